Background: an optimization exercise with open tools, aiming at small area. Do not read the settings as production practice.
RTL that was checked went through simulation tests only; none was proved equivalent to the original.
Runs are listed by start time; runs that overlapped did not see each other's results, and the first one shown may already differ from the original design.
Some runs may be left out. An edit can pass the tests and still lose a function that they never use.
No functional check of the RTL was part of runs 3, 4, 12, 14 and 19.

## flow/run.sh

```bash
#!/bin/bash
# synth_recipe.tcl (not shown) runs the flow's synth.tcl, then flattens the netlist and writes it again
# the make line also repeats each setting of config.mk as NAME=value (left out here)
make -C /OpenROAD-flow-scripts/flow DESIGN_CONFIG=/design/flow/config.mk WORK_HOME=/design/flow/orfs CLKGATE_MAP_FILE= SYNTH_SCRIPT=/design/flow/synth_recipe.tcl finish
```

## flow/config.mk

```make
export PLATFORM = sky130hd
export DESIGN_NAME = AES_Composite_enc
export DESIGN_NICKNAME = AES_Composite_enc
export VERILOG_FILES = /design/flow/design.v
export SDC_FILE = /design/flow/constraint.sdc
export NUM_CORES = 4
export LEC_CHECK = 0
export CAP_MARGIN = 20
export CORE_MARGIN = 2
export CORE_UTILIZATION = 40
export SLEW_MARGIN = 20
```

## flow/constraint.sdc

```tcl
create_clock -name core_clock -period 14.0 [get_ports {CLK}]
set_input_delay 2.8000 -clock core_clock [delete_from_list [all_inputs] [get_ports {CLK}]]
set_output_delay 2.8000 -clock core_clock [all_outputs]
set_load 0.01 [all_outputs]
```

## flow/design.v

```verilog
`timescale 1ns / 1ps
module AES_Composite_enc(Kin, Din, Dout, Krdy, Drdy, Kvld, Dvld, EN, BSY, CLK, RSTn, cc_out);  
   input  [127:0] Kin;   
   input [127:0]  Din;   
   output [127:0] Dout;  
   input          Krdy;  
   input          Drdy;  
   output         Kvld;  
   output         Dvld;  
   input          EN;    
   output         BSY;   
   input          CLK;   
   input          RSTn;  
   reg [127:0]    dat,key, rkey;
   reg [15:0]      dat0,dat1,dat2,dat3,dat4,dat5,dat6,dat7;   
   wire [127:0]   dat_next,rkey_next;
   wire [15:0] dat_next0;
   reg [79:0]      rnd;  
   reg [7:0]      rcon; 
   reg            sel;   
   reg            Dvld, Kvld, BSY;
   wire           rst;
	reg [79:0]      store;
   reg            m;
   reg [1:0]      n;
   reg [2:0]      k;
   reg [3:0]      l;
   reg [3:0] d;
   reg [7:0] i;  
   (* keep = "true" *) (* s = "true" *) output reg [31:0] cc_out;
   reg [31:0] R;
   wire [31:0] r;
   wire [31:0] b;
	reg [3:0] j;
	reg on;
assign rst = ~RSTn;
aes_core dut1(sel,i,dat,dat0,dat1,dat2,dat3,dat4,dat5,dat6,rkey_next,dat_next,dat_next0); 
KeyExpantion keyexpantion (.kin(rkey), .kout(rkey_next), .rcon(rcon));
always @(posedge CLK or posedge rst) begin
      if (rst)     Dvld <= 0;
      else if (EN) Dvld <= sel;
   end
   always @(posedge CLK or posedge rst) begin
      if (rst) Kvld <= 0;
      else if (EN) Kvld <= Krdy;
   end
   always @(posedge CLK or posedge rst) begin
      if (rst) BSY <= 0;
      else if (EN) BSY <= Drdy || (rnd[79:1] | sel);
   end  
 always@(posedge CLK or posedge rst)
 begin
  if(rst) i<=8'd0; 
  else if (EN) begin
       if(i[7])         i<=8'd1;
       else if(Drdy)    i<=8'd1;
       else if(~rnd[0]) i<={i[6:0],i[7]};
 end
 end
 always @(posedge CLK or posedge rst) begin
      if (rst)     sel <= 0;
      else if (EN) sel <= rnd[79];
   end
 always @(posedge CLK or posedge rst) begin
      if (rst)
      begin
              dat <= 128'h0;
              dat7<=16'h0;
      end
      else if (EN) begin
         if (Drdy)   
         begin             
         dat <= Din ^ Kin;
         end
         else if ((i[7]) && (~rnd[0]|sel)) 
            begin
            dat <= dat_next;   
            dat7<=dat_next0;   
            end
      end
   end
 always @(posedge CLK or posedge rst) begin
      if (rst)                 dat0 <= 16'h0;
      else if (EN) begin
          if ((i[0]) && (~rnd[0]|sel))  dat0 <= dat_next0;   
      end
   end
 always @(posedge CLK or posedge rst) begin
      if (rst)                 dat1 <= 16'h0;
      else if (EN) begin
          if ((i[1]) && (~rnd[0]|sel))  dat1 <= dat_next0; 
      end
   end
 always @(posedge CLK or posedge rst) begin
      if (rst)                 dat2 <= 16'h0;
      else if (EN) begin
          if ((i[2]) && (~rnd[0]|sel))  dat2 <= dat_next0; 
      end
   end
  always @(posedge CLK or posedge rst) begin
      if (rst)                 dat3 <= 16'h0;
      else if (EN) begin
          if ((i[3]) && (~rnd[0]|sel))  dat3<= dat_next0; 
      end
   end
always @(posedge CLK or posedge rst) begin
      if (rst)                 dat4 <= 16'h0;
      else if (EN) begin
          if ((i[4]) && (~rnd[0]|sel))  dat4<= dat_next0; 
      end
   end
always @(posedge CLK or posedge rst) begin
      if (rst)                 dat5 <= 16'h0;
      else if (EN) begin
          if ((i[5]) && (~rnd[0]|sel))  dat5<= dat_next0; 
      end
   end
always @(posedge CLK or posedge rst) begin
      if (rst)                 dat6 <= 16'h0;
      else if (EN) begin
          if ((i[6]) && (~rnd[0]|sel))  dat6<= dat_next0; 
      end
   end
 assign Dout = dat; 
 always @(posedge CLK or posedge rst) begin
      if (rst)     key <= 128'h0;
      else if (EN)
        if (Krdy)  key <= Kin;
   end
   always @(posedge CLK or posedge rst) begin
      if (rst)         rkey <= 128'h0;
      else if (EN) begin
         if (Krdy)        rkey <= Kin;
         else if (rnd[0] && ~on) rkey <= key;
         else if (i[7] && (~rnd[0]|sel)) rkey <= rkey_next;
      end
   end 
 always @(posedge CLK or posedge rst) begin
     if (rst)          rcon <= 8'h01;
     else if (EN) begin
        if (Drdy)    rcon <= 8'h01;
        else if ((i[7])&& ~rnd[0]) rcon <= xtime(rcon);
     end
   end
   function [7:0] xtime;
      input [7:0] x;
      xtime = (x[7]==1'b0)? {x[6:0],1'b0} : {x[6:0],1'b0} ^ 8'h1B;
   endfunction
	always @(posedge CLK or posedge rst) begin
      if (rst)                 m <= 1'b0;
		else if (m!=1'b0)           m <= 1'b0;
      else if (EN && (~store[0]) && (rnd[8] | rnd[72]) && d[0])   m <= 1'b1;
      else m <= 1'b0;
   end
   always @(posedge CLK or posedge rst) begin
      if (rst)                 n <= 2'b00;
		else if (n!=2'd0)           n <= {1'b0,n[1]};
      else if (EN && (~store[0]) && (rnd[8] | rnd[72]) && d[1])   n <= 2'b10;
		else n <= 2'd0;
   end
   always @(posedge CLK or posedge rst) begin
      if (rst)                 k <= 3'b000;
		else if (k!=3'd0)           k <= {1'b0,k[2:1]};    
      else if (EN && (~store[0]) && (rnd[8] | rnd[72]) && d[2])   k <= 3'b100;
		else k <= 3'd0;
   end
   always @(posedge CLK or posedge rst) begin
      if (rst)                 l <= 4'b0000;
		else if (l!=4'd0)           l <= {1'b0,l[3:1]};
      else if (EN && (~store[0]) && (rnd[8] | rnd[72]) && d[2])   l <= 4'b1000;
		else l <= 4'd0;
   end
	always @ (posedge CLK or posedge rst) begin
	   if (rst) on <= 1'b0;
		else if (rnd[8] | rnd[72] && ~store[0]) on <= 1'b1;
		else if ((!m) && (!n) && (!k) && (!l)) on <= 1'b0;
	end
	wire h = (on && (!m) && (!n) && (!k) && (!l));
	always @(posedge CLK or posedge rst) begin
      if (rst)    begin    rnd <= 80'd1;  store <= 80'd1; end
      else if (EN) begin
         if (Drdy)  begin       rnd <= {rnd[78:0], rnd[79]};  store <= 80'd0; end
         else if ((rnd[8] | rnd[72] && ~store[0]) || h)  begin 
                 if(store==80'd0) begin store <= {rnd[78:0], rnd[79]}; rnd <= 80'd1;  end
                 else if ((!m) && (!n) && (!k) && (!l)) begin rnd <= store; store <= 80'd0; end    
         end
			else if(~rnd[0])  rnd <= {rnd[78:0],rnd[79]};
      end
   end
   assign r = R;
   assign b = cc_out;
   always @ (posedge CLK or posedge rst) begin
   if (rst) R <= 32'hffffffff;
	else R <= cc_out;
   end
    always @ (posedge CLK or posedge rst) begin
      if (rst) j <= 4'd0;
		else if (sel) j <= 4'd0;
      else if (i[7]) j <= j + 4'd1;
      else j <= j;
    end
	wire g = ((|rnd[8:0]) || (j == 4'd9)) && BSY;
	always @ (*) begin
     if (rst) cc_out <= R;
     else if (g) begin  
		 case (dat_next0[1:0]%4)
         2'd0: cc_out[31:0] <= (r[0]==0)?(r[31:0]>>1):(r[31:0]<<1)+r[31:0]+32'd1;
         2'd1: cc_out[31:0] <= (r[0]==0)?(r[31:0]>>1):(r[31:0]<<2)+32'd1;
         2'd2: cc_out[31:0] <= (r[0]==0)?(r[31:0]>>1):(r[31:0]<<2)+r[31:0]+32'd1;
         2'd3: cc_out[31:0] <= (r[0]==0)?(r[31:0]>>1):(r[31:0]<<2)+(r[31:0]<<1)+32'd1;
         default: cc_out <= R;
       endcase
     end
     else cc_out <= R;
    end
	 wire [1:0]  p;
    assign p=cc_out%4;
    always@(*) begin
     case(p)
     0: begin d=4'b0001; end
     1: begin d=4'b0010; end
     2: begin d=4'b0100; end
     3: begin d=4'b1000; end
     endcase
	 end
endmodule
module aes_core(sel,i,dat,din0,din1,din2,din3,din4,din5,din6,k,datout,dout);
input sel;
input [7:0]i;
input [15:0] din0,din1,din2,din3,din4,din5,din6;
output reg[15:0] dout;
input [127:0] dat,k;
output [127:0] datout;
reg [15:0] a;
wire [15:0]b;  
wire [127:0]data,data1,data2;
wire [127:0] rx;  
wire [127:0] rs;  
wire [31:0] mx0,mx1,mx2,mx3;  
wire [31:0] my0,my1,my2,my3;  
masoleh f(a,b);
always@(*)begin 
    case(i)
    8'd1: begin
        a<=dat[127:112];
        dout<=b;
    end
    8'd2: begin
        a<=dat[111:96];
        dout<=b;
    end
    8'd4: begin
        a<=dat[95:80];
        dout<=b;
    end
    8'd8: begin
        a<=dat[79:64];
        dout<=b;
    end
    8'd16: begin
        a<=dat[63:48];
        dout<=b;
    end
    8'd32: begin
        a<=dat[47:32];
        dout<=b;
    end
    8'd64: begin
        a<=dat[31:16];
        dout<=b;
    end
    8'd128: begin
        a<=dat[15:0];
        dout<=b;
    end
	 default: begin
	     a<=dat[15:0];
        dout<=b;
	 end
    endcase
end
row_shift f17(rx,rs);
MixColumns f18(mx0,my0);
MixColumns f19(mx1,my1);
MixColumns f20(mx2,my2);
MixColumns f21(mx3,my3);
 assign data={din0,din1,din2,din3,din4,din5,din6,b};
 assign rx=data;
 assign data1=rs;
 assign {mx0,mx1,mx2,mx3}=data1;
 assign data2={my0,my1,my2,my3};
 assign datout=(sel)?data1^k:data2^k;
endmodule
module MixColumns(x, y);
   input  [31:0]  x;
   output [31:0]  y;
   wire [7:0]    a0, a1, a2, a3;
   wire [7:0]    b0, b1, b2, b3;
   assign a0 = x[31:24];
   assign a1 = x[23:16];
   assign a2 = x[15: 8];
   assign a3 = x[ 7: 0];
   assign b0 = xtime(a0);
   assign b1 = xtime(a1);
   assign b2 = xtime(a2);
   assign b3 = xtime(a3);
   assign y[31:24] =    b0 ^ a1^b1 ^ a2    ^ a3;
   assign y[23:16] = a0        ^b1 ^ a2^b2 ^ a3;
   assign y[15: 8] = a0    ^ a1        ^b2 ^ a3^b3;
   assign y[ 7: 0] = a0^b0 ^ a1    ^ a2        ^b3;
   function [7:0] xtime;
      input [7:0] x;
      xtime = (x[7]==1'b0)? {x[6:0],1'b0} : {x[6:0],1'b0} ^ 8'h1B;
   endfunction
endmodule  
module KeyExpantion (kin, kout, rcon);
   input [127:0]  kin;
   output [127:0] kout;
   input [7:0] 	  rcon;
   wire [31:0]   ws,wr, w0, w1, w2, w3;
   wire [15:0] ws1,ws2;
   masoleh max1({kin[23:16],kin[15:8]},ws1);
   masoleh max2({kin[7:0],kin[31:24]},ws2);
   assign ws={ws1,ws2};
   assign wr = {(ws[31:24] ^ rcon), ws[23:0]};
   assign w0 = wr ^ kin[127:96];
   assign w1 = w0 ^ kin[95:64];
   assign w2 = w1 ^ kin[63:32];
   assign w3 = w2 ^ kin[31:0];
   assign kout = {w0, w1, w2, w3};
endmodule  
module masoleh(x,y);  
input [15:0] x;
output [15:0] y;
wire [7:0] byte_in1, byte_in2;
wire [7:0] byte_out1, byte_out2;
assign byte_in1 = x[15:8];
assign byte_in2 = x[7:0];
Newlight_sbox cm1(byte_in1, byte_out1);
Newlight_sbox cm2(byte_in2, byte_out2);
assign y = {byte_out1, byte_out2};
endmodule
module Newlight_sbox( input [7:0] g,
                      output [7:0] s
    );
wire y1,y2,y3,y4,y5,y6,y7,y8,y9,y10,y11,y12,y13,y14,y15,y16,y17,y18;
wire l1,l2,l3,l4;
wire x1,x2,x3,x4;
wire r1,r2,r3,r4,r5,r6,r7,r8,r9,r10,r11,r12;
In_tf m1 (.g(g),.a0(y1),.a1(y2),.a2(y3),.a3(y4),.b0(y5),.b1(y6),.b2(y7),.b3(y8),
          .a01(y9),.a02(y10),.a13(y11),.a23(y12),.ap(y13),.b01(y14),.b02(y15),.b13(y16),.b23(y17),.bp(y18)   );
expo_comp m2 (.a0(y1) ,.a1(y2),.a2(y3),.a3(y4),.b0(y5),.b1(y6),.b2(y7),.b3(y8),
           .a01(y9),.a02(y10),.a13(y11),.a23(y12),.ap(y13),.b01(y14),.b02(y15),.b13(y16),.b23(y17),.bp(y18),.d0(l1),.d1(l2),.d2(l3),.d3(l4));
Inv_4 m3 (   .d0(l1),.d1(l2),.d2(l3),.d3(l4),.e0(x1),.e1(x2),.e2(x3),.e3(x4)  );
mul_out m4 ( .e0(x1),.e1(x2),.e2(x3),.e3(x4),.a0(y1),.a1(y2),.a2(y3),.a3(y4),.b0(y5),.b1(y6),.b2(y7),.b3(y8),
             .a01(y9),.a02(y10),.a13(y11),.a23(y12),.ap(y13),.b01(y14),.b02(y15),.b13(y16),.b23(y17),.bp(y18),
             .w0(r1),.w1(r2),.w2(r3),.w3(r4),.w4(r5),.w5(r6),.z0(r7),.z1(r8),.z2(r9),.z3(r10),.z4(r11),.z5(r12) );
out_tf m5 (  .w0(r1),.w1(r2),.w2(r3),.w3(r4),.w4(r5),.w5(r6),.z0(r7),.z1(r8),.z2(r9),.z3(r10),.z4(r11),.z5(r12),.s(s));            
endmodule
module In_tf(input [7:0] g,
             output a0,a1,a2,a3,b0,b1,b2,b3,
             output a01,a02,a13,a23,ap,b01,b02,b13,b23,bp
             );
             wire t0,t1;
assign a0 = b3^g[4];
assign a1 = a13^a3;
assign a2 = b3^g[7];
assign a3 = b3^g[1];
assign b0 = g[0];
assign b1 = b01^g[0];
assign b2 = b0^b02;
assign b3 = b23^b2;
assign a01 = a23^ap;
assign a02 = g[7]^g[4];
assign a13 = g[7]^g[2];
assign a23 = g[7]^g[1];
assign ap = g[4]^g[2];
assign b01 = t0^a01;
assign b02 = t1^g[6];
assign b13 = b02^bp;
assign b23 = t1^g[5];
assign bp = b23^b01;
assign t0 = g[3]^g[2];
assign t1 = t0^g[1]; 
endmodule
module expo_comp( input a0,a1,a2,a3,b0,b1,b2,b3,a01,a02,a13,a23,ap,b01,b02,b13,b23,bp,
                  output d0,d1,d2,d3  );
assign d0 = ~(a01&b01)^(~(a02&b02))^(~(a0&b0))^(~(a13|b13));
assign d1 = ~(a01&b01)^(~(a02|b02))^(~(a1&b1))^(~(ap&bp));
assign d2 = ~(a2|b2)^(~(a13&b13))^(~(a23&b23))^(~(a02&b02));
assign d3 = ~(a3&b3)^(~(ap&bp))^(~(a23|b23))^(~(a02&b02));                 
endmodule
module Inv_4( input d0,d1,d2,d3,
              output e0,e1,e2,e3 );
   assign e0 = d3&(d0^d1) | d2&((~d0)|d3);
   assign e1 = (~d2)&d3&(d0^~d1) | d2&(d1|(~d3));           
   assign e2 = d1&(d2^d3) | d0&((~d2)|d1);   
   assign e3 = (~d0)&d1&(d2^~d3) | d0&(d3 | (~d1));       
endmodule
module mul_out( input a0,a1,a2,a3,b0,b1,b2,b3,a01,a02,a13,a23,ap,b01,b02,b13,b23,bp,
                      e0,e1,e2,e3,
                output w0,w1,w2,w3,w4,w5,
                output z0,z1,z2,z3,z4,z5      
    );
  wire e02,e13;
assign  e02 = e0^e2;
assign  e13 = e1^e3;
assign w0 = ~(b1&e0)^(~(b01&e1)); 
assign w1 = ~(b0&e1)^(~(b01&e0));
assign w2 = ~(b3&e2)^(~(b23&e3));
assign w3 = ~(b2&e3)^(~(b23&e2));
assign w4 = ~(b13&e13)^(~(b02&e02));
assign w5 = ~(bp&e13)^(~(b13&e02));
assign z0 = ~(a1&e0)^(~(a01&e1));
assign z1 = ~(a0&e1)^(~(a01&e0));
assign z2 = ~(a3&e2)^(~(a23&e3));
assign z3 = ~(a2&e3)^(~(a23&e2));
assign z4 = ~(a13&e13)^(~(a02&e02));
assign z5 = ~(ap&e13)^(~(a13&e02));   
endmodule
module out_tf( input w0,w1,w2,w3,w4,w5,
               input z0,z1,z2,z3,z4,z5,
               output [7:0] s
                                         );
 wire t2,t3,t4,t5,t6;                                        
 assign t2 = w3^z1^z5;                                        
 assign t3 = w0^w2;
 assign t4 = w3^w5;
 assign t5 = w0^w4;  
 assign t6 = t5^z2;
 assign s[7] = t2^w5;
 assign s[6] = t4^~s[4];
 assign s[5] = t6^~z4;
 assign s[4] = t2^w1;
 assign s[3] = t3^s[4];
 assign s[2] = t6^z0^s[7];
 assign s[1] = t5^t4^s[0];
 assign s[0] = ~(t3^z3^z5);
endmodule
module row_shift(sb,rs);
input [127:0] sb;
output reg [127:0] rs;
always@(sb)
begin
       rs[127:120] = sb[127:120];  
       rs[119:112] = sb[87:80];  
       rs[111:104] = sb[47:40];  
       rs[103:96]  = sb[7:0];    
       rs[95:88]   = sb[95:88];  
       rs[87:80]   = sb[55:48];  
       rs[79:72]   = sb[15:8];   
       rs[71:64]   = sb[103:96]; 
       rs[63:56]   = sb[63:56];  
       rs[55:48]   = sb[23:16];  
       rs[47:40]   = sb[111:104]; 
       rs[39:32]   = sb[71:64];  
       rs[31:24]   = sb[31:24];  
       rs[23:16]   = sb[119:112];  
       rs[15:8]    = sb[79:72];  
       rs[7:0]     = sb[39:32];  
end                 
endmodule
```

==> run_results.csv, run 1 <==
group,metric,value,unit
timing,skew,0.0781,ns
worst_setup_path,worstPathArrival,10.54,ns
synth,yosysUniqueCellTypes,112,
timing,timing.fmax,74.9,MHz
routing,final_antenna_net_count,0,
worst_setup_path,critPathKind,"flop to primary output",
timing,min_period_over_period,95.3,%
timing,worst_pin_slew,1.30,ns
timing,rsz0062_at_grt,"no",
global_route,grt_use_total,32.9,%
clock_tree,cts.sinks,723,
routing,avgViaCountPerCell,5.86,
synth,synth_seq_area_share,33.6,%
place,dp_hpwl,178000,um
synth,ys_ff_latch,723,
worst_setup_path,crit_top_cell,"xnor2_1",
routing,first_pass_iters,6,
worst_setup_path,critPathRequiredTime,11.20,ns
place,gp_congestion,0.992,
global_route,grt_pass1_wl,330000,um
routing,drc,0,
worst_setup_path,start_kind,"flop",
synth,synth_cells,6466,
timing,drv_slew,0,
clock_tree,postCtsHoldBufs,0,
timing,finalSetupTns,0,ns
synth,synth_enable_flop_cells,0,
synth,synth_top_flop_cell,"dfrtp_1",
worst_setup_path,slowest_stage,"or4_4",
routing,initialDrtViolationCount,6159,
synth,ys_warn_count,4,
synth,netlist.area_leader.share,31.9,%
timing,hold_violations,0,
global_route,grt_max_degree,196,
clock_tree,cts_max_level,3,
synth,synth_area_per_cell,8.35,um2
clock_tree,cts.path.max_buffers,3,
clock_tree,clkTransAtPathRegs,0.06,ns
timing,period_needed,13.34,ns
finish,final_nets,6963,
floorplanning,die_w,371,um
synth,synth_area_leaders,"dfrtp_1 (32%), xnor2_1 (14%), o21ai_0 (6.6%)",
global_route,grt-ovfl-total,0,
synth,synth_area_leader_cell,"dfrtp_1",
finish,area_growth,16.7,%
clock_tree,clk_latency,0.74,ns
timing,timing.slew.headroom,12.7,%
routing,routed_wl,232000,um
synth,synth_nets,6822,
finish,drive_gt1_share,8.86,%
timing,final-setup-viol-count,0,
floorplanning,fp.dieArea,138000,um2
synth,syn_area,54000,um2
routing,vias,49600,
synth,synthArstFlopShare,100,%
floorplanning,io-pin-count,424,
timing,hold_ws,0.384,ns
clock_tree,cts_tree,"done",
floorplanning,coreArea,134000,um2
clock_tree,clockRootBuffer,"clkbuf_16",
worst_setup_path,setup.worst_path.end_class,"primary output",
worst_hold_path,holdCritPathClass,"flop to flop",
worst_setup_path,cp_max_fo,15,
global_route,grt_pass1_vias,45400,
finish,fillers,13100,
place,port_buffers,423,
routing,wl_per_cell,27.4,um
floorplanning,die_h,371,um
run,max_cap_violations,0,
clock_tree,cts_buffers,89,
worst_setup_path,max_stage_delay,0.69,ns
run_status,outcome,"finished clean",
floorplanning,std_cell_rows,134,
synth,yosysMostFrequentCell,"nand2_1",
floorplanning,initial_core_util,40.4,%
synth,synth.top_cells.by_count,"nand2_1 (932), xnor2_1 (860), o21ai_0 (708)",
global_route,grt_antenna_before_repair,34,
worst_setup_path,cp.buffers_inverters,7,
worst_setup_path,cp_top_family,"simple AND/OR/NAND/NOR gates",
-- per-stage QoR --
| step | setup WS (ns) | std cells | util (%) | instance area (um2) |
|---|---|---|---|---|
| floorplan | 2.38 | 6466 | - | 54000 |
| global placement | 0.639 | 8281 | 44.6 | 59700 |
| detailed placement | 0.634 | 8282 | 44.6 | 59700 |
| CTS | 0.00382 | 8447 | 47.0 | 62900 |
| global route | 0.0147 | 8450 | 47.1 | 63000 |
| finish | 0.656 | 8459 | 47.1 | 63000 |
-- routing by layer --
metal	vias up	global-route usage [%]	routed length [um]
li1	22500	-	-
met1	24300	47.9	102000
met2	2414	46.0	94500
met3	311	9.79	27000
met4	14	10.6	7990
met5	-	0	93
-- placed cells by master, fill, tap and decap left out, types with 44 or more instances in the layout --
cell and count:
ha_1 92, mux2i_1 53, a22oi_1 105, and3_1 47
clkdlybuf4s50_1 419, nor4_1 54, nand2_1 930, nand3_1 47
xnor2_1 850, nor3_1 61, inv_1 72, o21ai_1 44
dfrtp_1 684, clkbuf_16 89, mux2_2 145, nor2_1 445
o21ai_0 707, a21oi_1 503, buf_4 133, xor2_1 327
a211oi_1 101
-- final timing paths --
check / start / endpoint / slack (ns) / cells after the start
max: i[4] / cc_out[16] / 0.66 / 39
min: l[1] / l[0] / 0.38 / 0
max reg2reg: rkey[15] / dat[23] / 3.28 / 22
min reg2reg: l[1] / l[0] / 0.38 / 0
max in group asynchronous: RSTn / store[71] / 7.42 / 6
min in group asynchronous: RSTn / key[40] / 1.98 / 1
-- cells by family (layout without fill, tap and decap cells) --
logic type                 count (synthesis)  count (layout)  share of synthesized area, %
DFF                                      723             723                          33.6
buffers and inverters                    587             802                          4.20
muxes                                    199             199                          4.05
other                                      0              10                             0
AOI/OAI and AO/OA                       1780            1780                          19.5
adders and majority gates                 95              95                          2.23
xor gates and xnor gates                1245            1245                          21.5
and+or+nand+nor                         1837            1837                          15.0
-- area by class of cell --
type                       instances  area, um2  area share (%)
multi-input combinational       5156      33800            53.7
sequential                       723      18100            28.8
timing repair buffer             561       5340            8.47
clock buffer                     131       2680            4.24
tap                             1768       2210            3.51
clock inverter                    34        528           0.838
inverter                          76        285           0.453
antenna                           10       25.0          0.0397
-- registers in the layout, summed over array words and instances, names as in the netlist, 16 cells and up --
signal,cells
dat3,16
dat0,16
dat5,16
store,80
dat,128
dat2,16
key,128
rnd,80
dat6,16
R,32
dat1,16
rkey,128
dat4,16
-- repair_timing --
item / CTS / global route
resized for setup: 2 / 12
buffers inserted: 0 / 2
pin swaps: 0 / 1
setup endpoints to repair: 8 / 21
Power of run 1 is left out: the tool's default activity adds up to more than one toggle a clock period on the data nets, which glitch-free logic cannot reach.
==> run 2, diff against run 1 <==
==> flow/design.v (replaced) <==
`timescale 1ns / 1ps
module AES_Composite_enc(Kin, Din, Dout, Krdy, Drdy, Kvld, Dvld, EN, BSY, CLK, RSTn, cc_out);
   input  [127:0] Kin;   
   input  [127:0] Din;   
   output [127:0] Dout;  
   input          Krdy;  
   input          Drdy;  
   output         Kvld;  
   output         Dvld;  
   input          EN;    
   output         BSY;   
   input          CLK;   
   input          RSTn;  
   output reg [31:0] cc_out;
   wire rst = ~RSTn;
   reg [127:0] dat, key, rkey;
   reg [111:0] sh;           
   reg         Dvld, Kvld, BSY, sel;
   reg [7:0]   i;            
   reg [6:0]   p;            
   reg         sv;           
   reg [6:0]   sq;           
   reg [7:0]   rcon;
   reg         m;
   reg [1:0]   n;
   reg [2:0]   k;
   reg [3:0]   l;
   reg         on;
   reg [3:0]   j;
   reg [31:0]  R;
   wire p0  = (p == 7'd0);
   wire p8  = (p == 7'd8);
   wire p72 = (p == 7'd72);
   wire p79 = (p == 7'd79);
   wire [6:0] pinc = p79 ? 7'd0 : p + 7'd1;
   wire st0 = sv & (sq == 7'd0);            
   wire idle = (m == 1'b0) && (n == 2'd0) && (k == 3'd0) && (l == 4'd0);
   wire h = on & idle;
   wire ev = p8 | (p72 & ~st0);
   wire act = ~p0 | sel;                    
   wire i7 = i[7];
   reg  [15:0] a;
   always @(*) begin
      case (1'b1)
        i[0]: a = dat[127:112];
        i[1]: a = dat[111:96];
        i[2]: a = dat[95:80];
        i[3]: a = dat[79:64];
        i[4]: a = dat[63:48];
        i[5]: a = dat[47:32];
        i[6]: a = dat[31:16];
        default: a = dat[15:0];
      endcase
   end
   wire [15:0] sb;
   masoleh sbd (a, sb);
   wire [127:0] rkey_next;
   KeyExpantion keyexpantion (.kin(rkey), .kout(rkey_next), .rcon(rcon));
   wire [127:0] sub = {sh, sb};
   wire [127:0] rs = {sub[127:120], sub[87:80],  sub[47:40],  sub[7:0],
                      sub[95:88],   sub[55:48],  sub[15:8],   sub[103:96],
                      sub[63:56],   sub[23:16],  sub[111:104],sub[71:64],
                      sub[31:24],   sub[119:112],sub[79:72],  sub[39:32]};
   wire [127:0] mc;
   MixColumns mc0 (rs[127:96], mc[127:96]);
   MixColumns mc1 (rs[95:64],  mc[95:64]);
   MixColumns mc2 (rs[63:32],  mc[63:32]);
   MixColumns mc3 (rs[31:0],   mc[31:0]);
   wire [127:0] dat_next = (sel ? rs : mc) ^ rkey_next;
   assign Dout = dat;
   always @(posedge CLK) begin
      if (EN) begin
         if (Drdy) dat <= Din ^ Kin;
         else if (i7 && act) dat <= dat_next;
      end
   end
   always @(posedge CLK) begin
      if (EN && !Drdy && !i7 && !p0 && (|i[6:0])) sh <= {sh[95:0], sb};
   end
   wire [127:0] kd = Krdy ? Kin : key;
   always @(posedge CLK or posedge rst) begin
      if (rst) key <= 128'h0;
      else if (EN) key <= kd;
   end
   always @(posedge CLK) begin
      if (EN) begin
         if (Krdy || (p0 && !on)) rkey <= kd;
         else if (i7 && act) rkey <= rkey_next;
      end
   end
   always @(posedge CLK or posedge rst) begin
      if (rst) begin
         Dvld <= 1'b0; Kvld <= 1'b0; BSY <= 1'b0; sel <= 1'b0;
      end else if (EN) begin
         Dvld <= sel;
         Kvld <= Krdy;
         BSY  <= Drdy | ~p0 | sel;
         sel  <= p79;
      end
   end
   always @(posedge CLK or posedge rst) begin
      if (rst) i <= 8'd0;
      else if (EN) begin
         if (i7 || Drdy) i <= 8'd1;
         else if (!p0) i <= {i[6:0], i[7]};
      end
   end
   always @(posedge CLK or posedge rst) begin
      if (rst) rcon <= 8'h01;
      else if (EN) begin
         if (Drdy) rcon <= 8'h01;
         else if (i7 && !p0) rcon <= {rcon[6:0], 1'b0} ^ (rcon[7] ? 8'h1b : 8'h00);
      end
   end
   wire trig = EN & ~st0 & (p8 | p72);
   wire [3:0] d = 4'b0001 << cc_out[1:0];
   always @(posedge CLK or posedge rst) begin
      if (rst) begin
         m <= 1'b0; n <= 2'd0; k <= 3'd0; l <= 4'd0;
      end else begin
         m <= ~m & trig & d[0];
         if (n != 2'd0) n <= {1'b0, n[1]};
         else n <= {trig & d[1], 1'b0};
         if (k != 3'd0) k <= {1'b0, k[2:1]};
         else k <= {trig & d[2], 2'b0};
         if (l != 4'd0) l <= {1'b0, l[3:1]};
         else l <= {trig & d[2], 3'b0};
      end
   end
   always @(posedge CLK or posedge rst) begin
      if (rst) on <= 1'b0;
      else if (ev) on <= 1'b1;
      else if (idle) on <= 1'b0;
   end
   always @(posedge CLK or posedge rst) begin
      if (rst) begin
         p <= 7'd0; sv <= 1'b1; sq <= 7'd0;
      end else if (EN) begin
         if (Drdy) begin
            p <= pinc; sv <= 1'b0;
         end else if (ev || h) begin
            if (!sv) begin
               sv <= 1'b1; sq <= pinc; p <= 7'd0;
            end else if (idle) begin
               p <= sq; sv <= 1'b0;
            end
         end else if (!p0) p <= pinc;
      end
   end
   always @(posedge CLK or posedge rst) begin
      if (rst) j <= 4'd0;
      else if (sel) j <= 4'd0;
      else if (i7) j <= j + 4'd1;
   end
   always @(posedge CLK or posedge rst) begin
      if (rst) R <= 32'hffffffff;
      else R <= cc_out;
   end
   wire g = ((p <= 7'd8) || (j == 4'd9)) && BSY;
   wire [1:0] s = sb[1:0];
   wire [31:0] ca = (s == 2'd0) ? {R[30:0], 1'b0} : {R[29:0], 2'b0};
   wire [31:0] cb = (s == 2'd1) ? 32'd0 : (s == 2'd3) ? {R[30:0], 1'b0} : R;
   wire [31:0] csum = ca + cb + 32'd1;
   always @(*) begin
      if (g && !rst) cc_out = R[0] ? csum : {1'b0, R[31:1]};
      else cc_out = R;
   end
endmodule
module MixColumns(x, y);
   input  [31:0] x;
   output [31:0] y;
   wire [7:0] a0 = x[31:24], a1 = x[23:16], a2 = x[15:8], a3 = x[7:0];
   wire [7:0] s01 = a0 ^ a1, s12 = a1 ^ a2, s23 = a2 ^ a3, s30 = a3 ^ a0;
   assign y[31:24] = xtime(s01) ^ a1 ^ s23;
   assign y[23:16] = xtime(s12) ^ a2 ^ s30;
   assign y[15: 8] = xtime(s23) ^ a3 ^ s01;
   assign y[ 7: 0] = xtime(s30) ^ a0 ^ s12;
   function [7:0] xtime;
      input [7:0] v;
      xtime = {v[6:0], 1'b0} ^ (v[7] ? 8'h1b : 8'h00);
   endfunction
endmodule
module KeyExpantion (kin, kout, rcon);
   input  [127:0] kin;
   output [127:0] kout;
   input  [7:0]   rcon;
   wire [31:0] ws, wr, w0, w1, w2, w3;
   wire [15:0] ws1, ws2;
   masoleh max1({kin[23:16], kin[15:8]}, ws1);
   masoleh max2({kin[7:0], kin[31:24]}, ws2);
   assign ws = {ws1, ws2};
   assign wr = {(ws[31:24] ^ rcon), ws[23:0]};
   assign w0 = wr ^ kin[127:96];
   assign w1 = w0 ^ kin[95:64];
   assign w2 = w1 ^ kin[63:32];
   assign w3 = w2 ^ kin[31:0];
   assign kout = {w0, w1, w2, w3};
endmodule
module masoleh(x,y);  
input [15:0] x;
output [15:0] y;
wire [7:0] byte_in1, byte_in2;
wire [7:0] byte_out1, byte_out2;
assign byte_in1 = x[15:8];
assign byte_in2 = x[7:0];
Newlight_sbox cm1(byte_in1, byte_out1);
Newlight_sbox cm2(byte_in2, byte_out2);
assign y = {byte_out1, byte_out2};
endmodule
module Newlight_sbox( input [7:0] g,
                      output [7:0] s
    );
wire y1,y2,y3,y4,y5,y6,y7,y8,y9,y10,y11,y12,y13,y14,y15,y16,y17,y18;
wire l1,l2,l3,l4;
wire x1,x2,x3,x4;
wire r1,r2,r3,r4,r5,r6,r7,r8,r9,r10,r11,r12;
In_tf m1 (.g(g),.a0(y1),.a1(y2),.a2(y3),.a3(y4),.b0(y5),.b1(y6),.b2(y7),.b3(y8),
          .a01(y9),.a02(y10),.a13(y11),.a23(y12),.ap(y13),.b01(y14),.b02(y15),.b13(y16),.b23(y17),.bp(y18)   );
expo_comp m2 (.a0(y1) ,.a1(y2),.a2(y3),.a3(y4),.b0(y5),.b1(y6),.b2(y7),.b3(y8),
           .a01(y9),.a02(y10),.a13(y11),.a23(y12),.ap(y13),.b01(y14),.b02(y15),.b13(y16),.b23(y17),.bp(y18),.d0(l1),.d1(l2),.d2(l3),.d3(l4));
Inv_4 m3 (   .d0(l1),.d1(l2),.d2(l3),.d3(l4),.e0(x1),.e1(x2),.e2(x3),.e3(x4)  );
mul_out m4 ( .e0(x1),.e1(x2),.e2(x3),.e3(x4),.a0(y1),.a1(y2),.a2(y3),.a3(y4),.b0(y5),.b1(y6),.b2(y7),.b3(y8),
             .a01(y9),.a02(y10),.a13(y11),.a23(y12),.ap(y13),.b01(y14),.b02(y15),.b13(y16),.b23(y17),.bp(y18),
             .w0(r1),.w1(r2),.w2(r3),.w3(r4),.w4(r5),.w5(r6),.z0(r7),.z1(r8),.z2(r9),.z3(r10),.z4(r11),.z5(r12) );
out_tf m5 (  .w0(r1),.w1(r2),.w2(r3),.w3(r4),.w4(r5),.w5(r6),.z0(r7),.z1(r8),.z2(r9),.z3(r10),.z4(r11),.z5(r12),.s(s));            
endmodule
module In_tf(input [7:0] g,
             output a0,a1,a2,a3,b0,b1,b2,b3,
             output a01,a02,a13,a23,ap,b01,b02,b13,b23,bp
             );
             wire t0,t1;
assign a0 = b3^g[4];
assign a1 = a13^a3;
assign a2 = b3^g[7];
assign a3 = b3^g[1];
assign b0 = g[0];
assign b1 = b01^g[0];
assign b2 = b0^b02;
assign b3 = b23^b2;
assign a01 = a23^ap;
assign a02 = g[7]^g[4];
assign a13 = g[7]^g[2];
assign a23 = g[7]^g[1];
assign ap = g[4]^g[2];
assign b01 = t0^a01;
assign b02 = t1^g[6];
assign b13 = b02^bp;
assign b23 = t1^g[5];
assign bp = b23^b01;
assign t0 = g[3]^g[2];
assign t1 = t0^g[1]; 
endmodule
module expo_comp( input a0,a1,a2,a3,b0,b1,b2,b3,a01,a02,a13,a23,ap,b01,b02,b13,b23,bp,
                  output d0,d1,d2,d3  );
assign d0 = ~(a01&b01)^(~(a02&b02))^(~(a0&b0))^(~(a13|b13));
assign d1 = ~(a01&b01)^(~(a02|b02))^(~(a1&b1))^(~(ap&bp));
assign d2 = ~(a2|b2)^(~(a13&b13))^(~(a23&b23))^(~(a02&b02));
assign d3 = ~(a3&b3)^(~(ap&bp))^(~(a23|b23))^(~(a02&b02));                 
endmodule
module Inv_4( input d0,d1,d2,d3,
              output e0,e1,e2,e3 );
   assign e0 = d3&(d0^d1) | d2&((~d0)|d3);
   assign e1 = (~d2)&d3&(d0^~d1) | d2&(d1|(~d3));           
   assign e2 = d1&(d2^d3) | d0&((~d2)|d1);   
   assign e3 = (~d0)&d1&(d2^~d3) | d0&(d3 | (~d1));       
endmodule
module mul_out( input a0,a1,a2,a3,b0,b1,b2,b3,a01,a02,a13,a23,ap,b01,b02,b13,b23,bp,
                      e0,e1,e2,e3,
                output w0,w1,w2,w3,w4,w5,
                output z0,z1,z2,z3,z4,z5      
    );
  wire e02,e13;
assign  e02 = e0^e2;
assign  e13 = e1^e3;
assign w0 = ~(b1&e0)^(~(b01&e1)); 
assign w1 = ~(b0&e1)^(~(b01&e0));
assign w2 = ~(b3&e2)^(~(b23&e3));
assign w3 = ~(b2&e3)^(~(b23&e2));
assign w4 = ~(b13&e13)^(~(b02&e02));
assign w5 = ~(bp&e13)^(~(b13&e02));
assign z0 = ~(a1&e0)^(~(a01&e1));
assign z1 = ~(a0&e1)^(~(a01&e0));
assign z2 = ~(a3&e2)^(~(a23&e3));
assign z3 = ~(a2&e3)^(~(a23&e2));
assign z4 = ~(a13&e13)^(~(a02&e02));
assign z5 = ~(ap&e13)^(~(a13&e02));   
endmodule
module out_tf( input w0,w1,w2,w3,w4,w5,
               input z0,z1,z2,z3,z4,z5,
               output [7:0] s
                                         );
 wire t2,t3,t4,t5,t6;                                        
 assign t2 = w3^z1^z5;                                        
 assign t3 = w0^w2;
 assign t4 = w3^w5;
 assign t5 = w0^w4;  
 assign t6 = t5^z2;
 assign s[7] = t2^w5;
 assign s[6] = t4^~s[4];
 assign s[5] = t6^~z4;
 assign s[4] = t2^w1;
 assign s[3] = t3^s[4];
 assign s[2] = t6^z0^s[7];
 assign s[1] = t5^t4^s[0];
 assign s[0] = ~(t3^z3^z5);
endmodule
==> run 2 against run 1 <==
  * Still clean on timing, DRC and antenna
  * Final cell count decreased by 26%
  * Flip-flop and latch count decreased by 145
  * Sequential share of layout area increased by 2.2 points
  * Hold slack got worse by 0.0076 ns
  * First-iteration DRC count decreased by 32%
  * Critical path depth increased by 9
  * Register-to-register slack improved by 0.58 ns
  * Routed wire length decreased by 23%
  * Area after synthesis decreased by 20%
  * Highest routed layer unchanged
==> run_results.csv, run 2 <==
group,metric,value,unit
floorplanning,io-pin-count,424,
finish,drive_gt1_share,13.7,%
run,max_cap_violations,0,
timing,hold_violations,0,
global_route,grt_antenna_before_repair,7,
synth,synthArstFlopShare,36.3,%
worst_setup_path,crit_top_cell,"a21oi_2",
clock_tree,cts_buffers,72,
finish,area_growth,22.0,%
worst_setup_path,setup.worst_path.end_class,"primary output",
timing,drv_slew,0,
routing,vias,35400,
clock_tree,cts_tree,"done",
floorplanning,std_cell_rows,120,
clock_tree,clk_latency,0.70,ns
floorplanning,die_w,333,um
worst_setup_path,start_kind,"flop",
timing,hold_ws,0.376,ns
synth,synthAdderAreaFrac,1.81,%
place,port_buffers,423,
timing,timing.slew.headroom,18.9,%
synth,synth_nets,4640,
synth,synth_cells,4317,
floorplanning,initial_core_util,40.4,%
worst_hold_path,holdCritPathClass,"flop to flop",
worst_setup_path,slowest_stage,"dfrtp_2",
timing,worst_pin_slew,1.20,ns
global_route,grt_use_total,31.3,%
worst_setup_path,critPathKind,"flop to primary output",
timing,final-setup-viol-count,0,
floorplanning,die_h,333,um
synth,synthMuxAreaShare,8.53,%
synth,synth-xor-area-share,26.1,%
routing,final_antenna_net_count,0,
global_route,grt_max_degree,124,
finish,largestRegisters,"dat x128, key x128, rkey x128",
synth,synth.top_cells.by_count,"xnor2_1 (774), nand2_1 (403), edfxtp_1 (368)",
global_route,grt_pass1_wl,249000,um
synth,synth_seq_area_share,37.7,%
synth,synth_simple_gate_area_share,9.79,%
timing,skew,0.0490,ns
timing,period_needed,13.61,ns
synth,ys_ff_latch,578,
routing,avgViaCountPerCell,5.69,
synth,netlist.area_leader.share,25.5,%
routing,initialDrtViolationCount,4201,
worst_setup_path,max_stage_delay,0.47,ns
synth,synth_compound_area_share,13.3,%
routing,wl_per_cell,28.6,um
floorplanning,coreArea,107000,um2
clock_tree,cts.path.max_buffers,3,
place,gp_congestion,1.01,
synth,yosysMostFrequentCell,"xnor2_1",
timing,min_period_over_period,97.2,%
place,dp_cells,6059,
clock_tree,clockRootBuffer,"clkbuf_16",
run_status,outcome,"finished clean",
finish,final_cells,6229,
synth,synth_area_leaders,"edfxtp_1 (26%), xnor2_1 (16%), dfrtp_1 (10%)",
finish,mostFrequentLayoutCells,"xnor2_1 (763), clkdlybuf4s50_1 (417), nand2_1 (402), edfxtp_1 (368), xor2_1 (348)",
worst_setup_path,cp_max_fo,31,
clock_tree,postCtsHoldBufs,0,
floorplanning,fp.dieArea,111000,um2
finish,final_common_cell,"xnor2_1",
synth,synth_top_flop_cell,"edfxtp_1",
synth,synth_top_family_by_area,"XOR/XNOR gates",
clock_tree,cts.sinks,578,
worst_setup_path,worstPathArrival,10.81,ns
global_route,grt_pass1_vias,33400,
clock_tree,cts_max_level,3,
routing,drc,0,
clock_tree,clkTransAtPathRegs,0.06,ns
routing,first_pass_iters,7,
timing,timing.fmax,73.5,MHz
synth,synth_area_per_cell,10.0,um2
synth,syn_area,43300,um2
place,dp_hpwl,142000,um
synth,ys_warn_count,2,
finish,final_nets,5087,
synth,synth_area_leader_cell,"edfxtp_1",
global_route,grt-ovfl-total,0,
synth,synth_enable_flop_cells,368,
worst_setup_path,critPathRequiredTime,11.20,ns
routing,routed_wl,178000,um
synth,yosysUniqueCellTypes,109,
run 2: final cells by class:
type	count	area (um2)
clock buffers	95	2010
well taps	1403	1760
flip-flops and latches	578	16400
inverters	62	236
fillers	10000	54400
repair buffers	609	5730
diodes	2	5.00
clock inverters	39	493
multi-input cells	3441	26300
run 2: path summary, 6_finish.rpt:
path | from | end | slack, ns | cells after the start
min | l[2] | l[1] | 0.38 | 0
min in group asynchronous | RSTn | key[33] | 2.08 | 1
min reg2reg | l[2] | l[1] | 0.38 | 0
max in group asynchronous | RSTn | rcon[1] | 10.12 | 3
max | i[1] | cc_out[28] | 0.39 | 48
max reg2reg | i[5] | dat[80] | 3.86 | 29
run 2: routing by layer:
metal	routed length (um)	global-route usage (%)
met2	76200	46.3
met3	17300	8.11
met5	7	0
met1	75600	43.0
met4	8680	13.2
run 2: timing repair:
item / 4_1_cts / 5_1_grt
endpoints found under the setup margin: 7 / 7
pin swaps: 18 / 38
setup buffers: 14 / 20
resized for setup: 35 / 66
endpoints found under the hold margin: 0 / 0
run 2: per-stage QoR:
step | area, um2 | setup TNS (ns) | setup WS, ns | util [%]
CTS | 52400 | 0 | 0.0712 | 48.8
finish | 52800 | 0 | 0.386 | 49.3
floorplan | 43300 | 0 | 0.0756 | -
global placement | 49600 | -0.167 | -0.167 | 46.3
global route | 52800 | -0.0620 | -0.0445 | 49.3
detailed placement | 49600 | -0.282 | -0.232 | 46.3
run 2: cells by family after synthesis:
kind of cell               Yosys count
and+or+nand+nor                    939
muxes                              347
adders and majority gates           62
AOI/OAI and AO/OA                  902
xor gates and xnor gates          1191
buffers and inverters              298
DFF                                578
run 2: worst max-delay path, delay by kind of cell, from the launching register on:
family	cells	cell delay (ns)
xor+xnor	6	1.55
simple gates	7	1.66
fa+ha+maj	4	1.02
buf+inv	9	1.52
compound gates	20	3.72
mux	2	0.21
flops	1	0.47
Power of run 2 is left out for the same reason.
==> run 3, diff against run 2 <==
--- a/flow/design.v
+++ b/flow/design.v
@@ -54,19 +54,30 @@
    end
    wire [15:0] sb;
    masoleh sbd (a, sb);
-   wire [127:0] rkey_next;
-   KeyExpantion keyexpantion (.kin(rkey), .kout(rkey_next), .rcon(rcon));
+   wire [127:0] kd = Krdy ? Kin : key;
+   wire         rsel = EN & (Krdy | (p0 & ~on));
+   wire [127:0] rkd = rsel ? kd : rkey;
+   wire [15:0]  ks;
+   reg  [15:0]  kc;
+   masoleh sbk (i7 ? {rkey[7:0], rkey[31:24]} : rkd[23:8], ks);
+   always @(posedge CLK) if (!i7) kc <= ks;
+   wire [31:0] wr = {kc[15:8] ^ rcon, kc[7:0], ks};
+   wire [31:0] w0 = wr ^ rkey[127:96];
+   wire [31:0] w1 = w0 ^ rkey[95:64];
+   wire [31:0] w2 = w1 ^ rkey[63:32];
+   wire [31:0] w3 = w2 ^ rkey[31:0];
+   wire [127:0] rkey_next = {w0, w1, w2, w3};
    wire [127:0] sub = {sh, sb};
    wire [127:0] rs = {sub[127:120], sub[87:80],  sub[47:40],  sub[7:0],
                       sub[95:88],   sub[55:48],  sub[15:8],   sub[103:96],
                       sub[63:56],   sub[23:16],  sub[111:104],sub[71:64],
                       sub[31:24],   sub[119:112],sub[79:72],  sub[39:32]};
-   wire [127:0] mc;
-   MixColumns mc0 (rs[127:96], mc[127:96]);
-   MixColumns mc1 (rs[95:64],  mc[95:64]);
-   MixColumns mc2 (rs[63:32],  mc[63:32]);
-   MixColumns mc3 (rs[31:0],   mc[31:0]);
-   wire [127:0] dat_next = (sel ? rs : mc) ^ rkey_next;
+   wire [127:0] dl;
+   MixDelta mc0 (rs[127:96], dl[127:96]);
+   MixDelta mc1 (rs[95:64],  dl[95:64]);
+   MixDelta mc2 (rs[63:32],  dl[63:32]);
+   MixDelta mc3 (rs[31:0],   dl[31:0]);
+   wire [127:0] dat_next = rs ^ (dl & {128{~sel}}) ^ rkey_next;
    assign Dout = dat;
    always @(posedge CLK) begin
       if (EN) begin
@@ -77,16 +88,13 @@
    always @(posedge CLK) begin
       if (EN && !Drdy && !i7 && !p0 && (|i[6:0])) sh <= {sh[95:0], sb};
    end
-   wire [127:0] kd = Krdy ? Kin : key;
    always @(posedge CLK or posedge rst) begin
       if (rst) key <= 128'h0;
       else if (EN) key <= kd;
    end
    always @(posedge CLK) begin
-      if (EN) begin
-         if (Krdy || (p0 && !on)) rkey <= kd;
-         else if (i7 && act) rkey <= rkey_next;
-      end
+      if (EN && i7 && act && !rsel) rkey <= rkey_next;
+      else rkey <= rkd;
    end
    always @(posedge CLK or posedge rst) begin
       if (rst) begin
@@ -166,36 +174,21 @@
       else cc_out = R;
    end
 endmodule
-module MixColumns(x, y);
+module MixDelta(x, y);
    input  [31:0] x;
    output [31:0] y;
    wire [7:0] a0 = x[31:24], a1 = x[23:16], a2 = x[15:8], a3 = x[7:0];
    wire [7:0] s01 = a0 ^ a1, s12 = a1 ^ a2, s23 = a2 ^ a3, s30 = a3 ^ a0;
-   assign y[31:24] = xtime(s01) ^ a1 ^ s23;
-   assign y[23:16] = xtime(s12) ^ a2 ^ s30;
-   assign y[15: 8] = xtime(s23) ^ a3 ^ s01;
-   assign y[ 7: 0] = xtime(s30) ^ a0 ^ s12;
+   wire [7:0] t = s01 ^ s23;
+   assign y[31:24] = xtime(s01) ^ t;
+   assign y[23:16] = xtime(s12) ^ t;
+   assign y[15: 8] = xtime(s23) ^ t;
+   assign y[ 7: 0] = xtime(s30) ^ t;
    function [7:0] xtime;
       input [7:0] v;
       xtime = {v[6:0], 1'b0} ^ (v[7] ? 8'h1b : 8'h00);
    endfunction
 endmodule
-module KeyExpantion (kin, kout, rcon);
-   input  [127:0] kin;
-   output [127:0] kout;
-   input  [7:0]   rcon;
-   wire [31:0] ws, wr, w0, w1, w2, w3;
-   wire [15:0] ws1, ws2;
-   masoleh max1({kin[23:16], kin[15:8]}, ws1);
-   masoleh max2({kin[7:0], kin[31:24]}, ws2);
-   assign ws = {ws1, ws2};
-   assign wr = {(ws[31:24] ^ rcon), ws[23:0]};
-   assign w0 = wr ^ kin[127:96];
-   assign w1 = w0 ^ kin[95:64];
-   assign w2 = w1 ^ kin[63:32];
-   assign w3 = w2 ^ kin[31:0];
-   assign kout = {w0, w1, w2, w3};
-endmodule
 module masoleh(x,y);  
 input [15:0] x;
 output [15:0] y;
==> flow/flow/run.sh (new file) <==
#!/bin/bash
# Layout flow: the standard ORFS flow (standard.sh) with
#  - synthesis: the standard script, but abc maps for area (flow/abc_area.script)
#  - port buffers: buf_1 instead of the resizer's default pick
#  - CTS: clkbuf_4 buffers, no dummy loads
set -euo pipefail
W=$PWD
export MY_ABC_SCRIPT=$W/flow/abc_area.script
export FLOW_SYNTH_TCL=$W/synth_recipe.tcl
export BUFFER_PORTS_ARGS="-buffer_cell sky130_fd_sc_hd__buf_1"
export CTS_ARGS="-sink_clustering_enable -repair_clock_nets -dont_use_dummy_load -buf_list sky130_fd_sc_hd__clkbuf_4"
bash standard.sh SYNTH_SCRIPT=$W/flow/my_synth.tcl finish > $W/flow_make.log 2>&1
==> flow/flow/abc_area.script (new file) <==
strash
dch
amap
topo
==> flow/flow/my_synth.tcl (new file) <==
proc abc {args} {
  set i [lsearch -exact $args -script]
  if {$i >= 0} { lset args [expr {$i+1}] $::env(MY_ABC_SCRIPT) }
  puts "abc (area script): $args"
  yosys abc {*}$args
}
source $::env(FLOW_SYNTH_TCL)
==> flow/standard.sh (new file) <==
#!/bin/bash
# synth_recipe.tcl (not shown) runs the flow's synth.tcl, then flattens the netlist and writes it again
# the make line also repeats each setting of config.mk as NAME=value (left out here)
make -C /OpenROAD-flow-scripts/flow DESIGN_CONFIG=/design/flow/config.mk WORK_HOME=/design/flow/orfs CLKGATE_MAP_FILE= SYNTH_SCRIPT=/design/flow/synth_recipe.tcl "${@:-finish}"
removed: flow/run.sh
==> run 3 against run 2 <==
  * Now fails the layout checks on setup timing
  * Critical path depth is 29 higher
  * Hold slack lost 0.018 ns
  * Synthesized cell count grew 1.9%
  * Final area fell by 15%
  * Sequential share of layout area grew 6.1 points
  * Flip-flop and latch count up 16
  * Utilization is 0.50 points higher
  * Clock-buffer cell count rose by 80
  * First-iteration DRC count increased by 2.9%
  * Final cell count increased by 5.2%
  * Critical path type unchanged
  * Critical endpoint is now cc_out[6]
  * Largest cell class unchanged
==> run_results.csv, run 3 <==
group,metric,value,unit
run_status,outcome,"finished with violations",
run_status,failed_checks,"setup timing",
floorplanning,io-pin-count,424,
finish,area_growth,22.8,%
worst_setup_path,critPathKind,"flop to primary output",
synth,yosysUniqueCellTypes,49,
finish,largestRegisters,"dat x128, key x128, rkey x128",
timing,finalSetupTns,-1.65,ns
worst_setup_path,setup.worst_path.end_class,"primary output",
synth,synth_enable_flop_cells,368,
place,dp_hpwl,122000,um
finish,finalInstanceArea,45000,um2
clock_tree,clockRootBuffer,"clkbuf_4",
timing,skew,0.178,ns
timing,period_needed,14.71,ns
worst_setup_path,slowest_stage,"dfrtp_2",
worst_hold_path,holdCritPathClass,"flop to flop",
finish,final_common_cell,"nor2_1",
floorplanning,die_h,306,um
synth,ys_warn_count,2,
floorplanning,fp.dieArea,93900,um2
floorplanning,die_w,306,um
floorplanning,initial_core_util,40.5,%
timing,hold_violations,0,
floorplanning,coreArea,90300,um2
timing,final-setup-viol-count,4,
synth,ys_ff_latch,594,
global_route,grt_pass1_wl,231000,um
global_route,grt_antenna_before_repair,7,
place,port_buffers,423,
synth,synth_top_flop_cell,"edfxtp_1",
synth,synth_area_leader_cell,"edfxtp_1",
clock_tree,clk_latency,1.16,ns
synth,syn_area,36600,um2
synth,synth_area_leaders,"edfxtp_1 (30%), dfrtp_1 (12%), o22ai_1 (11%)",
worst_setup_path,start_kind,"flop",
finish,fillers,8858,
clock_tree,cts_max_level,4,
routing,drc,0,
routing,vias,39100,
synth,synth_seq_area_share,45.5,%
finish,drive_gt1_share,14.3,%
place,pre_cts_ws,-0.657,ns
routing,routed_wl,160000,um
timing,fin_ws,-0.706,ns
clock_tree,clkTransAtPathRegs,0.06,ns
routing,wl_per_cell,24.4,um
worst_setup_path,cp_max_fo,8,
clock_tree,postCtsHoldBufs,0,
clock_tree,cts_tree,"done",
synth,synthArstFlopShare,35.4,%
place,gp_congestion,0.990,
clock_tree,cts_buffers,175,
synth,synth_nets,4712,
global_route,grt_pass1_vias,35900,
synth,synth.top_cells.by_count,"nor2_1 (696), o22ai_1 (623), clkinv_1 (513)",
synth,yosysMostFrequentCell,"nor2_1",
worst_setup_path,worstPathArrival,11.91,ns
worst_setup_path,critPathRequiredTime,11.20,ns
worst_setup_path,max_stage_delay,0.42,ns
routing,final_antenna_net_count,0,
synth,synth_cells,4397,
timing,timing.slew.headroom,24.7,%
synth,netlist.area_leader.share,30.2,%
finish,final_nets,5686,
floorplanning,std_cell_rows,110,
global_route,grt-ovfl-total,0,
worst_setup_path,crit_top_cell,"buf_4",
routing,avgViaCountPerCell,5.96,
clock_tree,cts.path.max_buffers,3,
routing,initialDrtViolationCount,4323,
global_route,grt_use_total,33.2,%
synth,synth_area_per_cell,8.32,um2
place,placed_cell_area,42100,um2
timing,min_period_over_period,105,%
global_route,grt_max_degree,79,
finish,mostFrequentLayoutCells,"nor2_1 (663), o22ai_1 (607), clkinv_1 (482), a21oi_1 (464), nand2_1 (420)",
timing,drv_slew,0,
timing,worst_pin_slew,1.12,ns
timing,rsz0062_at_grt,"yes",
timing,timing.fmax,68.0,MHz
clock_tree,cts.sinks,594,
run,max_cap_violations,0,
routing,first_pass_iters,8,
run 3: cell count changes after synthesis, sizes merged, moves of 61 or more:
cell    before  now
xnor2      785   14
clkbuf     187    0
inv         61    0
nor2b       86    1
o22ai       14  623
clkinv       1  513
nor2       244  696
xor2       356    5
mux2i      170    0
a22oi       17   78
o22a         3   64
a21oi      225  493
mux2       177    0
run 3: cell type report:
class                           instances  area, um2  area share, %
Sequential cell                       594      16700           37.1
Antenna cell                            8       20.0         0.0445
Tap cell                             1176       1470           3.27
Inverter                              513       2000           4.45
Clock buffer                          175       1310           2.92
Multi-Input combinational cell       3284      18900           42.0
Timing Repair Buffer                  803       4570           10.2
run 3: cells by family after synthesis:
group | synth area share, %
xor+xnor | 0.455
compound gates | 33.3
flops | 45.5
buf+inv | 5.32
fa+ha+maj | 1.87
simple gates | 13.5
run 3: worst paths after layout:
path                       slack, ns  cells past startpoint  start         to
setup / recovery               -0.71                     77   i[4]  cc_out[6]
hold / removal                  0.36                      0   k[1]       k[0]
setup reg to reg                1.82                     45   i[6]    dat[82]
hold reg to reg                 0.36                      0   k[1]       k[0]
max in group asynchronous      10.30                      4   RSTn        sel
min in group asynchronous       1.93                      2   RSTn    key[12]
run 3: repair_timing:
item,4_1_cts,5_1_grt
endpoints found under the setup margin,18,19
gates cloned,0,0
resized for setup,135,92
pin swaps,66,55
setup buffers,68,23
run 3: per-stage QoR:
step | hold slack [ns] | utilization, % | instances
after detailed placement | 0.359 | 46.6 | 6288
after floorplan | 0.410 | - | 4397
final | 0.359 | 49.8 | 6553
after CTS | 0.363 | 49.2 | 6526
after global routing | 0.373 | 49.8 | 6548
after global placement | 0.349 | 46.6 | 6287
run 3: critical path: cells and delay by family (launching register included):
| kind | cells | cell delay (ns) |
|---|---|---|
| adders and majority gates | 3 | 0.76 |
| buffers and inverters | 42 | 5.31 |
| and+or+nand+nor | 10 | 0.71 |
| DFF | 1 | 0.42 |
| AOI/OAI and AO/OA | 22 | 3.53 |
run 3: per-layer routing:
layer  wire (um)  track usage [%]
met1       65300             44.3
met5          13                0
met4        7580             15.1
met3       14700             6.19
met2       72400             52.6
Power of run 3 is left out for the same reason.
==> run 4, diff against run 3 <==
--- a/flow/design.v
+++ b/flow/design.v
@@ -39,24 +39,37 @@
    wire ev = p8 | (p72 & ~st0);
    wire act = ~p0 | sel;                    
    wire i7 = i[7];
-   reg  [15:0] a;
+   reg  [7:0] ahi, anx;
+   reg  [7:0] alo;
    always @(*) begin
       case (1'b1)
-        i[0]: a = dat[127:112];
-        i[1]: a = dat[111:96];
-        i[2]: a = dat[95:80];
-        i[3]: a = dat[79:64];
-        i[4]: a = dat[63:48];
-        i[5]: a = dat[47:32];
-        i[6]: a = dat[31:16];
-        default: a = dat[15:0];
+        i[0]: ahi = dat[127:120];
+        i[1]: ahi = dat[111:104];
+        i[2]: ahi = dat[95:88];
+        i[3]: ahi = dat[79:72];
+        i[4]: ahi = dat[63:56];
+        i[5]: ahi = dat[47:40];
+        i[6]: ahi = dat[31:24];
+        default: ahi = dat[15:8];
       endcase
    end
+   always @(*) begin
+      case (1'b1)
+        i[0]: anx = dat[103:96];
+        i[1]: anx = dat[87:80];
+        i[2]: anx = dat[71:64];
+        i[3]: anx = dat[55:48];
+        i[4]: anx = dat[39:32];
+        i[5]: anx = dat[23:16];
+        default: anx = dat[7:0];
+      endcase
+   end
+   wire [15:0] a = {ahi, alo};
    wire [15:0] sb;
    masoleh sbd (a, sb);
-   wire [127:0] kd = Krdy ? Kin : key;
+   wire [127:0] key_d = (EN & Krdy) ? Kin : key;    
    wire         rsel = EN & (Krdy | (p0 & ~on));
-   wire [127:0] rkd = rsel ? kd : rkey;
+   wire [127:0] rkd = rsel ? key_d : rkey;
    wire [15:0]  ks;
    reg  [15:0]  kc;
    masoleh sbk (i7 ? {rkey[7:0], rkey[31:24]} : rkd[23:8], ks);
@@ -86,11 +99,18 @@
       end
    end
    always @(posedge CLK) begin
+      if (EN) begin
+         if (Drdy) alo <= Din[119:112] ^ Kin[119:112];
+         else if (i7) alo <= act ? dat_next[119:112] : dat[119:112];
+         else if (!p0) alo <= anx;
+      end
+   end
+   always @(posedge CLK) begin
       if (EN && !Drdy && !i7 && !p0 && (|i[6:0])) sh <= {sh[95:0], sb};
    end
    always @(posedge CLK or posedge rst) begin
       if (rst) key <= 128'h0;
-      else if (EN) key <= kd;
+      else key <= key_d;
    end
    always @(posedge CLK) begin
       if (EN && i7 && act && !rsel) rkey <= rkey_next;
==> flow/flow/abc_area.script (replaced) <==
strash
dch
amap -F 10 -A 10
topo
--- a/flow/config.mk
+++ b/flow/config.mk
@@ -7,5 +7,5 @@
 export LEC_CHECK = 0
 export CAP_MARGIN = 20
 export CORE_MARGIN = 2
-export CORE_UTILIZATION = 40
+export CORE_UTILIZATION = 55
 export SLEW_MARGIN = 20
==> run 4 against run 3 <==
  * Setup slack better by 0.18 ns
  * Synthesized cell count decreased by 2.9%
  * Via count is 5.2% lower
  * Non-clock buffer count fell by 146
  * Fmax up 1.3%
  * The layout still fails its checks (setup timing)
  * Utilization up 16 points
  * Flip-flop and latch count rose by 8
==> run_results.csv, run 4 <==
group,metric,value,unit
run_status,outcome,"finished with violations",
run_status,failed_checks,"setup timing",
global_route,grt_antenna_before_repair,3,
run,max_cap_violations,0,
floorplanning,coreArea,64300,um2
synth,ys_ff_latch,602,
floorplanning,fp.dieArea,67100,um2
timing,hold_violations,0,
routing,vias,37000,
synth,ys_warn_count,2,
synth,synth.top_cells.by_count,"o22ai_1 (651), o21ai_0 (569), clkinv_1 (541)",
global_route,grt_pass1_wl,198000,um
global_route,grt_use_total,39.1,%
routing,routed_wl,134000,um
synth,synth_cells,4271,
routing,wl_per_cell,22.6,um
synth,synth_nets,4586,
floorplanning,io-pin-count,424,
synth,synth_compound_area_share,33.1,%
synth,synth_simple_gate_area_share,11.2,%
worst_setup_path,crit_top_cell,"buf_4",
clock_tree,clkTransAtPathRegs,0.06,ns
finish,largestRegisters,"dat x128, key x128, rkey x128",
floorplanning,initial_core_util,55.6,%
synth,synth_area_leader_cell,"edfxtp_1",
routing,final_antenna_net_count,0,
clock_tree,cts_max_level,4,
timing,drv_slew,0,
finish,area_growth,17.6,%
synth,synthAdderAreaFrac,1.91,%
floorplanning,std_cell_rows,93,
timing,fin_ws,-0.521,ns
global_route,grt-ovfl-total,0,
synth,netlist.area_leader.share,31.6,%
place,gp_congestion,0.995,
global_route,grt_pass1_vias,33600,
timing,hold_ws,0.372,ns
worst_hold_path,hold_end,"l[2]",
synth,yosysUniqueCellTypes,47,
finish,fin_util,65.4,%
clock_tree,clockRootBuffer,"clkbuf_4",
floorplanning,die_w,259,um
clock_tree,cts.path.max_buffers,3,
synth,synth_area_leaders,"edfxtp_1 (32%), dfrtp_1 (12%), o22ai_1 (11%)",
synth,synth_top_family_by_area,"compound AO/OA/AOI/OAI gates",
place,port_buffers,423,
worst_setup_path,setup.worst_path.end_class,"flop",
global_route,grt_max_degree,129,
timing,final-setup-viol-count,6,
worst_setup_path,reg2reg_to,"R[28]",
clock_tree,postCtsHoldBufs,0,
timing,min_period_over_period,104,%
worst_hold_path,whs_path_depth,0,
routing,drc,0,
finish,mostFrequentLayoutCells,"o22ai_1 (643), o21ai_0 (546), clkinv_1 (524), a21oi_1 (505), nor2_1 (499)",
worst_setup_path,max_stage_delay,0.42,ns
timing,timing.fmax,68.9,MHz
synth,syn_area,35800,um2
synth,synth_top_flop_cell,"edfxtp_1",
timing,finalSetupTns,-1.85,ns
finish,drive_gt1_share,10.7,%
synth,yosysMostFrequentCell,"o22ai_1",
synth,synth_area_per_cell,8.37,um2
timing,rsz0062_at_grt,"yes",
worst_setup_path,critPathKind,"flop to flop",
clock_tree,cts_tree,"done",
routing,avgViaCountPerCell,6.23,
routing,first_pass_iters,10,
worst_setup_path,reg2reg_slack,-0.52,ns
synth,synthArstFlopShare,34.9,%
synth,synth-xor-area-share,0.833,%
routing,initialDrtViolationCount,4179,
finish,final_nets,5401,
worst_setup_path,slowest_stage,"edfxtp_1",
place,dp_hpwl,97200,um
worst_hold_path,holdCritPathClass,"flop to flop",
worst_setup_path,cp_max_fo,4,
worst_setup_path,start_kind,"flop",
clock_tree,cts.sinks,602,
finish,final_cells,5941,
worst_setup_path,worstPathArrival,15.41,ns
clock_tree,cts_buffers,162,
worst_hold_path,hp-start,"l[3]",
timing,worst_pin_slew,1.39,ns
timing,skew,0.0995,ns
timing,timing.slew.headroom,6.03,%
floorplanning,die_h,259,um
synth,synth_seq_area_share,47.3,%
synth,synthMuxAreaShare,0,%
worst_setup_path,r2r-start,"alo[2]",
finish,final_common_cell,"o22ai_1",
place,dp_cells,5690,
clock_tree,clk_latency,1.01,ns
timing,period_needed,14.52,ns
worst_setup_path,reg2regPathDepth,109,
worst_setup_path,critPathRequiredTime,14.89,ns
synth,synth_enable_flop_cells,376,
## run 4: cell type report
cell class,count,area [um2]
multi-input combinational,3122,17400
clock buffer,162,1220
tap,855,1070
sequential,602,16900
fill,5624,22300
inverter,541,2080
antenna,2,5.00
timing repair buffer,657,3420
## run 4: how the worst max path moves through the flow
stage	from	to	slack, ns	depth (start not counted)
after floorplan	alo[2]	cc_out[30]	0.04	71
after global placement	alo[2]	cc_out[30]	0.11	73
after detailed placement	alo[2]	cc_out[30]	-0.19	74
after CTS	alo[2]	cc_out[30]	0.0001	75
after global routing	alo[2]	R[28]	-1.36	109
final	alo[2]	R[28]	-0.52	109
## run 4: logic make-up (layout without fill, tap and decap cells)
logic type | after synthesis | count (layout)
other | 0 | 2
AO/OA/AOI/OAI | 2013 | 2013
AND/OR/NAND/NOR | 1021 | 1021
adder cells (fa/ha/maj) | 54 | 54
XOR/XNOR | 34 | 34
flip-flops | 602 | 602
buffers and inverters | 547 | 1360
## run 4: per-layer routing
metal / vias to the layer above / track usage, % / part of all wire [%]
met5: - / 0 / 0.023
met4: 4 / 16.5 / 4.2
met3: 336 / 9.12 / 11
met2: 2136 / 60.7 / 45
met1: 16800 / 52.8 / 40
li1: 17700 / - / -
## run 4: per-stage QoR
step / instance area [um2] / setup WS, ns
after global routing: 42100 / -1.36
after CTS: 41700 / 0.000142
after floorplan: 35800 / 0.0407
after detailed placement: 39700 / -0.186
after global placement: 39600 / 0.106
final: 42100 / -0.521
## run 4: what timing repair did
action                     in CTS  in global routing
buffers inserted               70                 17
resized for setup              90                 67
cloned                          0                  0
pin swaps                      26                 41
setup endpoints to repair       7                 11
## run 4: worst max-delay path: cells and delay by family (launching register included)
kind                       cells  cell delay, ns
AOI/OAI and AO/OA             32            4.70
adders and majority gates      4            0.94
DFF                            1            0.42
buffers and inverters         42            5.19
and+or+nand+nor               31            3.17
Power of run 4 is left out for the same reason.
==> run 5, diff against run 4 <==
--- a/flow/design.v
+++ b/flow/design.v
@@ -188,12 +188,57 @@
    wire [1:0] s = sb[1:0];
    wire [31:0] ca = (s == 2'd0) ? {R[30:0], 1'b0} : {R[29:0], 2'b0};
    wire [31:0] cb = (s == 2'd1) ? 32'd0 : (s == 2'd3) ? {R[30:0], 1'b0} : R;
-   wire [31:0] csum = ca + cb + 32'd1;
+   wire [31:0] csum;
+   bk_add32 cadd (ca, cb, 1'b1, csum);
    always @(*) begin
       if (g && !rst) cc_out = R[0] ? csum : {1'b0, R[31:1]};
       else cc_out = R;
    end
 endmodule
+module bk_add32(input [31:0] a, input [31:0] b, input cin, output [31:0] sum);
+   wire [31:0] p0 = a ^ b;
+   wire [31:0] g0 = a & b;
+   wire [31:0] gi = {g0[31:1], g0[0] | (p0[0] & cin)};
+   wire [31:0] pi = p0;
+   wire [31:0] G1, P1, G2, P2, G3, P3, G4, P4, G5, P5;
+   genvar x;
+   generate for (x = 0; x < 32; x = x + 1) begin : l1
+      if (x % 2 == 1) begin
+         assign G1[x] = gi[x] | (pi[x] & gi[x-1]); assign P1[x] = pi[x] & pi[x-1];
+      end else begin assign G1[x] = gi[x]; assign P1[x] = pi[x]; end
+   end endgenerate
+   generate for (x = 0; x < 32; x = x + 1) begin : l2
+      if (x % 4 == 3) begin
+         assign G2[x] = G1[x] | (P1[x] & G1[x-2]); assign P2[x] = P1[x] & P1[x-2];
+      end else begin assign G2[x] = G1[x]; assign P2[x] = P1[x]; end
+   end endgenerate
+   generate for (x = 0; x < 32; x = x + 1) begin : l3
+      if (x % 8 == 7) begin
+         assign G3[x] = G2[x] | (P2[x] & G2[x-4]); assign P3[x] = P2[x] & P2[x-4];
+      end else begin assign G3[x] = G2[x]; assign P3[x] = P2[x]; end
+   end endgenerate
+   generate for (x = 0; x < 32; x = x + 1) begin : l4
+      if (x % 16 == 15) begin
+         assign G4[x] = G3[x] | (P3[x] & G3[x-8]); assign P4[x] = P3[x] & P3[x-8];
+      end else begin assign G4[x] = G3[x]; assign P4[x] = P3[x]; end
+   end endgenerate
+   generate for (x = 0; x < 32; x = x + 1) begin : l5
+      if (x == 31) begin
+         assign G5[x] = G4[x] | (P4[x] & G4[x-16]); assign P5[x] = P4[x] & P4[x-16];
+      end else begin assign G5[x] = G4[x]; assign P5[x] = P4[x]; end
+   end endgenerate
+   wire [31:0] C;
+   generate for (x = 0; x < 32; x = x + 1) begin : dn
+      if (x == 0) assign C[x] = G5[0];
+      else if (x == 1 || x == 3 || x == 7 || x == 15 || x == 31) assign C[x] = G5[x];
+      else if (x % 16 == 15 && x > 15) assign C[x] = G5[x];
+      else if (x % 8 == 7) assign C[x] = G3[x] | (P3[x] & C[x-8]);
+      else if (x % 4 == 3) assign C[x] = G2[x] | (P2[x] & C[x-4]);
+      else if (x % 2 == 1) assign C[x] = G1[x] | (P1[x] & C[x-2]);
+      else assign C[x] = gi[x] | (pi[x] & C[x-1]);
+   end endgenerate
+   assign sum = p0 ^ {C[30:0], cin};
+endmodule
 module MixDelta(x, y);
    input  [31:0] x;
    output [31:0] y;
==> run 5 against run 4 <==
  * Now clean on timing, DRC and antenna
  * Flip-flop and latch count stayed put
  * Clock-buffer cell count is 2 higher
  * Sequential share of layout area is 1.0 points higher
  * Via count is 3.1% lower
  * Fmax is 9.2% higher
  * Register-to-register slack better by 1.9 ns
  * Hold slack worse by 0.0056 ns
  * First-iteration DRC count is 1.6% lower
  * Synthesized cell count is 2.2% lower
==> run_results.csv, run 5 <==
group,metric,value,unit
timing,final-setup-viol-count,0,
finish,mostFrequentLayoutCells,"o22ai_1 (625), o21ai_0 (520), clkinv_1 (503), a21oi_1 (489), nor2_1 (489)",
synth,synth_cells,4179,
synth,synth_area_leaders,"edfxtp_1 (32%), dfrtp_1 (12%), o22ai_1 (11%)",
clock_tree,clkTransAtPathRegs,0.05,ns
place,placed_cell_area,39100,um2
timing,min_period_over_period,95.0,%
clock_tree,cts.path.max_buffers,3,
synth,synth_nets,4507,
finish,area_growth,15.4,%
place,dp_cells,5555,
synth,synth_simple_gate_area_share,10.8,%
worst_setup_path,start_kind,"flop",
routing,routed_wl,133000,um
synth,ys_warn_count,2,
synth,syn_area,35600,um2
finish,final_common_cell,"o22ai_1",
worst_setup_path,setup.worst_path.end_class,"primary output",
synth,synthAdderAreaFrac,2.70,%
finish,multi_input_area,17200,um2
worst_setup_path,r2r-start,"i[4]",
global_route,grt-ovfl-total,0,
synth,yosysUniqueCellTypes,43,
routing,top_layer,"met5",
global_route,grt_use_total,39.2,%
place,dp_hpwl,98900,um
synth,synth_area_leader_cell,"edfxtp_1",
routing,wl_met2,58700,um
worst_setup_path,critPathRequiredTime,11.20,ns
clock_tree,cts.sinks,602,
synth,synth_top_flop_cell,"edfxtp_1",
timing,timing.slew.headroom,21.6,%
finish,fillers,5738,
finish,final_cells,5755,
worst_hold_path,hp-start,"k[2]",
floorplanning,fp.dieArea,66700,um2
routing,initialDrtViolationCount,4112,
synth,synthMuxAreaShare,0,%
finish,drive_gt1_share,8.72,%
place,port_buffers,423,
finish,final_nets,5224,
synth,yosysMostFrequentCell,"o22ai_1",
timing,skew,0.101,ns
clock_tree,cts_max_level,4,
routing,avgViaCountPerCell,6.23,
finish,finalInstanceArea,41000,um2
floorplanning,die_w,258,um
global_route,grt_pass1_vias,32400,
clock_tree,clk_latency,0.98,ns
synth,synth_enable_flop_cells,376,
synth,synth_compound_area_share,32.9,%
synth,synth_seq_area_share,47.6,%
synth,synth_area_per_cell,8.51,um2
worst_setup_path,startpoint,"alo[2]",
run,max_cap_violations,0,
routing,final_antenna_net_count,0,
routing,first_pass_iters,6,
timing,timing.fmax,75.2,MHz
timing,hold_violations,0,
routing,wl_met3,15100,um
worst_hold_path,holdCritPathClass,"flop to flop",
timing,drv_slew,0,
synth,synth-xor-area-share,0.468,%
routing,wl_met1,53200,um
worst_setup_path,critPathKind,"flop to primary output",
finish,largestRegisters,"dat x128, key x128, rkey x128",
worst_setup_path,worstPathArrival,10.50,ns
synth,synth.top_cells.by_count,"o22ai_1 (633), o21ai_0 (538), clkinv_1 (525)",
clock_tree,clockRootBuffer,"clkbuf_4",
synth,netlist.area_leader.share,31.8,%
worst_setup_path,slowest_stage,"edfxtp_1",
global_route,grt_antenna_before_repair,5,
floorplanning,die_h,258,um
run_status,outcome,"finished clean",
place,gp_congestion,1.03,
clock_tree,cts_tree,"done",
worst_setup_path,cp_max_fo,28,
worst_setup_path,cp.buffers_inverters,14,
finish,fin_util,63.9,%
synth,synth_top_family_by_area,"compound AO/OA/AOI/OAI gates",
routing,vias,35900,
floorplanning,std_cell_rows,93,
clock_tree,cts_buffers,164,
floorplanning,coreArea,64200,um2
finish,regArea,16900,um2
floorplanning,io-pin-count,424,
timing,worst_pin_slew,1.18,ns
global_route,grt_max_degree,111,
global_route,grt_pass1_wl,195000,um
timing,hold_ws,0.367,ns
synth,synthArstFlopShare,34.9,%
synth,ys_ff_latch,602,
routing,drc,0,
timing,period_needed,13.30,ns
routing,wl_per_cell,23.1,um
worst_setup_path,max_stage_delay,0.41,ns
worst_setup_path,cp_top_family,"compound AO/OA/AOI/OAI gates",
floorplanning,initial_core_util,55.3,%
==> run 5: metrics by stage <==
step / setup TNS (ns) / worst slack [ns]
floorplan: -0.0465 / -0.0465
global placement: 0 / 0.127
detailed placement: -0.423 / -0.215
CTS: 0 / 0.0145
global route: -0.317 / -0.122
finish: 0 / 0.701
==> run 5: logic make-up after synthesis <==
kind of cell	count (synthesis)
DFF	602
adders and majority gates	67
AOI/OAI and AO/OA	1975
buffers and inverters	531
xor gates and xnor gates	19
and+or+nand+nor	985
==> run 5: cell type report <==
type | count | share of cell area (%)
Antenna cell | 6 | 0.0366
Clock buffer | 164 | 3.00
Inverter | 525 | 4.92
Multi-Input combinational cell | 3046 | 41.8
Sequential cell | 602 | 41.2
Tap cell | 855 | 2.61
Timing Repair Buffer | 557 | 6.40
==> run 5: worst paths after layout <==
kind / endpoint / slack, ns / cells past startpoint
max in group asynchronous: rcon[3] / 10.20 / 3
min: k[1] / 0.37 / 0
min in group asynchronous: sq[1] / 1.96 / 1
max: cc_out[30] / 0.70 / 63
min reg2reg: k[1] / 0.37 / 0
max reg2reg: dat[95] / 1.41 / 46
==> run 5: repair_timing <==
action | CTS | global route
endpoints found under the hold margin | 0 | 0
hold buffers | 0 | 0
setup endpoints to repair | 8 | 11
pin swaps | 9 | 18
resized for setup | 61 | 58
setup buffers | 11 | 18
==> run 5: metal layers <==
layer | global-route usage (%) | vias up
met5 | 0 | -
met4 | 19.1 | 2
met3 | 10.2 | 333
met2 | 58.8 | 1972
met1 | 53.0 | 16400
li1 | - | 17200
Power of run 5 is left out for the same reason.
==> run 6, diff against run 5 <==
--- a/flow/flow/run.sh
+++ b/flow/flow/run.sh
@@ -8,5 +8,5 @@
 export MY_ABC_SCRIPT=$W/flow/abc_area.script
 export FLOW_SYNTH_TCL=$W/synth_recipe.tcl
 export BUFFER_PORTS_ARGS="-buffer_cell sky130_fd_sc_hd__buf_1"
-export CTS_ARGS="-sink_clustering_enable -repair_clock_nets -dont_use_dummy_load -buf_list sky130_fd_sc_hd__clkbuf_4"
+export CTS_ARGS="-sink_clustering_enable -repair_clock_nets -dont_use_dummy_load -buf_list sky130_fd_sc_hd__clkbuf_8 -sink_clustering_size 15 -sink_clustering_max_diameter 70"
 bash standard.sh SYNTH_SCRIPT=$W/flow/my_synth.tcl finish > $W/flow_make.log 2>&1
==> run 6 against run 5 <==
  * Fmax is 0.14% lower
  * Largest cell class unchanged
  * Synthesized cell count did not move
  * Non-clock buffer count decreased by 11
  * Clock skew is 0.022 ns lower
  * Utilization decreased by 1.2 points
  * Via count is 1.9% lower
  * Register-to-register slack worse by 0.08 ns
  * Still clean on timing, DRC and antenna
  * Area after synthesis unchanged
==> run_results.csv, run 6 <==
group,metric,value,unit
routing,first_pass_iters,6,
timing,final-setup-viol-count,0,
place,port_buffers,423,
synth,synth_nets,4507,
floorplanning,io-pin-count,424,
worst_setup_path,critPathCapture,"cc_out[30]",
floorplanning,fp.dieArea,66700,um2
finish,final_nets,5098,
timing,skew,0.0793,ns
routing,avgViaCountPerCell,6.26,
clock_tree,cts.sinks,602,
synth,synth_area_leaders,"edfxtp_1 (32%), dfrtp_1 (12%), o22ai_1 (11%)",
worst_setup_path,reg2reg_to,"dat[86]",
timing,period_needed,13.32,ns
timing,hold_ws,0.379,ns
place,dp_hpwl,98900,um
global_route,grt_use_total,38.5,%
finish,largestRegisters,"dat x128, key x128, rkey x128",
global_route,grt_pass1_vias,31400,
clock_tree,cts_tree,"done",
worst_setup_path,cp.buffers_inverters,14,
finish,regArea,16900,um2
clock_tree,cts_max_level,2,
finish,final_cells,5626,
worst_setup_path,cp_top_family,"compound AO/OA/AOI/OAI gates",
worst_setup_path,r2r-start,"i[4]",
clock_tree,clkTransAtPathRegs,0.10,ns
synth,yosysMostFrequentCell,"o22ai_1",
run,max_cap_violations,0,
timing,drv_slew,0,
routing,drc,0,
synth,synth.top_cells.by_count,"o22ai_1 (633), o21ai_0 (538), clkinv_1 (525)",
worst_setup_path,start_kind,"flop",
timing,timing.fmax,75.1,MHz
global_route,grt-ovfl-total,0,
finish,fillers,5766,
routing,final_antenna_net_count,0,
synth,ys_warn_count,2,
clock_tree,postCtsHoldBufs,0,
worst_setup_path,reg2reg_slack,1.33,ns
worst_setup_path,slowest_stage,"edfxtp_1",
worst_hold_path,holdCritPathClass,"flop to flop",
clock_tree,cts.path.max_buffers,3,
routing,wl_per_cell,23.5,um
finish,multi_input_area,17100,um2
worst_setup_path,worstPathArrival,10.52,ns
synth,yosysUniqueCellTypes,43,
synth,synth_top_flop_cell,"edfxtp_1",
floorplanning,initial_core_util,55.3,%
global_route,grt_pass1_wl,193000,um
worst_setup_path,critPathRequiredTime,11.20,ns
clock_tree,cts_buffers,49,
synth,synth_seq_area_share,47.6,%
worst_setup_path,crit_cells,65,
finish,area_growth,13.3,%
place,dp_cells,5555,
routing,initialDrtViolationCount,4362,
place,gp_congestion,1.03,
synth,synthArstFlopShare,34.9,%
floorplanning,die_h,258,um
synth,synth_cells,4179,
clock_tree,clockRootBuffer,"clkbuf_8",
worst_setup_path,crit_top_cell,"nand2_1",
global_route,grt_max_degree,111,
synth,synth_area_leader_cell,"edfxtp_1",
floorplanning,coreArea,64200,um2
synth,synth_area_per_cell,8.51,um2
worst_setup_path,reg2regPathDepth,49,
timing,worst_pin_slew,1.17,ns
timing,hold_violations,0,
run_status,outcome,"finished clean",
timing,min_period_over_period,95.1,%
floorplanning,std_cell_rows,93,
synth,synth_enable_flop_cells,376,
finish,mostFrequentLayoutCells,"o22ai_1 (627), o21ai_0 (518), clkinv_1 (506), a21oi_1 (489), nor2_1 (489)",
worst_setup_path,critPathKind,"flop to primary output",
timing,timing.slew.headroom,21.9,%
worst_setup_path,cp_max_fo,6,
worst_setup_path,max_stage_delay,0.45,ns
clock_tree,clk_latency,0.72,ns
finish,drive_gt1_share,6.15,%
worst_setup_path,startpoint,"alo[2]",
synth,netlist.area_leader.share,31.8,%
worst_setup_path,setup.worst_path.end_class,"primary output",
routing,routed_wl,132000,um
finish,final_common_cell,"o22ai_1",
synth,ys_ff_latch,602,
synth,syn_area,35600,um2
floorplanning,die_w,258,um
global_route,grt_antenna_before_repair,6,
routing,vias,35200,
[run 6: worst min-delay path by stage]
stage	cells past startpoint	to	startpoint
after floorplan	1	m	m
after global placement	0	k[1]	k[2]
after detailed placement	0	k[0]	k[1]
after CTS	0	k[1]	k[2]
after global routing	0	l[0]	l[1]
final	0	k[1]	k[2]
[run 6: metrics by stage]
| step | setup slack [ns] | utilization, % | TNS [ns] | cell area, um2 |
|---|---|---|---|---|
| 2_1_floorplan | -0.0465 | - | -0.0465 | 35600 |
| 3_3_place_gp | 0.127 | 60.9 | 0 | 39100 |
| 3_5_place_dp | -0.215 | 60.9 | -0.423 | 39100 |
| 4_1_cts | 0.0268 | 62.2 | 0 | 39900 |
| 5_1_grt | -0.0815 | 62.7 | -0.162 | 40300 |
| 6_report | 0.682 | 62.7 | 0 | 40300 |
[run 6: worst register-to-register path, delay by kind of cell (launching register included)]
kind,cells,cell delay [ns]
simple gates,15,1.55
compound gates,27,8.64
flops,1,0.66
fa+ha+maj,2,0.64
buf+inv,5,0.94
[run 6: cell families after synthesis]
kind of cell | after synthesis | share of synthesized area (%)
DFF | 602 | 47.6
adders and majority gates | 67 | 2.70
xor gates and xnor gates | 19 | 0.468
AOI/OAI and AO/OA | 1975 | 32.9
buffers and inverters | 531 | 5.61
and+or+nand+nor | 985 | 10.8
[run 6: area by class of cell]
type                            instances  area share, %
Tap cell                              855           2.66
Multi-Input combinational cell       3046           42.4
Timing Repair Buffer                  546           6.31
Sequential cell                       602           42.0
Clock buffer                           49           1.67
Antenna cell                            3         0.0186
Inverter                              525           4.99
[run 6: routing by layer]
| metal | up-vias | share of wire [%] | track usage, % |
|---|---|---|---|
| met3 | 293 | 11 | 7.82 |
| met2 | 1872 | 44 | 58.9 |
| met5 | - | 0.020 | 0 |
| li1 | 16900 | - | - |
| met4 | 4 | 4.6 | 15.7 |
| met1 | 16100 | 40 | 53.8 |
[run 6: repair_timing]
action,CTS,global route
pin swaps,3,18
resized for setup,33,71
setup buffers,4,14
setup endpoints to repair,6,26
Power of run 6 is left out for the same reason.
==> run 7, diff against run 6 <==
--- a/flow/flow/run.sh
+++ b/flow/flow/run.sh
@@ -8,5 +8,5 @@
 export MY_ABC_SCRIPT=$W/flow/abc_area.script
 export FLOW_SYNTH_TCL=$W/synth_recipe.tcl
 export BUFFER_PORTS_ARGS="-buffer_cell sky130_fd_sc_hd__buf_1"
-export CTS_ARGS="-sink_clustering_enable -repair_clock_nets -dont_use_dummy_load -buf_list sky130_fd_sc_hd__clkbuf_8 -sink_clustering_size 15 -sink_clustering_max_diameter 70"
+export CTS_ARGS="-sink_clustering_enable -repair_clock_nets -dont_use_dummy_load -buf_list {sky130_fd_sc_hd__clkbuf_16 sky130_fd_sc_hd__clkbuf_8} -sink_clustering_size 28 -sink_clustering_max_diameter 90"
 bash standard.sh SYNTH_SCRIPT=$W/flow/my_synth.tcl finish > $W/flow_make.log 2>&1
==> run 7 against run 6 <==
  * Clock skew down 0.025 ns
  * Fmax up 0.93%
  * Critical path type unchanged
  * Synthesized cell count unchanged
  * Hold slack worse by 0.0027 ns
  * Largest cell class unchanged
  * Via count down 0.22%
  * Final area up 0.39%
==> run_results.csv, run 7 <==
group,metric,value,unit
finish,final_cells,5608,
synth,synth_cells,4179,
synth,synth_enable_flop_cells,376,
clock_tree,cts_tree,"done",
worst_setup_path,critPathKind,"flop to primary output",
routing,drc,0,
finish,finalInstanceArea,40400,um2
synth,synth_nets,4507,
routing,initialDrtViolationCount,4366,
place,gp_congestion,1.03,
timing,period_needed,13.20,ns
run,max_cap_violations,0,
timing,skew,0.0542,ns
clock_tree,clockRootBuffer,"clkbuf_16",
clock_tree,cts_max_level,2,
synth,synth_area_per_cell,8.51,um2
synth,yosysMostFrequentCell,"o22ai_1",
synth,synth_top_family_by_area,"compound AO/OA/AOI/OAI gates",
global_route,grt_use_total,38.5,%
synth,ys_ff_latch,602,
clock_tree,clkTransAtPathRegs,0.09,ns
synth,synth.top_cells.by_count,"o22ai_1 (633), o21ai_0 (538), clkinv_1 (525)",
synth,synthArstFlopShare,34.9,%
run_status,outcome,"finished clean",
worst_setup_path,reg2reg_slack,1.35,ns
clock_tree,clk_latency,0.61,ns
synth,synth-xor-area-share,0.468,%
floorplanning,die_h,258,um
synth,synthAdderAreaFrac,2.70,%
synth,synth_seq_area_share,47.6,%
global_route,grt_pass1_vias,31400,
finish,final_nets,5081,
worst_hold_path,holdCritPathClass,"flop to flop",
routing,wl_per_cell,23.5,um
timing,min_period_over_period,94.3,%
finish,area_growth,13.8,%
place,pre_cts_ws,-0.215,ns
synth,netlist.area_leader.share,31.8,%
timing,timing.fmax,75.8,MHz
timing,timing.slew.headroom,21.1,%
synth,synthMuxAreaShare,0,%
floorplanning,die_w,258,um
worst_setup_path,worstPathArrival,10.40,ns
timing,hold_ws,0.376,ns
synth,synth_area_leaders,"edfxtp_1 (32%), dfrtp_1 (12%), o22ai_1 (11%)",
global_route,grt-ovfl-total,0,
finish,largestRegisters,"dat x128, key x128, rkey x128",
synth,synth_top_flop_cell,"edfxtp_1",
routing,vias,35100,
clock_tree,cts.sinks,602,
worst_setup_path,slowest_stage,"edfxtp_1",
finish,drive_gt1_share,5.77,%
routing,first_pass_iters,6,
floorplanning,coreArea,64200,um2
global_route,grt_pass1_wl,193000,um
synth,synth_compound_area_share,32.9,%
global_route,grt_max_degree,111,
synth,yosysUniqueCellTypes,43,
clock_tree,cts_buffers,35,
routing,routed_wl,132000,um
timing,drv_slew,0,
place,dp_cells,5555,
timing,fin_ws,0.805,ns
clock_tree,cts.path.max_buffers,3,
finish,fillers,5737,
floorplanning,initial_core_util,55.3,%
worst_setup_path,setup.worst_path.end_class,"primary output",
routing,avgViaCountPerCell,6.27,
floorplanning,io-pin-count,424,
finish,final_common_cell,"o22ai_1",
floorplanning,fp.dieArea,66700,um2
synth,synth_simple_gate_area_share,10.8,%
finish,mostFrequentLayoutCells,"o22ai_1 (626), o21ai_0 (516), clkinv_1 (505), nor2_1 (490), a21oi_1 (488)",
floorplanning,std_cell_rows,93,
place,dp_hpwl,98900,um
routing,final_antenna_net_count,0,
timing,worst_pin_slew,1.18,ns
place,port_buffers,423,
synth,ys_warn_count,2,
place,placed_cell_area,39100,um2
worst_setup_path,crit_top_cell,"nand2_1",
timing,hold_violations,0,
synth,synth_area_leader_cell,"edfxtp_1",
global_route,grt_antenna_before_repair,4,
worst_setup_path,critPathRequiredTime,11.20,ns
synth,syn_area,35600,um2
worst_setup_path,max_stage_delay,0.41,ns
worst_setup_path,start_kind,"flop",
timing,final-setup-viol-count,0,
worst_setup_path,cp_max_fo,6,
## run 7: cell count changes in the layout (fill, tap and decap cells not counted), moves of 2 or more
cell,change
a21oi_2,+2
o22ai_2,+2
clkbuf_16,+35
o21ai_2,-2
buf_4,-3
o21ai_0,-2
o21ai_1,+4
clkbuf_8,-49
## run 7: cells by family after synthesis
family	Yosys count
buf+inv	531
fa+ha+maj	67
xor+xnor	19
simple gates	985
flops	602
compound gates	1975
## run 7: timing repair
item,CTS,global route
pin swaps,4,16
buffers inserted,2,13
endpoints found under the setup margin,6,33
hold buffers,0,0
resized for setup,35,69
## run 7: path summary, 6_finish.rpt
check,endpoint,cells after the start,start
max reg2reg,dat[95],46,i[4]
min in group asynchronous,sq[0],1,RSTn
min,k[1],0,k[2]
min reg2reg,k[1],0,k[2]
max in group asynchronous,key[115],3,RSTn
max,cc_out[30],65,alo[2]
## run 7: routing by layer
layer	GRT usage, %	up-vias	routed length [um]
met2	59.2	1905	58400
met4	15.6	2	5920
met1	53.5	16100	53100
met3	8.01	287	14500
li1	-	16900	-
met5	0	-	13
## run 7: final cells by class
cell class                      count  area (um2)  share of cell area, %
Multi-Input combinational cell   3046       17000                   42.2
Sequential cell                   602       16900                   41.8
Timing Repair Buffer              543        2520                   6.23
Inverter                          525        2010                   4.98
Tap cell                          855        1070                   2.65
Clock buffer                       35         876                   2.17
Antenna cell                        2        5.00                 0.0124
## run 7: critical path: cells and delay by family, from the launching register on
family | cells | cell delay (ns)
simple gates | 19 | 1.70
compound gates | 28 | 4.77
flops | 1 | 0.41
buf+inv | 14 | 1.69
fa+ha+maj | 4 | 1.22
## run 7: metrics by stage
| stage | TNS [ns] | util (%) |
|---|---|---|
| 2_1_floorplan | -0.0465 | - |
| 3_3_place_gp | 0 | 60.9 |
| 5_1_grt | -0.128 | 63.0 |
| 6_report | 0 | 63.0 |
| 4_1_cts | 0 | 62.5 |
| 3_5_place_dp | -0.423 | 60.9 |
Power of run 7 is left out for the same reason.
==> run 8, diff against run 7 <==
--- a/flow/flow/run.sh
+++ b/flow/flow/run.sh
@@ -8,5 +8,5 @@
 export MY_ABC_SCRIPT=$W/flow/abc_area.script
 export FLOW_SYNTH_TCL=$W/synth_recipe.tcl
 export BUFFER_PORTS_ARGS="-buffer_cell sky130_fd_sc_hd__buf_1"
-export CTS_ARGS="-sink_clustering_enable -repair_clock_nets -dont_use_dummy_load -buf_list {sky130_fd_sc_hd__clkbuf_16 sky130_fd_sc_hd__clkbuf_8} -sink_clustering_size 28 -sink_clustering_max_diameter 90"
+export CTS_ARGS="-sink_clustering_enable -repair_clock_nets -dont_use_dummy_load -buf_list sky130_fd_sc_hd__clkbuf_8 -sink_clustering_size 15 -sink_clustering_max_diameter 70"
 bash standard.sh SYNTH_SCRIPT=$W/flow/my_synth.tcl finish > $W/flow_make.log 2>&1
--- a/flow/config.mk
+++ b/flow/config.mk
@@ -7,5 +7,5 @@
 export LEC_CHECK = 0
 export CAP_MARGIN = 20
 export CORE_MARGIN = 2
-export CORE_UTILIZATION = 55
+export CORE_UTILIZATION = 65
 export SLEW_MARGIN = 20
==> run 8 against run 7 <==
  * Area after synthesis is the same
  * Largest cell class unchanged
  * Final area shrank 0.99%
  * Non-clock buffer count shrank 4
  * Synthesized cell count is the same
  * Register-to-register slack lost 0.18 ns
  * Clock skew grew 0.054 ns
  * Sequential share of layout area grew 0.41 points
  * Clock-buffer cell count grew 13
  * Hold slack lost 0.0065 ns
  * Global-route usage grew 5.2 points
  * Critical path type unchanged
  * Utilization grew 11 points
  * Critical endpoint unchanged
  * Final cell count shrank 2.7%
==> run_results.csv, run 8 <==
group,metric,value,unit
clock_tree,clockRootBuffer,"clkbuf_8",
synth,yosysUniqueCellTypes,43,
clock_tree,cts_buffers,48,
synth,netlist.area_leader.share,31.8,%
synth,synth_area_leaders,"edfxtp_1 (32%), dfrtp_1 (12%), o22ai_1 (11%)",
clock_tree,cts.sinks,602,
synth,ys_ff_latch,602,
timing,skew,0.108,ns
routing,vias,36700,
worst_setup_path,setup.worst_path.end_class,"primary output",
synth,syn_area,35600,um2
finish,mostFrequentLayoutCells,"o22ai_1 (624), o21ai_0 (521), clkinv_1 (507), a21oi_1 (488), nor2_1 (487)",
worst_setup_path,slowest_stage,"edfxtp_1",
timing,period_needed,13.35,ns
global_route,grt_pass1_vias,32500,
place,dp_hpwl,93800,um
global_route,grt_pass1_wl,188000,um
routing,wl_per_cell,23.3,um
worst_hold_path,holdCritPathClass,"flop to flop",
timing,min_period_over_period,95.3,%
floorplanning,io-pin-count,424,
floorplanning,coreArea,53900,um2
floorplanning,die_w,238,um
timing,final-setup-viol-count,0,
synth,synth_nets,4507,
synth,synth_top_flop_cell,"edfxtp_1",
timing,timing.fmax,74.9,MHz
routing,avgViaCountPerCell,6.72,
routing,final_antenna_net_count,0,
timing,worst_pin_slew,1.22,ns
finish,final_nets,5090,
timing,drv_slew,0,
floorplanning,fp.dieArea,56600,um2
finish,multi_input_area,17100,um2
global_route,grt_max_degree,70,
worst_setup_path,cp_max_fo,6,
finish,fillers,4246,
finish,finalInstanceArea,40000,um2
clock_tree,clkTransAtPathRegs,0.09,ns
routing,drc,0,
worst_setup_path,crit_top_cell,"nand2_1",
worst_setup_path,max_stage_delay,0.42,ns
timing,timing.slew.headroom,18.0,%
synth,ys_warn_count,2,
floorplanning,die_h,238,um
synth,synth_area_per_cell,8.51,um2
routing,routed_wl,127000,um
synth,synth_enable_flop_cells,376,
global_route,grt-ovfl-total,0,
place,placed_cell_area,38800,um2
worst_setup_path,start_kind,"flop",
routing,initialDrtViolationCount,4711,
clock_tree,postCtsHoldBufs,0,
synth,yosysMostFrequentCell,"o22ai_1",
global_route,grt_antenna_before_repair,4,
synth,synth.top_cells.by_count,"o22ai_1 (633), o21ai_0 (538), clkinv_1 (525)",
worst_setup_path,critPathKind,"flop to primary output",
clock_tree,cts.path.max_buffers,3,
synth,synthArstFlopShare,34.9,%
floorplanning,initial_core_util,65.9,%
routing,first_pass_iters,9,
timing,hold_violations,0,
finish,area_growth,12.6,%
worst_setup_path,critPathRequiredTime,11.20,ns
synth,synth_cells,4179,
finish,drive_gt1_share,5.97,%
run,max_cap_violations,0,
finish,regArea,16900,um2
floorplanning,std_cell_rows,85,
place,port_buffers,423,
clock_tree,clk_latency,0.74,ns
run_status,outcome,"finished clean",
place,gp_congestion,1.03,
finish,largestRegisters,"dat x128, key x128, rkey x128",
clock_tree,cts_tree,"done",
global_route,grt_use_total,43.6,%
synth,synth_seq_area_share,47.6,%
finish,final_common_cell,"o22ai_1",
clock_tree,cts_max_level,2,
synth,synth_area_leader_cell,"edfxtp_1",
worst_setup_path,worstPathArrival,10.55,ns
-- run 8: cell counts after synthesis --
Identical to the previous run, type by type.
-- run 8: per-stage QoR --
stage | instances | hold WS, ns | worst slack [ns] | util (%) | setup TNS, ns
global placement | 5381 | 0.350 | 0.256 | 71.9 | 0
finish | 5459 | 0.370 | 0.654 | 74.3 | 0
global route | 5458 | 0.389 | -0.181 | 74.3 | -0.457
CTS | 5442 | 0.367 | 0.00620 | 73.7 | 0
detailed placement | 5381 | 0.361 | 0.0688 | 71.9 | 0
floorplan | 4179 | 0.410 | -0.0465 | - | -0.0465
-- run 8: final cells by class --
type                    count  area share (%)
multi-input cells        3046            42.6
flip-flops and latches    602            42.2
repair buffers            539            6.28
inverters                 525            5.02
well taps                 696            2.17
clock buffers              48            1.65
diodes                      3          0.0187
-- run 8: path summary, 6_finish.rpt --
path | startpoint | endpoint | slack [ns] | cells past startpoint
worst max register to register | i[4] | dat[82] | 1.17 | 50
min in group asynchronous | RSTn | key[22] | 2.21 | 2
worst min-delay path | n[1] | n[0] | 0.37 | 0
worst max-delay path | alo[2] | cc_out[30] | 0.65 | 67
worst min register to register | n[1] | n[0] | 0.37 | 0
max in group asynchronous | RSTn | key[120] | 9.59 | 4
-- run 8: routing by layer --
layer  part of all wire [%]  global-route usage (%)  up-vias
met1                     36                    59.9    16600
met5                      0                       0        -
li1                       -                       -    16900
met3                     14                    9.14      445
met2                     43                    66.3     2713
met4                    5.9                    21.8        0
-- run 8: worst max-delay path: cells and delay by family, from the launching register on --
family,cells,cell delay [ns]
compound gates,26,4.29
fa+ha+maj,5,1.44
buf+inv,13,1.49
flops,1,0.42
simple gates,23,2.27
-- run 8: logic make-up after synthesis --
group           synth area share (%)
xor+xnor                       0.468
buf+inv                         5.61
compound gates                  32.9
simple gates                    10.8
fa+ha+maj                       2.70
flops                           47.6
-- run 8: what timing repair did --
| item | in CTS | in global routing |
|---|---|---|
| endpoints found under the setup margin | 6 | 14 |
| resized for setup | 43 | 58 |
| setup buffers | 13 | 13 |
| pin swaps | 4 | 10 |
Power of run 8 is left out for the same reason.
==> run 9, diff against run 8 <==
--- a/flow/config.mk
+++ b/flow/config.mk
@@ -7,5 +7,6 @@
 export LEC_CHECK = 0
 export CAP_MARGIN = 20
 export CORE_MARGIN = 2
-export CORE_UTILIZATION = 65
+export CORE_UTILIZATION = 55
+export GPL_TIMING_DRIVEN = 0
 export SLEW_MARGIN = 20
==> run 9 against run 8 <==
  * Critical path type unchanged
  * Area after synthesis is the same
  * Via count shrank 3.6%
  * Non-clock buffer count shrank 9
  * Synthesized cell count is the same
  * Global-route usage shrank 5.6 points
  * Final area grew 3.5%
  * Clock skew shrank 0.0097 ns
==> run_results.csv, run 9 <==
group,metric,value,unit
routing,first_pass_iters,6,
worst_setup_path,setup.worst_path.end_class,"primary output",
worst_hold_path,hold_end,"l[0]",
routing,final_antenna_net_count,0,
place,port_buffers,423,
timing,timing.slew.headroom,15.9,%
synth,synth_area_leaders,"edfxtp_1 (32%), dfrtp_1 (12%), o22ai_1 (11%)",
floorplanning,initial_core_util,55.3,%
floorplanning,std_cell_rows,93,
worst_setup_path,crit_top_cell,"nor2_1",
place,dp_hpwl,93600,um
synth,ys_ff_latch,602,
worst_setup_path,reg2reg_to,"dat[86]",
clock_tree,cts_max_level,2,
place,gp_congestion,0.959,
synth,synth_nets,4507,
routing,drc,0,
synth,netlist.area_leader.share,31.8,%
global_route,grt-ovfl-total,0,
routing,vias,35300,
worst_setup_path,critPathKind,"flop to primary output",
finish,fillers,5592,
timing,worst_pin_slew,1.25,ns
worst_setup_path,reg2regPathDepth,49,
synth,synth_cells,4179,
synth,syn_area,35600,um2
timing,drv_slew,0,
timing,final-setup-viol-count,0,
timing,skew,0.0984,ns
synth,synthArstFlopShare,34.9,%
global_route,grt_pass1_wl,190000,um
floorplanning,die_w,258,um
timing,min_period_over_period,96.5,%
floorplanning,fp.dieArea,66700,um2
global_route,grt_antenna_before_repair,4,
worst_setup_path,cp_max_fo,5,
global_route,grt_pass1_vias,30900,
clock_tree,cts_buffers,53,
global_route,grt_use_total,38.0,%
floorplanning,coreArea,64200,um2
timing,period_needed,13.52,ns
routing,initialDrtViolationCount,4388,
synth,ys_warn_count,2,
timing,timing.fmax,74.0,MHz
synth,synth_area_leader_cell,"edfxtp_1",
finish,final_common_cell,"o22ai_1",
synth,synth_enable_flop_cells,376,
timing,hold_violations,0,
worst_setup_path,slowest_stage,"edfxtp_1",
clock_tree,cts.sinks,602,
clock_tree,clockRootBuffer,"clkbuf_8",
worst_setup_path,start_kind,"flop",
worst_setup_path,worstPathArrival,10.72,ns
finish,mostFrequentLayoutCells,"o22ai_1 (620), clkinv_1 (492), o21ai_0 (490), nor2_1 (487), a21oi_1 (467)",
synth,yosysMostFrequentCell,"o22ai_1",
finish,drive_gt1_share,7.42,%
finish,final_nets,5089,
synth,yosysUniqueCellTypes,43,
run,max_cap_violations,0,
run_status,outcome,"finished clean",
clock_tree,clkTransAtPathRegs,0.10,ns
worst_setup_path,reg2reg_slack,0.70,ns
finish,area_growth,16.6,%
clock_tree,cts.path.max_buffers,3,
synth,synth.top_cells.by_count,"o22ai_1 (633), o21ai_0 (538), clkinv_1 (525)",
worst_setup_path,r2r-start,"i[6]",
routing,avgViaCountPerCell,6.29,
finish,largestRegisters,"dat x128, key x128, rkey x128",
global_route,grt_max_degree,130,
worst_setup_path,critPathRequiredTime,11.20,ns
floorplanning,io-pin-count,424,
routing,wl_per_cell,23.4,um
worst_hold_path,whs_path_depth,1,
worst_setup_path,max_stage_delay,0.46,ns
place,dp_cells,5498,
worst_hold_path,hp-start,"l[1]",
finish,final_cells,5618,
synth,synth_area_per_cell,8.51,um2
clock_tree,clk_latency,0.74,ns
worst_hold_path,holdCritPathClass,"flop to flop",
synth,synth_seq_area_share,47.6,%
synth,synth_top_flop_cell,"edfxtp_1",
routing,routed_wl,131000,um
clock_tree,cts_tree,"done",
floorplanning,die_h,258,um
## run 9: cell counts after synthesis
No cell type changed its count.
## run 9: layout make-up
| class | instances | area, um2 | area share, % |
|---|---|---|---|
| timing repair buffer | 524 | 3100 | 7.47 |
| buffer | 6 | 22.5 | 0.0543 |
| sequential | 602 | 16900 | 40.8 |
| tap | 855 | 1070 | 2.58 |
| antenna | 4 | 10.0 | 0.0241 |
| multi-input combinational | 3049 | 17500 | 42.3 |
| clock buffer | 53 | 729 | 1.76 |
| inverter | 525 | 2070 | 5.00 |
## run 9: per-stage QoR
stage | setup TNS, ns | area [um2] | setup slack [ns] | utilization, % | hold WS (ns)
after global routing | -0.299 | 41500 | -0.118 | 64.5 | 0.428
after detailed placement | -156.24 | 39300 | -2.51 | 61.2 | 0.423
final | 0 | 41500 | 0.484 | 64.5 | 0.425
after global placement | -3832.18 | 38300 | -13.12 | 59.6 | 0.425
after floorplan | -0.0465 | 35600 | -0.0465 | - | 0.410
after CTS | 0 | 40900 | 0.00559 | 63.7 | 0.423
## run 9: metal layers
layer / wire length, um / share of wire, % / vias up / GRT usage (%)
met5: 0 / 0 / - / 0
met4: 5540 / 4.2 / 0 / 13.7
met3: 13300 / 10 / 264 / 6.09
met2: 58400 / 44 / 1787 / 59.1
met1: 54100 / 41 / 16400 / 54.2
li1: - / - / 16900 / -
## run 9: cell families (layout without fill, tap and decap cells)
| group | count (synthesis) | after routing | share of synthesized area [%] |
|---|---|---|---|
| flops | 602 | 602 | 47.6 |
| fa+ha+maj | 67 | 67 | 2.70 |
| compound gates | 1975 | 1975 | 32.9 |
| simple gates | 985 | 988 | 10.8 |
| buf+inv | 531 | 1108 | 5.61 |
| other cells | 0 | 4 | 0 |
| xor+xnor | 19 | 19 | 0.468 |
## run 9: worst max-delay path by stage
stage            endpoint  depth (start not counted)  slack (ns)   start
2_1_floorplan     dat[11]                         49       -0.05      EN
3_3_place_gp      dat[48]                          3      -13.12    Drdy
3_5_place_dp   cc_out[31]                         61       -2.51  alo[2]
4_1_cts        cc_out[30]                         65       0.006  alo[2]
5_1_grt        cc_out[31]                         66       -0.12  alo[2]
6_report       cc_out[31]                         66        0.48  alo[2]
## run 9: worst max-delay path: cells and delay by family, from the launching register on
kind            cells  cell delay (ns)
simple gates       21             1.98
xor+xnor            1             0.15
compound gates     26             4.56
buf+inv            13             1.54
flops               1             0.46
fa+ha+maj           5             1.29
## run 9: what timing repair did
item,in CTS,in global routing
setup buffers,41,17
pin swaps,17,22
endpoints found under the setup margin,115,106
hold buffers,0,0
gates cloned,3,0
hold endpoints to repair,0,0
resized for setup,117,112
Power of run 9 is left out for the same reason.
==> run 10, diff against run 9 <==
--- a/flow/design.v
+++ b/flow/design.v
@@ -243,12 +243,13 @@
    input  [31:0] x;
    output [31:0] y;
    wire [7:0] a0 = x[31:24], a1 = x[23:16], a2 = x[15:8], a3 = x[7:0];
-   wire [7:0] s01 = a0 ^ a1, s12 = a1 ^ a2, s23 = a2 ^ a3, s30 = a3 ^ a0;
+   wire [7:0] s01 = a0 ^ a1, s12 = a1 ^ a2, s23 = a2 ^ a3;
    wire [7:0] t = s01 ^ s23;
+   wire [7:0] xt = xtime(t);
    assign y[31:24] = xtime(s01) ^ t;
    assign y[23:16] = xtime(s12) ^ t;
-   assign y[15: 8] = xtime(s23) ^ t;
-   assign y[ 7: 0] = xtime(s30) ^ t;
+   assign y[15: 8] = y[31:24] ^ xt;
+   assign y[ 7: 0] = y[23:16] ^ xt;
    function [7:0] xtime;
       input [7:0] v;
       xtime = {v[6:0], 1'b0} ^ (v[7] ? 8'h1b : 8'h00);
==> flow/flow/abc_area.script (replaced) <==
strash
dc2
dch -f
amap -F 10 -A 10
topo
--- a/flow/config.mk
+++ b/flow/config.mk
@@ -7,6 +7,5 @@
 export LEC_CHECK = 0
 export CAP_MARGIN = 20
 export CORE_MARGIN = 2
-export CORE_UTILIZATION = 55
-export GPL_TIMING_DRIVEN = 0
+export CORE_UTILIZATION = 65
 export SLEW_MARGIN = 20
==> run 10 against run 9 <==
  * Die area is 16% lower
  * Hold slack lost 0.042 ns
  * Clock skew shrank 0.020 ns
  * Fmax increased by 0.94%
  * Sequential share of layout area is 1.3 points higher
  * Routed wire length shrank 0.66%
  * Critical endpoint is now cc_out[30]
  * Highest routed layer is now met5
==> run_results.csv, run 10 <==
group,metric,value,unit
run_status,outcome,"finished clean",
place,gp_congestion,1.01,
worst_setup_path,reg2reg_slack,1.75,ns
clock_tree,cts_max_level,2,
synth,synth_area_per_cell,8.49,um2
worst_setup_path,reg2reg_to,"dat[68]",
synth,ys_warn_count,2,
worst_setup_path,max_stage_delay,0.45,ns
synth,synth_top_flop_cell,"edfxtp_1",
floorplanning,std_cell_rows,85,
worst_setup_path,startpoint,"alo[2]",
finish,regArea,16900,um2
synth,synth_seq_area_share,47.9,%
synth,yosysUniqueCellTypes,48,
clock_tree,clockRootBuffer,"clkbuf_8",
floorplanning,fp.dieArea,56200,um2
worst_setup_path,setup.worst_path.end_class,"primary output",
finish,mostFrequentLayoutCells,"o22ai_1 (565), nor2_1 (545), o21ai_0 (521), nand2_1 (496), clkinv_1 (457)",
worst_hold_path,whs_path_depth,0,
synth,synth.top_cells.by_count,"o22ai_1 (577), nor2_1 (549), o21ai_0 (542)",
worst_setup_path,cp_max_fo,6,
global_route,grt_use_total,45.5,%
synth,yosysMostFrequentCell,"o22ai_1",
synth,synth_cells,4160,
worst_setup_path,start_kind,"flop",
timing,worst_pin_slew,1.15,ns
synth,synth_area_leader_cell,"edfxtp_1",
global_route,grt_pass1_vias,32700,
worst_setup_path,worstPathArrival,10.59,ns
run,max_cap_violations,0,
clock_tree,postCtsHoldBufs,0,
global_route,grt_max_degree,113,
finish,fillers,4116,
synth,synth_area_leaders,"edfxtp_1 (32%), dfrtp_1 (12%), o22ai_1 (10%)",
worst_setup_path,reg2regPathDepth,49,
timing,final-setup-viol-count,0,
timing,skew,0.0788,ns
finish,largestRegisters,"dat x128, key x128, rkey x128",
routing,drc,0,
clock_tree,cts.path.max_buffers,3,
floorplanning,die_w,237,um
routing,initialDrtViolationCount,5234,
finish,final_common_cell,"o22ai_1",
worst_setup_path,slowest_stage,"edfxtp_1",
timing,min_period_over_period,95.7,%
timing,timing.slew.headroom,23.0,%
worst_hold_path,hp-start,"k[2]",
routing,routed_wl,131000,um
worst_setup_path,r2r-start,"i[5]",
clock_tree,cts.sinks,602,
floorplanning,io-pin-count,424,
routing,avgViaCountPerCell,6.60,
routing,vias,36100,
global_route,grt_pass1_wl,192000,um
routing,wl_per_cell,23.9,um
clock_tree,clkTransAtPathRegs,0.10,ns
clock_tree,cts_buffers,50,
floorplanning,die_h,237,um
finish,finalInstanceArea,40100,um2
floorplanning,coreArea,53800,um2
worst_setup_path,critPathKind,"flop to primary output",
finish,final_nets,5098,
global_route,grt_antenna_before_repair,3,
place,dp_hpwl,96200,um
synth,synth_nets,4488,
routing,final_antenna_net_count,0,
place,placed_cell_area,38900,um2
synth,synthArstFlopShare,34.9,%
timing,drv_slew,0,
routing,first_pass_iters,8,
finish,drive_gt1_share,6.48,%
synth,syn_area,35300,um2
finish,multi_input_area,17100,um2
clock_tree,cts_tree,"done",
synth,synth_enable_flop_cells,376,
synth,ys_ff_latch,602,
timing,hold_violations,0,
floorplanning,initial_core_util,65.6,%
place,port_buffers,423,
worst_setup_path,critPathRequiredTime,11.20,ns
clock_tree,clk_latency,0.75,ns
finish,area_growth,13.6,%
timing,period_needed,13.39,ns
global_route,grt-ovfl-total,0,
synth,netlist.area_leader.share,32.0,%
worst_hold_path,hold_end,"k[1]",
timing,timing.fmax,74.7,MHz
worst_hold_path,holdCritPathClass,"flop to flop",
[run 10: cell types whose count changed after synthesis, moves of 9 or more]
cell      change
a21oi_1      -73
nand2_1      +66
o22ai_1      -56
nor2_1       +55
clkinv_1     -49
o22a_1       -17
xor2_1       +15
o211ai_1     +13
or2_0        +12
a22oi_1      +10
a31oi_1       +9
a32oi_1       -9
[run 10: worst max-delay path by stage]
| stage | end | slack [ns] | cells after the start |
|---|---|---|---|
| global route | cc_out[30] | -0.12 | 63 |
| floorplan | dat[10] | 0.06 | 43 |
| global placement | cc_out[30] | -0.001 | 65 |
| detailed placement | cc_out[30] | -0.30 | 63 |
| CTS | cc_out[30] | 0.01 | 66 |
| finish | cc_out[30] | 0.61 | 61 |
[run 10: layout make-up]
class                           instances  share of cell area (%)
Antenna cell                            2                  0.0125
Clock buffer                           50                    1.72
Inverter                              476                    4.52
Multi-Input combinational cell       3076                    42.6
Sequential cell                       602                    42.2
Tap cell                              696                    2.17
Timing Repair Buffer                  564                    6.79
[run 10: routing by layer]
layer | GRT usage, % | part of all wire, % | vias up | wire (um)
met5 | 0 | 0.010 | - | 13
met4 | 24.9 | 6.6 | 2 | 8570
met3 | 11.1 | 14 | 443 | 18800
met2 | 66.9 | 42 | 2656 | 55100
met1 | 62.4 | 37 | 16300 | 48000
li1 | - | - | 16700 | -
[run 10: logic make-up after synthesis]
group,after synthesis,synth area share [%]
and+or+nand+nor,1130,12.5
xor gates and xnor gates,42,1.04
DFF,602,47.9
AOI/OAI and AO/OA,1837,30.7
buffers and inverters,482,5.12
adders and majority gates,67,2.71
[run 10: per-stage QoR]
stage | TNS, ns | setup slack (ns) | utilization, % | hold WS [ns] | cells
after floorplan | 0 | 0.0623 | - | 0.410 | 4160
after global placement | -0.00126 | -0.00126 | 72.3 | 0.354 | 5403
after detailed placement | -0.533 | -0.298 | 72.3 | 0.358 | 5403
after CTS | 0 | 0.0118 | 74.0 | 0.382 | 5456
after global routing | -0.322 | -0.125 | 74.5 | 0.403 | 5465
final | 0 | 0.609 | 74.5 | 0.382 | 5466
[run 10: repair_timing]
action	4_1_cts	5_1_grt
resized for setup	39	63
setup buffers	3	8
endpoints found under the setup margin	8	10
pin swaps	6	17
[run 10: critical path: cells and delay by family, from the launching register on]
| kind | cells | cell delay (ns) |
|---|---|---|
| AND/OR/NAND/NOR | 12 | 1.04 |
| AO/OA/AOI/OAI | 31 | 5.25 |
| adder cells (fa/ha/maj) | 5 | 1.42 |
| buffers and inverters | 13 | 1.66 |
| flip-flops | 1 | 0.45 |
Power of run 10 is left out for the same reason.
==> run 11, diff against run 10 <==
==> flow/flow/abc_area.script (replaced) <==
strash
dch
amap -F 10 -A 10
topo
==> run 11 against run 10 <==
  * Non-clock buffer count is 17 lower
  * Hold slack worse by 0.052 ns
  * Flip-flop and latch count stayed put
  * Final cell count is 0.37% lower
  * Still clean
  * Critical path depth is 5 higher
  * Critical path type unchanged
  * Largest cell class unchanged
==> run_results.csv, run 11 <==
group,metric,value,unit
routing,drc,0,
worst_setup_path,reg2reg_to,"dat[66]",
floorplanning,die_h,237,um
global_route,grt_pass1_wl,189000,um
synth,synth_enable_flop_cells,376,
finish,multi_input_area,17100,um2
worst_setup_path,max_stage_delay,0.42,ns
floorplanning,die_w,237,um
worst_setup_path,reg2regPathDepth,49,
floorplanning,initial_core_util,65.7,%
clock_tree,cts.sinks,602,
synth,synth_area_per_cell,8.49,um2
timing,hold_violations,0,
worst_setup_path,critPathKind,"flop to primary output",
place,port_buffers,423,
finish,final_common_cell,"nor2_1",
routing,routed_wl,128000,um
timing,period_needed,13.46,ns
timing,timing.slew.headroom,13.0,%
clock_tree,cts.path.max_buffers,3,
routing,initialDrtViolationCount,4680,
global_route,grt_use_total,44.4,%
global_route,grt_max_degree,143,
synth,yosysUniqueCellTypes,43,
timing,worst_pin_slew,1.29,ns
worst_setup_path,setup.worst_path.end_class,"primary output",
run_status,outcome,"finished clean",
synth,yosysMostFrequentCell,"nor2_1",
worst_hold_path,holdCritPathClass,"flop to flop",
routing,final_antenna_net_count,0,
timing,final-setup-viol-count,0,
finish,area_growth,13.1,%
worst_setup_path,cp.buffers_inverters,13,
finish,fillers,4079,
routing,wl_per_cell,23.5,um
floorplanning,fp.dieArea,56200,um2
finish,mostFrequentLayoutCells,"nor2_1 (556), o22ai_1 (553), o21ai_0 (518), a21oi_1 (513), nand2_1 (451)",
synth,syn_area,35300,um2
worst_setup_path,startpoint,"alo[7]",
finish,largestRegisters,"dat x128, key x128, rkey x128",
clock_tree,cts_buffers,50,
routing,vias,36200,
place,dp_hpwl,94200,um
finish,regArea,16900,um2
worst_setup_path,critPathCapture,"cc_out[30]",
timing,skew,0.125,ns
routing,first_pass_iters,8,
worst_setup_path,r2r-start,"i[4]",
synth,synth_top_flop_cell,"edfxtp_1",
floorplanning,std_cell_rows,85,
timing,min_period_over_period,96.2,%
synth,synthArstFlopShare,34.9,%
synth,synth_nets,4484,
place,dp_cells,5367,
global_route,grt_pass1_vias,32400,
clock_tree,clkTransAtPathRegs,0.10,ns
clock_tree,clk_latency,0.73,ns
synth,ys_warn_count,2,
worst_setup_path,critPathRequiredTime,11.20,ns
floorplanning,coreArea,53700,um2
worst_setup_path,cp_top_family,"compound AO/OA/AOI/OAI gates",
clock_tree,postCtsHoldBufs,0,
synth,synth_area_leaders,"edfxtp_1 (32%), dfrtp_1 (12%), o22ai_1 (10%)",
finish,fin_util,74.3,%
place,gp_congestion,1.03,
synth,netlist.area_leader.share,32.0,%
finish,drive_gt1_share,6.30,%
global_route,grt_antenna_before_repair,5,
global_route,grt-ovfl-total,0,
floorplanning,io-pin-count,424,
worst_setup_path,crit_top_cell,"a21oi_2",
clock_tree,cts_max_level,2,
worst_setup_path,crit_cells,66,
worst_setup_path,slowest_stage,"edfxtp_1",
finish,final_cells,5446,
worst_setup_path,cp_max_fo,6,
synth,synth_area_leader_cell,"edfxtp_1",
clock_tree,cts_tree,"done",
synth,synth.top_cells.by_count,"nor2_1 (563), o22ai_1 (562), o21ai_0 (534)",
routing,avgViaCountPerCell,6.65,
clock_tree,clockRootBuffer,"clkbuf_8",
worst_setup_path,worstPathArrival,10.66,ns
timing,drv_slew,0,
worst_setup_path,start_kind,"flop",
synth,synth_seq_area_share,47.9,%
synth,ys_ff_latch,602,
run,max_cap_violations,0,
worst_setup_path,reg2reg_slack,0.88,ns
timing,timing.fmax,74.3,MHz
finish,final_nets,5077,
synth,synth_cells,4156,
## run 11: changes by cell type after synthesis, moves of 11 or more
cell	previous run	this run
a21oi_1	430	530
clkinv_1	476	451
xnor2_1	19	5
o22ai_1	577	562
a22oi_1	32	18
a22o_1	53	64
nand2_1	498	454
nor2b_1	6	18
o22a_1	40	53
nor2_1	549	563
## run 11: worst register-to-register path: cells and delay by family (launching register included)
family          cells  cell delay [ns]
buf+inv             7             1.79
flops               1             0.39
xor+xnor            1             0.20
fa+ha+maj           2             0.66
simple gates       14             1.68
compound gates     25             8.10
## run 11: worst min-delay path by stage
| stage | from | endpoint | slack (ns) | cells after the start |
|---|---|---|---|---|
| after floorplan | m | m | 0.41 | 1 |
| after global placement | n[1] | n[0] | 0.35 | 0 |
| after detailed placement | n[1] | n[0] | 0.35 | 0 |
| after CTS | l[2] | l[1] | 0.34 | 0 |
| after global routing | l[2] | l[1] | 0.35 | 0 |
| final | l[2] | l[1] | 0.33 | 0 |
## run 11: cell type report
class / count / share of cell area [%]
flip-flops and latches: 602 / 42.4
multi-input cells: 3097 / 42.9
clock buffers: 50 / 1.72
diodes: 3 / 0.0188
inverters: 451 / 4.33
repair buffers: 547 / 6.53
well taps: 696 / 2.18
## run 11: per-layer routing
layer  GRT usage (%)  wire (um)  vias up
met5               0         29        -
met4            22.9       7600        4
met3            9.80      18300      419
met2            66.0      55000     2676
met1            61.6      47000    16400
li1                -          -    16700
## run 11: cells by family after synthesis
kind of cell / after synthesis / share of synthesized area, %
AO/OA/AOI/OAI: 1907 / 31.7
adder cells (fa/ha/maj): 67 / 2.72
buffers and inverters: 457 / 4.86
XOR/XNOR: 20 / 0.496
flip-flops: 602 / 47.9
AND/OR/NAND/NOR: 1103 / 12.3
## run 11: what timing repair did
| item | CTS | global route |
|---|---|---|
| endpoints found under the setup margin | 5 | 10 |
| pin swaps | 2 | 12 |
| gates resized for setup | 34 | 69 |
| buffers inserted | 7 | 19 |
## run 11: metrics by stage
step / setup WS (ns) / setup TNS [ns] / hold slack (ns) / instance area, um2
2_1_floorplan: 0.0450 / 0 / 0.410 / 35400
3_3_place_gp: 0.445 / 0 / 0.349 / 38700
3_5_place_dp: 0.152 / 0 / 0.353 / 38700
4_1_cts: 0.00854 / 0 / 0.338 / 39500
5_1_grt: -0.258 / -0.557 / 0.348 / 39900
6_report: 0.538 / 0 / 0.330 / 39900
Power of run 11 is left out for the same reason.
==> run 12, diff against run 11 <==
--- a/flow/design.v
+++ b/flow/design.v
@@ -21,10 +21,7 @@
    reg         sv;           
    reg [6:0]   sq;           
    reg [7:0]   rcon;
-   reg         m;
-   reg [1:0]   n;
-   reg [2:0]   k;
-   reg [3:0]   l;
+   reg  [2:0]  cnt;          
    reg         on;
    reg [3:0]   j;
    reg [31:0]  R;
@@ -34,37 +31,24 @@
    wire p79 = (p == 7'd79);
    wire [6:0] pinc = p79 ? 7'd0 : p + 7'd1;
    wire st0 = sv & (sq == 7'd0);            
-   wire idle = (m == 1'b0) && (n == 2'd0) && (k == 3'd0) && (l == 4'd0);
+   wire idle = (cnt == 3'd0);
    wire h = on & idle;
    wire ev = p8 | (p72 & ~st0);
    wire act = ~p0 | sel;                    
    wire i7 = i[7];
-   reg  [7:0] ahi, anx;
-   reg  [7:0] alo;
+   reg  [15:0] a;
    always @(*) begin
       case (1'b1)
-        i[0]: ahi = dat[127:120];
-        i[1]: ahi = dat[111:104];
-        i[2]: ahi = dat[95:88];
-        i[3]: ahi = dat[79:72];
-        i[4]: ahi = dat[63:56];
-        i[5]: ahi = dat[47:40];
-        i[6]: ahi = dat[31:24];
-        default: ahi = dat[15:8];
+        i[0]: a = dat[127:112];
+        i[1]: a = dat[111:96];
+        i[2]: a = dat[95:80];
+        i[3]: a = dat[79:64];
+        i[4]: a = dat[63:48];
+        i[5]: a = dat[47:32];
+        i[6]: a = dat[31:16];
+        default: a = dat[15:0];
       endcase
    end
-   always @(*) begin
-      case (1'b1)
-        i[0]: anx = dat[103:96];
-        i[1]: anx = dat[87:80];
-        i[2]: anx = dat[71:64];
-        i[3]: anx = dat[55:48];
-        i[4]: anx = dat[39:32];
-        i[5]: anx = dat[23:16];
-        default: anx = dat[7:0];
-      endcase
-   end
-   wire [15:0] a = {ahi, alo};
    wire [15:0] sb;
    masoleh sbd (a, sb);
    wire [127:0] key_d = (EN & Krdy) ? Kin : key;    
@@ -99,13 +83,6 @@
       end
    end
    always @(posedge CLK) begin
-      if (EN) begin
-         if (Drdy) alo <= Din[119:112] ^ Kin[119:112];
-         else if (i7) alo <= act ? dat_next[119:112] : dat[119:112];
-         else if (!p0) alo <= anx;
-      end
-   end
-   always @(posedge CLK) begin
       if (EN && !Drdy && !i7 && !p0 && (|i[6:0])) sh <= {sh[95:0], sb};
    end
    always @(posedge CLK or posedge rst) begin
@@ -143,17 +120,9 @@
    wire trig = EN & ~st0 & (p8 | p72);
    wire [3:0] d = 4'b0001 << cc_out[1:0];
    always @(posedge CLK or posedge rst) begin
-      if (rst) begin
-         m <= 1'b0; n <= 2'd0; k <= 3'd0; l <= 4'd0;
-      end else begin
-         m <= ~m & trig & d[0];
-         if (n != 2'd0) n <= {1'b0, n[1]};
-         else n <= {trig & d[1], 1'b0};
-         if (k != 3'd0) k <= {1'b0, k[2:1]};
-         else k <= {trig & d[2], 2'b0};
-         if (l != 4'd0) l <= {1'b0, l[3:1]};
-         else l <= {trig & d[2], 3'b0};
-      end
+      if (rst) cnt <= 3'd0;
+      else if (cnt != 3'd0) cnt <= cnt - 3'd1;
+      else if (trig) cnt <= {d[2], d[1], d[0]};
    end
    always @(posedge CLK or posedge rst) begin
       if (rst) on <= 1'b0;
==> flow/flow/run.sh (replaced) <==
#!/bin/bash
# Layout flow: the standard ORFS flow (standard.sh) with
#  - synthesis: the standard script, but abc maps for area (flow/abc_area.script),
#    except the Collatz adder (kept as a module until the final flatten), which is
#    mapped with flow/abc_fast.script for delay
#  - port buffers: buf_1 instead of the resizer's default pick
#  - CTS: clkbuf_8 buffers, clusters of up to 15 sinks within 70 um, no dummy loads
# The make output goes to flow_make.log; ORFS writes each step's log under orfs/logs/.
set -euo pipefail
W=$PWD
export MY_ABC_SCRIPT=$W/flow/abc_area.script
export MY_ABC_FAST_SCRIPT=$W/flow/abc_fast.script
export SYNTH_KEEP_MODULES="bk_add32"
export FLOW_SYNTH_TCL=$W/synth_recipe.tcl
export BUFFER_PORTS_ARGS="-buffer_cell sky130_fd_sc_hd__buf_1"
export CTS_ARGS="-sink_clustering_enable -repair_clock_nets -dont_use_dummy_load -buf_list sky130_fd_sc_hd__clkbuf_8 -sink_clustering_size 15 -sink_clustering_max_diameter 70"
bash standard.sh SYNTH_SCRIPT=$W/flow/my_synth.tcl finish > $W/flow_make.log 2>&1
==> flow/flow/abc_fast.script (new file) <==
strash
dch
map -a
topo
==> flow/flow/my_synth.tcl (replaced) <==
proc abc {args} {
  set i [lsearch -exact $args -script]
  set fast_args $args
  lset fast_args [expr {$i+1}] $::env(MY_ABC_FAST_SCRIPT)
  set area_args $args
  lset area_args [expr {$i+1}] $::env(MY_ABC_SCRIPT)
  puts "abc (fast script) on $::env(SYNTH_KEEP_MODULES)"
  yosys abc {*}$fast_args {*}$::env(SYNTH_KEEP_MODULES)
  puts "abc (area script) on the rest"
  yosys abc {*}$area_args
}
source $::env(FLOW_SYNTH_TCL)
==> run 12 against run 11 <==
  * Sequential share of layout area decreased by 1.1 points
  * Die area fell by 0.95%
  * First-iteration DRC count rose by 16%
  * Via count rose by 1.9%
  * Critical path depth shrank 12
  * Non-clock buffer count rose by 87
  * Clock-buffer cell count decreased by 2
==> run_results.csv, run 12 <==
group,metric,value,unit
timing,timing.fmax,75.2,MHz
routing,wl_per_cell,23.9,um
worst_setup_path,cp_top_family,"compound AO/OA/AOI/OAI gates",
synth,netlist.area_leader.share,31.6,%
finish,antenna_cells,0,
floorplanning,std_cell_rows,84,
finish,final_nets,5182,
finish,finalInstanceArea,40000,um2
synth,ys_ff_latch,587,
worst_hold_path,holdCritPathClass,"flop to flop",
clock_tree,postCtsHoldBufs,0,
synth,synth_nets,4497,
synth,yosysMostFrequentCell,"o22ai_1",
timing,period_needed,13.30,ns
clock_tree,cts.sinks,587,
synth,synth_enable_flop_cells,368,
synth,synth_area_leader_cell,"edfxtp_1",
finish,regArea,16500,um2
floorplanning,io-pin-count,424,
finish,multi_input_area,16800,um2
worst_setup_path,reg2regPathDepth,48,
finish,fin_util,75.6,%
synth,yosysUniqueCellTypes,45,
worst_setup_path,setup.worst_path.end_class,"primary output",
clock_tree,cts_tree,"done",
place,placed_cell_area,39100,um2
routing,final_antenna_net_count,0,
synth,synth_area_leaders,"edfxtp_1 (32%), dfrtp_1 (12%), o22ai_1 (11%)",
worst_setup_path,max_stage_delay,0.46,ns
global_route,grt-ovfl-total,0,
finish,drive_gt1_share,7.15,%
place,port_buffers,423,
floorplanning,fp.dieArea,55600,um2
timing,hold_ws,0.469,ns
timing,min_period_over_period,95.0,%
worst_setup_path,critPathKind,"flop to primary output",
run,max_cap_violations,0,
clock_tree,cts_max_level,2,
synth,synth.top_cells.by_count,"o22ai_1 (611), nor2_1 (594), a21oi_1 (532)",
worst_setup_path,start_kind,"flop",
worst_setup_path,critPathRequiredTime,11.20,ns
finish,fillers,3972,
finish,final_common_cell,"o22ai_1",
timing,skew,0.0794,ns
timing,drv_slew,0,
worst_setup_path,cp_max_fo,21,
synth,synthArstFlopShare,34.6,%
floorplanning,initial_core_util,66.1,%
worst_setup_path,cp.buffers_inverters,11,
synth,syn_area,34900,um2
worst_hold_path,whs_path_depth,0,
timing,hold_violations,0,
finish,largestRegisters,"dat x128, key x128, rkey x128",
global_route,grt_pass1_wl,196000,um
routing,initialDrtViolationCount,5446,
routing,vias,36900,
timing,timing.slew.headroom,22.7,%
global_route,grt_antenna_before_repair,2,
clock_tree,clkTransAtPathRegs,0.11,ns
synth,synth_top_flop_cell,"edfxtp_1",
global_route,grt_max_degree,78,
global_route,grt_pass1_vias,32900,
clock_tree,cts.path.max_buffers,3,
floorplanning,coreArea,52900,um2
run_status,outcome,"finished clean",
synth,synth_cells,4168,
routing,routed_wl,132000,um
clock_tree,clk_latency,0.73,ns
clock_tree,cts_buffers,48,
synth,synth_area_per_cell,8.38,um2
global_route,grt_use_total,46.3,%
synth,ys_warn_count,2,
worst_setup_path,crit_cells,54,
synth,synth_seq_area_share,47.2,%
floorplanning,die_w,236,um
clock_tree,clockRootBuffer,"clkbuf_8",
worst_setup_path,worstPathArrival,10.50,ns
timing,final-setup-viol-count,0,
routing,first_pass_iters,7,
timing,worst_pin_slew,1.15,ns
routing,avgViaCountPerCell,6.66,
routing,drc,0,
floorplanning,die_h,236,um
finish,area_growth,14.4,%
worst_setup_path,slowest_stage,"fa_1",
place,gp_congestion,1.04,
worst_setup_path,crit_top_cell,"nor2_1",
finish,mostFrequentLayoutCells,"o22ai_1 (608), nor2_1 (592), a21oi_1 (521), clkinv_1 (485), nand2_1 (460)",
place,dp_hpwl,101000,um
[run 12: changes by cell type after synthesis, moves of 11 or more]
cell      change
o21ai_0      -67
o22ai_1      +49
a22o_1       -47
clkinv_1     +46
nor2_1       +31
o22a_1       +14
a22oi_1      -13
xnor2_1      +12
o311ai_0     -11
xor2_1       +11
[run 12: through the flow]
stage               TNS (ns)  std cells  worst slack (ns)
global placement      -0.400       5487            -0.121
detailed placement     -1.19       5487            -0.331
floorplan                  0       4168             0.187
global route          -0.200       5539           -0.0965
CTS                        0       5535            0.0474
finish                     0       5539             0.698
[run 12: cell families (layout without fill, tap and decap cells)]
family,count (synthesis),after routing,synth area share [%]
other,2,2,0.0215
adder cells (fa/ha/maj),68,68,2.80
AO/OA/AOI/OAI,1854,1854,31.2
AND/OR/NAND/NOR,1117,1117,12.4
buffers and inverters,497,1180,5.34
flip-flops,587,587,47.2
XOR/XNOR,43,43,1.08
[run 12: Yosys stat by module, one instance, submodules excluded]
module	copies in the design	flops+latches	cells
AES_Composite_enc	1	587	4015
bk_add32	1	0	153
[run 12: routing by layer]
metal / up-vias / GRT usage [%] / wire, um
li1: 16900 / - / -
met1: 16600 / 62.4 / 46900
met2: 2945 / 69.6 / 56700
met3: 505 / 11.3 / 19800
met4: 2 / 24.7 / 8700
met5: - / 0 / 13
[run 12: final timing paths]
path	slack, ns	to	from
worst max-delay path	0.70	cc_out[30]	i[6]
worst min-delay path	0.47	sh[53]	sh[37]
worst max register to register	1.54	dat[68]	i[4]
worst min register to register	0.47	sh[53]	sh[37]
max in group asynchronous	9.77	i[5]	RSTn
min in group asynchronous	2.14	key[103]	RSTn
[run 12: area by class of cell]
type | count | area share [%]
clock buffer | 48 | 1.65
sequential | 587 | 41.3
tap | 688 | 2.15
timing repair inverter | 1 | 0.0125
timing repair buffer | 634 | 8.07
inverter | 497 | 4.72
multi-input combinational | 3084 | 42.1
[run 12: timing repair]
item                                    in CTS  in global routing
pin swaps                                    0                  1
resized for setup                           14                 43
gates cloned                                 0                  1
buffers inserted                             0                  3
endpoints found under the setup margin      14                 26
Power of run 12 is left out for the same reason.
==> run 13, diff against run 12 <==
==> flow/design.v: back to that of run 10 <==
==> run 13 against run 12 <==
  * Utilization is 2.4 points lower
  * Critical path type unchanged
  * Final area is 1.5% lower
  * Non-clock buffer count is 130 lower
  * Fmax is 2.0% higher
  * Final cell count is 2.2% lower
  * Still clean on timing, DRC and antenna
  * Clock skew hardly changed
  * Routed wire length is 4.4% lower
==> run_results.csv, run 13 <==
group,metric,value,unit
global_route,grt_max_degree,74,
worst_hold_path,whs_path_depth,0,
synth,ys_warn_count,2,
routing,final_antenna_net_count,0,
worst_setup_path,slowest_stage,"edfxtp_1",
routing,avgViaCountPerCell,6.60,
timing,skew,0.0791,ns
finish,final_nets,5046,
clock_tree,clkTransAtPathRegs,0.11,ns
finish,multi_input_area,16800,um2
finish,drive_gt1_share,4.22,%
worst_setup_path,critPathRequiredTime,11.20,ns
floorplanning,die_h,237,um
floorplanning,initial_core_util,65.8,%
timing,timing.slew.headroom,18.7,%
clock_tree,cts_max_level,2,
global_route,grt_antenna_before_repair,6,
routing,vias,35800,
global_route,grt_use_total,44.0,%
global_route,grt-ovfl-total,0,
worst_setup_path,max_stage_delay,0.43,ns
synth,ys_ff_latch,602,
floorplanning,coreArea,53800,um2
synth,synth_enable_flop_cells,376,
run,max_cap_violations,0,
timing,rsz0062_at_grt,"no",
timing,worst_pin_slew,1.21,ns
clock_tree,cts.sinks,602,
clock_tree,cts_buffers,50,
floorplanning,io-pin-count,424,
floorplanning,std_cell_rows,85,
clock_tree,clk_latency,0.72,ns
synth,yosysMostFrequentCell,"o22ai_1",
synth,synth_top_flop_cell,"edfxtp_1",
timing,hold_violations,0,
synth,synth_area_leader_cell,"edfxtp_1",
routing,routed_wl,126000,um
worst_setup_path,cp_max_fo,32,
timing,final-setup-viol-count,0,
timing,finalSetupTns,0,ns
routing,drc,0,
place,pre_cts_ws,0.315,ns
place,placed_cell_area,38600,um2
synth,synth_area_per_cell,8.50,um2
finish,largestRegisters,"dat x128, key x128, rkey x128",
worst_setup_path,critPathKind,"flop to primary output",
place,gp_congestion,1.05,
global_route,grt_pass1_wl,188000,um
floorplanning,fp.dieArea,56400,um2
synth,synth_area_leaders,"edfxtp_1 (32%), dfrtp_1 (12%), o22ai_1 (11%)",
synth,synthArstFlopShare,34.9,%
synth,syn_area,35400,um2
synth,synth_seq_area_share,47.8,%
finish,mostFrequentLayoutCells,"o22ai_1 (616), nor2_1 (551), a21oi_1 (510), clkinv_1 (485), o21ai_0 (482)",
finish,fillers,4216,
synth,yosysUniqueCellTypes,49,
timing,period_needed,13.04,ns
clock_tree,cts.path.max_buffers,3,
synth,synth_cells,4168,
clock_tree,cts_tree,"done",
routing,wl_per_cell,23.3,um
timing,drv_slew,0,
synth,synth_nets,4496,
place,port_buffers,423,
routing,first_pass_iters,6,
finish,final_common_cell,"o22ai_1",
run_status,outcome,"finished clean",
clock_tree,postCtsSetupBuffers,0,
worst_setup_path,worstPathArrival,10.24,ns
worst_setup_path,reg2regPathDepth,45,
clock_tree,clockRootBuffer,"clkbuf_8",
worst_setup_path,start_kind,"flop",
finish,finalInstanceArea,39400,um2
place,dp_hpwl,93600,um
timing,fin_ws,0.961,ns
finish,area_growth,11.2,%
synth,synth.top_cells.by_count,"o22ai_1 (618), nor2_1 (552), a21oi_1 (512)",
timing,timing.fmax,76.7,MHz
floorplanning,die_w,237,um
finish,regArea,16900,um2
worst_setup_path,setup.worst_path.end_class,"primary output",
worst_hold_path,holdCritPathClass,"flop to flop",
global_route,grt_pass1_vias,32200,
routing,initialDrtViolationCount,5010,
synth,netlist.area_leader.share,31.9,%
timing,min_period_over_period,93.1,%
run 13: path summary, 6_finish.rpt:
| check | slack [ns] | to | startpoint |
|---|---|---|---|
| worst min register to register | 0.37 | l[2] | l[3] |
| min in group asynchronous | 2.02 | key[61] | RSTn |
| worst max-delay path | 0.96 | cc_out[29] | alo[2] |
| worst min-delay path | 0.37 | l[2] | l[3] |
| worst max register to register | 1.80 | dat[76] | i[4] |
| max in group asynchronous | 10.08 | l[1] | RSTn |
run 13: through the flow:
stage | util [%] | hold WS [ns] | instances
after floorplan | - | 0.410 | 4168
after global placement | 71.7 | 0.349 | 5362
after detailed placement | 71.7 | 0.355 | 5362
after CTS | 73.0 | 0.375 | 5412
after global routing | 73.2 | 0.392 | 5415
final | 73.2 | 0.374 | 5416
run 13: layer usage:
| layer | up-vias | part of all wire [%] | global-route usage (%) |
|---|---|---|---|
| met5 | - | 0.029 | 0 |
| met4 | 6 | 5.8 | 21.9 |
| met3 | 421 | 14 | 10.5 |
| met2 | 2527 | 44 | 66.7 |
| met1 | 16100 | 37 | 59.7 |
| li1 | 16700 | - | - |
run 13: final cells by class:
type                       count  share of cell area [%]
antenna                        4                  0.0254
clock buffer                  50                    1.75
inverter                     491                    4.73
multi-input combinational   3069                    42.7
sequential                   602                    42.9
tap                          696                    2.21
timing repair buffer         504                    5.66
run 13: logic make-up after synthesis:
logic type               count (synthesis)  synth area share (%)
AO/OA/AOI/OAI                         1880                  31.3
AND/OR/NAND/NOR                       1079                  11.9
flip-flops                             602                  47.8
buffers and inverters                  497                  5.27
adder cells (fa/ha/maj)                 67                  2.73
XOR/XNOR                                41                  1.01
other                                    2                0.0212
run 13: worst max-delay path, delay by kind of cell, from the launching register on:
kind | cells | cell delay, ns
adders and majority gates | 5 | 1.64
AOI/OAI and AO/OA | 23 | 5.01
xor gates and xnor gates | 1 | 0.17
and+or+nand+nor | 11 | 0.96
buffers and inverters | 9 | 1.30
DFF | 1 | 0.43
run 13: per-module statistics from Yosys, one instance, submodules excluded:
module	copies in the design	area, um2	flops+latches	cells
AES_Composite_enc	1	34200	602	4015
bk_add32	1	1250	0	153
run 13: what timing repair did:
action | 4_1_cts | 5_1_grt
hold buffers | 0 | 0
resized for setup | 7 | 25
endpoints found under the hold margin | 0 | 0
cloned | 0 | 0
setup endpoints to repair | 8 | 20
Power of run 13 is left out for the same reason.
==> run 14, diff against run 13 <==
--- a/flow/design.v
+++ b/flow/design.v
@@ -21,10 +21,7 @@
    reg         sv;           
    reg [6:0]   sq;           
    reg [7:0]   rcon;
-   reg         m;
-   reg [1:0]   n;
-   reg [2:0]   k;
-   reg [3:0]   l;
+   reg  [2:0]  cnt;          
    reg         on;
    reg [3:0]   j;
    reg [31:0]  R;
@@ -34,7 +31,7 @@
    wire p79 = (p == 7'd79);
    wire [6:0] pinc = p79 ? 7'd0 : p + 7'd1;
    wire st0 = sv & (sq == 7'd0);            
-   wire idle = (m == 1'b0) && (n == 2'd0) && (k == 3'd0) && (l == 4'd0);
+   wire idle = (cnt == 3'd0);
    wire h = on & idle;
    wire ev = p8 | (p72 & ~st0);
    wire act = ~p0 | sel;                    
@@ -86,11 +83,11 @@
                       sub[63:56],   sub[23:16],  sub[111:104],sub[71:64],
                       sub[31:24],   sub[119:112],sub[79:72],  sub[39:32]};
    wire [127:0] dl;
-   MixDelta mc0 (rs[127:96], dl[127:96]);
-   MixDelta mc1 (rs[95:64],  dl[95:64]);
-   MixDelta mc2 (rs[63:32],  dl[63:32]);
-   MixDelta mc3 (rs[31:0],   dl[31:0]);
-   wire [127:0] dat_next = rs ^ (dl & {128{~sel}}) ^ rkey_next;
+   MixDelta mc0 (rs[127:96], ~sel, dl[127:96]);
+   MixDelta mc1 (rs[95:64],  ~sel, dl[95:64]);
+   MixDelta mc2 (rs[63:32],  ~sel, dl[63:32]);
+   MixDelta mc3 (rs[31:0],   ~sel, dl[31:0]);
+   wire [127:0] dat_next = rs ^ dl ^ rkey_next;
    assign Dout = dat;
    always @(posedge CLK) begin
       if (EN) begin
@@ -143,17 +140,9 @@
    wire trig = EN & ~st0 & (p8 | p72);
    wire [3:0] d = 4'b0001 << cc_out[1:0];
    always @(posedge CLK or posedge rst) begin
-      if (rst) begin
-         m <= 1'b0; n <= 2'd0; k <= 3'd0; l <= 4'd0;
-      end else begin
-         m <= ~m & trig & d[0];
-         if (n != 2'd0) n <= {1'b0, n[1]};
-         else n <= {trig & d[1], 1'b0};
-         if (k != 3'd0) k <= {1'b0, k[2:1]};
-         else k <= {trig & d[2], 2'b0};
-         if (l != 4'd0) l <= {1'b0, l[3:1]};
-         else l <= {trig & d[2], 3'b0};
-      end
+      if (rst) cnt <= 3'd0;
+      else if (cnt != 3'd0) cnt <= cnt - 3'd1;
+      else if (trig) cnt <= {d[2], d[1], d[0]};
    end
    always @(posedge CLK or posedge rst) begin
       if (rst) on <= 1'b0;
@@ -239,12 +228,15 @@
    end endgenerate
    assign sum = p0 ^ {C[30:0], cin};
 endmodule
-module MixDelta(x, y);
+module MixDelta(x, m, y);
    input  [31:0] x;
+   input         m;
    output [31:0] y;
    wire [7:0] a0 = x[31:24], a1 = x[23:16], a2 = x[15:8], a3 = x[7:0];
-   wire [7:0] s01 = a0 ^ a1, s12 = a1 ^ a2, s23 = a2 ^ a3;
-   wire [7:0] t = s01 ^ s23;
+   wire [7:0] mm = {8{m}};
+   wire [7:0] s01 = (a0 ^ a1) & mm;
+   wire [7:0] s12 = (a1 ^ a2) & mm;
+   wire [7:0] t = (a0 ^ a1 ^ a2 ^ a3) & mm;
    wire [7:0] xt = xtime(t);
    assign y[31:24] = xtime(s01) ^ t;
    assign y[23:16] = xtime(s12) ^ t;
==> run 14 against run 13 <==
  * Register-to-register slack got worse by 0.25 ns
  * Flip-flop and latch count shrank 7
  * Synthesized cell count decreased by 0.91%
  * Routed wire length down 2.5%
  * Utilization shrank 0.23 points
  * Final area fell by 0.51%
  * Clock skew fell by 0.0083 ns
  * Via count shrank 1.5%
  * Still clean
  * Critical endpoint unchanged
  * Final cell count shrank 0.59%
==> run_results.csv, run 14 <==
group,metric,value,unit
routing,vias,35200,
finish,largestRegisters,"dat x128, key x128, rkey x128",
routing,routed_wl,123000,um
clock_tree,cts_tree,"done",
timing,hold_ws,0.477,ns
floorplanning,initial_core_util,65.5,%
synth,synth_area_per_cell,8.52,um2
worst_setup_path,r2r-start,"i[2]",
synth,ys_warn_count,2,
worst_setup_path,worstPathArrival,10.41,ns
routing,first_pass_iters,8,
timing,drv_slew,0,
finish,area_growth,11.4,%
synth,synth_nets,4460,
synth,yosysUniqueCellTypes,47,
place,gp_congestion,1.02,
worst_setup_path,start_kind,"flop",
clock_tree,postCtsHoldBufs,0,
synth,syn_area,35200,um2
finish,fillers,4178,
floorplanning,std_cell_rows,85,
synth,netlist.area_leader.share,32.1,%
synth,synth_seq_area_share,47.6,%
global_route,grt_antenna_before_repair,1,
synth,synth_cells,4130,
worst_hold_path,holdCritPathClass,"flop to flop",
clock_tree,clkTransAtPathRegs,0.10,ns
timing,hold_violations,0,
worst_setup_path,critPathRequiredTime,11.20,ns
global_route,grt_pass1_vias,31400,
timing,min_period_over_period,94.4,%
finish,final_nets,5019,
worst_setup_path,startpoint,"alo[2]",
synth,synth_area_leaders,"edfxtp_1 (32%), dfrtp_1 (12%), o22ai_1 (11%)",
timing,skew,0.0708,ns
timing,worst_pin_slew,1.15,ns
global_route,grt-ovfl-total,0,
finish,final_common_cell,"o22ai_1",
routing,avgViaCountPerCell,6.55,
finish,drive_gt1_share,4.33,%
clock_tree,clk_latency,0.70,ns
synth,synth_area_leader_cell,"edfxtp_1",
timing,final-setup-viol-count,0,
clock_tree,cts_max_level,2,
synth,ys_ff_latch,595,
routing,initialDrtViolationCount,4527,
floorplanning,coreArea,53700,um2
clock_tree,clockRootBuffer,"clkbuf_8",
worst_setup_path,setup.worst_path.end_class,"primary output",
synth,synth_top_flop_cell,"edfxtp_1",
worst_setup_path,cp_max_fo,32,
floorplanning,die_h,237,um
global_route,grt_pass1_wl,183000,um
synth,yosysMostFrequentCell,"o22ai_1",
place,port_buffers,423,
global_route,grt_max_degree,75,
clock_tree,cts_buffers,48,
synth,synth.top_cells.by_count,"o22ai_1 (609), clkinv_1 (524), nor2_1 (520)",
worst_setup_path,crit_top_cell,"clkinv_1",
worst_setup_path,max_stage_delay,0.43,ns
synth,synth_enable_flop_cells,376,
finish,mostFrequentLayoutCells,"o22ai_1 (607), clkinv_1 (520), nor2_1 (520), o21ai_0 (489), nand2_1 (464)",
routing,wl_per_cell,22.9,um
floorplanning,fp.dieArea,56000,um2
worst_setup_path,slowest_stage,"edfxtp_1",
floorplanning,die_w,237,um
timing,timing.slew.headroom,23.3,%
synth,synthArstFlopShare,34.1,%
timing,timing.fmax,75.7,MHz
worst_hold_path,hp-start,"j[3]",
worst_setup_path,critPathKind,"flop to primary output",
routing,final_antenna_net_count,0,
floorplanning,io-pin-count,424,
place,dp_hpwl,91700,um
timing,period_needed,13.21,ns
routing,drc,0,
run,max_cap_violations,0,
global_route,grt_use_total,43.2,%
run_status,outcome,"finished clean",
clock_tree,cts.path.max_buffers,3,
clock_tree,cts.sinks,595,
## run 14: cell count changes in the layout (fill, tap and decap cells not counted), moves of 9 or more
cell,change
a21oi_1,-62
a221oi_1,+11
a22oi_1,+10
clkinv_1,+35
nand2_1,+16
nor2_1,-31
o221ai_1,+11
o22ai_1,-9
o311ai_0,-11
or2_0,-14
xnor2_1,+12
## run 14: stage by stage
step | setup slack, ns | area, um2 | instances | setup TNS (ns) | util (%)
after floorplan | 0.284 | 35200 | 4130 | 0 | -
after global placement | 0.818 | 38400 | 5334 | 0 | 71.5
after detailed placement | 0.539 | 38400 | 5334 | 0 | 71.5
after CTS | 0.141 | 39100 | 5382 | 0 | 72.7
after global routing | -0.132 | 39200 | 5384 | -0.227 | 73.0
final | 0.791 | 39200 | 5384 | 0 | 73.0
## run 14: metal layers
layer	up-vias	track usage (%)	routed length, um
met4	0	20.7	6990
met3	373	10.5	16700
met5	-	0	0
met1	16000	59.3	46300
met2	2335	65.1	53200
li1	16600	-	-
## run 14: cells by family after synthesis
kind of cell	share of synthesized area (%)
xor+xnor	1.34
compound gates	31.2
fa+ha+maj	2.82
simple gates	11.4
flops	47.6
buf+inv	5.59
other cells	0.0214
## run 14: path summary, 6_finish.rpt
| path | to | slack, ns | depth (start not counted) |
|---|---|---|---|
| max | cc_out[29] | 0.79 | 50 |
| min reg2reg | j[3] | 0.48 | 1 |
| max in group asynchronous | key[12] | 10.13 | 3 |
| min in group asynchronous | p[4] | 2.09 | 1 |
| max reg2reg | dat[78] | 1.55 | 44 |
| min | j[3] | 0.48 | 1 |
## run 14: per-module statistics from Yosys (local to each module, per instance)
module,times used,cells inside
AES_Composite_enc,1,3977
bk_add32,1,153
## run 14: layout make-up
| class | count | area, um2 | share of cell area (%) |
|---|---|---|---|
| well taps | 696 | 871 | 2.22 |
| diodes | 1 | 2.50 | 0.00639 |
| flip-flops and latches | 595 | 16700 | 42.7 |
| inverters | 524 | 1980 | 5.06 |
| repair buffers | 509 | 2270 | 5.80 |
| clock buffers | 48 | 661 | 1.69 |
| multi-input cells | 3011 | 16700 | 42.5 |
## run 14: timing repair
item | 4_1_cts | 5_1_grt
cloned | 0 | 0
setup buffers | 0 | 1
endpoints found under the setup margin | 4 | 20
resized for setup | 3 | 30
## run 14: critical path: cells and delay by family (launching register included)
kind	cells	cell delay [ns]
AO/OA/AOI/OAI	23	4.85
XOR/XNOR	1	0.17
adder cells (fa/ha/maj)	5	1.56
buffers and inverters	9	1.45
flip-flops	1	0.43
AND/OR/NAND/NOR	12	1.24
Power of run 14 is left out for the same reason.
==> run 15, diff against run 14 <==
--- a/flow/design.v
+++ b/flow/design.v
@@ -36,34 +36,22 @@
    wire ev = p8 | (p72 & ~st0);
    wire act = ~p0 | sel;                    
    wire i7 = i[7];
-   reg  [7:0] ahi, anx;
-   reg  [7:0] alo;
+   reg  [15:0] a;
    always @(*) begin
       case (1'b1)
-        i[0]: ahi = dat[127:120];
-        i[1]: ahi = dat[111:104];
-        i[2]: ahi = dat[95:88];
-        i[3]: ahi = dat[79:72];
-        i[4]: ahi = dat[63:56];
-        i[5]: ahi = dat[47:40];
-        i[6]: ahi = dat[31:24];
-        default: ahi = dat[15:8];
+        i[0]: a = dat[127:112];
+        i[1]: a = dat[111:96];
+        i[2]: a = dat[95:80];
+        i[3]: a = dat[79:64];
+        i[4]: a = dat[63:48];
+        i[5]: a = dat[47:32];
+        i[6]: a = dat[31:16];
+        default: a = dat[15:0];
       endcase
    end
-   always @(*) begin
-      case (1'b1)
-        i[0]: anx = dat[103:96];
-        i[1]: anx = dat[87:80];
-        i[2]: anx = dat[71:64];
-        i[3]: anx = dat[55:48];
-        i[4]: anx = dat[39:32];
-        i[5]: anx = dat[23:16];
-        default: anx = dat[7:0];
-      endcase
-   end
-   wire [15:0] a = {ahi, alo};
    wire [15:0] sb;
-   masoleh sbd (a, sb);
+   Newlight_sbox sbh (a[15:8], sb[15:8]);
+   Newlight_sbox_f sbl (a[7:0], sb[7:0]);    
    wire [127:0] key_d = (EN & Krdy) ? Kin : key;    
    wire         rsel = EN & (Krdy | (p0 & ~on));
    wire [127:0] rkd = rsel ? key_d : rkey;
@@ -96,13 +84,6 @@
       end
    end
    always @(posedge CLK) begin
-      if (EN) begin
-         if (Drdy) alo <= Din[119:112] ^ Kin[119:112];
-         else if (i7) alo <= act ? dat_next[119:112] : dat[119:112];
-         else if (!p0) alo <= anx;
-      end
-   end
-   always @(posedge CLK) begin
       if (EN && !Drdy && !i7 && !p0 && (|i[6:0])) sh <= {sh[95:0], sb};
    end
    always @(posedge CLK or posedge rst) begin
@@ -262,6 +243,23 @@
                       output [7:0] s
     );
 wire y1,y2,y3,y4,y5,y6,y7,y8,y9,y10,y11,y12,y13,y14,y15,y16,y17,y18;
+wire l1,l2,l3,l4;
+wire x1,x2,x3,x4;
+wire r1,r2,r3,r4,r5,r6,r7,r8,r9,r10,r11,r12;
+In_tf m1 (.g(g),.a0(y1),.a1(y2),.a2(y3),.a3(y4),.b0(y5),.b1(y6),.b2(y7),.b3(y8),
+          .a01(y9),.a02(y10),.a13(y11),.a23(y12),.ap(y13),.b01(y14),.b02(y15),.b13(y16),.b23(y17),.bp(y18)   );
+expo_comp m2 (.a0(y1) ,.a1(y2),.a2(y3),.a3(y4),.b0(y5),.b1(y6),.b2(y7),.b3(y8),
+           .a01(y9),.a02(y10),.a13(y11),.a23(y12),.ap(y13),.b01(y14),.b02(y15),.b13(y16),.b23(y17),.bp(y18),.d0(l1),.d1(l2),.d2(l3),.d3(l4));
+Inv_4 m3 (   .d0(l1),.d1(l2),.d2(l3),.d3(l4),.e0(x1),.e1(x2),.e2(x3),.e3(x4)  );
+mul_out m4 ( .e0(x1),.e1(x2),.e2(x3),.e3(x4),.a0(y1),.a1(y2),.a2(y3),.a3(y4),.b0(y5),.b1(y6),.b2(y7),.b3(y8),
+             .a01(y9),.a02(y10),.a13(y11),.a23(y12),.ap(y13),.b01(y14),.b02(y15),.b13(y16),.b23(y17),.bp(y18),
+             .w0(r1),.w1(r2),.w2(r3),.w3(r4),.w4(r5),.w5(r6),.z0(r7),.z1(r8),.z2(r9),.z3(r10),.z4(r11),.z5(r12) );
+out_tf m5 (  .w0(r1),.w1(r2),.w2(r3),.w3(r4),.w4(r5),.w5(r6),.z0(r7),.z1(r8),.z2(r9),.z3(r10),.z4(r11),.z5(r12),.s(s));            
+endmodule
+module Newlight_sbox_f( input [7:0] g,
+                      output [7:0] s
+    );
+wire y1,y2,y3,y4,y5,y6,y7,y8,y9,y10,y11,y12,y13,y14,y15,y16,y17,y18;
 wire l1,l2,l3,l4;
 wire x1,x2,x3,x4;
 wire r1,r2,r3,r4,r5,r6,r7,r8,r9,r10,r11,r12;
==> flow/flow/run.sh (replaced) <==
#!/bin/bash
# Layout flow: the standard ORFS flow (standard.sh) with
#  - synthesis: the standard script, but abc maps for area (flow/abc_area.script),
#    except the Collatz adder and the S-box that feeds it (kept as modules until the final flatten), which are
#    mapped with flow/abc_fast.script for delay
#  - port buffers: buf_1 instead of the resizer's default pick
#  - CTS: clkbuf_8 buffers, clusters of up to 15 sinks within 70 um, no dummy loads
# The make output goes to flow_make.log; ORFS writes each step's log under orfs/logs/.
set -euo pipefail
W=$PWD
export MY_ABC_SCRIPT=$W/flow/abc_area.script
export MY_ABC_FAST_SCRIPT=$W/flow/abc_fast.script
export SYNTH_KEEP_MODULES="bk_add32 Newlight_sbox_f"
export FLOW_SYNTH_TCL=$W/synth_recipe.tcl
export BUFFER_PORTS_ARGS="-buffer_cell sky130_fd_sc_hd__buf_1"
export CTS_ARGS="-sink_clustering_enable -repair_clock_nets -dont_use_dummy_load -buf_list sky130_fd_sc_hd__clkbuf_8 -sink_clustering_size 15 -sink_clustering_max_diameter 70"
bash standard.sh SYNTH_SCRIPT=$W/flow/my_synth.tcl finish > $W/flow_make.log 2>&1
--- a/flow/config.mk
+++ b/flow/config.mk
@@ -8,4 +8,5 @@
 export CAP_MARGIN = 20
 export CORE_MARGIN = 2
 export CORE_UTILIZATION = 65
+export PLACE_DENSITY = 0.8
 export SLEW_MARGIN = 20
==> run 15 against run 14 <==
  * Highest routed layer is now met5
  * Clock-buffer cell count decreased by 1
  * Area after synthesis is 1.3% lower
  * Critical path depth unchanged
  * Via count grew 0.78%
  * Hold slack got worse by 0.018 ns
  * Critical endpoint is now cc_out[31]
  * Fmax down 3.6%
  * Routed wire length grew 4.5%
  * Clock skew rose by 0.039 ns
  * Setup slack lost 0.49 ns
  * Register-to-register slack better by 0.18 ns
  * Final cell count is 1.2% lower
  * Final area decreased by 0.20%
==> run_results.csv, run 15 <==
group,metric,value,unit
worst_setup_path,max_stage_delay,0.47,ns
finish,fin_util,74.3,%
synth,ys_ff_latch,587,
finish,drive_gt1_share,5.48,%
run_status,outcome,"finished clean",
synth,synth_area_leaders,"edfxtp_1 (32%), dfrtp_1 (12%), o22ai_1 (11%)",
synth,yosysMostFrequentCell,"o22ai_1",
worst_setup_path,worstPathArrival,10.90,ns
synth,synth_cells,4045,
floorplanning,coreArea,52700,um2
clock_tree,cts_buffers,47,
finish,fillers,4053,
timing,hold_violations,0,
timing,hold_ws,0.459,ns
worst_setup_path,crit_top_cell,"buf_4",
clock_tree,cts.sinks,587,
worst_hold_path,holdCritPathClass,"flop to flop",
timing,timing.fmax,73.0,MHz
global_route,grt_pass1_wl,190000,um
floorplanning,initial_core_util,65.9,%
worst_setup_path,cp_max_fo,20,
clock_tree,cts_tree,"done",
synth,syn_area,34700,um2
synth,synth_seq_area_share,47.5,%
synth,synth_area_per_cell,8.58,um2
timing,min_period_over_period,97.9,%
global_route,grt-ovfl-total,0,
worst_setup_path,start_kind,"flop",
floorplanning,die_w,235,um
timing,period_needed,13.70,ns
clock_tree,clockRootBuffer,"clkbuf_8",
routing,wl_per_cell,24.2,um
routing,avgViaCountPerCell,6.67,
floorplanning,fp.dieArea,55300,um2
finish,largestRegisters,"dat x128, key x128, rkey x128",
place,gp_congestion,1.03,
routing,first_pass_iters,7,
timing,worst_pin_slew,1.22,ns
place,port_buffers,423,
worst_setup_path,critPathKind,"flop to primary output",
clock_tree,cts_max_level,2,
routing,final_antenna_net_count,0,
finish,final_nets,4962,
synth,synth_top_flop_cell,"edfxtp_1",
timing,drv_slew,0,
clock_tree,cts.path.max_buffers,3,
global_route,grt_pass1_vias,31600,
global_route,grt_antenna_before_repair,2,
synth,synthArstFlopShare,34.6,%
run,max_cap_violations,0,
synth,netlist.area_leader.share,31.8,%
timing,skew,0.110,ns
synth,ys_warn_count,2,
routing,vias,35500,
floorplanning,std_cell_rows,84,
worst_setup_path,critPathRequiredTime,11.20,ns
finish,area_growth,12.7,%
clock_tree,clk_latency,0.73,ns
finish,mostFrequentLayoutCells,"o22ai_1 (637), clkinv_1 (507), o21ai_0 (493), nand2_1 (479), nor2_1 (456)",
floorplanning,io-pin-count,424,
place,dp_hpwl,96300,um
synth,synth_enable_flop_cells,368,
finish,final_common_cell,"o22ai_1",
routing,initialDrtViolationCount,5684,
clock_tree,clkTransAtPathRegs,0.10,ns
global_route,grt_use_total,45.1,%
timing,final-setup-viol-count,0,
synth,synth_area_leader_cell,"edfxtp_1",
routing,drc,0,
global_route,grt_max_degree,105,
worst_setup_path,setup.worst_path.end_class,"primary output",
timing,timing.slew.headroom,17.8,%
synth,yosysUniqueCellTypes,47,
floorplanning,die_h,235,um
synth,synth.top_cells.by_count,"o22ai_1 (638), clkinv_1 (514), o21ai_0 (499)",
synth,synth_nets,4372,
worst_setup_path,slowest_stage,"dfrtp_2",
routing,routed_wl,129000,um
-- run 15: cell types whose count changed after synthesis, moves of 7 or more --
cell      before  now
o41ai_1       13    6
a31oi_1       16    9
edfxtp_1     376  368
xnor2_1       24   57
o311ai_0       1    8
o221ai_1      36   26
a221oi_1      48   12
xor2_1        30   65
a21oi_1      455  387
clkinv_1     524  514
o22ai_1      609  638
nand2_1      466  483
nor2_1       520  459
-- run 15: worst paths after layout --
check	from	to	slack, ns	depth (start not counted)
hold / removal	sh[20]	sh[36]	0.46	0
min in group asynchronous	RSTn	key[58]	2.38	2
max in group asynchronous	RSTn	sel	10.08	3
setup reg to reg	i[5]	dat[66]	1.73	48
hold reg to reg	sh[20]	sh[36]	0.46	0
setup / recovery	i[6]	cc_out[31]	0.30	50
-- run 15: critical path, delay by kind of cell, from the launching register on --
kind | cells | cell delay, ns
xor gates and xnor gates | 15 | 3.07
AOI/OAI and AO/OA | 14 | 2.99
DFF | 1 | 0.47
buffers and inverters | 9 | 1.44
and+or+nand+nor | 8 | 0.89
adders and majority gates | 4 | 1.32
-- run 15: layer usage --
| layer | vias to the layer above | track usage (%) | wire [um] |
|---|---|---|---|
| met5 | - | 0 | 26 |
| met4 | 4 | 20.9 | 7460 |
| met3 | 495 | 12.3 | 20300 |
| met2 | 2867 | 66.9 | 55000 |
| met1 | 16000 | 62.0 | 46000 |
| li1 | 16200 | - | - |
-- run 15: cell type report --
type / count / area, um2 / share of cell area (%)
timing repair buffer: 540 / 2520 / 6.44
timing repair inverter: 1 / 8.76 / 0.0224
clock buffer: 47 / 647 / 1.65
tap: 688 / 861 / 2.20
multi-input combinational: 2944 / 16600 / 42.5
inverter: 514 / 1960 / 5.01
sequential: 587 / 16500 / 42.2
antenna: 1 / 2.50 / 0.00640
-- run 15: kinds of logic after synthesis --
group                    after synthesis  synth area share [%]
AO/OA/AOI/OAI                       1760                  30.0
XOR/XNOR                             122                  3.08
adder cells (fa/ha/maj)               66                  2.75
buffers and inverters                514                  5.56
flip-flops                           587                  47.5
other                                  2                0.0216
AND/OR/NAND/NOR                      994                  11.1
-- run 15: modules after synthesis, one instance, submodules excluded --
module	cells inside	flops+latches	copies in the design	area, um2
bk_add32	153	0	1	1250
Newlight_sbox_f	129	0	1	832
AES_Composite_enc	3763	587	1	32600
-- run 15: what timing repair did --
action                                  4_1_cts  5_1_grt
pin swaps                                     8       18
hold buffers                                  0        0
resized for setup                            16       40
buffers inserted                              6       18
cloned                                        0        1
endpoints found under the setup margin       16       22
-- run 15: stage by stage --
stage | setup TNS, ns | setup WS [ns] | instance area (um2) | std cells
global route | -0.418 | -0.146 | 39100 | 5321
floorplan | 0 | 0.0755 | 34800 | 4045
CTS | 0 | 0.00320 | 38800 | 5302
detailed placement | -2.39 | -0.503 | 38000 | 5249
finish | 0 | 0.298 | 39100 | 5322
global placement | -1.02 | -0.294 | 38000 | 5249
Power of run 15 is left out for the same reason.
==> run 16, diff against run 15 <==
--- a/flow/config.mk
+++ b/flow/config.mk
@@ -8,5 +8,4 @@
 export CAP_MARGIN = 20
 export CORE_MARGIN = 2
 export CORE_UTILIZATION = 65
-export PLACE_DENSITY = 0.8
 export SLEW_MARGIN = 20
==> run 16 against run 15 <==
  * Critical path depth is 1 lower
  * Via count is 0.86% lower
  * Sequential share of layout area is 0.053 points higher
  * Die area stayed put
==> run_results.csv, run 16 <==
group,metric,value,unit
worst_setup_path,cp_max_fo,31,
floorplanning,coreArea,52700,um2
global_route,grt_antenna_before_repair,4,
synth,synth_cells,4045,
synth,synth_nets,4372,
global_route,grt_pass1_wl,190000,um
worst_setup_path,start_kind,"flop",
clock_tree,cts_buffers,46,
worst_setup_path,critPathKind,"flop to primary output",
floorplanning,initial_core_util,65.9,%
synth,yosysUniqueCellTypes,47,
synth,synth_enable_flop_cells,368,
clock_tree,clockRootBuffer,"clkbuf_8",
finish,largestRegisters,"dat x128, key x128, rkey x128",
place,dp_hpwl,96100,um
clock_tree,cts_tree,"done",
global_route,grt_pass1_vias,31900,
timing,final-setup-viol-count,0,
timing,hold_violations,0,
routing,wl_per_cell,24.2,um
global_route,grt_max_degree,102,
routing,first_pass_iters,6,
synth,synth_area_leader_cell,"edfxtp_1",
clock_tree,cts.path.max_buffers,3,
floorplanning,std_cell_rows,84,
timing,timing.fmax,73.2,MHz
timing,period_needed,13.66,ns
synth,synth_seq_area_share,47.5,%
worst_setup_path,max_stage_delay,0.46,ns
routing,initialDrtViolationCount,5185,
worst_setup_path,critPathRequiredTime,11.20,ns
place,gp_congestion,1.05,
place,port_buffers,423,
clock_tree,clkTransAtPathRegs,0.11,ns
routing,drc,0,
worst_hold_path,holdCritPathClass,"flop to flop",
run_status,outcome,"finished clean",
synth,synth_top_flop_cell,"edfxtp_1",
clock_tree,cts.sinks,587,
synth,synth_area_leaders,"edfxtp_1 (32%), dfrtp_1 (12%), o22ai_1 (11%)",
synth,syn_area,34700,um2
global_route,grt_use_total,45.1,%
synth,synth.top_cells.by_count,"o22ai_1 (638), clkinv_1 (514), o21ai_0 (499)",
routing,routed_wl,129000,um
worst_setup_path,crit_top_cell,"xor2_1",
global_route,grt-ovfl-total,0,
synth,netlist.area_leader.share,31.8,%
clock_tree,clk_latency,0.70,ns
synth,synth_area_per_cell,8.58,um2
finish,drive_gt1_share,5.06,%
synth,ys_warn_count,2,
timing,timing.slew.headroom,18.6,%
finish,final_nets,4951,
routing,vias,35200,
finish,area_growth,12.5,%
worst_setup_path,worstPathArrival,10.86,ns
synth,synthArstFlopShare,34.6,%
routing,avgViaCountPerCell,6.62,
finish,final_cells,5317,
worst_setup_path,setup.worst_path.end_class,"primary output",
timing,min_period_over_period,97.6,%
synth,ys_ff_latch,587,
floorplanning,die_w,235,um
floorplanning,die_h,235,um
timing,worst_pin_slew,1.21,ns
floorplanning,fp.dieArea,55300,um2
finish,final_common_cell,"o22ai_1",
floorplanning,io-pin-count,424,
finish,mostFrequentLayoutCells,"o22ai_1 (637), clkinv_1 (508), o21ai_0 (496), nand2_1 (480), nor2_1 (456)",
run,max_cap_violations,0,
synth,yosysMostFrequentCell,"o22ai_1",
timing,skew,0.0627,ns
worst_setup_path,slowest_stage,"xor2_1",
routing,final_antenna_net_count,0,
place,dp_cells,5246,
clock_tree,cts_max_level,2,
timing,drv_slew,0,
[run 16: cell counts after synthesis]
Identical to the previous run, type by type.
[run 16: final timing paths]
path	end	cells past startpoint	slack [ns]	startpoint
max	cc_out[29]	49	0.34	i[5]
min	j[3]	1	0.48	j[3]
max reg2reg	dat[70]	44	1.47	i[4]
min reg2reg	j[3]	1	0.48	j[3]
max in group asynchronous	sel	2	10.42	RSTn
min in group asynchronous	key[81]	1	2.15	RSTn
[run 16: logic make-up after synthesis]
kind of cell / after synthesis / synth area share, %
buffers and inverters: 514 / 5.56
adder cells (fa/ha/maj): 66 / 2.75
flip-flops: 587 / 47.5
AO/OA/AOI/OAI: 1760 / 30.0
XOR/XNOR: 122 / 3.08
other: 2 / 0.0216
AND/OR/NAND/NOR: 994 / 11.1
[run 16: area by class of cell]
cell class | instances | area (um2)
multi-input cells | 2944 | 16500
diodes | 7 | 17.5
inverters | 514 | 1950
well taps | 688 | 861
clock buffers | 46 | 633
flip-flops and latches | 587 | 16500
repair buffers | 531 | 2550
fillers | 4053 | 13600
[run 16: Yosys stat by module, one instance, submodules excluded]
module | cells inside | area (um2)
AES_Composite_enc | 3763 | 32600
bk_add32 | 153 | 1250
Newlight_sbox_f | 129 | 832
[run 16: per-layer routing]
layer  vias to the layer above  track usage (%)  routed length (um)
met5                         -                0                  27
met4                         4             20.9                7170
met3                       426             12.6               20100
met2                      2765             67.0               54600
met1                     15900             61.9               46800
li1                      16200                -                   -
[run 16: what timing repair did]
action                                  in CTS  in global routing
pin swaps                                    3                  9
gates resized for setup                     16                 22
hold endpoints to repair                     0                  0
hold buffers                                 0                  0
endpoints found under the setup margin      23                 18
buffers inserted                             3                 11
gates cloned                                 0                  1
[run 16: critical path: cells and delay by family, from the launching register on]
family | cells | cell delay (ns)
buffers and inverters | 9 | 1.13
AOI/OAI and AO/OA | 14 | 3.00
DFF | 1 | 0.43
and+or+nand+nor | 8 | 1.10
adders and majority gates | 4 | 1.26
xor gates and xnor gates | 14 | 3.20
[run 16: metrics by stage]
stage	hold slack (ns)	setup slack, ns	TNS [ns]	util [%]	instance area, um2
2_1_floorplan	0.435	0.0755	0	-	34800
3_3_place_gp	0.446	-0.423	-1.75	72.2	38000
3_5_place_dp	0.449	-0.759	-4.37	72.2	38000
4_1_cts	0.481	0.0463	0	73.6	38800
5_1_grt	0.500	-0.0972	-0.262	74.1	39000
6_report	0.481	0.339	0	74.2	39100
Power of run 16 is left out for the same reason.
==> run 17, diff against run 16 <==
==> flow/flow/abc_area.script (replaced) <==
strash
dc2
dch -f
amap -F 10 -A 10
topo
==> run 17 against run 16 <==
  * Synthesized cell count decreased by 0.17%
  * Area after synthesis about the same
  * Clock skew increased by 0.014 ns
  * Critical path depth decreased by 2
  * Global-route usage increased by 1.8 points
  * Routed wire length increased by 3.9%
  * Hold slack got worse by 0.019 ns
  * Utilization decreased by 0.29 points
  * Sequential share of layout area increased by 0.17 points
  * Via count increased by 1.1%
  * Non-clock buffer count decreased by 18
  * Critical path type unchanged
  * Largest cell class unchanged
  * Highest routed layer unchanged
==> run_results.csv, run 17 <==
group,metric,value,unit
run_status,outcome,"finished clean",
timing,worst_pin_slew,1.20,ns
place,gp_congestion,1.08,
timing,finalSetupTns,0,ns
timing,skew,0.0762,ns
clock_tree,cts_tree,"done",
finish,antenna_cells,0,
finish,drive_gt1_share,4.76,%
routing,avgViaCountPerCell,6.73,
floorplanning,io-pin-count,424,
synth,ys_warn_count,2,
global_route,grt_max_degree,129,
worst_setup_path,cp_top_family,"XOR/XNOR gates",
synth,syn_area,34700,um2
place,dp_hpwl,102000,um
routing,wl_per_cell,25.3,um
clock_tree,cts.path.max_buffers,3,
global_route,grt_antenna_before_repair,5,
clock_tree,clk_latency,0.72,ns
routing,vias,35600,
timing,hold_ws,0.462,ns
synth,ys_ff_latch,587,
clock_tree,clkTransAtPathRegs,0.11,ns
floorplanning,coreArea,52700,um2
floorplanning,die_h,235,um
floorplanning,die_w,235,um
synth,synth_area_leader_cell,"edfxtp_1",
synth,synthArstFlopShare,34.6,%
synth,synth_enable_flop_cells,368,
clock_tree,clockRootBuffer,"clkbuf_8",
routing,final_antenna_net_count,0,
finish,largestRegisters,"dat x128, key x128, rkey x128",
floorplanning,fp.dieArea,55300,um2
worst_setup_path,start_kind,"flop",
finish,final_common_cell,"o22ai_1",
timing,timing.slew.headroom,19.8,%
floorplanning,initial_core_util,65.9,%
synth,yosysUniqueCellTypes,50,
synth,synth.top_cells.by_count,"o22ai_1 (608), o21ai_0 (509), clkinv_1 (508)",
finish,fin_util,73.9,%
routing,routed_wl,134000,um
clock_tree,cts_max_level,2,
global_route,grt_pass1_wl,196000,um
synth,synth_cells,4038,
worst_setup_path,cp_max_fo,37,
worst_setup_path,crit_top_cell,"xor2_1",
synth,synth_nets,4365,
worst_setup_path,max_stage_delay,0.40,ns
timing,final-setup-viol-count,0,
routing,drc,0,
clock_tree,cts_buffers,47,
worst_setup_path,critPathRequiredTime,11.20,ns
global_route,grt-ovfl-total,0,
timing,timing.fmax,73.8,MHz
timing,min_period_over_period,96.8,%
clock_tree,cts.sinks,587,
worst_setup_path,slowest_stage,"dfrtp_1",
finish,mostFrequentLayoutCells,"o22ai_1 (608), clkinv_1 (500), o21ai_0 (498), nand2_1 (469), nor2_1 (437)",
synth,synth_area_leaders,"edfxtp_1 (32%), dfrtp_1 (12%), o22ai_1 (11%)",
worst_hold_path,holdCritPathClass,"flop to flop",
timing,period_needed,13.55,ns
worst_setup_path,setup.worst_path.end_class,"primary output",
floorplanning,std_cell_rows,84,
finish,final_nets,4927,
global_route,grt_pass1_vias,32000,
place,port_buffers,423,
synth,netlist.area_leader.share,31.8,%
worst_setup_path,critPathKind,"flop to primary output",
timing,hold_violations,0,
worst_setup_path,worstPathArrival,10.75,ns
global_route,grt_use_total,47.0,%
synth,synth_area_per_cell,8.60,um2
finish,area_growth,12.1,%
routing,initialDrtViolationCount,5233,
timing,drv_slew,0,
synth,synth_top_flop_cell,"edfxtp_1",
worst_setup_path,cp.buffers_inverters,8,
synth,yosysMostFrequentCell,"o22ai_1",
synth,synth_seq_area_share,47.5,%
routing,first_pass_iters,8,
run,max_cap_violations,0,
run 17: changes by cell type after synthesis, moves of 17 or more:
cell	before	now
a22o_1	31	56
o22ai_1	638	608
a21oi_1	387	422
o22a_1	58	38
nor2_1	459	442
a22oi_1	20	44
run 17: path summary, 6_finish.rpt:
kind | depth (start not counted) | slack, ns | endpoint | start
worst min-delay path | 0 | 0.46 | sh[30] | sh[14]
max in group asynchronous | 3 | 10.29 | i[4] | RSTn
worst min register to register | 0 | 0.46 | sh[30] | sh[14]
worst max-delay path | 47 | 0.45 | cc_out[29] | i[5]
min in group asynchronous | 1 | 1.99 | key[48] | RSTn
worst max register to register | 44 | 1.83 | dat[74] | i[5]
run 17: layer usage:
metal | share of wire [%] | track usage [%]
met1 | 35 | 60.6
met2 | 43 | 70.2
met3 | 15 | 13.2
met4 | 7.8 | 29.3
met5 | 0.042 | 0
run 17: worst register-to-register path: cells and delay by family, from the launching register on:
family	cells	cell delay, ns
AND/OR/NAND/NOR	10	1.09
flip-flops	1	0.40
buffers and inverters	7	1.66
adder cells (fa/ha/maj)	1	0.33
AO/OA/AOI/OAI	26	8.48
run 17: final cells by class:
type                            instances  area, um2
Tap cell                              688        861
Inverter                              508       1950
Multi-Input combinational cell       2943      16600
Timing Repair Buffer                  513       2360
Sequential cell                       587      16500
Fill cell                            3981      13800
Clock buffer                           47        647
run 17: modules after synthesis (local to each module, per instance):
| module | flip-flops and latches | cell area, um2 |
|---|---|---|
| AES_Composite_enc | 587 | 32600 |
| bk_add32 | 0 | 1250 |
| Newlight_sbox_f | 0 | 832 |
run 17: cell families after synthesis:
group / Yosys count / synth area share [%]
flops: 587 / 47.5
compound gates: 1791 / 30.4
other cells: 2 / 0.0216
buf+inv: 508 / 5.49
fa+ha+maj: 66 / 2.75
simple gates: 955 / 10.6
xor+xnor: 129 / 3.25
run 17: metrics by stage:
stage,cells,setup slack (ns),instance area (um2)
floorplan,4038,0.0298,34800
global placement,5233,0.358,38000
detailed placement,5233,0.0240,38000
CTS,5280,0.0257,38700
global route,5286,-0.0322,38900
finish,5286,0.451,38900
run 17: what timing repair did:
item / in CTS / in global routing
pin swaps: 0 / 5
gates cloned: 0 / 0
hold buffers: 0 / 0
gates resized for setup: 10 / 30
setup endpoints to repair: 14 / 28
buffers inserted: 0 / 4
Power of run 17 is left out for the same reason.
==> run 18, diff against run 17 <==
==> flow/flow/run.sh (replaced) <==
#!/bin/bash
# Layout flow: the standard ORFS flow (standard.sh) with
#  - synthesis: the standard script, but abc maps for area (flow/abc_area.script),
#    except the Collatz adder and the S-box that feeds it (kept as modules until the final flatten), which are
#    mapped with flow/abc_fast.script for delay
#  - port buffers: buf_1 instead of the resizer's default pick
#  - CTS: clkbuf_4 buffers, clusters of up to 8 sinks within 50 um, no dummy loads
# The make output goes to flow_make.log; ORFS writes each step's log under orfs/logs/.
set -euo pipefail
W=$PWD
export MY_ABC_SCRIPT=$W/flow/abc_area.script
export MY_ABC_FAST_SCRIPT=$W/flow/abc_fast.script
export SYNTH_KEEP_MODULES="bk_add32 Newlight_sbox_f"
export FLOW_SYNTH_TCL=$W/synth_recipe.tcl
export BUFFER_PORTS_ARGS="-buffer_cell sky130_fd_sc_hd__buf_1"
export CTS_ARGS="-sink_clustering_enable -repair_clock_nets -dont_use_dummy_load -buf_list sky130_fd_sc_hd__clkbuf_4 -sink_clustering_size 8 -sink_clustering_max_diameter 50"
bash standard.sh SYNTH_SCRIPT=$W/flow/my_synth.tcl finish > $W/flow_make.log 2>&1
==> run 18 against run 17 <==
  * Still clean on timing, DRC and antenna
  * Hold slack lost 0.0096 ns
  * Utilization grew 0.25 points
  * Flip-flop and latch count is the same
  * Register-to-register slack gained 0.12 ns
  * Synthesized cell count is the same
==> run_results.csv, run 18 <==
group,metric,value,unit
run_status,outcome,"finished clean",
place,dp_cells,5233,
routing,wl_per_cell,25.2,um
global_route,grt_max_degree,129,
synth,synth_cells,4038,
timing,worst_pin_slew,1.16,ns
synth,synth_seq_area_share,47.5,%
finish,drive_gt1_share,5.75,%
global_route,grt_pass1_wl,197000,um
timing,min_period_over_period,97.4,%
clock_tree,cts_tree,"done",
timing,timing.slew.headroom,22.8,%
timing,timing.fmax,73.3,MHz
synth,synth_enable_flop_cells,368,
floorplanning,coreArea,52700,um2
finish,regArea,16500,um2
synth,ys_warn_count,2,
clock_tree,cts_max_level,3,
floorplanning,io-pin-count,424,
global_route,grt_use_total,47.2,%
global_route,grt_pass1_vias,32400,
clock_tree,clk_latency,0.92,ns
floorplanning,initial_core_util,65.9,%
timing,final-setup-viol-count,0,
clock_tree,cts_buffers,87,
run,max_cap_violations,0,
synth,synth.top_cells.by_count,"o22ai_1 (608), o21ai_0 (509), clkinv_1 (508)",
finish,final_cells,5340,
floorplanning,die_h,235,um
synth,synth_area_leaders,"edfxtp_1 (32%), dfrtp_1 (12%), o22ai_1 (11%)",
floorplanning,fp.dieArea,55300,um2
finish,fin_util,74.1,%
worst_setup_path,start_kind,"flop",
worst_setup_path,slowest_stage,"fa_1",
synth,synthArstFlopShare,34.6,%
routing,initialDrtViolationCount,5204,
place,dp_hpwl,102000,um
worst_setup_path,critPathRequiredTime,11.20,ns
synth,syn_area,34700,um2
clock_tree,postCtsHoldBufs,0,
clock_tree,cts.sinks,587,
synth,synth_area_leader_cell,"edfxtp_1",
synth,synth_nets,4365,
synth,netlist.area_leader.share,31.8,%
finish,area_growth,12.4,%
worst_hold_path,holdCritPathClass,"flop to flop",
place,gp_congestion,1.08,
finish,largestRegisters,"dat x128, key x128, rkey x128",
routing,first_pass_iters,8,
clock_tree,cts.path.max_buffers,3,
finish,fillers,3995,
worst_setup_path,critPathKind,"flop to primary output",
worst_setup_path,max_stage_delay,0.46,ns
finish,final_nets,4975,
timing,skew,0.117,ns
finish,final_common_cell,"o22ai_1",
synth,synth_top_flop_cell,"edfxtp_1",
routing,drc,0,
timing,finalSetupTns,0,ns
timing,period_needed,13.64,ns
global_route,grt_antenna_before_repair,6,
timing,drv_slew,0,
floorplanning,die_w,235,um
routing,avgViaCountPerCell,6.71,
clock_tree,clockRootBuffer,"clkbuf_4",
synth,yosysUniqueCellTypes,50,
routing,final_antenna_net_count,0,
finish,multi_input_area,16600,um2
clock_tree,clkTransAtPathRegs,0.09,ns
worst_setup_path,setup.worst_path.end_class,"primary output",
worst_setup_path,cp_max_fo,30,
place,port_buffers,423,
synth,yosysMostFrequentCell,"o22ai_1",
synth,synth_area_per_cell,8.60,um2
global_route,grt-ovfl-total,0,
routing,vias,35800,
synth,ys_ff_latch,587,
finish,mostFrequentLayoutCells,"o22ai_1 (607), clkinv_1 (501), o21ai_0 (498), nand2_1 (469), nor2_1 (437)",
routing,routed_wl,135000,um
worst_setup_path,worstPathArrival,10.84,ns
timing,hold_violations,0,
floorplanning,std_cell_rows,84,
[run 18: cell counts after synthesis]
No cell type changed its count.
[run 18: worst paths after layout]
path	startpoint	endpoint	slack, ns	cells past startpoint
max in group asynchronous	RSTn	i[4]	10.45	3
setup / recovery	i[6]	cc_out[30]	0.36	44
hold reg to reg	sh[84]	sh[100]	0.45	0
min in group asynchronous	RSTn	key[48]	1.80	1
setup reg to reg	i[5]	dat[74]	1.95	41
hold / removal	sh[84]	sh[100]	0.45	0
[run 18: stage by stage]
step / hold slack, ns / instance area, um2 / worst slack (ns)
2_1_floorplan: 0.457 / 34800 / 0.0298
3_3_place_gp: 0.468 / 38000 / 0.358
3_5_place_dp: 0.477 / 38000 / 0.0240
4_1_cts: 0.443 / 38800 / 0.0446
5_1_grt: 0.456 / 39000 / -0.128
6_report: 0.452 / 39000 / 0.358
[run 18: metal layers]
| metal | global-route usage [%] | vias to the layer above | wire [um] |
|---|---|---|---|
| li1 | - | 16200 | - |
| met3 | 14.3 | 618 | 19600 |
| met1 | 60.4 | 16200 | 47400 |
| met5 | 0 | - | 38 |
| met2 | 70.7 | 2807 | 57500 |
| met4 | 29.0 | 6 | 10300 |
[run 18: cells by family after synthesis]
kind of cell / synth area share (%)
AOI/OAI and AO/OA: 30.4
and+or+nand+nor: 10.6
DFF: 47.5
buffers and inverters: 5.49
xor gates and xnor gates: 3.25
adders and majority gates: 2.75
other: 0.0216
[run 18: modules after synthesis (local to each module, per instance)]
module	flip-flops and latches	cells
bk_add32	0	153
AES_Composite_enc	587	3756
Newlight_sbox_f	0	129
[run 18: layout make-up]
| type | instances | area share [%] |
|---|---|---|
| Sequential cell | 587 | 42.3 |
| Tap cell | 688 | 2.21 |
| Inverter | 508 | 4.99 |
| Multi-Input combinational cell | 2943 | 42.5 |
| Antenna cell | 6 | 0.0385 |
| Clock buffer | 87 | 1.67 |
| Timing Repair Buffer | 521 | 6.31 |
[run 18: critical path: cells and delay by family (launching register included)]
family	cells	cell delay, ns
xor gates and xnor gates	12	2.94
AOI/OAI and AO/OA	13	2.50
buffers and inverters	9	1.50
and+or+nand+nor	7	1.35
adders and majority gates	3	1.19
DFF	1	0.45
[run 18: timing repair]
item / CTS / global route
hold endpoints to repair: 0 / 0
buffers inserted: 3 / 8
pin swaps: 4 / 7
gates resized for setup: 16 / 27
setup endpoints to repair: 16 / 22
gates cloned: 0 / 1
Power of run 18 is left out for the same reason.
==> run 19, diff against run 18 <==
==> flow/design.v: back to that of run 14 <==
==> flow/flow/run.sh (replaced) <==
#!/bin/bash
# Layout flow: the standard ORFS flow (standard.sh) with
#  - synthesis: the standard script, but abc maps for area (flow/abc_area.script),
#    except the Collatz adder (kept as a module until the final flatten), which is
#    mapped with flow/abc_fast.script for delay
#  - port buffers: buf_1 instead of the resizer's default pick
#  - CTS: clkbuf_8 buffers, clusters of up to 15 sinks within 70 um, no dummy loads
# The make output goes to flow_make.log; ORFS writes each step's log under orfs/logs/.
set -euo pipefail
W=$PWD
export MY_ABC_SCRIPT=$W/flow/abc_area.script
export MY_ABC_FAST_SCRIPT=$W/flow/abc_fast.script
export SYNTH_KEEP_MODULES="bk_add32"
export FLOW_SYNTH_TCL=$W/synth_recipe.tcl
export BUFFER_PORTS_ARGS="-buffer_cell sky130_fd_sc_hd__buf_1"
export CTS_ARGS="-sink_clustering_enable -repair_clock_nets -dont_use_dummy_load -buf_list sky130_fd_sc_hd__clkbuf_8 -sink_clustering_size 15 -sink_clustering_max_diameter 70"
bash standard.sh SYNTH_SCRIPT=$W/flow/my_synth.tcl finish > $W/flow_make.log 2>&1
==> run 19 against run 18 <==
  * Sequential share of layout area up 0.11 points
  * Flip-flop and latch count up 8
  * Clock skew is 0.015 ns lower
  * Final area grew 1.2%
  * Still clean
  * First-iteration DRC count is 4.1% lower
  * Critical path depth up 8
  * Setup slack improved by 0.57 ns
  * Non-clock buffer count increased by 25
==> run_results.csv, run 19 <==
group,metric,value,unit
run_status,outcome,"finished clean",
synth,yosysMostFrequentCell,"o22ai_1",
synth,synth_area_leader_cell,"edfxtp_1",
worst_setup_path,r2r-start,"i[3]",
clock_tree,clkTransAtPathRegs,0.11,ns
global_route,grt_max_degree,148,
clock_tree,cts.sinks,595,
finish,final_common_cell,"o22ai_1",
clock_tree,cts.path.max_buffers,3,
synth,synth_area_per_cell,8.50,um2
timing,hold_violations,0,
clock_tree,cts_buffers,46,
synth,synth_enable_flop_cells,376,
finish,mostFrequentLayoutCells,"o22ai_1 (591), o21ai_0 (523), clkinv_1 (505), nand2_1 (495), nor2_1 (493)",
synth,syn_area,35200,um2
clock_tree,cts_max_level,2,
global_route,top_usage_layer,"met2",
worst_hold_path,holdCritPathClass,"flop to flop",
clock_tree,clk_latency,0.73,ns
routing,routed_wl,132000,um
floorplanning,fp.dieArea,56000,um2
timing,skew,0.102,ns
timing,fin_ws,0.927,ns
synth,netlist.area_leader.share,32.1,%
worst_setup_path,critPathRequiredTime,11.20,ns
routing,first_pass_iters,8,
synth,synth_area_leaders,"edfxtp_1 (32%), dfrtp_1 (12%), o22ai_1 (11%)",
worst_setup_path,cp_max_fo,14,
timing,final-setup-viol-count,0,
finish,finalInstanceArea,39500,um2
worst_setup_path,worstPathArrival,10.27,ns
worst_setup_path,start_kind,"flop",
floorplanning,initial_core_util,65.5,%
finish,fillers,4116,
clock_tree,cts_tree,"done",
clock_tree,clockRootBuffer,"clkbuf_8",
floorplanning,die_h,237,um
timing,worst_pin_slew,1.21,ns
finish,regArea,16700,um2
floorplanning,io-pin-count,424,
worst_setup_path,slowest_stage,"edfxtp_1",
timing,drv_slew,0,
place,gp_congestion,1.03,
routing,initialDrtViolationCount,4989,
routing,vias,36200,
place,pre_cts_ws,0.494,ns
global_route,grt_pass1_vias,32700,
global_route,met3_usage,12.5,%
place,dp_hpwl,96900,um
run,max_cap_violations,0,
global_route,grt_antenna_before_repair,7,
clock_tree,postCtsHoldBufs,0,
global_route,grt_pass1_wl,195000,um
global_route,grtUsageMet2,66.6,%
place,port_buffers,423,
floorplanning,std_cell_rows,85,
finish,area_growth,12.3,%
global_route,grt_use_met1,61.2,%
synth,synth_nets,4470,
worst_setup_path,critPathKind,"flop to primary output",
worst_hold_path,hp-start,"j[3]",
routing,avgViaCountPerCell,6.67,
timing,min_period_over_period,93.4,%
finish,multi_input_area,16700,um2
finish,fin_util,73.5,%
worst_setup_path,max_stage_delay,0.49,ns
worst_setup_path,setup.worst_path.end_class,"primary output",
synth,synth_seq_area_share,47.6,%
synth,synth_cells,4140,
timing,timing.slew.headroom,19.1,%
global_route,grt-ovfl-total,0,
synth,synth_top_flop_cell,"edfxtp_1",
worst_setup_path,startpoint,"alo[2]",
global_route,grt_use_total,46.1,%
finish,largestRegisters,"dat x128, key x128, rkey x128",
finish,drive_gt1_share,5.09,%
floorplanning,coreArea,53700,um2
synth,ys_warn_count,2,
place,placed_cell_area,38700,um2
finish,final_nets,5064,
timing,period_needed,13.07,ns
timing,timing.fmax,76.5,MHz
synth,ys_ff_latch,595,
routing,final_antenna_net_count,0,
routing,wl_per_cell,24.3,um
routing,drc,0,
timing,hold_ws,0.495,ns
floorplanning,die_w,237,um
synth,synth.top_cells.by_count,"o22ai_1 (595), o21ai_0 (531), clkinv_1 (510)",
synth,synthArstFlopShare,34.1,%
synth,yosysUniqueCellTypes,51,
## run 19: cell count changes after synthesis, sizes merged, moves of 13 or more
cell / delta
a221oi: +35
o22ai: -13
o21ai: +22
xnor2: -28
a22o: -15
or2: +14
xor2: -41
nand2: +25
a21oi: +29
nor2: +51
## run 19: layout make-up
type / instances / share of cell area [%]
timing repair buffer: 546 / 6.51
tap: 696 / 2.21
clock buffer: 46 / 1.60
multi-input combinational: 3035 / 42.3
inverter: 510 / 4.94
antenna: 4 / 0.0253
sequential: 595 / 42.4
## run 19: worst paths after layout
| check | end | cells after the start | slack, ns |
|---|---|---|---|
| worst min register to register | j[3] | 1 | 0.50 |
| worst min-delay path | j[3] | 1 | 0.50 |
| worst max register to register | dat[67] | 36 | 2.04 |
| max in group asynchronous | key[100] | 2 | 10.85 |
| worst max-delay path | cc_out[29] | 52 | 0.93 |
| min in group asynchronous | key[45] | 1 | 1.99 |
## run 19: modules after synthesis, one instance, submodules excluded
module	cell area, um2	cells	flops+latches	copies in the design
AES_Composite_enc	33900	3987	595	1
bk_add32	1250	153	0	1
## run 19: timing repair
item                       in CTS  in global routing
setup buffers                   0                  4
resized for setup               3                 29
pin swaps                       0                  2
cloned                          0                  0
setup endpoints to repair       6                 22
## run 19: kinds of logic (layout without fill, tap and decap cells)
kind of cell / count (synthesis) / count (layout) / synth area share (%)
AO/OA/AOI/OAI: 1858 / 1858 / 31.1
adder cells (fa/ha/maj): 69 / 69 / 2.82
flip-flops: 595 / 595 / 47.6
AND/OR/NAND/NOR: 1046 / 1046 / 11.5
buffers and inverters: 510 / 1102 / 5.44
other: 2 / 6 / 0.0213
XOR/XNOR: 60 / 60 / 1.49
## run 19: layer usage
layer | share of wire, % | routed length [um] | vias up
li1 | - | - | 16600
met1 | 36 | 47400 | 16200
met2 | 42 | 55100 | 2865
met3 | 14 | 19000 | 531
met4 | 8.0 | 10500 | 4
met5 | 0.020 | 26 | -
## run 19: per-stage QoR
stage / cells / setup TNS, ns
6_report: 5432 / 0
5_1_grt: 5430 / -0.0492
4_1_cts: 5424 / 0
3_5_place_dp: 5378 / 0
3_3_place_gp: 5378 / 0
2_1_floorplan: 4140 / 0
## run 19: critical path: cells and delay by family (launching register included)
family	cells	cell delay (ns)
compound gates	23	4.24
fa+ha+maj	5	1.69
buf+inv	10	1.63
simple gates	13	1.34
flops	1	0.49
xor+xnor	1	0.15
Power of run 19 is left out for the same reason.

[static timing again, ports no longer ideal]
The results above use ideal ports. As a check the final layouts listed here were re-extracted and re-timed, cells and wires unchanged. Step 1 sets driving cells, clkbuf_16 on the clock port and buf_2 on the other inputs (assumed; they add their load-dependent delay and slew). Step 2 also shifts input and output timing later by t, the mid clock arrival at the registers, as if the neighbouring blocks saw the same clock. Slacks: ideal ports / drivers / drivers and shift; pairs: ideal ports / drivers.
run	t, ns	setup WS [ns]	latest minus earliest clock arrival (ns)
run 1	0.784	0.656 / 0.578 / 1.362	0.081 / 0.081
run 2	0.745	0.386 / 0.316 / 1.061	0.050 / 0.050
run 3	1.134	-0.706 / -0.770 / 0.364	0.179 / 0.179
run 4	1.027	-0.521 / -0.521 / -0.521	0.110 / 0.110
run 5	1.002	0.701 / 0.634 / 0.017	0.103 / 0.102
run 6	0.752	0.682 / 0.614 / 0.243	0.079 / 0.079
run 7	0.651	0.805 / 0.736 / 0.391	0.054 / 0.055
run 8	0.752	0.654 / 0.591 / 0.218	0.109 / 0.108
run 9	0.760	0.484 / 0.417 / 0.089	0.099 / 0.099
run 10	0.764	0.609 / 0.541 / 0.760	0.104 / 0.104
run 11	0.732	0.538 / 0.474 / 0.384	0.125 / 0.125
run 12	0.745	0.698 / 0.638 / 1.111	0.079 / 0.080
run 13	0.744	0.961 / 0.896 / 0.555	0.080 / 0.080
run 14	0.727	0.791 / 0.732 / 0.811	0.074 / 0.074
run 15	0.722	0.298 / 0.237 / 0.362	0.145 / 0.145
run 16	0.734	0.339 / 0.275 / 0.446	0.063 / 0.064
run 17	0.738	0.451 / 0.391 / 0.415	0.077 / 0.076
run 18	0.928	0.358 / 0.295 / 0.070	0.117 / 0.117
run 19	0.742	0.927 / 0.865 / 0.990	0.103 / 0.103
For run 5, which loses most, drivers alone change the setup slack by -0.067 ns; drivers and shift together by -0.684 ns.
